This design comes from an exercise in tuning for small area on the open sky130 flow, not from production work.
RTL that was checked went through simulation tests only; none was proved equivalent to the original.
The runs stand in the order in which they began. Some may have run side by side, so a run need not build on the results above it, and the first need not be the original design.
The series may have gaps, and a smaller design here may also do less where the tests do not look.
Function not checked in runs 2, 3, 8, 10, 13, 14, 19 and 20: the RTL went through the layout flow alone.
The flow treats the clock pin as an ideal source, which a real chip does not have.
No activity file was given, so power comes from the tool's default toggle rates.

## design.v

```verilog
`timescale 1ns / 1ps
module clk_gen(
    input clk, rst,
    input [16:0] baud,
    output tx_tick, rx_tick
);
int rx_max, tx_max;
int rx_count, tx_count;
reg tx_clk, rx_clk;
always@(posedge clk) begin
    if(rst)begin
        rx_max <= 0;
        tx_max <= 0;  
      end
    else begin    
        case(baud)
            4800 :  begin
                rx_max <=11'd649;
                tx_max <=14'd10416; 
                end
            9600  : begin
                rx_max <=11'd324;
                tx_max <=14'd5208;
                end
            14400 : begin 
                rx_max <=11'd215;
                tx_max <=14'd3472;
                end
            19200 : begin 
                rx_max <=11'd161;
                tx_max <=14'd2604;
                end
            38400: begin
                rx_max <=11'd79;
                tx_max <=14'd1302;
                end
            57600 : begin 
                rx_max <=11'd52;
                tx_max <=14'd868; 
                end             
            115200: begin 
                rx_max <=11'd25;
                tx_max <=14'd434; 
                end
            128000: begin 
                rx_max <=11'd23;
                tx_max <=14'd392; 
                end
            default: begin 
                rx_max <=11'd324;
                tx_max <=14'd5208;  
                end
        endcase
    end
end
always@(posedge clk)
begin
    if(rst) begin
        rx_count <= 0;
        rx_clk <= 0;
    end
    else begin
        if(rx_count <= rx_max)
        begin
            rx_count <= rx_count + 1;
        end
        else begin
            rx_clk   <= ~rx_clk;
            rx_count <= 0;
        end
    end
end
always@(posedge clk)
begin
    if(rst) begin
        tx_count <= 0;
        tx_clk <= 0;
    end
    else begin
        if(tx_count <= tx_max) begin
            tx_count <= tx_count + 1;
        end
        else begin
            tx_clk   <= ~tx_clk;
            tx_count <= 0;
        end
    end
end
assign rx_tick = !rst && !rx_clk && !(rx_count <= rx_max);
assign tx_tick = !rst && !tx_clk && !(tx_count <= tx_max);
endmodule
`timescale 1ns / 1ps
module uart_tx(
    input clk, tx_tick, tx_start,
    input rst, 
    input [7:0] tx_data,
    input [3:0] length,
    input parity_type,parity_en,
    input stop2,
    output reg tx, tx_done, tx_err
);
    logic [7:0] tx_reg;
    logic start_b;
    logic stop_b;
    logic parity_bit;
    integer count;
    localparam [2:0] idle = 0, 
                     start_bit = 1, 
                     send_data = 2, 
                     send_parity = 3, 
                     send_first_stop = 4, 
                     send_sec_stop = 5, 
                     done = 6;
    logic [2:0] state, next_state;
    assign start_b = 1'b0;
    assign stop_b  = 1'b1;
    always@(posedge clk)
    begin
        if(rst)
            parity_bit <= 1'b0;
        else if(tx_tick) begin
        if(parity_type == 1'b1) begin 
            case(length)
                4'd5 : parity_bit <= ^(tx_data[4:0]);  
                4'd6 : parity_bit <= ^(tx_data[5:0]); 
                4'd7 : parity_bit <= ^(tx_data[6:0]);
                4'd8 : parity_bit <= ^(tx_data[7:0]);
                default : parity_bit <= 1'b0; 
            endcase
        end
        else begin  
            case(length)
                4'd5 : parity_bit <= ~^(tx_data[4:0]); 
                4'd6 : parity_bit <= ~^(tx_data[5:0]); 
                4'd7 : parity_bit <= ~^(tx_data[6:0]);
                4'd8 : parity_bit <= ~^(tx_data[7:0]);
                default : parity_bit <= 1'b0; 
            endcase
         end 
        end
    end
    always@(posedge clk)
    begin
        if(rst)
            state <= idle;
        else if(tx_tick)
            state <= next_state;
    end
    always@(posedge clk)
    begin
        if(tx_tick && state == start_bit)
            tx_reg <= tx_data;
    end
    always@(*)
    begin
    next_state  = state;
    tx          = 1'b1;
    tx_done     = 1'b0; 
    tx_err      = 1'b0;
    case(state)
        idle : begin
            if(tx_start) 
                next_state = start_bit;
            else
                next_state = idle;
        end
        start_bit : begin
            tx          = start_b;
            next_state  = send_data;
        end  
        send_data: begin
            if(count < (length - 1)) begin
                next_state = send_data;
                tx         = tx_reg[count];
            end
            else if (parity_en)begin
                tx         = tx_reg[count];
                next_state  = send_parity;
            end
            else begin
                tx         = tx_reg[count];
                next_state  = send_first_stop;
            end
        end  
        send_parity: begin
            tx          = parity_bit;
            next_state  = send_first_stop;
        end
        send_first_stop : begin
            tx  = stop_b;
            if(stop2)           
                next_state  = send_sec_stop;       
            else
                next_state  = done;
        end
        send_sec_stop : begin
            tx          = stop_b;
            next_state  = done;
        end
        done : begin
            tx_done        = 1'b1;
            next_state  = idle;
        end
        default : next_state  = idle;
    endcase
    end
always@(posedge clk)
 begin
    if(rst)
        count <= 0;
    else if(tx_tick) begin
    case(state)
        send_data: begin
            count <= count + 1;
        end
        default : count <= 0;
    endcase
    end
 end
endmodule
`timescale 1ns / 1ps
module uart_rx(
    input clk, rx_tick, rx_start,
    input rst, rx,
    input [3:0] length,
    input parity_type,parity_en,
    input stop2,
    output reg [7:0] rx_out,
    output logic rx_done, rx_error
    );
 logic parity;   
 logic rx_par;
 logic [7:0] datard;
 int count;
 int bit_count;
 localparam [2:0] idle = 0, start_bit = 1, recv_data = 2, check_parity = 3, check_first_stop = 4, check_sec_stop= 5, done = 6;
 logic [2:0] state, next_state;
    always@(posedge clk)
    begin
        if(rst)
            state <= idle;
        else if(rx_tick)
            state <= next_state;
    end
    always@(*)
    begin
        next_state = state;
        rx_done    = (state == done);
        case(state)
            idle: begin
                if(rx_start && !rx)
                   next_state = start_bit;
                else
                   next_state = idle; 
            end
            start_bit: begin
                if(count == 7 && rx)  begin
                        next_state = idle;
                    end
                else if(count == 15) begin
                        next_state = recv_data;
                    end
                else  begin
                        next_state = start_bit;
                    end
            end
            recv_data: begin              
                if(count == 15 && bit_count == (length - 1)) begin
                    if(parity_en)
                        next_state = check_parity;
                    else
                        next_state = check_first_stop;
                end
                else
                    next_state = recv_data;
            end  
            check_parity: begin
                if (count == 15)
                    next_state = check_first_stop;
            end 
            check_first_stop : begin
                if (count == 15) begin
                    if(stop2)
                        next_state = check_sec_stop;
                    else
                        next_state = done; 
                   end
            end
            check_sec_stop: begin
                if (count == 15)
                    next_state = done; 
             end
            done :  begin
               next_state = idle;
            end    
            default : next_state = idle;
        endcase
    end
    always@(*)
    begin
        case(length)
            5: rx_par = ^datard[7:3];
            6: rx_par = ^datard[7:2];
            7: rx_par = ^datard[7:1];
            8: rx_par = ^datard[7:0];
            default : rx_par = 1'b0;
        endcase
    end
    always@(posedge clk)
    begin
        if(rst) begin
            count     <= 0;
            bit_count <= 0;
            datard    <= 0;
            parity    <= 0;
            rx_out    <= 0;
            rx_error  <= 0;
        end
        else if(rx_tick) begin
        case(state)
            idle: begin
                count     <= 0;
                bit_count <= 0;
                if(rx_start && !rx)
                    rx_error <= 1'b0;
             end
            start_bit: begin
                if(count < 15)
                    count <= count + 1;
                else
                    count <= 0;
            end
            recv_data: begin
                if(count < 15)
                    count <= count + 1;
                else begin
                    count <= 0;
                    bit_count <= bit_count + 1;
                end
                if(count == 7) begin
                    datard[7:0]   <=  {rx,datard[7:1]};   
                end
                else if(count == 15 && bit_count == (length - 1)) begin
                    case(length)
                        5: rx_out <= datard[7:3];
                        6: rx_out <= datard[7:2];
                        7: rx_out <= datard[7:1];
                        8: rx_out <= datard[7:0];
                        default : rx_out <= 8'h00;
                    endcase
                    if(parity_type)
                        parity <= rx_par;
                    else
                        parity <= ~rx_par;
                end
            end  
            check_parity: begin
                if(count < 15)
                    count <= count + 1;
                else
                    count <= 0; 
                if(count == 7 && rx != parity)
                    rx_error <= 1'b1;
            end   
            check_first_stop: begin
                if(count < 15)
                    count <= count + 1;
                else
                    count <= 0;
                if(count == 7 && rx != 1'b1)
                    rx_error <= 1'b1;
            end
            check_sec_stop: begin
                if(count < 15)
                    count <= count + 1;
                else
                    count <= 0;
                if(count == 7 && rx != 1'b1)
                    rx_error <= 1'b1;
            end
            done:  begin
                count <= 0;
                bit_count <= 0;
            end    
            default: begin
                count <= 0;
                bit_count <= 0;
            end
        endcase
        end
    end
 endmodule
`timescale 1ns / 1ps    
module uart_top (
    input clk, rst,
    input tx_start, rx_start,
    input [7:0] tx_data,
    input [16:0] baud,
    input [3:0] length,
    input parity_type, parity_en,
    input stop2,
    output tx_done,rx_done, tx_err, rx_err,
    output [7:0] rx_out
 );
wire tx_tick, rx_tick;
wire tx_rx;
clk_gen clk_dut (clk, rst, baud,tx_tick, rx_tick); 
uart_tx tx_dut  (clk, tx_tick,tx_start, rst, tx_data, length, parity_type, parity_en, stop2, tx_rx, tx_done, tx_err);
uart_rx rx_dut  (clk, rx_tick, rx_start, rst, tx_rx, length,parity_type, parity_en, stop2,rx_out,rx_done, rx_err);
endmodule
```

## run.sh

```bash
#!/bin/bash
# synth_recipe.tcl (not shown) runs the flow's synth.tcl, then flattens the netlist and writes it again
# the make line also repeats each setting of config.mk as NAME=value (left out here)
make -C /OpenROAD-flow-scripts/flow DESIGN_CONFIG=/design/flow/config.mk WORK_HOME=/design/flow/orfs CLKGATE_MAP_FILE= SYNTH_SCRIPT=/design/flow/synth_recipe.tcl finish
```

## config.mk

```make
export PLATFORM = sky130hd
export DESIGN_NAME = uart_top
export DESIGN_NICKNAME = uart_top
export VERILOG_FILES = /design/flow/design.v
export SDC_FILE = /design/flow/constraint.sdc
export NUM_CORES = 4
export LEC_CHECK = 0
export CAP_MARGIN = 20
export CORE_MARGIN = 2
export CORE_UTILIZATION = 40
export PLACE_DENSITY = 0.6
export SLEW_MARGIN = 20
```

## constraint.sdc

```tcl
create_clock -name core_clock -period 10.0 [get_ports {clk}]
set_input_delay 2.0000 -clock core_clock [delete_from_list [all_inputs] [get_ports {clk}]]
set_output_delay 2.0000 -clock core_clock [all_outputs]
set_load 0.01 [all_outputs]
```

==> summary.txt, run 1 <==
status no timing/DRC/antenna violations; total power 1.88 mW; DR vias/cell about 5.6; Crit Path Max Fanout 30; ys async rst share 0%; DRT iter0 DRCs roughly 750; H-tree Lvls 1; clock sink total about 210; DRT Pass-1 Iters 6; WP data arrival ~5.5 ns; hold_buf cts 0; EDFF count, synth 8; largest net degree at the start of global routing roughly 70; Port Buffers 46; register area share after synthesis about 36%; crit start category input port; Final ANT Viol Nets 0; DR vias 10.3k; ys flop type dfxtp_1; Clock Power Share between 40% and 50%; fin cells about 1.8k; Gate power share 5.9%; Die Y 178 um; most area-consuming cells after synthesis dfxtp_1, ha_1, nor2_1, xnor2_1, a21oi_1; first-pass GRT wire length 48.2 mm; DP Worst Slack approximately 4.3 ns; leakage around 4.6 nW; RSZ-0062 raised after global routing no; antenna violations before repair 0; Final Hold Fails 0; Post-Route Setup TNS 0 ns; vias in the first global route 9734; clk buf depth 3; clock latency (worst-skew pair) 0.52 ns; Chip Width 178 um; CTS resizes 0; dpl cell area about 13000 um^2; Final period util roughly half; Clk pin slew, worst setup/hold paths about 0.060 ns; Slew @ Worst Pin approximately 1.1 ns; WS Path Type in2reg; Power Density ~140 nW/um^2; Worst Setup End Kind register; min cycle time layout approximately 5.2 ns; final core occ between 40% and 50%; core area slightly below 30000 um^2; Clock Skew approximately 0.012 ns; Net Sw Frac 23.0%; Hold Slack roughly 0.46 ns; All-Layer GR Usage a little under a fifth; most common cell after layout, fill and taps aside dfxtp_1; Area Overhead vs Synth 13.2%; CP required between 10 and 15 ns; unique cell type count in the Yosys netlist 85; top-area cell type share of the netlist area between 30% and 40%; setup bufs post-CTS 0; mapped cell area between 10000 and 15000 um^2; Setup WS post-layout 4.84 ns; Slew Limit Fails 0; setup violators final 0; internal power 1.45 mW; nets@finish about 1.5k; worst vdd ir around 130 uV; GP Congestion 0.812; HPWL Detailed between 15 and 20 mm; Root Driver clkbuf_16; f_max 194 MHz; syn avg cell area 8.47 um^2; CTS buffer count 25; synthesized flop and latch total about 210; DRC 0; leading area contributor after synthesis dfxtp_1; WL/cell between 15 and 20 um; Synth Instances 1423; P_sw 0.433 mW; grt total ovfl 0; DP Cell Count between 1.5k and 2k; n_diodes 0; Rows between 60 and 70; Synthesized Nets 1522; most frequent cells in the layout dfxtp_1, nor2_1, nand2_1; CTS tree built; die area 31500 um^2; I/O pins 48; class of the worst hold path reg2reg; design area between 10000 and 15000 um^2; sequential share of power 46.0%; Max Cap Viol 0; Total Routed Length between 20 and 30 mm; Synth warnings 3; layout cell share with drive strength beyond 1 roughly 5.8%; Initial Util between 40% and 50%; Slew headroom 27.0%
## kinds of logic after synthesis
family | count (synthesis) | share of synthesized area [%]
DFF | 213 | 36.0
AOI/OAI and AO/OA | 274 | 15.8
other | 1 | 0.0311
muxes | 35 | 3.11
and+or+nand+nor | 589 | 25.3
xor gates and xnor gates | 117 | 8.73
adders and majority gates | 63 | 6.54
buffers and inverters | 131 | 4.49
## Yosys cell counts (all sizes together), types with 21 or more instances
cell type  instances
nand2             93
a21oi             87
xnor2             77
nand3             57
mux2i             33
clkbuf            43
nor4              45
ha                63
o31ai             21
dfxtp            205
a2111oi           27
inv               64
and3              24
buf               24
nand4             46
xor2              38
o21ai             42
nor2             186
or4               25
## worst paths after layout
| kind | end | slack (ns) | from | depth (start not counted) |
|---|---|---|---|---|
| worst min-delay path | clk_dut.tx_count[0] | 0.46 | clk_dut.tx_count[0] | 1 |
| worst max-delay path | tx_dut.state[2] | 4.84 | length[0] | 11 |
| worst min register to register | clk_dut.tx_count[0] | 0.46 | clk_dut.tx_count[0] | 1 |
| worst max register to register | tx_dut.count[13] | 6.51 | clk_dut.tx_count[5] | 9 |
## worst max-delay path: stages
cell and delay, ns:
clkdlybuf4s50_1 0.52, inv_1 0.13, ha_1 0.22, or3b_2 0.78, ha_1 0.42, and2_1 0.19, a221o_1 0.31, a221oi_1 0.50
nand2_1 0.14, o31ai_1 0.22, o41ai_1 0.10
## power by group through the flow
stage | clock [mW] | combinational (mW) | sequential, mW
after CTS | 0.936 | 0.112 | 0.863
final | 0.905 | 0.111 | 0.864
after global placement | 0 | 0.111 | 0.882
after floorplan | 0 | 0.0726 | 0.880
after detailed placement | 0 | 0.111 | 0.882
after global routing | 0.966 | 0.123 | 0.864
## routing by layer
metal / vias up / wire length [um] / GRT usage [%] / part of all wire, %
met3: 44 / 1160 / 2.57 / 4.1
met5: - / 0 / 0 / 0
met1: 4818 / 13800 / 25.4 / 49
met4: 0 / 643 / 4.88 / 2.3
li1: 5243 / - / - / -
met2: 201 / 12800 / 29.0 / 45
## cell type report
cell class	count	area, um^2
fill	2967	16000
inverter	64	240
clock inverter	6	62.6
multi-input combinational	1079	7210
timing repair buffer	58	548
sequential	213	4340
clock buffer	39	758
tap	390	488
==> inputs of run 2 (changes only) <==
==> design.v (replaced) <==
`timescale 1ns / 1ps
module clk_gen(
    input clk, rst,
    input [16:0] baud,
    output tx_tick, rx_tick
);
reg [13:0] tx_lim;
reg [9:0]  rx_lim;
always @(*) begin
    case (baud)
        17'd4800:   begin tx_lim = 14'd10417; rx_lim = 10'd650; end
        17'd9600:   begin tx_lim = 14'd5209;  rx_lim = 10'd325; end
        17'd14400:  begin tx_lim = 14'd3473;  rx_lim = 10'd216; end
        17'd19200:  begin tx_lim = 14'd2605;  rx_lim = 10'd162; end
        17'd38400:  begin tx_lim = 14'd1303;  rx_lim = 10'd80;  end
        17'd57600:  begin tx_lim = 14'd869;   rx_lim = 10'd53;  end
        17'd115200: begin tx_lim = 14'd435;   rx_lim = 10'd26;  end
        17'd128000: begin tx_lim = 14'd393;   rx_lim = 10'd24;  end
        default:    begin tx_lim = 14'd5209;  rx_lim = 10'd325; end
    endcase
end
reg [13:0] tx_count;
reg [9:0]  rx_count;
reg tx_ph, rx_ph;
wire tx_wrap = &(tx_count | ~tx_lim);
wire rx_wrap = &(rx_count | ~rx_lim);
always @(posedge clk) begin
    if (rst || tx_wrap) tx_count <= 0;
    else                tx_count <= tx_count + 1'b1;
    if (rst)            tx_ph <= 0;
    else if (tx_wrap)   tx_ph <= ~tx_ph;
end
always @(posedge clk) begin
    if (rst || rx_wrap) rx_count <= 0;
    else                rx_count <= rx_count + 1'b1;
    if (rst)            rx_ph <= 0;
    else if (rx_wrap)   rx_ph <= ~rx_ph;
end
assign tx_tick = tx_wrap && !tx_ph;
assign rx_tick = rx_wrap && !rx_ph;
endmodule
`timescale 1ns / 1ps
module uart_tx(
    input clk, tx_tick, tx_start,
    input rst,
    input [7:0] tx_data,
    input [3:0] length,
    input parity_type, parity_en,
    input stop2,
    output tx, tx_done
);
localparam [3:0] IDLE = 4'd0, START = 4'd1, PAR = 4'd2, STOP1 = 4'd3,
                 STOP2 = 4'd4, DONE = 4'd5;
reg [3:0] pos;
reg [7:0] tx_reg;
reg parity_bit;
wire [2:0] last = {1'b1, length[3] | (length[1] & length[0]), ~length[0]};
wire is_data = pos[3];
wire is_last = is_data && pos[2:0] == last;
wire par = ^(tx_data[4:0]) ^ (tx_data[5] & (length[3] | length[1]))
         ^ (tx_data[6] & (length[3] | (length[1] & length[0])))
         ^ (tx_data[7] & length[3]) ^ ~parity_type;
always @(posedge clk) begin
    if (pos == START) tx_reg <= tx_data;
    if (is_last) parity_bit <= par;
end
always @(posedge clk) begin
    if (rst)
        pos <= IDLE;
    else if (tx_tick) begin
        if (is_data)
            pos <= is_last ? (parity_en ? PAR : STOP1) : pos + 1'b1;
        else case (pos)
            IDLE:    pos <= tx_start ? START : IDLE;
            START:   pos <= 4'd8;
            PAR:     pos <= STOP1;
            STOP1:   pos <= stop2 ? STOP2 : DONE;
            STOP2:   pos <= DONE;
            default: pos <= IDLE;
        endcase
    end
end
assign tx = is_data ? tx_reg[pos[2:0]] :
            (pos == START) ? 1'b0 :
            (pos == PAR) ? parity_bit : 1'b1;
assign tx_done = (pos == DONE);
endmodule
`timescale 1ns / 1ps
module uart_rx(
    input clk, rx_tick, rx_start,
    input rst, rx,
    input [3:0] length,
    input parity_type, parity_en,
    input stop2,
    output reg [7:0] rx_out,
    output rx_done,
    output reg rx_error
);
localparam [3:0] IDLE = 4'd0, START = 4'd1, PAR = 4'd2, STOP1 = 4'd3,
                 STOP2 = 4'd4, DONE = 4'd5;
reg [3:0] pos;
reg [3:0] count;
reg [7:0] datard;
wire is_data = pos[3];
wire c7  = (count == 4'd7);
wire c15 = (count == 4'd15);
wire [3:0] first = {2'b10, length[1] ^ length[0], length[0]};   
always @(posedge clk) begin
    if (rx_tick) begin
        count <= (pos == IDLE) ? 4'd0 : count + 1'b1;
        if (is_data && c7)
            datard <= {rx & length[3],
                       (length[1] & length[0]) ? rx : datard[7],
                       (length[1] & ~length[0]) ? rx : datard[6],
                       (~length[1] & length[0]) ? rx : datard[5],
                       datard[4:1]};
    end
end
always @(posedge clk) begin
    if (rst) begin
        pos      <= IDLE;
        rx_out   <= 8'd0;
        rx_error <= 1'b0;
    end
    else if (rx_tick) begin
        if (is_data) begin
            if (c15) begin
                if (pos == 4'd15) begin
                    rx_out <= datard;
                    pos <= parity_en ? PAR : STOP1;
                end
                else
                    pos <= pos + 1'b1;
            end
        end
        else case (pos)
            IDLE: if (rx_start && !rx) begin
                pos <= START;
                rx_error <= 1'b0;
            end
            START: begin
                if (c7 && rx) pos <= IDLE;
                else if (c15) pos <= first;
            end
            PAR: begin
                if (c7 && (rx ^ ^rx_out ^ ~parity_type)) rx_error <= 1'b1;
                if (c15) pos <= STOP1;
            end
            STOP1: begin
                if (c7 && !rx) rx_error <= 1'b1;
                if (c15) pos <= stop2 ? STOP2 : DONE;
            end
            STOP2: begin
                if (c7 && !rx) rx_error <= 1'b1;
                if (c15) pos <= DONE;
            end
            default: pos <= IDLE;
        endcase
    end
end
assign rx_done = (pos == DONE);
endmodule
`timescale 1ns / 1ps
module uart_top (
    input clk, rst,
    input tx_start, rx_start,
    input [7:0] tx_data,
    input [16:0] baud,
    input [3:0] length,
    input parity_type, parity_en,
    input stop2,
    output tx_done,rx_done, tx_err, rx_err,
    output [7:0] rx_out
 );
wire tx_tick, rx_tick;
wire tx_rx;
clk_gen clk_dut (clk, rst, baud, tx_tick, rx_tick);
uart_tx tx_dut  (clk, tx_tick, tx_start, rst, tx_data, length, parity_type, parity_en, stop2, tx_rx, tx_done);
uart_rx rx_dut  (clk, rx_tick, rx_start, rst, tx_rx, length, parity_type, parity_en, stop2, rx_out, rx_done, rx_err);
assign tx_err = 1'b0;
endmodule
==> summary.txt, run 2 <==
adder-cell share of the synthesized area 4.52% (-2.0 points); XOR/XNOR share of the synthesized area 9.04% (+0.31 points); core area 9330 um^2 (-69%); Final ANT Viol Nets 0 (unchanged); crit start category input port; Synth Instances 415 (-71%); clk buf depth 2 (-1); worst vdd ir 58.8 uV (-55%); main combinational cell family by area after synthesis simple AND/OR/NAND/NOR gates; top cells by count, synth nor2_1, dfxtp_1, xnor2_1; DR vias 3094 (-70%); die area 10500 um^2 (-67%); first-pass GRT wire length 13.9 mm (-71%); Rows 35 (-44%); antenna violations before repair 0 (unchanged); synthesized flop and latch total 64 (-70%); ys async rst share 0% (unchanged); unique cell type count in the Yosys netlist 76 (-11%); max FFs per register 14; sequential cell area 1490 um^2 (-66%); critical path's top delay family simple AND/OR/NAND/NOR gates; fillcell total 922 (-69%); top-area cell type share of the netlist area 22.2% (-12 points); CP max-delay cell or4_4; I/O pins 48 (unchanged); Crit Path Max Fanout 10 (-67%); Initial Util 41.6% (+0.89 points); Worst Setup End Kind register; Total Routed Length 8.34 mm (-71%); Port Buffers 45 (-2.2%); class of the worst hold path reg2reg; Final Hold Fails 0 (unchanged); status no timing/DRC/antenna violations; Area Overhead vs Synth 17.5%; mux cell area share after synthesis 5.68% (+2.6 points); Clock Skew 0.00656 ns (-0.00562 ns); most common cell after layout, fill and taps aside nor2_1; GP Congestion 0.826 (+1.8%); Synthesized Nets 465 (-69%); DR vias/cell 5.20 (-6.7%); Die Y 102 um (-42%); total power 0.499 mW (-73%); CTS resizes 0 (unchanged); layout cell share with drive strength beyond 1 8.15% (+2.3 points); clock sink total 64 (-70%); most frequent cell after synthesis nor2_1; DRT Pass-1 Iters 4 (-2); Synth warnings 3 (unchanged); min cycle time layout 5.14 ns (-0.0298 ns); WS Path Type in2reg; DRT iter0 DRCs 123 (-84%); multi-input logic area 2200 um^2 (-69%); HP Start rx_dut.datard[4]; Largest Register clk_dut.tx_count; register area share after synthesis 38.5% (+2.4 points); setup violators final 0 (unchanged); hold_buf cts 0 (unchanged); syn avg cell area 9.34 um^2 (+10%); H-tree Lvls 3 (+2); leading area contributor after synthesis dfxtp_1; Chip Width 102 um (-42%); ys flop type dfxtp_1; clock latency (worst-skew pair) 0.34 ns (-0.18 ns); post-synthesis compound-gate area fraction 13.6% (-2.2 points); DRC 0 (unchanged); top flop regs clk_dut.tx_count x14, clk_dut.rx_count x10; largest net degree at the start of global routing 18 (-75%); Slew Limit Fails 0 (unchanged); Final period util 51.4% (-0.30 points); WL/cell 14.0 um (-8.8%); number of stages on the worst setup path 9 (-2); nets@finish 511 (-67%); most frequent cells in the layout nor2_1, clkdlybuf4s50_1, dfxtp_1; most area-consuming cells after synthesis dfxtp_1, edfxtp_1, xnor2_1, nor2_1, ha_1; RSZ-0062 raised after global routing no; CTS tree built; Root Driver clkbuf_8; Post-Route Setup TNS 0 ns (unchanged); WHS Endpoint rx_dut.datard[3]; setup bufs post-CTS 0 (unchanged); hold depth 0 (-1); Clk pin slew, worst setup/hold paths 0.07 ns (about the same); Worst R2R Path Depth 8 (-1); grt total ovfl 0 (unchanged); n_diodes 0 (unchanged); All-Layer GR Usage 16.8% (-1.2 points); WP data arrival 5.13 ns (-0.41 ns); EDFF count, synth 21 (+13); CTS buffer count 9 (-64%); CP required 10.00 ns (-0.38 ns); Power Density 110 nW/um^2 (-20%); Slew headroom 45.2% (+18 points); WP buf/inv 2 (unchanged); Slew @ Worst Pin 0.812 ns (-0.281 ns); Synth Area in Simple Gates 23.8% (-1.4 points); HPWL Detailed 6.35 mm (-68%); Reg2Reg Launch Point clk_dut.rx_count[2]; mapped cell area 3880 um^2 (-68%); worst reg2reg setup slack 7.36 ns (+0.85 ns); f_max 195 MHz (+0.58%); vias in the first global route 2932 (-70%); Max Cap Viol 0 (unchanged); critical path, cell by cell clkdlybuf4s50_1 > nor4bb_1 > nand4_1 > a21oi_2 > a41oi_1 > a2bb2oi_2 > or4_4 > clkinv_4 > and3_1; RR Endpoint rx_dut.datard[6]; CP max stage delay 0.58 ns (-0.20 ns); leakage 1.55 nW (-66%)
==> run 2: final cells by class <==
class / instances / share of cell area, %
Multi-Input combinational cell: 318 / 48.3
Sequential cell: 64 / 32.7
Timing Repair Buffer: 47 / 10.2
Tap cell: 129 / 3.54
Clock buffer: 11 / 2.88
Inverter: 21 / 1.84
Clock inverter: 5 / 0.522
==> run 2: worst register-to-register path, stage by stage (launching register included) <==
cell	delay, ns
dfxtp_1	0.46
nand2_1	0.09
o2bb2ai_1	0.12
a21o_1	0.17
a221oi_1	0.35
nor2_1	0.10
or4_4	0.49
clkinv_4	0.12
and3_1	0.40
==> run 2: kinds of logic after synthesis <==
logic type	Yosys count
flops	64
other cells	1
mux	19
simple gates	173
fa+ha+maj	14
xor+xnor	40
buf+inv	33
compound gates	71
==> run 2: how the worst max path moves through the flow <==
stage / start / to / slack, ns
2_1_floorplan: baud[1] / rx_dut.datard[0] / 5.28
3_3_place_gp: baud[1] / rx_dut.datard[7] / 4.54
3_5_place_dp: baud[1] / rx_dut.datard[7] / 4.52
4_1_cts: baud[1] / rx_dut.datard[7] / 4.88
5_1_grt: baud[12] / rx_dut.datard[6] / 4.68
6_report: baud[12] / rx_dut.datard[6] / 4.86
==> run 2: per-layer routing <==
layer / share of wire, % / track usage (%)
met5: 0 / 0
met1: 50 / 23.1
met3: 3.2 / 3.69
met2: 45 / 26.6
met4: 1.2 / 4.92
==> run 2: power breakdown <==
group	internal [mW]	leakage, nW	switching (mW)	total [mW]
clock network	0.0875	0.0843	0.0973	0.185
logic	0.0230	0.922	0.0187	0.0417
registers	0.270	0.544	0.00291	0.273
==> run 2: stage by stage <==
step                cells  worst slack [ns]  hold WS [ns]  cell area [um^2]  util [%]
floorplan             415              5.28         0.426              3880         -
global placement      579              4.54         0.439              4400      47.2
detailed placement    579              4.52         0.435              4400      47.2
CTS                   595              4.88         0.450              4560      48.9
global route          595              4.68         0.464              4560      48.9
finish                595              4.86         0.450              4560      48.9
==> inputs of run 3 (changes only) <==
--- a/config.mk
+++ b/config.mk
@@ -10,2 +10,5 @@
 export CORE_UTILIZATION = 40
+export CTS_BUF_LIST = sky130_fd_sc_hd__clkbuf_4
+export CTS_CLUSTER_DIAMETER = 100
+export CTS_CLUSTER_SIZE = 30
 export PLACE_DENSITY = 0.6
==> summary.txt, run 3 <==
layout cell share with drive strength beyond 1 8.58% (+0.43 points); DP Cell Count 579 (unchanged); WL/cell 14.0 um (about the same); register area share after synthesis 38.5% (unchanged); Die Y 102 um (unchanged); mapped cell area 3880 um^2 (unchanged); most frequent cell after synthesis nor2_1; grt total ovfl 0 (unchanged); fillcell total 931 (+0.98%); die area 10500 um^2 (unchanged); Clk pin slew, worst setup/hold paths 0.11 ns (+0.04 ns); CTS tree built; EDFF count, synth 21 (unchanged); top cells by count, synth nor2_1, dfxtp_1, xnor2_1; WS Path Type in2reg; leakage 1.53 nW (-1.1%); Final Hold Fails 0 (unchanged); most frequent cells in the layout nor2_1, clkdlybuf4s50_1, dfxtp_1; worst vdd ir 61.7 uV (+4.9%); most common cell after layout, fill and taps aside nor2_1; DR vias/cell 5.21 (+0.23%); sequential cell area 1490 um^2 (unchanged); status no timing/DRC/antenna violations; hold_buf cts 0 (unchanged); f_max 198 MHz (+1.7%); P_sw 0.115 mW (-3.4%); Rows 35 (unchanged); vias in the first global route 2926 (-0.20%); Post-Route Setup TNS 0 ns (unchanged); DP Worst Slack 4.52 ns (unchanged); top flop regs clk_dut.tx_count x14, clk_dut.rx_count x10; DRC 0 (unchanged); CTS resizes 0 (unchanged); Initial Util 41.6% (unchanged); All-Layer GR Usage 17.0% (+0.14 points); clock sink total 64 (unchanged); Synth warnings 3 (unchanged); Worst Setup End Kind register; setup violators final 0 (unchanged); syn avg cell area 9.34 um^2 (unchanged); setup bufs post-CTS 0 (unchanged); multi-input logic area 2200 um^2 (unchanged); first-pass GRT wire length 13.9 mm (+0.15%); crit start category input port; WP data arrival 5.13 ns (about the same); synthesized flop and latch total 64 (unchanged); DRT Pass-1 Iters 4 (unchanged); H-tree Lvls 3 (unchanged); largest net degree at the start of global routing 18 (unchanged); n_diodes 0 (unchanged); Slew headroom 47.0% (+1.8 points); Synthesized Nets 465 (unchanged); Area Overhead vs Synth 16.3%; clk buf depth 2 (unchanged); sequential share of power 59.0% (+4.4 points); nets@finish 511 (unchanged); Chip Width 102 um (unchanged); HPWL Detailed 6.35 mm (unchanged); internal power 0.347 mW (-8.8%); Gate power share 9.0% (+0.7 points); top-area cell type share of the netlist area 22.2% (unchanged); DR vias 3101 (+0.23%); ys flop type dfxtp_1; Net Sw Frac 24.9% (+1.1 points); min cycle time layout 5.05 ns (-0.0877 ns); class of the worst hold path reg2reg; Clock Power Share 31.9% (-5.1 points); Max Cap Viol 0 (unchanged); DRT iter0 DRCs 86 (-30%); core area 9330 um^2 (unchanged); Clock Skew 0.00977 ns (+0.00321 ns); RSZ-0062 raised after global routing no; Final period util 50.5% (-0.88 points); GP Congestion 0.826 (unchanged); ys async rst share 0% (unchanged); max FFs per register 14 (unchanged); Crit Path Max Fanout 10 (unchanged); Final ANT Viol Nets 0 (unchanged); CP required 10.08 ns (+0.08 ns); Total Routed Length 8.33 mm (about the same); Largest Register clk_dut.tx_count; Port Buffers 45 (unchanged); Slew Limit Fails 0 (unchanged); CTS buffer count 9 (unchanged); Power Density 102 nW/um^2 (-6.5%); leading area contributor after synthesis dfxtp_1; clock latency (worst-skew pair) 0.41 ns (+0.07 ns); I/O pins 48 (unchanged); Setup WS post-layout 4.95 ns (+0.0877 ns); unique cell type count in the Yosys netlist 76 (unchanged); total power 0.462 mW (-7.5%); Synth Instances 415 (unchanged); Root Driver clkbuf_4; fin cells 595 (unchanged); antenna violations before repair 0 (unchanged); Slew @ Worst Pin 0.784 ns (-0.0273 ns); most area-consuming cells after synthesis dfxtp_1, edfxtp_1, xnor2_1, nor2_1, ha_1
[run 3: cell counts after synthesis]
No cell type changed its count.
[run 3: cell families (layout without fill, tap and decap cells)]
family	count (synthesis)	count (layout)	share of synthesized area [%]
simple gates	173	173	23.8
other cells	1	1	0.0967
compound gates	71	71	13.6
flops	64	64	38.5
fa+ha+maj	14	14	4.52
xor+xnor	40	40	9.04
buf+inv	33	84	4.81
mux	19	19	5.68
[run 3: worst paths after layout]
path / from / end / slack (ns) / cells after the start
min: rx_dut.datard[4] / rx_dut.datard[3] / 0.46 / 0
max: baud[12] / rx_dut.datard[4] / 4.95 / 9
max reg2reg: clk_dut.rx_count[2] / rx_dut.datard[4] / 7.36 / 8
min reg2reg: rx_dut.datard[4] / rx_dut.datard[3] / 0.46 / 0
[run 3: worst max-delay path: stages]
cell,delay [ns]
clkdlybuf4s50_1,0.53
nor4bb_1,0.56
nand4_1,0.30
a211oi_4,0.38
a21o_1,0.17
a2bb2oi_2,0.08
or4_4,0.58
clkinv_4,0.12
and3_1,0.39
[run 3: per-stage QoR]
stage / hold slack, ns / instance area (um^2) / util (%)
floorplan: 0.426 / 3880 / -
global placement: 0.439 / 4400 / 47.2
detailed placement: 0.435 / 4400 / 47.2
CTS: 0.456 / 4510 / 48.3
global route: 0.473 / 4510 / 48.3
finish: 0.457 / 4510 / 48.3
[run 3: area by class of cell]
cell class | instances | area share (%)
clock buffers | 11 | 1.83
flip-flops and latches | 64 | 33.1
well taps | 129 | 3.58
multi-input cells | 318 | 48.8
clock inverters | 5 | 0.527
inverters | 21 | 1.86
repair buffers | 47 | 10.3
[run 3: power by group through the flow]
stage / clock network, mW / logic (mW) / registers (mW)
CTS: 0.155 / 0.0421 / 0.273
detailed placement: 0 / 0.0420 / 0.279
finish: 0.148 / 0.0417 / 0.273
global route: 0.166 / 0.0456 / 0.273
global placement: 0 / 0.0414 / 0.279
floorplan: 0 / 0.0223 / 0.278
[run 3: per-layer routing]
layer,wire length (um),GRT usage [%],vias to the layer above,share of wire (%)
met3,280,3.69,8,3.4
li1,-,-,1590,-
met1,4160,23.2,1457,50
met2,3780,26.9,46,45
met5,0,0,-,0
met4,114,5.23,0,1.4
==> inputs of run 4 (changes only) <==
--- a/design.v
+++ b/design.v
@@ -6,24 +6,31 @@
 );
-reg [13:0] tx_lim;
-reg [9:0]  rx_lim;
-always @(*) begin
-    case (baud)
-        17'd4800:   begin tx_lim = 14'd10417; rx_lim = 10'd650; end
-        17'd9600:   begin tx_lim = 14'd5209;  rx_lim = 10'd325; end
-        17'd14400:  begin tx_lim = 14'd3473;  rx_lim = 10'd216; end
-        17'd19200:  begin tx_lim = 14'd2605;  rx_lim = 10'd162; end
-        17'd38400:  begin tx_lim = 14'd1303;  rx_lim = 10'd80;  end
-        17'd57600:  begin tx_lim = 14'd869;   rx_lim = 10'd53;  end
-        17'd115200: begin tx_lim = 14'd435;   rx_lim = 10'd26;  end
-        17'd128000: begin tx_lim = 14'd393;   rx_lim = 10'd24;  end
-        default:    begin tx_lim = 14'd5209;  rx_lim = 10'd325; end
-    endcase
-end
 reg [13:0] tx_count;
-reg [9:0]  rx_count;
+reg [9:0] rx_count;
 reg tx_ph, rx_ph;
-wire tx_wrap = &(tx_count | ~tx_lim);
-wire rx_wrap = &(rx_count | ~rx_lim);
+wire c4800 = (baud == 17'd4800);
+wire c14400 = (baud == 17'd14400);
+wire c19200 = (baud == 17'd19200);
+wire c38400 = (baud == 17'd38400);
+wire c57600 = (baud == 17'd57600);
+wire c115200 = (baud == 17'd115200);
+wire c128000 = (baud == 17'd128000);
+wire c9600 = ~(c4800 | c14400 | c19200 | c38400 | c57600 | c115200 | c128000);
+wire tx_wrap = (c4800 & tx_count[3] & tx_count[5] & tx_count[8] & tx_count[11] & tx_count[13]) |
+    (c9600 & tx_count[4] & tx_count[6] & tx_count[7] & tx_count[10] & tx_count[12]) |
+    (c14400 & tx_count[3] & tx_count[9] & tx_count[10] & tx_count[11]) |
+    (c19200 & tx_count[2] & tx_count[5] & tx_count[7] & tx_count[9] & tx_count[11]) |
+    (c38400 & tx_count[1] & tx_count[2] & tx_count[3] & tx_count[7] & tx_count[8] & tx_count[10]) |
+    (c57600 & tx_count[2] & tx_count[3] & tx_count[4] & tx_count[6] & tx_count[7] & tx_count[8] & tx_count[9]) |
+    (c115200 & tx_count[1] & tx_count[3] & tx_count[5] & tx_count[9]) |
+    (c128000 & tx_count[9]);
+wire rx_wrap = (c4800 & rx_count[1] & rx_count[3] & rx_count[7] & rx_count[9]) |
+    (c9600 & rx_count[0] & rx_count[2] & rx_count[6] & rx_count[8]) |
+    (c14400 & rx_count[3] & rx_count[4] & rx_count[6] & rx_count[7]) |
+    (c19200 & rx_count[1] & rx_count[5] & rx_count[7]) |
+    (c38400 & rx_count[4] & rx_count[6]) |
+    (c57600 & rx_count[0] & rx_count[2] & rx_count[4] & rx_count[5]) |
+    (c115200 & rx_count[1] & rx_count[3] & rx_count[4]) |
+    (c128000 & rx_count[3] & rx_count[4]);
 always @(posedge clk) begin
-    if (rst || tx_wrap) tx_count <= 0;
+    if (rst || tx_wrap) tx_count <= 14'd119;
     else                tx_count <= tx_count + 1'b1;
@@ -33,3 +40,3 @@
 always @(posedge clk) begin
-    if (rst || rx_wrap) rx_count <= 0;
+    if (rst || rx_wrap) rx_count <= 10'd0;
     else                rx_count <= rx_count + 1'b1;
@@ -55,3 +62,2 @@
 reg [7:0] tx_reg;
-reg parity_bit;
 wire [2:0] last = {1'b1, length[3] | (length[1] & length[0]), ~length[0]};
@@ -64,3 +70,3 @@
     if (pos == START) tx_reg <= tx_data;
-    if (is_last) parity_bit <= par;
+    else if (is_last) tx_reg[0] <= par;
 end
@@ -84,3 +90,3 @@
             (pos == START) ? 1'b0 :
-            (pos == PAR) ? parity_bit : 1'b1;
+            (pos == PAR) ? tx_reg[0] : 1'b1;
 assign tx_done = (pos == DONE);
@@ -103,2 +109,3 @@
 reg [7:0] datard;
+reg par;
 wire is_data = pos[3];
@@ -110,2 +117,4 @@
         count <= (pos == IDLE) ? 4'd0 : count + 1'b1;
+        if (pos == IDLE) par <= ~parity_type;
+        else if (is_data && c7) par <= par ^ rx;
         if (is_data && c7)
@@ -145,3 +154,3 @@
             PAR: begin
-                if (c7 && (rx ^ ^rx_out ^ ~parity_type)) rx_error <= 1'b1;
+                if (c7 && (rx ^ par)) rx_error <= 1'b1;
                 if (c15) pos <= STOP1;
==> flow/run.sh (new file) <==
#!/bin/bash
# Standard layout (standard synthesis unchanged), with two changes:
#  - every input and output port still gets its own buffer, but a buf_1
#    instead of the flow's default port buffer cell;
#  - clock tree built from clkbuf_2 cells, without dummy loads.
set -euo pipefail
export BUFFER_PORTS_ARGS="-buffer_cell sky130_fd_sc_hd__buf_1"
export CTS_ARGS="-sink_clustering_enable -repair_clock_nets -buf_list sky130_fd_sc_hd__clkbuf_8 -root_buf sky130_fd_sc_hd__clkbuf_8 -sink_clustering_size 64 -sink_clustering_max_diameter 500 -dont_use_dummy_load"
bash standard.sh > standard_flow.log 2>&1
==> standard.sh (new file) <==
#!/bin/bash
# synth_recipe.tcl (not shown) runs the flow's synth.tcl, then flattens the netlist and writes it again
# the make line also repeats each setting of config.mk as NAME=value (left out here)
make -C /OpenROAD-flow-scripts/flow DESIGN_CONFIG=/design/flow/config.mk WORK_HOME=/design/flow/orfs CLKGATE_MAP_FILE= SYNTH_SCRIPT=/design/flow/synth_recipe.tcl "${@:-finish}"
--- a/config.mk
+++ b/config.mk
@@ -10,5 +10,2 @@
 export CORE_UTILIZATION = 40
-export CTS_BUF_LIST = sky130_fd_sc_hd__clkbuf_4
-export CTS_CLUSTER_DIAMETER = 100
-export CTS_CLUSTER_SIZE = 30
 export PLACE_DENSITY = 0.6
removed: run.sh
==> summary.txt, run 4 <==
layout cell share with drive strength beyond 1 7.24% (-1.3 points); CTS tree built; Rows 34 (-2.9%); EDFF count, synth 21 (unchanged); Crit Path Max Fanout 9 (-1); WP data arrival 3.94 ns (-1.19 ns); Synth Instances 396 (-4.6%); DR vias 2994 (-3.5%); WS Path Type in2reg; I/O pins 48 (unchanged); Port Buffers 45 (unchanged); RR Endpoint rx_dut.rx_error; sequential cell area 1490 um^2 (unchanged); worst reg2reg setup slack 7.54 ns (+0.18 ns); ys flop type dfxtp_1; clock latency (worst-skew pair) 0.34 ns (-0.07 ns); Max Cap Viol 0 (unchanged); first-pass GRT wire length 13.4 mm (-4.1%); Slew headroom 50.3% (+3.3 points); status no timing/DRC/antenna violations; top-area cell type share of the netlist area 23.4% (+1.2 points); dpl cell area 3950 um^2 (-10%); CP required 9.96 ns (-0.12 ns); hold depth 1 (+1); Area Overhead vs Synth 10.7%; most area-consuming cells after synthesis dfxtp_1, edfxtp_1, nor2_1, ha_1, xnor2_1; CTS buffer count 9 (unchanged); clock sink total 64 (unchanged); n_diodes 0 (unchanged); Slew @ Worst Pin 0.745 ns (-0.0390 ns); Final Hold Fails 0 (unchanged); Root Driver clkbuf_8; mapped cell area 3680 um^2 (-5.1%); syn avg cell area 9.29 um^2 (-0.55%); core area 8810 um^2 (-5.6%); All-Layer GR Usage 16.5% (-0.50 points); leading area contributor after synthesis dfxtp_1; Total Routed Length 7.74 mm (-7.2%); total power 0.488 mW (+5.7%); Worst R2R Path Depth 8 (unchanged); DR vias/cell 5.44 (+4.4%); die area 9980 um^2 (-4.9%); most common cell after layout, fill and taps aside nor2_1; Initial Util 41.8% (+0.22 points); Reg2Reg Launch Point tx_dut.pos[0]; WHS Endpoint clk_dut.tx_count[0]; Post-Route Setup TNS 0 ns (unchanged); H-tree Lvls 3 (unchanged); clk buf depth 2 (unchanged); most frequent cell after synthesis nor2_1; Clock Skew 0.0246 ns (+0.0148 ns); Chip Width 99.9 um (-2.5%); leakage 1.44 nW (-6.3%); setup bufs post-CTS 0 (unchanged); multi-input logic area 2080 um^2 (-5.2%); GP Congestion 0.880 (+6.5%); setup violators final 0 (unchanged); Power Density 120 nW/um^2 (+17%); DRC 0 (unchanged); Final period util 39.8% (-11 points); worst vdd ir 81.2 uV (+32%); grt total ovfl 0 (unchanged); CTS resizes 0 (unchanged); top cells by count, synth nor2_1, dfxtp_1, nand2_1; RSZ-0062 raised after global routing no; Largest Register clk_dut.tx_count; register area share after synthesis 40.5% (+2.1 points); HPWL Detailed 5.85 mm (-8.0%); synthesized flop and latch total 64 (unchanged); final core occ 46.3% (-2.1 points); hold_buf cts 0 (unchanged); largest net degree at the start of global routing 18 (unchanged); min cycle time layout 3.98 ns (-1.06 ns); class of the worst hold path reg2reg; f_max 251 MHz (+27%); vias in the first global route 2952 (+0.89%); DRT Pass-1 Iters 4 (unchanged); HP Start clk_dut.tx_count[0]; Clk pin slew, worst setup/hold paths 0.07 ns (-0.04 ns); unique cell type count in the Yosys netlist 62 (-18%); Die Y 99.9 um (-2.5%); fillcell total 859 (-7.7%); crit start category input port; max FFs per register 14 (unchanged); design area 4080 um^2 (-9.6%); top flop regs clk_dut.tx_count x14, clk_dut.rx_count x10; Worst Setup End Kind register; WL/cell 14.1 um (+0.45%); Synth warnings 3 (unchanged); Slew Limit Fails 0 (unchanged); most frequent cells in the layout nor2_1, buf_1, dfxtp_1; antenna violations before repair 0 (unchanged); Final ANT Viol Nets 0 (unchanged); nets@finish 494 (-3.3%); ys async rst share 0% (unchanged); Synthesized Nets 446 (-4.1%); DRT iter0 DRCs 108 (+26%)
==> run 4: metrics by stage <==
step                setup slack, ns  hold slack [ns]  instances
global route                   5.79            0.459        550
CTS                            5.96            0.420        550
global placement               5.65            0.403        541
detailed placement             5.63            0.404        541
floorplan                      6.26            0.384        396
finish                         6.02            0.418        550
==> run 4: cells by family after synthesis <==
logic type,synth area share [%]
AND/OR/NAND/NOR,25.5
AO/OA/AOI/OAI,13.6
flip-flops,40.5
XOR/XNOR,7.85
buffers and inverters,2.82
multiplexers,4.86
adder cells (fa/ha/maj),4.76
other,0.102
==> run 4: power breakdown <==
group	total (mW)	internal (mW)	switching (mW)	leakage, nW
clock network	0.162	0.0798	0.0825	0.0647
logic	0.0435	0.0195	0.0239	0.828
registers	0.283	0.274	0.00861	0.545
==> run 4: layout make-up <==
type / count / share of cell area (%)
Multi-Input combinational cell: 306 / 51.2
Sequential cell: 64 / 36.6
Timing Repair Buffer: 46 / 4.33
Tap cell: 108 / 3.32
Clock buffer: 9 / 3.04
Inverter: 17 / 1.57
==> run 4: how the worst max path moves through the flow <==
stage	start	endpoint	slack, ns	cells past startpoint
5_1_grt	baud[10]	rx_dut.datard[0]	5.79	7
6_report	baud[7]	rx_dut.datard[0]	6.02	7
4_1_cts	baud[7]	rx_dut.datard[0]	5.96	7
3_5_place_dp	baud[7]	rx_dut.datard[0]	5.63	7
3_3_place_gp	baud[7]	rx_dut.datard[0]	5.65	7
2_1_floorplan	baud[1]	rx_dut.datard[0]	6.26	6
==> run 4: critical path, cell delays in order <==
cell and delay, ns:
buf_1 0.15, nor4bb_1 0.59, nand4_1 0.16, nor3_1 0.16
a2111o_2 0.21, o21ai_4 0.11, nor2_1 0.56
==> run 4: metal layers <==
metal  track usage (%)  vias to the layer above  share of wire, %
met4              4.43                        0               1.2
met5                 0                        -                 0
met1              21.1                     1384                46
met2              27.9                       82                47
met3              4.18                        8               5.6
li1                  -                     1520                 -
==> inputs of run 5 (changes only) <==
--- a/flow/run.sh
+++ b/flow/run.sh
@@ -7,3 +7,3 @@
 export BUFFER_PORTS_ARGS="-buffer_cell sky130_fd_sc_hd__buf_1"
-export CTS_ARGS="-sink_clustering_enable -repair_clock_nets -buf_list sky130_fd_sc_hd__clkbuf_8 -root_buf sky130_fd_sc_hd__clkbuf_8 -sink_clustering_size 64 -sink_clustering_max_diameter 500 -dont_use_dummy_load"
+export CTS_ARGS="-sink_clustering_enable -repair_clock_nets -buf_list sky130_fd_sc_hd__clkbuf_4 -sink_clustering_size 32 -sink_clustering_max_diameter 300 -dont_use_dummy_load"
 bash standard.sh > standard_flow.log 2>&1
==> summary.txt, run 5 <==
status no timing/DRC/antenna violations; clock latency (worst-skew pair) 0.40 ns (+0.06 ns); class of the worst hold path reg2reg; WS Path Type in2reg; Root Driver clkbuf_4; Clock Skew 0.0391 ns (+0.0145 ns); leakage 1.41 nW (-1.6%); syn avg cell area 9.29 um^2 (unchanged); Synth warnings 3 (unchanged); worst reg2reg setup slack 7.54 ns (about the same); register area share after synthesis 40.5% (unchanged); DR vias 2970 (-0.80%); Final Hold Fails 0 (unchanged); setup violators final 0 (unchanged); top-area cell type share of the netlist area 23.4% (unchanged); EDFF count, synth 21 (unchanged); top flop regs clk_dut.tx_count x14, clk_dut.rx_count x10; clock sink total 64 (unchanged); mux cell area share after synthesis 4.86% (unchanged); Synthesized Nets 446 (unchanged); ys flop type dfxtp_1; RSZ-0062 raised after global routing no; Rows 34 (unchanged); Slew Limit Fails 0 (unchanged); Port Buffers 45 (unchanged); Crit Path Max Fanout 9 (unchanged); HPWL Detailed 5.85 mm (unchanged); most common cell after layout, fill and taps aside nor2_1; hold_buf cts 0 (unchanged); Slew headroom 50.0% (-0.35 points); Clk pin slew, worst setup/hold paths 0.10 ns (+0.03 ns); n_diodes 0 (unchanged); CTS buffer count 9 (unchanged); worst vdd ir 65.4 uV (-20%); Synth Area in Simple Gates 25.5% (unchanged); clk buf depth 2 (unchanged); Worst Setup End Kind register; setup bufs post-CTS 0 (unchanged); Post-Route Setup TNS 0 ns (unchanged); Max Cap Viol 0 (unchanged); most frequent cells in the layout nor2_1, buf_1, dfxtp_1; XOR/XNOR share of the synthesized area 7.85% (unchanged); H-tree Lvls 3 (unchanged); DRT Pass-1 Iters 5 (+1); vias in the first global route 2941 (-0.37%); CP required 10.01 ns (+0.05 ns); Die Y 99.9 um (unchanged); All-Layer GR Usage 16.6% (+0.088 points); antenna violations before repair 0 (unchanged); Synth Instances 396 (unchanged); Final ANT Viol Nets 0 (unchanged); grt total ovfl 0 (unchanged); Slew @ Worst Pin 0.751 ns (+0.00524 ns); adder-cell share of the synthesized area 4.76% (unchanged); first-pass GRT wire length 13.4 mm (unchanged); WP data arrival 3.95 ns (about the same); Power Density 111 nW/um^2 (-7.6%); DRT iter0 DRCs 144 (+33%); nets@finish 494 (unchanged); leading area contributor after synthesis dfxtp_1; top cells by count, synth nor2_1, dfxtp_1, nand2_1; Total Routed Length 7.67 mm (-0.87%); max FFs per register 14 (unchanged); CTS resizes 0 (unchanged); Largest Register clk_dut.tx_count; die area 9980 um^2 (unchanged); mapped cell area 3680 um^2 (unchanged); most frequent cell after synthesis nor2_1; Net Sw Frac 24.7% (+1.2 points); Clock Power Share 26.8% (-6.4 points); Final period util 39.4% (-0.48 points); Initial Util 41.8% (unchanged); Gate power share 9.8% (+0.9 points); DR vias/cell 5.40 (-0.80%); CTS tree built; unique cell type count in the Yosys netlist 62 (unchanged); WL/cell 13.9 um (-0.87%); core area 8810 um^2 (unchanged); total power 0.445 mW (-8.9%); post-synthesis compound-gate area fraction 13.6% (unchanged); min cycle time layout 3.94 ns (-0.0479 ns); layout cell share with drive strength beyond 1 7.24% (unchanged); sequential share of power 63.4% (+5.5 points); crit start category input port; DRC 0 (unchanged); P_sw 0.110 mW (-4.4%); GP Congestion 0.880 (unchanged); most area-consuming cells after synthesis dfxtp_1, edfxtp_1, nor2_1, ha_1, xnor2_1; Area Overhead vs Synth 9.21%; I/O pins 48 (unchanged); Chip Width 99.9 um (unchanged); f_max 254 MHz (+1.2%); main combinational cell family by area after synthesis simple AND/OR/NAND/NOR gates; synthesized flop and latch total 64 (unchanged); internal power 0.335 mW (-10%); ys async rst share 0% (unchanged); largest net degree at the start of global routing 18 (unchanged)
-- run 5: final timing paths --
kind | start | endpoint | depth (start not counted)
max | baud[7] | rx_dut.datard[1] | 7
max reg2reg | tx_dut.pos[0] | rx_dut.rx_error | 8
min reg2reg | clk_dut.tx_count[0] | clk_dut.tx_count[0] | 1
min | clk_dut.tx_count[0] | clk_dut.tx_count[0] | 1
-- run 5: per-layer routing --
metal  GRT usage [%]  wire length, um  up-vias
li1                -                -     1520
met5               0                0        -
met4            3.48               42        0
met1            21.0             3650     1386
met3            5.15              310        4
met2            28.0             3670       60
-- run 5: through the flow --
| stage | setup slack, ns | cells | hold WS [ns] | area, um^2 | utilization, % |
|---|---|---|---|---|---|
| 2_1_floorplan | 6.26 | 396 | 0.384 | 3680 | - |
| 3_3_place_gp | 5.65 | 541 | 0.403 | 3950 | 44.9 |
| 3_5_place_dp | 5.63 | 541 | 0.404 | 3950 | 44.9 |
| 4_1_cts | 6.04 | 550 | 0.429 | 4020 | 45.6 |
| 5_1_grt | 5.89 | 550 | 0.466 | 4020 | 45.6 |
| 6_report | 6.06 | 550 | 0.425 | 4020 | 45.6 |
-- run 5: power groups by stage --
stage          sequential [mW]  clock (mW)  combinational, mW
2_1_floorplan            0.286           0             0.0296
3_3_place_gp             0.288           0             0.0430
3_5_place_dp             0.288           0             0.0437
4_1_cts                  0.282       0.127             0.0442
5_1_grt                  0.284       0.137             0.0496
6_report                 0.282       0.119             0.0435
-- run 5: cell type report --
| cell class | instances | area [um^2] |
|---|---|---|
| fill | 864 | 4790 |
| multi-input combinational | 306 | 2080 |
| sequential | 64 | 1490 |
| timing repair buffer | 46 | 176 |
| tap | 108 | 135 |
| clock buffer | 9 | 67.6 |
| inverter | 17 | 63.8 |
-- run 5: cell families (layout without fill, tap and decap cells) --
| group | count (synthesis) | after routing |
|---|---|---|
| compound gates | 70 | 70 |
| xor+xnor | 33 | 33 |
| fa+ha+maj | 14 | 14 |
| buf+inv | 26 | 72 |
| flops | 64 | 64 |
| mux | 15 | 15 |
| other cells | 1 | 1 |
| simple gates | 173 | 173 |
-- run 5: worst max-delay path, stage by stage --
cell      delay, ns
buf_1          0.16
nor4bb_1       0.59
nand4_1        0.16
nor3_1         0.16
a2111o_2       0.21
o21ai_4        0.11
nor2_1         0.56
==> inputs of run 6 (changes only) <==
--- a/flow/run.sh
+++ b/flow/run.sh
@@ -8,2 +8,3 @@
 export CTS_ARGS="-sink_clustering_enable -repair_clock_nets -buf_list sky130_fd_sc_hd__clkbuf_4 -sink_clustering_size 32 -sink_clustering_max_diameter 300 -dont_use_dummy_load"
+export RECOVER_POWER=100
 bash standard.sh > standard_flow.log 2>&1
==> summary.txt, run 6 <==
hold_buf cts 0 (unchanged); most frequent cells in the layout nor2_1, dfxtp_1, buf_1; layout cell share with drive strength beyond 1 6.11% (-1.1 points); main combinational cell family by area after synthesis simple AND/OR/NAND/NOR gates; class of the worst hold path reg2reg; adder-cell share of the synthesized area 4.76% (unchanged); ys flop type dfxtp_1; CP max-delay cell o21ai_0; crit start category input port; Root Driver clkbuf_4; hold depth 1 (unchanged); Rows 34 (unchanged); post-synthesis compound-gate area fraction 13.6% (unchanged); critical path's top delay family compound AO/OA/AOI/OAI gates; most common cell after layout, fill and taps aside nor2_1; leading area contributor after synthesis dfxtp_1; busiest metal layer after global routing met2; EDFF count, synth 21 (unchanged); met3 Resource Use GR 5.15% (unchanged); most area-consuming cells after synthesis dfxtp_1, edfxtp_1, nor2_1, ha_1, xnor2_1; mapped cell area 3680 um^2 (unchanged); setup bufs post-CTS 0 (unchanged); register area share after synthesis 40.5% (unchanged); Worst R2R Path Depth 7 (-1); Post-Route Setup TNS 0 ns (unchanged); CTS tree built; Final period util 45.3% (+5.9 points); WL/cell 14.0 um (about the same); Clk pin slew, worst setup/hold paths 0.10 ns (about the same); top cells by count, synth nor2_1, dfxtp_1, nand2_1; Net Sw Frac 24.9% (+0.19 points); max FFs per register 14 (unchanged); clock sink total 64 (unchanged); Slew Limit Fails 0 (unchanged); die area 9980 um^2 (unchanged); worst reg2reg setup slack 7.32 ns (-0.22 ns); setup violators final 0 (unchanged); critical path, cell by cell buf_1 > nor4bb_1 > o21ai_0 > a21oi_1 > nor3_1 > o21ai_0 > inv_1 > a32o_1; Worst Setup End Kind register; mux cell area share after synthesis 4.86% (unchanged); multi-input logic area 2040 um^2 (-2.2%); DR vias 2977 (+0.24%); global routing usage on met1 21.0% (unchanged); Die Y 99.9 um (unchanged); nets@finish 494 (unchanged); HPWL Detailed 5.85 mm (unchanged); DR vias/cell 5.41 (+0.24%); All-Layer GR Usage 16.6% (unchanged); internal power 0.335 mW (about the same); top flop regs clk_dut.tx_count x14, clk_dut.rx_count x10; Initial Util 41.8% (unchanged); antenna violations before repair 0 (unchanged); I/O pins 48 (unchanged); CP most frequent cell o21ai_0; WS Path Type in2reg; Final Hold Fails 0 (unchanged); Chip Width 99.9 um (unchanged); n_diodes 0 (unchanged); total power 0.446 mW (+0.24%); DRC 0 (unchanged); grt total ovfl 0 (unchanged); Synth Area in Simple Gates 25.5% (unchanged); vias in the first global route 2941 (unchanged); Area Overhead vs Synth 7.89%; RSZ-0062 raised after global routing no; Reg2Reg Launch Point clk_dut.rx_count[4]; Total Routed Length 7.68 mm (about the same); synthesized flop and latch total 64 (unchanged); Gate power share 9.8% (about the same); Clock Power Share 27.0% (+0.2 points); WP data arrival 4.81 ns (+0.86 ns); status no timing/DRC/antenna violations; syn avg cell area 9.29 um^2 (unchanged); GP Congestion 0.880 (unchanged); H-tree Lvls 3 (unchanged); RR Endpoint rx_dut.pos[3]; Crit Path Max Fanout 9 (unchanged); Power Density 112 nW/um^2 (+1.5%); unique cell type count in the Yosys netlist 62 (unchanged); largest net degree at the start of global routing 18 (unchanged); CTS resizes 0 (unchanged); sequential cell area 1490 um^2 (unchanged); CP required 10.28 ns (+0.27 ns); Synth warnings 3 (unchanged); DRT iter0 DRCs 132 (-8.3%); Max Cap Viol 0 (unchanged); Slew @ Worst Pin 1.10 ns (+0.347 ns); first-pass GRT wire length 13.4 mm (unchanged); DRT Pass-1 Iters 4 (-1); Synth Instances 396 (unchanged); leakage 1.40 nW (-0.94%); clock latency (worst-skew pair) 0.41 ns (about the same); clk buf depth 2 (unchanged); CTS buffer count 9 (unchanged); f_max 221 MHz (-13%); Port Buffers 45 (unchanged); Clock Skew 0.0389 ns (-0.000249 ns); Synthesized Nets 446 (unchanged); sequential share of power 63.3% (about the same); ys async rst share 0% (unchanged); most frequent cell after synthesis nor2_1; WHS Endpoint clk_dut.tx_count[0]; worst vdd ir 65.4 uV (about the same); fillcell total 872 (+0.93%); XOR/XNOR share of the synthesized area 7.85% (unchanged); top-area cell type share of the netlist area 23.4% (unchanged); min cycle time layout 4.53 ns (+0.591 ns); core area 8810 um^2 (unchanged); WP buf/inv 2 (+1); CP max stage delay 0.80 ns (+0.21 ns); HP Start clk_dut.tx_count[0]; Largest Register clk_dut.tx_count; Slew headroom 26.8% (-23 points); P_sw 0.111 mW (+1.0%); met2 Usage GRT 28.0% (unchanged); Final ANT Viol Nets 0 (unchanged); final core occ 45.1% (-0.55 points)
-- run 6: cell counts after synthesis --
Identical to the previous run, type by type.
-- run 6: how the worst max path moves through the flow --
stage	slack [ns]	depth (start not counted)	start	to
floorplan	6.26	6	baud[1]	rx_dut.datard[0]
global placement	5.65	7	baud[7]	rx_dut.datard[0]
detailed placement	5.63	7	baud[7]	rx_dut.datard[0]
CTS	6.04	7	baud[7]	rx_dut.datard[0]
global route	5.25	8	baud[7]	rx_dut.pos[3]
finish	5.47	8	baud[7]	rx_dut.pos[3]
-- run 6: metal layers --
| layer | up-vias | share of wire [%] |
|---|---|---|
| met1 | 1383 | 47 |
| met2 | 64 | 48 |
| met5 | - | 0 |
| met4 | 0 | 0.98 |
| met3 | 8 | 4.1 |
| li1 | 1522 | - |
-- run 6: per-stage QoR --
stage	hold slack (ns)	area (um^2)	setup slack, ns	cells
5_1_grt	0.466	3970	5.25	550
6_report	0.425	3970	5.47	550
3_5_place_dp	0.404	3950	5.63	541
3_3_place_gp	0.403	3950	5.65	541
4_1_cts	0.429	4020	6.04	550
2_1_floorplan	0.384	3680	6.26	396
-- run 6: power groups by stage --
| stage | registers, mW | clock network, mW | logic [mW] |
|---|---|---|---|
| 6_report | 0.282 | 0.120 | 0.0435 |
| 5_1_grt | 0.284 | 0.137 | 0.0495 |
| 4_1_cts | 0.282 | 0.127 | 0.0442 |
| 3_5_place_dp | 0.288 | 0 | 0.0437 |
| 3_3_place_gp | 0.288 | 0 | 0.0430 |
| 2_1_floorplan | 0.286 | 0 | 0.0296 |
-- run 6: logic make-up (layout without fill, tap and decap cells) --
logic type                 Yosys count  count (layout)
buffers and inverters               26              72
xor gates and xnor gates            33              33
AOI/OAI and AO/OA                   70              70
other                                1               1
muxes                               15              15
DFF                                 64              64
and+or+nand+nor                    173             173
adders and majority gates           14              14
-- run 6: final cells by class --
cell class | instances | area share [%]
Multi-Input combinational cell | 306 | 51.4
Timing Repair Buffer | 46 | 4.35
Clock buffer | 9 | 1.70
Sequential cell | 64 | 37.6
Inverter | 17 | 1.61
Tap cell | 108 | 3.40
==> inputs of run 7 (changes only) <==
--- a/flow/run.sh
+++ b/flow/run.sh
@@ -4,3 +4,4 @@
 #    instead of the flow's default port buffer cell;
-#  - clock tree built from clkbuf_2 cells, without dummy loads.
+#  - clock tree built from clkbuf_4 cells, without dummy loads;
+#  - power recovery (downsizing of gates with slack) after global routing.
 set -euo pipefail
==> summary.txt, run 7 <==
Final ANT Viol Nets 0 (unchanged); ys async rst share 0% (unchanged); All-Layer GR Usage 16.6% (unchanged); Gate power share 9.8% (about the same); sequential cell area 1490 um^2 (unchanged); internal power 0.335 mW (unchanged); DRC 0 (unchanged); vias in the first global route 2941 (unchanged); Rows 34 (unchanged); ys flop type dfxtp_1; hold_buf cts 0 (unchanged); Worst Setup End Kind register; CTS tree built; fillcell total 872 (unchanged); HP Start clk_dut.tx_count[0]; multi-input logic area 2040 um^2 (unchanged); worst vdd ir 65.4 uV (unchanged); I/O pins 48 (unchanged); n_diodes 0 (unchanged); top flop regs clk_dut.tx_count x14, clk_dut.rx_count x10; grt total ovfl 0 (unchanged); first-pass GRT wire length 13.4 mm (unchanged); Clock Power Share 27.0% (about the same); Clock Skew 0.0389 ns (unchanged); Synth Instances 396 (unchanged); Synth warnings 3 (unchanged); sequential share of power 63.3% (about the same); max FFs per register 14 (unchanged); clock sink total 64 (unchanged); class of the worst hold path reg2reg; Final Hold Fails 0 (unchanged); Port Buffers 45 (unchanged); setup violators final 0 (unchanged); DR vias/cell 5.41 (unchanged); setup bufs post-CTS 0 (unchanged); Final period util 45.3% (unchanged); Net Sw Frac 24.9% (unchanged); nets@finish 494 (unchanged); Initial Util 41.8% (unchanged); die area 9980 um^2 (unchanged); Setup WS post-layout 5.47 ns (unchanged); most area-consuming cells after synthesis dfxtp_1, edfxtp_1, nor2_1, ha_1, xnor2_1; largest net degree at the start of global routing 18 (unchanged); Clk pin slew, worst setup/hold paths 0.10 ns (about the same); GP Congestion 0.880 (unchanged); min cycle time layout 4.53 ns (unchanged); Chip Width 99.9 um (unchanged); RSZ-0062 raised after global routing no; Power Density 112 nW/um^2 (unchanged); layout cell share with drive strength beyond 1 6.11% (unchanged); CTS buffer count 9 (unchanged); DP Worst Slack 5.63 ns (unchanged); clock latency (worst-skew pair) 0.41 ns (about the same); mapped cell area 3680 um^2 (unchanged); WHS Endpoint clk_dut.tx_count[0]; Worst R2R Path Depth 7 (unchanged); f_max 221 MHz (unchanged); worst reg2reg setup slack 7.32 ns (about the same); Post-Route Setup TNS 0 ns (unchanged); hold depth 1 (unchanged); WS Path Type in2reg; WP data arrival 4.81 ns (about the same); RR Endpoint rx_dut.pos[3]; HPWL Detailed 5.85 mm (unchanged); Slew Limit Fails 0 (unchanged); core area 8810 um^2 (unchanged); DRT iter0 DRCs 132 (unchanged); Total Routed Length 7.68 mm (unchanged); most common cell after layout, fill and taps aside nor2_1; Crit Path Max Fanout 9 (unchanged); top-area cell type share of the netlist area 23.4% (unchanged); Area Overhead vs Synth 7.89% (unchanged); Slew headroom 26.8% (unchanged); clk buf depth 2 (unchanged); EDFF count, synth 21 (unchanged); P_sw 0.111 mW (unchanged); CP required 10.28 ns (about the same); Root Driver clkbuf_4; H-tree Lvls 3 (unchanged); Synthesized Nets 446 (unchanged); Slew @ Worst Pin 1.10 ns (unchanged); DR vias 2977 (unchanged); CTS resizes 0 (unchanged); Hold Slack 0.425 ns (unchanged); synthesized flop and latch total 64 (unchanged); DRT Pass-1 Iters 4 (unchanged); top cells by count, synth nor2_1, dfxtp_1, nand2_1; most frequent cell after synthesis nor2_1; register area share after synthesis 40.5% (unchanged); Max Cap Viol 0 (unchanged); leakage 1.40 nW (unchanged); leading area contributor after synthesis dfxtp_1; antenna violations before repair 0 (unchanged); syn avg cell area 9.29 um^2 (unchanged); status no timing/DRC/antenna violations; most frequent cells in the layout nor2_1, dfxtp_1, buf_1; Die Y 99.9 um (unchanged); WL/cell 14.0 um (unchanged); Largest Register clk_dut.tx_count; total power 0.446 mW (unchanged); crit start category input port; unique cell type count in the Yosys netlist 62 (unchanged); Reg2Reg Launch Point clk_dut.rx_count[4]
==> run 7: cell counts after synthesis <==
No cell type changed its count.
==> run 7: routing by layer <==
| layer | routed length, um | up-vias | part of all wire (%) | GRT usage [%] |
|---|---|---|---|---|
| met3 | 315 | 8 | 4.1 | 5.15 |
| met1 | 3640 | 1383 | 47 | 21.0 |
| met2 | 3650 | 64 | 48 | 28.0 |
| met4 | 75 | 0 | 0.98 | 3.48 |
| li1 | - | 1522 | - | - |
| met5 | 0 | - | 0 | 0 |
==> run 7: layout make-up <==
type                       count  share of cell area, %
clock buffer                   9                   1.70
inverter                      17                   1.61
multi-input combinational    306                   51.4
sequential                    64                   37.6
tap                          108                   3.40
timing repair buffer          46                   4.35
==> run 7: power groups by stage <==
stage | registers, mW | clock network [mW] | logic, mW
global placement | 0.288 | 0 | 0.0430
global route | 0.284 | 0.137 | 0.0495
finish | 0.282 | 0.120 | 0.0435
detailed placement | 0.288 | 0 | 0.0437
CTS | 0.282 | 0.127 | 0.0442
floorplan | 0.286 | 0 | 0.0296
==> run 7: through the flow <==
step	utilization (%)	instances	instance area, um^2
floorplan	-	396	3680
global placement	44.9	541	3950
detailed placement	44.9	541	3950
CTS	45.6	550	4020
global route	45.1	550	3970
finish	45.1	550	3970
==> run 7: kinds of logic after synthesis <==
family	after synthesis	share of synthesized area [%]
adder cells (fa/ha/maj)	14	4.76
XOR/XNOR	33	7.85
AO/OA/AOI/OAI	70	13.6
AND/OR/NAND/NOR	173	25.5
multiplexers	15	4.86
buffers and inverters	26	2.82
flip-flops	64	40.5
other	1	0.102
==> run 7: worst max-delay path by stage <==
stage	start	endpoint	slack, ns	cells after the start
5_1_grt	baud[7]	rx_dut.pos[3]	5.25	8
3_5_place_dp	baud[7]	rx_dut.datard[0]	5.63	7
4_1_cts	baud[7]	rx_dut.datard[0]	6.04	7
3_3_place_gp	baud[7]	rx_dut.datard[0]	5.65	7
2_1_floorplan	baud[1]	rx_dut.datard[0]	6.26	6
6_report	baud[7]	rx_dut.pos[3]	5.47	8
==> run 7: worst max-delay path, stage by stage <==
cell and delay (ns):
buf_1 0.16, nor4bb_1 0.59, o21ai_0 0.18, a21oi_1 0.27, nor3_1 0.13, o21ai_0 0.80
inv_1 0.37, a32o_1 0.31
==> inputs of run 8 (changes only) <==
--- a/design.v
+++ b/design.v
@@ -17,10 +17,10 @@
 wire c9600 = ~(c4800 | c14400 | c19200 | c38400 | c57600 | c115200 | c128000);
-wire tx_wrap = (c4800 & tx_count[3] & tx_count[5] & tx_count[8] & tx_count[11] & tx_count[13]) |
-    (c9600 & tx_count[4] & tx_count[6] & tx_count[7] & tx_count[10] & tx_count[12]) |
-    (c14400 & tx_count[3] & tx_count[9] & tx_count[10] & tx_count[11]) |
-    (c19200 & tx_count[2] & tx_count[5] & tx_count[7] & tx_count[9] & tx_count[11]) |
-    (c38400 & tx_count[1] & tx_count[2] & tx_count[3] & tx_count[7] & tx_count[8] & tx_count[10]) |
-    (c57600 & tx_count[2] & tx_count[3] & tx_count[4] & tx_count[6] & tx_count[7] & tx_count[8] & tx_count[9]) |
-    (c115200 & tx_count[1] & tx_count[3] & tx_count[5] & tx_count[9]) |
-    (c128000 & tx_count[9]);
+wire tx_wrap = (c4800 & tx_count[5] & tx_count[8] & tx_count[11] & tx_count[13]) |
+    (c9600 & tx_count[3] & tx_count[6] & tx_count[7] & tx_count[10] & tx_count[12]) |
+    (c14400 & tx_count[9] & tx_count[10] & tx_count[11]) |
+    (c19200 & tx_count[2] & tx_count[3] & tx_count[4] & tx_count[7] & tx_count[9] & tx_count[11]) |
+    (c38400 & tx_count[1] & tx_count[2] & tx_count[7] & tx_count[8] & tx_count[10]) |
+    (c57600 & tx_count[2] & tx_count[4] & tx_count[6] & tx_count[7] & tx_count[8] & tx_count[9]) |
+    (c115200 & tx_count[1] & tx_count[5] & tx_count[9]) |
+    (c128000 & tx_count[3] & tx_count[4] & tx_count[5] & tx_count[6] & tx_count[7] & tx_count[8]);
 wire rx_wrap = (c4800 & rx_count[1] & rx_count[3] & rx_count[7] & rx_count[9]) |
@@ -33,5 +33,16 @@
     (c128000 & rx_count[3] & rx_count[4]);
-always @(posedge clk) begin
-    if (rst || tx_wrap) tx_count <= 14'd119;
-    else                tx_count <= tx_count + 1'b1;
+reg [14:0] tx_c;
+reg [10:0] rx_c;
+integer i;
+always @(*) begin
+    tx_c[0] = 1'b1;
+    for (i = 0; i < 14; i = i + 1) tx_c[i+1] = tx_c[i] & tx_count[i];
+    rx_c[0] = 1'b1;
+    for (i = 0; i < 10; i = i + 1) rx_c[i+1] = rx_c[i] & rx_count[i];
+end
+wire [13:0] tx_inc = tx_count ^ tx_c[13:0];
+wire [9:0] rx_inc = rx_count ^ rx_c[9:0];
+always @(posedge clk) begin
+    if (rst || tx_wrap) tx_count <= 14'd111;
+    else                tx_count <= tx_inc;
     if (rst)            tx_ph <= 0;
@@ -41,3 +52,3 @@
     if (rst || rx_wrap) rx_count <= 10'd0;
-    else                rx_count <= rx_count + 1'b1;
+    else                rx_count <= rx_inc;
     if (rst)            rx_ph <= 0;
--- a/flow/run.sh
+++ b/flow/run.sh
@@ -1,3 +1,3 @@
 #!/bin/bash
-# Standard layout (standard synthesis unchanged), with two changes:
+# Standard layout (standard synthesis unchanged), with three changes:
 #  - every input and output port still gets its own buffer, but a buf_1
@@ -6,2 +6,4 @@
 #  - power recovery (downsizing of gates with slack) after global routing.
+# The make output goes to standard_flow.log; ORFS keeps each step's log
+# under orfs/logs.
 set -euo pipefail
==> summary.txt, run 8 <==
DRT iter0 DRCs 119 (-9.8%); sequential share of power 63.5% (+0.2 points); Rows 34 (unchanged); worst vdd ir 49.6 uV (-24%); ys async rst share 0% (unchanged); Slew Limit Fails 9 (+9); P_sw 0.107 mW (-3.6%); syn avg cell area 9.85 um^2 (+6.1%); CP max stage delay 2.74 ns (+1.94 ns); I/O pins 48 (unchanged); setup bufs post-CTS 0 (unchanged); layout cell share with drive strength beyond 1 5.88% (-0.23 points); mapped cell area 3590 um^2 (-2.5%); Total Routed Length 7.22 mm (-5.9%); RSZ-0062 raised after global routing no; All-Layer GR Usage 15.9% (-0.65 points); top flop regs clk_dut.tx_count x14, clk_dut.rx_count x10; leakage 1.41 nW (+0.38%); WS Path Type in2reg; Crit Path Max Fanout 8 (-1); top cells by count, synth dfxtp_1, nor2_1, ha_1; Final period util 61.8% (+17 points); vias in the first global route 2673 (-9.1%); total power 0.440 mW (-1.2%); Clock Skew 0.0406 ns (+0.00178 ns); fin cells 516 (-6.2%); Clock Power Share 27.8% (+0.8 points); design area 3890 um^2 (-1.9%); Worst Setup End Kind register; leading area contributor after synthesis dfxtp_1; unique cell type count in the Yosys netlist 55 (-11%); internal power 0.333 mW (-0.43%); min cycle time layout 6.18 ns (+1.65 ns); EDFF count, synth 21 (unchanged); Net Sw Frac 24.3% (-0.61 points); Final Hold Fails 0 (unchanged); DRC 0 (unchanged); met1 WL 3.56 mm (-2.1%); CTS tree built; Synth warnings 3 (unchanged); final core occ 44.7% (-0.42 points); Hold Slack 0.391 ns (-0.0348 ns); critical path, cell by cell buf_1 > nor2b_1 > nand4_1 > a2111oi_2 > a2111oi_0 > a2111oi_0 > mux2i_1 > nor2_1; top-area cell type share of the netlist area 24.0% (+0.60 points); register area share after synthesis 41.6% (+1.0 points); Largest Register clk_dut.tx_count; most frequent cell after synthesis dfxtp_1; WL/cell 14.0 um (+0.29%); CP most frequent cell a2111oi_0; Failed Checks capacitance limit, slew limit; most common cell after layout, fill and taps aside buf_1; die area 9740 um^2 (-2.4%); Post-Route Setup TNS 0 ns (unchanged); core area 8720 um^2 (-0.97%); clk buf depth 2 (unchanged); CP max-delay cell a2111oi_0; synthesized flop and latch total 64 (unchanged); Slew headroom -135% (-160 points); Power Density 113 nW/um^2 (+0.67%); H-tree Lvls 3 (unchanged); GP Congestion 0.855 (-2.8%); nets@finish 478 (-3.2%); dpl cell area 3860 um^2 (-2.4%); most area-consuming cells after synthesis dfxtp_1, edfxtp_1, ha_1, nor2_1, mux2i_1; largest net degree at the start of global routing 32 (+14); DP Cell Count 507 (-6.3%); met2 wire len 3.21 mm (-12%); grt total ovfl 0 (unchanged); Final ANT Viol Nets 0 (unchanged); Gate power share 8.7% (-1.1 points); setup violators final 0 (unchanged); WP data arrival 6.46 ns (+1.65 ns); CTS resizes 0 (unchanged); Die Y 98.7 um (-1.2%); Slew @ Worst Pin 3.44 ns (+2.34 ns); Synth Instances 364 (-8.1%); f_max 162 MHz (-27%); n_diodes 0 (unchanged); Root Driver clkbuf_4; Initial Util 41.1% (-0.65 points); clock sink total 64 (unchanged); ys flop type dfxtp_1; CP required 10.28 ns (about the same); CTS buffer count 9 (unchanged); DP Worst Slack 5.41 ns (-0.221 ns); DR vias/cell 5.34 (-1.4%); most frequent cells in the layout buf_1, dfxtp_1, nor2_1; class of the worst hold path reg2reg; Setup WS post-layout 3.82 ns (-1.65 ns); first-pass GRT wire length 12.6 mm (-5.5%); antenna violations before repair 0 (unchanged); clock latency (worst-skew pair) 0.42 ns (about the same); Clk pin slew, worst setup/hold paths 0.08 ns (-0.02 ns); HPWL Detailed 5.46 mm (-6.5%); status finished with violations; Max Cap Viol 1 (+1); Synthesized Nets 432 (-3.1%); Top Metal Used met4; DR WL met3 334 um (+6.0%); max FFs per register 14 (unchanged); Port Buffers 45 (unchanged); Area Overhead vs Synth 8.58%; DRT Pass-1 Iters 5 (+1); DR vias 2755 (-7.5%); hold_buf cts 0 (unchanged); crit start category input port; Chip Width 98.7 um (-1.2%)
run 8: kinds of logic after synthesis:
group           synth area share, %
buf+inv                        3.70
compound gates                 12.4
simple gates                   21.8
mux                            5.58
xor+xnor                       3.66
flops                          41.6
fa+ha+maj                      11.2
other cells                   0.105
run 8: per-layer routing:
metal | track usage, % | up-vias
met2 | 24.8 | 72
met5 | 0 | -
li1 | - | 1404
met3 | 3.12 | 10
met1 | 21.9 | 1269
met4 | 6.43 | 0
run 8: final timing paths:
check                        endpoint  depth (start not counted)  slack, ns                start
setup / recovery     rx_dut.rx_out[1]                          8       3.82             baud[12]
hold / removal    clk_dut.tx_count[0]                          1       0.39  clk_dut.tx_count[0]
setup reg to reg     rx_dut.rx_out[1]                          7       5.53  clk_dut.rx_count[7]
hold reg to reg   clk_dut.tx_count[0]                          1       0.39  clk_dut.tx_count[0]
run 8: area by class of cell:
type | instances | area, um^2
clock buffers | 9 | 67.6
fillers | 857 | 4830
inverters | 22 | 82.6
multi-input cells | 266 | 1940
flip-flops and latches | 64 | 1490
well taps | 108 | 135
repair buffers | 47 | 180
run 8: power groups by stage:
stage	clock, mW	combinational [mW]	sequential (mW)
after global routing	0.139	0.0441	0.281
after detailed placement	0	0.0389	0.286
final	0.122	0.0383	0.280
after CTS	0.128	0.0392	0.280
after global placement	0	0.0379	0.285
after floorplan	0	0.0253	0.284
run 8: worst max-delay path, delay by kind of cell:
family	cells	cell delay, ns
buf+inv	1	0.13
compound gates	3	3.29
mux	1	0.36
simple gates	3	0.68
==> inputs of run 9 (changes only) <==
--- a/design.v
+++ b/design.v
@@ -17,18 +17,18 @@
 wire c9600 = ~(c4800 | c14400 | c19200 | c38400 | c57600 | c115200 | c128000);
-wire tx_wrap = (c4800 & tx_count[5] & tx_count[8] & tx_count[11] & tx_count[13]) |
-    (c9600 & tx_count[3] & tx_count[6] & tx_count[7] & tx_count[10] & tx_count[12]) |
-    (c14400 & tx_count[9] & tx_count[10] & tx_count[11]) |
-    (c19200 & tx_count[2] & tx_count[3] & tx_count[4] & tx_count[7] & tx_count[9] & tx_count[11]) |
-    (c38400 & tx_count[1] & tx_count[2] & tx_count[7] & tx_count[8] & tx_count[10]) |
-    (c57600 & tx_count[2] & tx_count[4] & tx_count[6] & tx_count[7] & tx_count[8] & tx_count[9]) |
-    (c115200 & tx_count[1] & tx_count[5] & tx_count[9]) |
-    (c128000 & tx_count[3] & tx_count[4] & tx_count[5] & tx_count[6] & tx_count[7] & tx_count[8]);
-wire rx_wrap = (c4800 & rx_count[1] & rx_count[3] & rx_count[7] & rx_count[9]) |
-    (c9600 & rx_count[0] & rx_count[2] & rx_count[6] & rx_count[8]) |
-    (c14400 & rx_count[3] & rx_count[4] & rx_count[6] & rx_count[7]) |
-    (c19200 & rx_count[1] & rx_count[5] & rx_count[7]) |
-    (c38400 & rx_count[4] & rx_count[6]) |
-    (c57600 & rx_count[0] & rx_count[2] & rx_count[4] & rx_count[5]) |
-    (c115200 & rx_count[1] & rx_count[3] & rx_count[4]) |
-    (c128000 & rx_count[3] & rx_count[4]);
+wire tx_wrap = (c4800 & tx_count[6] & tx_count[7] & tx_count[11] & tx_count[13]) |
+    (c9600 & tx_count[3] & tx_count[5] & tx_count[6] & tx_count[10] & tx_count[12]) |
+    (c14400 & tx_count[5] & tx_count[7] & tx_count[8] & tx_count[10] & tx_count[11]) |
+    (c19200 & tx_count[2] & tx_count[3] & tx_count[4] & tx_count[5] & tx_count[9] & tx_count[11]) |
+    (c38400 & tx_count[1] & tx_count[2] & tx_count[5] & tx_count[8] & tx_count[10]) |
+    (c57600 & tx_count[2] & tx_count[4] & tx_count[5] & tx_count[6] & tx_count[8] & tx_count[9]) |
+    (c115200 & tx_count[1] & tx_count[6] & tx_count[7] & tx_count[8]) |
+    (c128000 & tx_count[3] & tx_count[4] & tx_count[7] & tx_count[8]);
+wire rx_wrap = (c4800 & rx_count[1] & rx_count[3] & rx_count[4] & rx_count[7] & rx_count[9]) |
+    (c9600 & rx_count[0] & rx_count[2] & rx_count[4] & rx_count[6] & rx_count[8]) |
+    (c14400 & rx_count[3] & rx_count[5] & rx_count[6] & rx_count[7]) |
+    (c19200 & rx_count[1] & rx_count[4] & rx_count[5] & rx_count[7]) |
+    (c38400 & rx_count[5] & rx_count[6]) |
+    (c57600 & rx_count[0] & rx_count[2] & rx_count[6]) |
+    (c115200 & rx_count[1] & rx_count[3] & rx_count[5]) |
+    (c128000 & rx_count[3] & rx_count[5]);
 reg [14:0] tx_c;
@@ -45,3 +45,3 @@
 always @(posedge clk) begin
-    if (rst || tx_wrap) tx_count <= 14'd111;
+    if (rst || tx_wrap) tx_count <= 14'd15;
     else                tx_count <= tx_inc;
@@ -51,3 +51,3 @@
 always @(posedge clk) begin
-    if (rst || rx_wrap) rx_count <= 10'd0;
+    if (rst || rx_wrap) rx_count <= 10'd16;
     else                rx_count <= rx_inc;
==> summary.txt, run 9 <==
ys flop type dfxtp_1; Worst Setup End Kind register; max FFs per register 14 (unchanged); Reg2Reg Launch Point clk_dut.tx_count[0]; synthesized flop and latch total 64 (unchanged); hold depth 1 (unchanged); syn avg cell area 9.90 um^2 (+0.48%); H-tree Lvls 3 (unchanged); Post-Route Setup TNS 0 ns (unchanged); setup violators final 0 (unchanged); clk buf depth 2 (unchanged); Crit Path Max Fanout 8 (unchanged); DP Worst Slack 5.16 ns (-0.244 ns); DRT Pass-1 Iters 4 (-1); crit start category input port; mapped cell area 3570 um^2 (-0.35%); worst vdd ir 51.0 uV (+2.8%); leakage 1.51 nW (+7.3%); CP required 10.01 ns (-0.27 ns); nets@finish 477 (-0.21%); hold_buf cts 0 (unchanged); ys async rst share 0% (unchanged); top-area cell type share of the netlist area 24.1% (+0.084 points); Rows 34 (unchanged); RR Endpoint clk_dut.tx_count[13]; Final period util 46.8% (-15 points); Max Cap Viol 0 (-1); Clk pin slew, worst setup/hold paths 0.11 ns (+0.03 ns); Synthesized Nets 429 (-0.69%); Synth Instances 361 (-0.82%); WP data arrival 4.68 ns (-1.78 ns); Largest Register clk_dut.tx_count; design area 3890 um^2 (-0.22%); CTS tree built; Area Overhead vs Synth 8.72%; clock sink total 64 (unchanged); core area 8680 um^2 (-0.49%); min cycle time layout 4.68 ns (-1.50 ns); unique cell type count in the Yosys netlist 63 (+15%); HPWL Detailed 5.40 mm (-1.1%); CTS buffer count 9 (unchanged); WHS Endpoint clk_dut.tx_count[0]; Port Buffers 45 (unchanged); antenna violations before repair 0 (unchanged); setup bufs post-CTS 0 (unchanged); leading area contributor after synthesis dfxtp_1; top cells by count, synth dfxtp_1, nor2_1, ha_1; All-Layer GR Usage 15.3% (-0.58 points); vias in the first global route 2706 (+1.2%); most frequent cells in the layout buf_1, dfxtp_1, nor2_1; WS Path Type in2reg; worst reg2reg setup slack 6.95 ns (+1.42 ns); largest net degree at the start of global routing 32 (unchanged); RSZ-0062 raised after global routing no; Power Density 112 nW/um^2 (-1.0%); I/O pins 48 (unchanged); WL/cell 13.9 um (-0.82%); final core occ 44.8% (+0.12 points); top flop regs clk_dut.tx_count x14, clk_dut.rx_count x10; HP Start clk_dut.tx_count[0]; Slew @ Worst Pin 1.20 ns (-2.24 ns); clock latency (worst-skew pair) 0.41 ns (about the same); fillcell total 879 (+2.6%); die area 9710 um^2 (-0.33%); status no timing/DRC/antenna violations; Chip Width 98.5 um (-0.17%); Clock Skew 0.0417 ns (+0.00104 ns); most frequent cell after synthesis dfxtp_1; Worst R2R Path Depth 14 (+7); class of the worst hold path reg2reg; Die Y 98.5 um (-0.17%); Initial Util 41.2% (+0.057 points); Slew headroom 19.1% (+150 points); n_diodes 0 (unchanged); Slew Limit Fails 0 (-9); Synth warnings 3 (unchanged); most common cell after layout, fill and taps aside buf_1; Final ANT Viol Nets 0 (unchanged); dpl cell area 3850 um^2 (-0.23%); DRT iter0 DRCs 104 (-13%); most area-consuming cells after synthesis dfxtp_1, edfxtp_1, ha_1, mux2i_1, and2_1; layout cell share with drive strength beyond 1 5.90% (+0.014 points); Root Driver clkbuf_4; CTS resizes 0 (unchanged); first-pass GRT wire length 12.2 mm (-3.1%); sequential cell area 1490 um^2 (unchanged); multi-input logic area 1970 um^2 (+1.7%); DR vias 2778 (+0.83%); register area share after synthesis 41.7% (+0.15 points); total power 0.435 mW (-1.2%); GP Congestion 0.821 (-4.0%); Total Routed Length 7.15 mm (-1.0%); EDFF count, synth 21 (unchanged); Setup WS post-layout 5.32 ns (+1.50 ns); DR vias/cell 5.39 (+1.0%); DRC 0 (unchanged); Final Hold Fails 0 (unchanged); f_max 214 MHz (+32%); grt total ovfl 0 (unchanged)
[run 9: changes by cell type after synthesis, sizes merged, moves of 5 or more]
cell | before | now
nor2b | 8 | 2
and2 | 11 | 20
nand4 | 14 | 6
inv | 22 | 12
a21oi | 12 | 17
[run 9: worst max-delay path by stage]
| stage | start | end | slack (ns) | depth (start not counted) |
|---|---|---|---|---|
| after floorplan | baud[8] | rx_dut.datard[0] | 5.79 | 7 |
| final | baud[10] | rx_dut.datard[7] | 5.32 | 8 |
| after global placement | baud[10] | rx_dut.datard[7] | 5.27 | 8 |
| after global routing | baud[10] | rx_dut.datard[7] | 5.00 | 8 |
| after detailed placement | baud[10] | rx_dut.datard[0] | 5.16 | 8 |
| after CTS | baud[10] | rx_dut.datard[7] | 5.59 | 8 |
[run 9: stage by stage]
step	hold slack, ns	cells
after floorplan	0.362	361
after global placement	0.378	506
after detailed placement	0.374	506
after CTS	0.402	515
after global routing	0.408	515
final	0.400	515
[run 9: power breakdown]
part	total [mW]	leakage [nW]	switching [mW]	internal, mW
Sequential	0.278	0.536	0.00507	0.273
Clock	0.123	0.0414	0.0809	0.0419
Combinational	0.0343	0.931	0.0183	0.0161
Total	0.435	1.51	0.104	0.331
[run 9: layout make-up]
cell class              instances  area share (%)
clock buffers                   9            1.74
multi-input cells             276            50.7
inverters                      12            1.16
repair buffers                 46            4.54
well taps                     108            3.48
flip-flops and latches         64            38.4
[run 9: worst max-delay path: stages]
cell and delay (ns):
buf_1 0.12, nor4b_1 0.74, nand3_1 0.31, nor3_1 0.23, a2111oi_0 0.09, o21ai_0 0.46
nand2b_4 0.15, nor2_1 0.58
[run 9: routing by layer]
layer,GRT usage [%],up-vias,part of all wire [%]
met5,0,-,0
met2,24.8,69,47
met3,3.05,14,4.1
li1,-,1407,-
met1,19.9,1288,47
met4,7.17,0,1.8
[run 9: cell families after synthesis]
group / count (synthesis) / synth area share, %
compound gates: 54 / 9.73
other cells: 1 / 0.105
mux: 20 / 6.47
flops: 64 / 41.7
xor+xnor: 17 / 4.17
buf+inv: 21 / 2.35
simple gates: 152 / 24.3
fa+ha+maj: 32 / 11.2
==> inputs of run 10 (changes only) <==
==> design.v: back to that of run 8 <==
==> flow/run.sh (replaced) <==
#!/bin/bash
# Standard layout (standard synthesis unchanged), with these changes:
#  - every input and output port still gets its own buffer, but a buf_1
#    instead of the flow's default port buffer cell;
#  - clock tree built from clkbuf_4 cells, without dummy loads; leaf
#    buffers with many flip-flops are upsized (flow/post_cts.tcl);
#  - power recovery (downsizing of gates with slack) before global routing
#    (flow/pre_grt.tcl), whose repair_design then runs as usual.
# The make output goes to standard_flow.log; ORFS keeps each step's log
# under orfs/logs.
set -euo pipefail
HERE=$(pwd)
export BUFFER_PORTS_ARGS="-buffer_cell sky130_fd_sc_hd__buf_1"
export CTS_ARGS="-sink_clustering_enable -repair_clock_nets -buf_list sky130_fd_sc_hd__clkbuf_4 -sink_clustering_size 32 -sink_clustering_max_diameter 300 -dont_use_dummy_load"
export POST_CTS_TCL=$HERE/flow/post_cts.tcl
export PRE_GLOBAL_ROUTE_TCL=$HERE/flow/pre_grt.tcl
bash standard.sh > standard_flow.log 2>&1
==> flow/post_cts.tcl (new file) <==
set block [ord::get_db_block]
set big [[ord::get_db] findMaster sky130_fd_sc_hd__clkbuf_8]
foreach inst [$block getInsts] {
  if {[[$inst getMaster] getName] ne "sky130_fd_sc_hd__clkbuf_4"} { continue }
  set out [[$inst findITerm X] getNet]
  if {$out eq "NULL" || [$out getSigType] ne "CLOCK"} { continue }
  set n [llength [$out getITerms]]
  if {$n > 10} {
    puts "post_cts: [$inst getName] drives [expr {$n - 1}] pins, upsized to clkbuf_8"
    $inst swapMaster $big
  }
}
detailed_placement
==> flow/pre_grt.tcl (new file) <==
# Power recovery (downsizing gates that have slack) before global routing,
# so that global route's own repair_design still fixes any slew or
# capacitance violation it leaves.
estimate_parasitics -placement
repair_timing -recover_power 100 -verbose
detailed_placement
==> summary.txt, run 10 <==
Synth Area in Simple Gates 21.8% (-2.4 points); Rows 34 (unchanged); core area 8720 um^2 (+0.49%); mapped cell area 3590 um^2 (+0.35%); most area-consuming cells after synthesis dfxtp_1, edfxtp_1, ha_1, nor2_1, mux2i_1; sequential share of power 62.1% (-1.8 points); Synthesized Nets 432 (+0.70%); min cycle time layout 4.25 ns (-0.429 ns); Final ANT Viol Nets 0 (unchanged); EDFF count, synth 21 (unchanged); clock latency (worst-skew pair) 0.41 ns (about the same); Slew @ Worst Pin 1.03 ns (-0.175 ns); XOR/XNOR share of the synthesized area 3.66% (-0.50 points); ys async rst share 0% (unchanged); Net Sw Frac 24.1% (+0.18 points); leakage 1.43 nW (-5.4%); max FFs per register 14 (unchanged); Final Hold Fails 0 (unchanged); post-synthesis compound-gate area fraction 12.4% (+2.7 points); Clock Skew 0.0261 ns (-0.0156 ns); grt total ovfl 0 (unchanged); Slew Limit Fails 0 (unchanged); Max Cap Viol 0 (unchanged); most frequent cell after synthesis dfxtp_1; class of the worst hold path reg2reg; All-Layer GR Usage 16.0% (+0.66 points); Initial Util 41.1% (-0.057 points); setup violators final 0 (unchanged); DRT Pass-1 Iters 6 (+2); n_diodes 0 (unchanged); most frequent cells in the layout buf_1, dfxtp_1, nor2_1; Power Density 115 nW/um^2 (+2.7%); ys flop type dfxtp_1; main combinational cell family by area after synthesis simple AND/OR/NAND/NOR gates; CP required 10.32 ns (+0.31 ns); Clock Power Share 29.4% (+1.2 points); DR vias/cell 5.35 (-0.87%); Largest Register clk_dut.tx_count; Port Buffers 45 (unchanged); first-pass GRT wire length 12.7 mm (+3.8%); syn avg cell area 9.85 um^2 (-0.48%); f_max 235 MHz (+10%); clock sink total 64 (unchanged); synthesized flop and latch total 64 (unchanged); top cells by count, synth dfxtp_1, nor2_1, ha_1; largest net degree at the start of global routing 32 (unchanged); Crit Path Max Fanout 10 (+2); top-area cell type share of the netlist area 24.0% (-0.084 points); leading area contributor after synthesis dfxtp_1; RSZ-0062 raised after global routing no; mux cell area share after synthesis 5.58% (-0.89 points); CTS tree built; DRT iter0 DRCs 101 (-2.9%); hold depth 1 (unchanged); GP Congestion 0.855 (+4.2%); WS Path Type in2reg; Clk pin slew, worst setup/hold paths 0.08 ns (-0.03 ns); HPWL Detailed 5.46 mm (+1.2%); most common cell after layout, fill and taps aside buf_1; DRC 0 (unchanged); nets@finish 480 (+0.63%); P_sw 0.109 mW (+4.4%); antenna violations before repair 0 (unchanged); Post-Route Setup TNS 0 ns (unchanged); vias in the first global route 2694 (-0.44%); layout cell share with drive strength beyond 1 6.34% (+0.44 points); Worst Setup End Kind register; total power 0.451 mW (+3.6%); Total Routed Length 7.29 mm (+1.9%); unique cell type count in the Yosys netlist 55 (-13%); Gate power share 8.5% (+0.6 points); crit start category input port; Synth warnings 3 (unchanged); Final period util 42.5% (-4.3 points); Area Overhead vs Synth 9.21%; DR vias 2770 (-0.29%); fillcell total 861 (-2.0%); WP data arrival 4.57 ns (-0.11 ns); WL/cell 14.1 um (+1.3%); Chip Width 98.7 um (+0.17%); Slew headroom 29.9% (+11 points); Die Y 98.7 um (+0.17%); adder-cell share of the synthesized area 11.2% (-0.039 points); register area share after synthesis 41.6% (-0.15 points); worst vdd ir 49.6 uV (-2.8%); top flop regs clk_dut.tx_count x14, clk_dut.rx_count x10; I/O pins 48 (unchanged); Synth Instances 364 (+0.83%); internal power 0.342 mW (+3.3%); Worst R2R Path Depth 9 (-5); die area 9740 um^2 (+0.34%); status no timing/DRC/antenna violations
==> run 10: cell count changes after synthesis, moves of 4 or more <==
cell / previous run / this run
nor2b_1: 2 / 8
nor3_1: 12 / 8
a31oi_1: 2 / 6
nand2_1: 18 / 23
nand4_1: 6 / 13
inv_1: 12 / 22
and2_1: 20 / 11
==> run 10: worst paths after layout <==
| check | startpoint | end | slack, ns |
|---|---|---|---|
| setup reg to reg | tx_dut.pos[0] | rx_dut.pos[2] | 6.97 |
| hold / removal | clk_dut.tx_count[0] | clk_dut.tx_count[0] | 0.39 |
| setup / recovery | baud[12] | rx_dut.pos[2] | 5.75 |
| hold reg to reg | clk_dut.tx_count[0] | clk_dut.tx_count[0] | 0.39 |
==> run 10: stage by stage <==
step                hold WS, ns  area, um^2  std cells  worst slack, ns  utilization, %
floorplan                 0.362        3590        364             5.95               -
global placement          0.373        3860        507             5.37            44.2
detailed placement        0.374        3860        507             5.41            44.2
global route              0.412        3920        518             5.52            44.9
finish                    0.391        3920        518             5.75            44.9
==> run 10: power by group through the flow <==
stage	sequential, mW	combinational [mW]	clock (mW)
5_1_grt	0.280	0.0442	0.149
6_report	0.280	0.0383	0.133
3_3_place_gp	0.285	0.0379	0
3_5_place_dp	0.286	0.0389	0
2_1_floorplan	0.284	0.0253	0
==> run 10: area by class of cell <==
type	instances	area, um^2	area share, %
sequential	64	1490	38.1
timing repair buffer	49	190	4.85
clock buffer	9	80.1	2.04
tap	108	135	3.45
inverter	22	82.6	2.11
multi-input combinational	266	1940	49.5
==> run 10: logic make-up (layout without fill, tap and decap cells) <==
kind of cell	count (synthesis)	count (layout)
AO/OA/AOI/OAI	59	59
buffers and inverters	34	80
flip-flops	64	64
adder cells (fa/ha/maj)	32	32
XOR/XNOR	15	15
AND/OR/NAND/NOR	142	142
multiplexers	17	17
other	1	1
==> run 10: worst max-delay path, stage by stage <==
cell and delay (ns):
buf_1 0.10, nor2b_1 0.22, nand4_1 0.20, o32ai_2 0.09, a2111oi_0 0.92, nand2_1 0.16, nand2b_1 0.23, inv_1 0.22
nand3_1 0.23, mux2i_1 0.20
==> run 10: metal layers <==
layer,vias to the layer above,GRT usage (%),wire length [um]
li1,1408,-,-
met1,1272,21.9,3530
met2,79,25.1,3280
met3,11,3.12,368
met4,0,6.43,109
met5,-,0,0
==> inputs of run 11 (changes only) <==
==> design.v: back to that of run 9 <==
==> summary.txt, run 11 <==
Synth Area in Simple Gates 24.3% (+2.4 points); syn avg cell area 9.90 um^2 (+0.48%); Chip Width 98.5 um (-0.17%); mux cell area share after synthesis 6.48% (+0.89 points); top cells by count, synth dfxtp_1, nor2_1, ha_1; DP Cell Count 506 (-0.20%); RSZ-0062 raised after global routing no; top flop regs clk_dut.tx_count x14, clk_dut.rx_count x10; sequential share of power 62.4% (+0.3 points); adder-cell share of the synthesized area 11.2% (+0.039 points); antenna violations before repair 0 (unchanged); Final ANT Viol Nets 0 (unchanged); Port Buffers 45 (unchanged); leading area contributor after synthesis dfxtp_1; WS Path Type in2reg; crit path to rx_dut.datard[7]; DRT iter0 DRCs 108 (+6.9%); clock sink total 64 (unchanged); unique cell type count in the Yosys netlist 63 (+15%); Slew headroom 45.1% (+15 points); CP max stage delay 0.74 ns (-0.18 ns); fillcell total 875 (+1.6%); max FFs per register 14 (unchanged); DR vias 2796 (+0.94%); DRT Pass-1 Iters 4 (-2); I/O pins 48 (unchanged); Clock Power Share 29.8% (+0.4 points); Final Hold Fails 0 (unchanged); Clk pin slew, worst setup/hold paths 0.07 ns (about the same); leakage 1.52 nW (+6.8%); RR Endpoint clk_dut.tx_count[13]; n_diodes 0 (unchanged); ys flop type dfxtp_1; largest net degree at the start of global routing 32 (unchanged); Initial Util 41.2% (+0.057 points); critical path's top delay family simple AND/OR/NAND/NOR gates; layout cell share with drive strength beyond 1 5.90% (-0.44 points); grt total ovfl 0 (unchanged); Area Overhead vs Synth 9.10% (about the same); most common cell after layout, fill and taps aside buf_1; f_max 217 MHz (-8.0%); vias in the first global route 2683 (-0.41%); WP data arrival 4.63 ns (+0.06 ns); worst vdd ir 51.0 uV (+2.9%); Slew @ Worst Pin 0.811 ns (-0.214 ns); die area 9710 um^2 (-0.33%); Slew Limit Fails 0 (unchanged); EDFF count, synth 21 (unchanged); top-area cell type share of the netlist area 24.1% (+0.084 points); WL/cell 13.9 um (-1.3%); critical path, cell by cell buf_1 > nor4b_1 > nand3_1 > nor3_1 > a2111oi_1 > o21ai_1 > nand2b_4 > nor2_1; Setup crit start baud[10]; crit start category input port; Net Sw Frac 23.8% (-0.39 points); post-synthesis compound-gate area fraction 9.73% (-2.7 points); Post-Route Setup TNS 0 ns (unchanged); GP Congestion 0.821 (-4.0%); setup violators final 0 (unchanged); internal power 0.339 mW (-0.74%); CP required 10.02 ns (-0.30 ns); Worst Setup End Kind register; Gate power share 7.7% (-0.8 points); Total Routed Length 7.15 mm (-1.9%); Die Y 98.5 um (-0.17%); Worst R2R Path Depth 14 (+5); Reg2Reg Launch Point clk_dut.tx_count[1]; Rows 34 (unchanged); nets@finish 477 (-0.63%); ys async rst share 0% (unchanged); most frequent cell after synthesis dfxtp_1; clock latency (worst-skew pair) 0.40 ns (about the same); register area share after synthesis 41.7% (+0.15 points); Hold Slack 0.392 ns (+0.000894 ns); Crit Path Max Fanout 8 (-2); mapped cell area 3570 um^2 (-0.35%); status no timing/DRC/antenna violations; DR vias/cell 5.43 (+1.5%); Synthesized Nets 429 (-0.69%); most frequent cells in the layout buf_1, dfxtp_1, nor2_1; Synth warnings 3 (unchanged); class of the worst hold path reg2reg; synthesized flop and latch total 64 (unchanged); Max Cap Viol 0 (unchanged); main combinational cell family by area after synthesis simple AND/OR/NAND/NOR gates; Power Density 114 nW/um^2 (-0.80%); All-Layer GR Usage 15.4% (-0.63 points); DRC 0 (unchanged); CTS tree built; CP max-delay cell nor4b_1; number of stages on the worst setup path 8 (-2); Synth Instances 361 (-0.82%); Final period util 46.2% (+3.7 points); core area 8680 um^2 (-0.49%); WP buf/inv 1 (-1); HPWL Detailed 5.40 mm (-1.1%); min cycle time layout 4.62 ns (+0.367 ns); P_sw 0.106 mW (-2.8%); Largest Register clk_dut.tx_count; Clock Skew 0.0275 ns (+0.00143 ns); fin cells 515 (-0.58%); first-pass GRT wire length 12.2 mm (-3.6%); worst reg2reg setup slack 6.97 ns (about the same); most area-consuming cells after synthesis dfxtp_1, edfxtp_1, ha_1, mux2i_1, and2_1; XOR/XNOR share of the synthesized area 4.17% (+0.50 points)
[run 11: logic make-up (layout without fill, tap and decap cells)]
family,after synthesis,in the layout
AO/OA/AOI/OAI,54,54
adder cells (fa/ha/maj),32,32
multiplexers,20,20
other,1,1
buffers and inverters,21,67
flip-flops,64,64
XOR/XNOR,17,17
AND/OR/NAND/NOR,152,152
[run 11: worst min-delay path by stage]
stage                                   start                   to  slack [ns]  cells past startpoint
after floorplan           clk_dut.tx_count[0]  clk_dut.tx_count[0]        0.36                      1
after global placement    clk_dut.tx_count[0]  clk_dut.tx_count[0]        0.38                      1
after detailed placement  clk_dut.tx_count[0]  clk_dut.tx_count[0]        0.37                      1
after global routing      clk_dut.tx_count[0]  clk_dut.tx_count[0]        0.40                      1
final                     clk_dut.tx_count[0]  clk_dut.tx_count[0]        0.39                      1
[run 11: final cells by class]
cell class | count | area, um^2 | area share, %
repair buffers | 46 | 176 | 4.52
flip-flops and latches | 64 | 1490 | 38.2
well taps | 108 | 135 | 3.46
inverters | 12 | 45.0 | 1.15
clock buffers | 9 | 80.1 | 2.05
multi-input cells | 276 | 1970 | 50.6
[run 11: worst register-to-register path: cells and delay by family (launching register included)]
kind / cells / cell delay (ns)
simple gates: 1 / 0.06
xor+xnor: 1 / 0.15
fa+ha+maj: 12 / 2.40
flops: 1 / 0.33
[run 11: power by group through the flow]
| stage | clock network, mW | registers (mW) | logic, mW |
|---|---|---|---|
| floorplan | 0 | 0.282 | 0.0221 |
| global placement | 0 | 0.284 | 0.0335 |
| detailed placement | 0 | 0.284 | 0.0350 |
| global route | 0.147 | 0.279 | 0.0404 |
| finish | 0.133 | 0.278 | 0.0344 |
[run 11: per-layer routing]
metal  GRT usage (%)  routed length [um]  vias to the layer above
met5               0                   0                        -
met3            3.05                 335                       14
met1            20.0                3330                     1294
li1                -                   -                     1407
met4            7.17                 130                        0
met2            24.7                3350                       81
[run 11: per-stage QoR]
| step | area [um^2] | util, % | setup slack (ns) | power, mW |
|---|---|---|---|---|
| finish | 3900 | 44.9 | 5.38 | 0.445 |
| floorplan | 3570 | - | 5.79 | 0.304 |
| global route | 3900 | 44.9 | 5.07 | 0.466 |
| global placement | 3850 | 44.3 | 5.27 | 0.317 |
| detailed placement | 3850 | 44.3 | 5.16 | 0.319 |
==> inputs of run 12 (changes only) <==
--- a/flow/run.sh
+++ b/flow/run.sh
@@ -6,4 +6,5 @@
 #    buffers with many flip-flops are upsized (flow/post_cts.tcl);
-#  - power recovery (downsizing of gates with slack) before global routing
-#    (flow/pre_grt.tcl), whose repair_design then runs as usual.
+#  - power recovery (downsizing of gates with slack) after global routing
+#    (RECOVER_POWER), followed by a repair_design pass for any slew or
+#    capacitance violation it leaves (flow/post_grt.tcl).
 # The make output goes to standard_flow.log; ORFS keeps each step's log
@@ -15,3 +16,4 @@
 export POST_CTS_TCL=$HERE/flow/post_cts.tcl
-export PRE_GLOBAL_ROUTE_TCL=$HERE/flow/pre_grt.tcl
+export RECOVER_POWER=100
+export POST_GLOBAL_ROUTE_TCL=$HERE/flow/post_grt.tcl
 bash standard.sh > standard_flow.log 2>&1
==> flow/post_grt.tcl (new file) <==
# Global route's power recovery (RECOVER_POWER) runs after its repair_design;
# repair any slew or capacitance violation it left, then legalize and
# update the routing of the changed nets.
global_route -start_incremental
estimate_parasitics -global_routing
repair_design -verbose
detailed_placement
global_route -end_incremental
estimate_parasitics -global_routing
report_check_types -max_slew -max_capacitance -violators
removed: flow/pre_grt.tcl
==> summary.txt, run 12 <==
DRC 0 (unchanged); dpl cell area 3850 um^2 (unchanged); Port Buffers 45 (unchanged); Synth Instances 361 (unchanged); grt total ovfl 0 (unchanged); busiest metal layer after global routing met2; Rows 34 (unchanged); most frequent cells in the layout buf_1, dfxtp_1, nor2_1; syn avg cell area 9.90 um^2 (unchanged); Final Hold Fails 0 (unchanged); WS Path Type in2reg; met2 Usage GRT 24.6% (-0.10 points); Final ANT Viol Nets 0 (unchanged); met3 Resource Use GR 3.05% (unchanged); clock sink total 64 (unchanged); ys async rst share 0% (unchanged); Synth warnings 3 (unchanged); WL/cell 13.8 um (-0.24%); vias in the first global route 2694 (+0.41%); DP Cell Count 506 (unchanged); crit start category input port; CP max stage delay 0.75 ns (about the same); leading area contributor after synthesis dfxtp_1; mapped cell area 3570 um^2 (unchanged); Clock Power Share 29.9% (about the same); DR vias/cell 5.38 (-0.89%); global routing usage on met1 20.1% (+0.045 points); Synthesized Nets 429 (unchanged); Area Overhead vs Synth 9.07% (about the same); ys flop type dfxtp_1; top flop regs clk_dut.tx_count x14, clk_dut.rx_count x10; All-Layer GR Usage 15.4% (about the same); Final period util 46.8% (+0.65 points); Clk pin slew, worst setup/hold paths 0.07 ns (about the same); sequential share of power 62.4% (about the same); WP data arrival 4.70 ns (+0.07 ns); max FFs per register 14 (unchanged); Post-Route Setup TNS 0 ns (unchanged); unique cell type count in the Yosys netlist 63 (unchanged); Max Cap Viol 0 (unchanged); CP required 10.02 ns (about the same); setup violators final 0 (unchanged); Gate power share 7.7% (about the same); internal power 0.339 mW (about the same); largest net degree at the start of global routing 32 (unchanged); antenna violations before repair 0 (unchanged); class of the worst hold path reg2reg; Net Sw Frac 23.8% (about the same); register area share after synthesis 41.7% (unchanged); DRT Pass-1 Iters 4 (unchanged); sequential cell area 1490 um^2 (unchanged); Clock Skew 0.0280 ns (+0.000547 ns); clock latency (worst-skew pair) 0.40 ns (about the same); fin cells 515 (unchanged); die area 9710 um^2 (unchanged); DR vias 2771 (-0.89%); nets@finish 477 (unchanged); GP Congestion 0.821 (unchanged); n_diodes 0 (unchanged); Power Density 114 nW/um^2 (about the same); multi-input logic area 1970 um^2 (about the same); min cycle time layout 4.68 ns (+0.0649 ns); total power 0.445 mW (about the same); Chip Width 98.5 um (unchanged); worst reg2reg setup slack 6.96 ns (about the same); top-area cell type share of the netlist area 24.1% (unchanged); EDFF count, synth 21 (unchanged); I/O pins 48 (unchanged); critical path's top delay family simple AND/OR/NAND/NOR gates; Hold Slack 0.392 ns (+0.0000440 ns); Total Routed Length 7.13 mm (-0.24%); WHS Endpoint clk_dut.tx_count[0]; layout cell share with drive strength beyond 1 5.90% (unchanged); Worst Setup End Kind register; HPWL Detailed 5.40 mm (unchanged); Die Y 98.5 um (unchanged); most frequent cell after synthesis dfxtp_1; DRT iter0 DRCs 108 (unchanged); most common cell after layout, fill and taps aside buf_1; critical path, cell by cell buf_1 > nor4b_1 > nand3_1 > nor3_1 > a2111oi_0 > o21ai_0 > nand2b_4 > nor2_1; WP buf/inv 1 (unchanged); worst vdd ir 51.0 uV (about the same); synthesized flop and latch total 64 (unchanged); core area 8680 um^2 (unchanged); Slew Limit Fails 0 (unchanged); Largest Register clk_dut.tx_count; status no timing/DRC/antenna violations; Slew headroom 18.5% (-27 points); Slew @ Worst Pin 1.21 ns (+0.399 ns); HP Start clk_dut.tx_count[0]; RR Endpoint clk_dut.tx_count[13]; top cells by count, synth dfxtp_1, nor2_1, ha_1; P_sw 0.106 mW (about the same); hold depth 1 (unchanged); most area-consuming cells after synthesis dfxtp_1, edfxtp_1, ha_1, mux2i_1, and2_1; design area 3900 um^2 (about the same); fillcell total 876 (+0.11%); Crit Path Max Fanout 8 (unchanged); leakage 1.51 nW (-0.64%); Initial Util 41.2% (unchanged); first-pass GRT wire length 12.2 mm (unchanged); Worst R2R Path Depth 14 (unchanged); CTS tree built; CP max-delay cell nor4b_1; Reg2Reg Launch Point clk_dut.tx_count[1]; f_max 214 MHz (-1.4%)
==> run 12: worst register-to-register path, cell delays in order, from the launching register on <==
cell     delay [ns]
dfxtp_1        0.33
ha_1           0.19
ha_1           0.20
ha_1           0.20
ha_1           0.20
ha_1           0.20
ha_1           0.20
ha_1           0.20
ha_1           0.20
ha_1           0.20
ha_1           0.19
ha_1           0.20
ha_1           0.22
xnor2_1        0.15
nor3_1         0.06
==> run 12: power by group through the flow <==
stage          clock network (mW)  logic (mW)  registers, mW
2_1_floorplan                   0      0.0221          0.282
3_3_place_gp                    0      0.0335          0.284
3_5_place_dp                    0      0.0350          0.284
6_report                    0.133      0.0343          0.278
==> run 12: how the worst max path moves through the flow <==
stage | end | start | cells after the start | slack [ns]
final | rx_dut.datard[7] | baud[10] | 8 | 5.32
after global placement | rx_dut.datard[7] | baud[10] | 8 | 5.27
after floorplan | rx_dut.datard[0] | baud[8] | 7 | 5.79
after detailed placement | rx_dut.datard[0] | baud[10] | 8 | 5.16
==> run 12: kinds of logic (layout without fill, tap and decap cells) <==
family	Yosys count	after routing	share of synthesized area (%)
xor gates and xnor gates	17	17	4.17
and+or+nand+nor	152	152	24.3
buffers and inverters	21	67	2.35
other	1	1	0.105
DFF	64	64	41.7
AOI/OAI and AO/OA	54	54	9.73
adders and majority gates	32	32	11.2
muxes	20	20	6.47
==> run 12: metal layers <==
metal | part of all wire [%] | vias up
met5 | 0 | -
met4 | 1.8 | 0
met3 | 4.2 | 14
met2 | 47 | 68
met1 | 47 | 1285
li1 | - | 1404
==> run 12: layout make-up <==
type                    count  share of cell area, %
flip-flops and latches     64                   38.3
repair buffers             46                   4.53
multi-input cells         276                   50.5
clock buffers               9                   2.05
inverters                  12                   1.16
well taps                 108                   3.47
==> run 12: stage by stage <==
step / setup slack [ns] / utilization, %
finish: 5.32 / 44.9
detailed placement: 5.16 / 44.3
global placement: 5.27 / 44.3
floorplan: 5.79 / -
==> inputs of run 13 (changes only) <==
--- a/design.v
+++ b/design.v
@@ -17,10 +17,10 @@
 wire c9600 = ~(c4800 | c14400 | c19200 | c38400 | c57600 | c115200 | c128000);
-wire tx_wrap = (c4800 & tx_count[6] & tx_count[7] & tx_count[11] & tx_count[13]) |
-    (c9600 & tx_count[3] & tx_count[5] & tx_count[6] & tx_count[10] & tx_count[12]) |
-    (c14400 & tx_count[5] & tx_count[7] & tx_count[8] & tx_count[10] & tx_count[11]) |
-    (c19200 & tx_count[2] & tx_count[3] & tx_count[4] & tx_count[5] & tx_count[9] & tx_count[11]) |
-    (c38400 & tx_count[1] & tx_count[2] & tx_count[5] & tx_count[8] & tx_count[10]) |
-    (c57600 & tx_count[2] & tx_count[4] & tx_count[5] & tx_count[6] & tx_count[8] & tx_count[9]) |
-    (c115200 & tx_count[1] & tx_count[6] & tx_count[7] & tx_count[8]) |
-    (c128000 & tx_count[3] & tx_count[4] & tx_count[7] & tx_count[8]);
+wire tx_wrap = (c4800 & tx_count[3] & tx_count[5] & tx_count[7] & tx_count[8] & tx_count[9] & tx_count[11] & tx_count[13]) |
+    (c9600 & tx_count[4] & tx_count[6] & tx_count[8] & tx_count[9] & tx_count[10] & tx_count[12]) |
+    (c14400 & tx_count[3] & tx_count[7] & tx_count[12]) |
+    (c19200 & tx_count[2] & tx_count[5] & tx_count[8] & tx_count[10] & tx_count[11]) |
+    (c38400 & tx_count[1] & tx_count[2] & tx_count[3] & tx_count[11]) |
+    (c57600 & tx_count[2] & tx_count[3] & tx_count[4] & tx_count[6] & tx_count[9] & tx_count[10]) |
+    (c115200 & tx_count[1] & tx_count[3] & tx_count[5] & tx_count[7] & tx_count[10]) |
+    (c128000 & tx_count[7] & tx_count[10]);
 wire rx_wrap = (c4800 & rx_count[1] & rx_count[3] & rx_count[4] & rx_count[7] & rx_count[9]) |
@@ -45,3 +45,3 @@
 always @(posedge clk) begin
-    if (rst || tx_wrap) tx_count <= 14'd15;
+    if (rst || tx_wrap) tx_count <= 14'd759;
     else                tx_count <= tx_inc;
@@ -69,4 +69,4 @@
 );
-localparam [3:0] IDLE = 4'd0, START = 4'd1, PAR = 4'd2, STOP1 = 4'd3,
-                 STOP2 = 4'd4, DONE = 4'd5;
+localparam [3:0] PAR = 4'd0, START = 4'd1, STOP1 = 4'd2, STOP2 = 4'd3,
+                 DONE = 4'd4, IDLE = 4'd6;
 reg [3:0] pos;
@@ -99,5 +99,3 @@
 end
-assign tx = is_data ? tx_reg[pos[2:0]] :
-            (pos == START) ? 1'b0 :
-            (pos == PAR) ? tx_reg[0] : 1'b1;
+assign tx = (is_data || pos == PAR) ? tx_reg[pos[2:0]] : (pos != START);
 assign tx_done = (pos == DONE);
==> summary.txt, run 13 <==
clock latency (worst-skew pair) 0.40 ns (about the same); Synth Instances 364 (+0.83%); Rows 34 (unchanged); Final ANT Viol Nets 0 (unchanged); top-area cell type share of the netlist area 24.3% (+0.21 points); Final Hold Fails 0 (unchanged); sequential share of power 63.3% (+0.9 points); WP data arrival 4.81 ns (+0.11 ns); internal power 0.339 mW (about the same); mapped cell area 3540 um^2 (-0.88%); Slew headroom 24.8% (+6.3 points); Hold Slack 0.398 ns (+0.00648 ns); EDFF count, synth 21 (unchanged); top cells by count, synth dfxtp_1, nor2_1, ha_1; Setup crit start baud[5]; DRC 0 (unchanged); worst vdd ir 63.6 uV (+25%); DR vias 2898 (+4.6%); die area 9630 um^2 (-0.84%); DR WL met3 390 um (+29%); Max Cap Viol 0 (unchanged); unique cell type count in the Yosys netlist 57 (-9.5%); number of stages on the worst setup path 7 (-1); most frequent cell after synthesis dfxtp_1; Slew Limit Fails 0 (unchanged); Largest Register clk_dut.tx_count; core area 8640 um^2 (-0.49%); Net Sw Frac 23.4% (-0.32 points); Synthesized Nets 432 (+0.70%); DRT iter0 DRCs 166 (+54%); ys async rst share 0% (unchanged); CP max-delay cell a21oi_1; All-Layer GR Usage 16.2% (+0.79 points); Top Metal Used met4; I/O pins 48 (unchanged); largest net degree at the start of global routing 32 (unchanged); WL/cell 14.5 um (+4.5%); met1 WL 3.49 mm (+4.8%); most common cell after layout, fill and taps aside buf_1; Clock Power Share 27.8% (-2.1 points); Post-Route Setup TNS 0 ns (unchanged); Chip Width 98.1 um (-0.42%); clock sink total 64 (unchanged); GP Congestion 0.865 (+5.3%); status no timing/DRC/antenna violations; min cycle time layout 4.55 ns (-0.131 ns); CP required 10.26 ns (+0.24 ns); class of the worst hold path reg2reg; ys flop type dfxtp_1; synthesized flop and latch total 64 (unchanged); final core occ 45.0% (+0.091 points); most frequent cells in the layout buf_1, dfxtp_1, nor2_1; Slew @ Worst Pin 1.13 ns (-0.0821 ns); f_max 220 MHz (+2.9%); layout cell share with drive strength beyond 1 5.12% (-0.77 points); DR vias/cell 5.59 (+4.0%); DP Worst Slack 5.10 ns (-0.0607 ns); RR Endpoint clk_dut.tx_count[13]; first-pass GRT wire length 12.6 mm (+3.3%); Worst Setup End Kind register; Setup WS post-layout 5.45 ns (+0.131 ns); Clock Skew 0.0393 ns (+0.0113 ns); most area-consuming cells after synthesis dfxtp_1, edfxtp_1, ha_1, nor2_1, and2_1; critical path, cell by cell buf_1 > or4_1 > nor4b_1 > a221oi_1 > a21oi_1 > mux2i_1 > nor2_1; leakage 1.48 nW (-2.5%); Die Y 98.1 um (-0.42%); Total Routed Length 7.50 mm (+5.1%); Gate power share 8.9% (+1.2 points); Crit Path Max Fanout 8 (unchanged); Port Buffers 45 (unchanged); max FFs per register 14 (unchanged); met2 wire len 3.54 mm (+5.1%); Worst R2R Path Depth 14 (unchanged); leading area contributor after synthesis dfxtp_1; P_sw 0.104 mW (-1.9%); worst reg2reg setup slack 6.99 ns (+0.03 ns); CP max stage delay 0.94 ns (+0.19 ns); vias in the first global route 2728 (+1.3%); syn avg cell area 9.73 um^2 (-1.7%); DRT Pass-1 Iters 5 (+1); Area Overhead vs Synth 9.71%; crit start category input port; n_diodes 0 (unchanged); Initial Util 41.0% (-0.16 points); nets@finish 480 (+0.63%); Reg2Reg Launch Point clk_dut.tx_count[0]; register area share after synthesis 42.1% (+0.37 points); Power Density 114 nW/um^2 (-0.21%); Synth warnings 3 (unchanged); CTS tree built; Final period util 45.5% (-1.3 points); Clk pin slew, worst setup/hold paths 0.11 ns (+0.04 ns); antenna violations before repair 0 (unchanged); setup violators final 0 (unchanged); HPWL Detailed 5.64 mm (+4.5%); critical path's top delay family simple AND/OR/NAND/NOR gates; top flop regs clk_dut.tx_count x14, clk_dut.rx_count x10; WP buf/inv 1 (unchanged); WS Path Type in2reg; grt total ovfl 0 (unchanged); crit path to rx_dut.rx_out[2]
==> run 13: metrics by stage <==
step	std cells	cell area, um^2	power, mW
2_1_floorplan	364	3540	0.310
3_5_place_dp	509	3820	0.326
6_report	518	3890	0.443
3_3_place_gp	509	3820	0.325
==> run 13: kinds of logic after synthesis <==
group / after synthesis / share of synthesized area [%]
XOR/XNOR: 15 / 3.71
adder cells (fa/ha/maj): 32 / 11.3
multiplexers: 14 / 4.77
flip-flops: 64 / 42.1
AND/OR/NAND/NOR: 146 / 22.7
buffers and inverters: 27 / 2.97
other: 1 / 0.106
AO/OA/AOI/OAI: 65 / 12.4
==> run 13: area by class of cell <==
class                   count  area (um^2)
fillers                   858         4750
multi-input cells         273         1940
flip-flops and latches     64         1490
repair buffers             46          176
well taps                 108          135
clock buffers               9         73.8
inverters                  18         67.6
==> run 13: routing by layer <==
layer,global-route usage [%],vias up
met5,0,-
met4,3.74,0
met3,4.80,6
met2,25.9,72
met1,21.6,1384
li1,-,1436
==> run 13: worst min-delay path by stage <==
stage	startpoint	end	cells after the start
floorplan	clk_dut.tx_count[0]	clk_dut.tx_count[0]	1
finish	clk_dut.tx_count[0]	clk_dut.tx_count[0]	1
global placement	clk_dut.tx_count[0]	clk_dut.tx_count[0]	1
detailed placement	clk_dut.tx_count[0]	clk_dut.tx_count[0]	1
==> run 13: power by group through the flow <==
stage	Clock (mW)	Sequential [mW]	Combinational (mW)
2_1_floorplan	0	0.284	0.0264
3_3_place_gp	0	0.286	0.0390
3_5_place_dp	0	0.286	0.0395
6_report	0.123	0.280	0.0395
==> inputs of run 14 (changes only) <==
--- a/design.v
+++ b/design.v
@@ -16,19 +16,18 @@
 wire c128000 = (baud == 17'd128000);
-wire c9600 = ~(c4800 | c14400 | c19200 | c38400 | c57600 | c115200 | c128000);
-wire tx_wrap = (c4800 & tx_count[3] & tx_count[5] & tx_count[7] & tx_count[8] & tx_count[9] & tx_count[11] & tx_count[13]) |
-    (c9600 & tx_count[4] & tx_count[6] & tx_count[8] & tx_count[9] & tx_count[10] & tx_count[12]) |
-    (c14400 & tx_count[3] & tx_count[7] & tx_count[12]) |
-    (c19200 & tx_count[2] & tx_count[5] & tx_count[8] & tx_count[10] & tx_count[11]) |
-    (c38400 & tx_count[1] & tx_count[2] & tx_count[3] & tx_count[11]) |
-    (c57600 & tx_count[2] & tx_count[3] & tx_count[4] & tx_count[6] & tx_count[9] & tx_count[10]) |
-    (c115200 & tx_count[1] & tx_count[3] & tx_count[5] & tx_count[7] & tx_count[10]) |
-    (c128000 & tx_count[7] & tx_count[10]);
-wire rx_wrap = (c4800 & rx_count[1] & rx_count[3] & rx_count[4] & rx_count[7] & rx_count[9]) |
-    (c9600 & rx_count[0] & rx_count[2] & rx_count[4] & rx_count[6] & rx_count[8]) |
-    (c14400 & rx_count[3] & rx_count[5] & rx_count[6] & rx_count[7]) |
-    (c19200 & rx_count[1] & rx_count[4] & rx_count[5] & rx_count[7]) |
-    (c38400 & rx_count[5] & rx_count[6]) |
-    (c57600 & rx_count[0] & rx_count[2] & rx_count[6]) |
-    (c115200 & rx_count[1] & rx_count[3] & rx_count[5]) |
-    (c128000 & rx_count[3] & rx_count[5]);
+wire tx_wrap = (1'b1 & tx_count[5] & tx_count[6] & tx_count[7] & tx_count[11] & tx_count[13]) |
+    (~c4800 & tx_count[3] & tx_count[7] & tx_count[10] & tx_count[12]) |
+    (c14400 & tx_count[6] & tx_count[7] & tx_count[8] & tx_count[10] & tx_count[11]) |
+    (c19200 & tx_count[2] & tx_count[3] & tx_count[4] & tx_count[6] & tx_count[9] & tx_count[11]) |
+    (c38400 & tx_count[1] & tx_count[2] & tx_count[6] & tx_count[8] & tx_count[10]) |
+    (c57600 & tx_count[2] & tx_count[4] & tx_count[7] & tx_count[8] & tx_count[9]) |
+    (c115200 & tx_count[1] & tx_count[5] & tx_count[6] & tx_count[7] & tx_count[8]) |
+    (c128000 & tx_count[3] & tx_count[4] & tx_count[5] & tx_count[7] & tx_count[8]);
+wire rx_wrap = (1'b1 & rx_count[1] & rx_count[4] & rx_count[7] & rx_count[9]) |
+    (~c4800 & rx_count[0] & rx_count[2] & rx_count[3] & rx_count[6] & rx_count[8]) |
+    (c14400 & rx_count[5] & rx_count[6] & rx_count[7]) |
+    (c19200 & rx_count[1] & rx_count[3] & rx_count[5] & rx_count[7]) |
+    (c38400 & rx_count[3] & rx_count[4] & rx_count[6]) |
+    (c57600 & rx_count[0] & rx_count[2] & rx_count[3] & rx_count[4] & rx_count[5]) |
+    (c115200 & rx_count[1] & rx_count[5]) |
+    (c128000 & rx_count[5]);
 reg [14:0] tx_c;
@@ -45,3 +44,3 @@
 always @(posedge clk) begin
-    if (rst || tx_wrap) tx_count <= 14'd759;
+    if (rst || tx_wrap) tx_count <= 14'd47;
     else                tx_count <= tx_inc;
@@ -51,3 +50,3 @@
 always @(posedge clk) begin
-    if (rst || rx_wrap) rx_count <= 10'd16;
+    if (rst || rx_wrap) rx_count <= 10'd8;
     else                rx_count <= rx_inc;
@@ -118,3 +117,2 @@
 reg [7:0] datard;
-reg par;
 wire is_data = pos[3];
@@ -126,4 +124,2 @@
         count <= (pos == IDLE) ? 4'd0 : count + 1'b1;
-        if (pos == IDLE) par <= ~parity_type;
-        else if (is_data && c7) par <= par ^ rx;
         if (is_data && c7)
@@ -163,3 +159,3 @@
             PAR: begin
-                if (c7 && (rx ^ par)) rx_error <= 1'b1;
+                if (c7 && (rx ^ ^rx_out ^ ~parity_type)) rx_error <= 1'b1;
                 if (c15) pos <= STOP1;
==> summary.txt, run 14 <==
Power Density 111 nW/um^2 (-2.2%); most area-consuming cells after synthesis dfxtp_1, edfxtp_1, ha_1, nor2_1, xnor2_1; sequential share of power 63.0% (-0.3 points); clock sink total 63 (-1.6%); Post-Route Setup TNS 0 ns (unchanged); core area 8680 um^2 (+0.49%); DRT iter0 DRCs 119 (-28%); I/O pins 48 (unchanged); Final ANT Viol Nets 0 (unchanged); grt total ovfl 0 (unchanged); clock latency (worst-skew pair) 0.39 ns (about the same); Final Hold Fails 0 (unchanged); Slew @ Worst Pin 0.862 ns (-0.266 ns); DRT Pass-1 Iters 4 (-1); DRC 0 (unchanged); Largest Register clk_dut.tx_count; synthesized flop and latch total 63 (-1.6%); CTS tree built; internal power 0.332 mW (-1.9%); DP Cell Count 506 (-0.59%); Clk pin slew, worst setup/hold paths 0.08 ns (-0.03 ns); syn avg cell area 9.88 um^2 (+1.5%); leakage 1.44 nW (-2.6%); final core occ 45.0% (about the same); Max Cap Viol 0 (unchanged); layout cell share with drive strength beyond 1 5.64% (+0.52 points); Worst Setup End Kind register; Die Y 98.5 um (+0.34%); DR vias/cell 5.40 (-3.5%); Port Buffers 45 (unchanged); most frequent cell after synthesis dfxtp_1; WP data arrival 5.01 ns (+0.20 ns); Slew headroom 42.5% (+18 points); Hold Slack 0.393 ns (-0.00550 ns); first-pass GRT wire length 12.0 mm (-5.0%); Final period util 49.6% (+4.1 points); nets@finish 478 (-0.42%); Clock Power Share 28.2% (+0.4 points); mapped cell area 3570 um^2 (+0.71%); leading area contributor after synthesis dfxtp_1; DR vias 2787 (-3.8%); top-area cell type share of the netlist area 24.1% (-0.17 points); fillcell total 874 (+1.9%); P_sw 0.102 mW (-1.2%); CP max-delay cell a21oi_1; die area 9690 um^2 (+0.67%); unique cell type count in the Yosys netlist 54 (-5.3%); fin cells 516 (-0.39%); top flop regs clk_dut.tx_count x14, clk_dut.rx_count x10; largest net degree at the start of global routing 32 (unchanged); GP Congestion 0.908 (+4.9%); Gate power share 8.8% (about the same); setup violators final 0 (unchanged); Rows 34 (unchanged); All-Layer GR Usage 15.0% (-1.2 points); critical path, cell by cell clkbuf_1 > or4b_1 > or4b_4 > o32ai_2 > o21ai_0 > a21oi_1 > and3_1; CP required 10.05 ns (-0.21 ns); register area share after synthesis 41.0% (-1.1 points); ys flop type dfxtp_1; EDFF count, synth 20 (-4.8%); min cycle time layout 4.96 ns (+0.412 ns); Synth warnings 3 (unchanged); Slew Limit Fails 0 (unchanged); n_diodes 0 (unchanged); most frequent cells in the layout dfxtp_1, buf_1, nor2_1; ys async rst share 0% (unchanged); status no timing/DRC/antenna violations; Area Overhead vs Synth 9.40%; class of the worst hold path reg2reg; vias in the first global route 2694 (-1.2%); Total Routed Length 7.10 mm (-5.2%); Net Sw Frac 23.6% (+0.13 points); crit start category input port; WS Path Type in2reg; Initial Util 41.1% (+0.087 points); Synth Instances 361 (-0.82%); antenna violations before repair 0 (unchanged); f_max 202 MHz (-8.3%); Chip Width 98.5 um (+0.34%); total power 0.435 mW (-1.8%); worst vdd ir 71.1 uV (+12%); HPWL Detailed 5.35 mm (-5.1%); top cells by count, synth dfxtp_1, nor2_1, ha_1; WL/cell 13.8 um (-4.9%); Clock Skew 0.0254 ns (-0.0139 ns); Crit Path Max Fanout 10 (+2); max FFs per register 14 (unchanged); CP max stage delay 0.77 ns (-0.17 ns); Synthesized Nets 429 (-0.69%)
## run 14: changes by cell type after synthesis, moves of 4 or more
cell and delta:
or3_1 -5, mux2i_1 +4, a211oi_1 -4, xnor2_1 +4, o21ai_0 -6, nor2_1 +6
## run 14: final timing paths
path | cells after the start | slack, ns | to | start
hold reg to reg | 1 | 0.39 | clk_dut.tx_count[0] | clk_dut.tx_count[0]
setup reg to reg | 6 | 6.96 | rx_dut.datard[5] | clk_dut.rx_count[7]
hold / removal | 1 | 0.39 | clk_dut.tx_count[0] | clk_dut.tx_count[0]
setup / recovery | 7 | 5.04 | rx_dut.datard[5] | baud[16]
## run 14: final cells by class
class | count | area [um^2] | share of cell area (%)
Clock buffer | 9 | 73.8 | 1.89
Sequential cell | 63 | 1460 | 37.4
Tap cell | 108 | 135 | 3.46
Multi-Input combinational cell | 275 | 2000 | 51.2
Timing Repair Buffer | 47 | 184 | 4.71
Inverter | 14 | 52.6 | 1.35
## run 14: stage by stage
stage	worst slack, ns	cell area, um^2
final	5.04	3900
after detailed placement	4.60	3840
after global placement	4.69	3840
after floorplan	5.32	3570
## run 14: power by group through the flow
stage                     combinational, mW  sequential, mW  clock (mW)
final                                0.0381           0.274       0.123
after detailed placement             0.0389           0.280           0
after floorplan                      0.0251           0.278           0
after global placement               0.0381           0.280           0
## run 14: worst max-delay path: cells and delay by family
| family | cells | cell delay, ns |
|---|---|---|
| AOI/OAI and AO/OA | 3 | 1.24 |
| buffers and inverters | 1 | 0.14 |
| and+or+nand+nor | 3 | 1.62 |
## run 14: kinds of logic after synthesis
logic type | synth area share (%)
adders and majority gates | 11.2
and+or+nand+nor | 22.3
DFF | 41.0
xor gates and xnor gates | 6.03
other | 0.105
AOI/OAI and AO/OA | 10.0
buffers and inverters | 2.52
muxes | 6.80
## run 14: routing by layer
layer	share of wire [%]	up-vias	routed length, um	global-route usage [%]
li1	-	1404	-	-
met1	46	1300	3270	18.8
met2	48	75	3410	25.7
met3	4.7	8	335	2.70
met4	1.2	0	88	5.58
met5	0	-	0	0
==> inputs of run 15 (changes only) <==
--- a/design.v
+++ b/design.v
@@ -16,18 +16,18 @@
 wire c128000 = (baud == 17'd128000);
-wire tx_wrap = (1'b1 & tx_count[5] & tx_count[6] & tx_count[7] & tx_count[11] & tx_count[13]) |
-    (~c4800 & tx_count[3] & tx_count[7] & tx_count[10] & tx_count[12]) |
-    (c14400 & tx_count[6] & tx_count[7] & tx_count[8] & tx_count[10] & tx_count[11]) |
-    (c19200 & tx_count[2] & tx_count[3] & tx_count[4] & tx_count[6] & tx_count[9] & tx_count[11]) |
-    (c38400 & tx_count[1] & tx_count[2] & tx_count[6] & tx_count[8] & tx_count[10]) |
-    (c57600 & tx_count[2] & tx_count[4] & tx_count[7] & tx_count[8] & tx_count[9]) |
-    (c115200 & tx_count[1] & tx_count[5] & tx_count[6] & tx_count[7] & tx_count[8]) |
-    (c128000 & tx_count[3] & tx_count[4] & tx_count[5] & tx_count[7] & tx_count[8]);
-wire rx_wrap = (1'b1 & rx_count[1] & rx_count[4] & rx_count[7] & rx_count[9]) |
-    (~c4800 & rx_count[0] & rx_count[2] & rx_count[3] & rx_count[6] & rx_count[8]) |
-    (c14400 & rx_count[5] & rx_count[6] & rx_count[7]) |
-    (c19200 & rx_count[1] & rx_count[3] & rx_count[5] & rx_count[7]) |
-    (c38400 & rx_count[3] & rx_count[4] & rx_count[6]) |
-    (c57600 & rx_count[0] & rx_count[2] & rx_count[3] & rx_count[4] & rx_count[5]) |
-    (c115200 & rx_count[1] & rx_count[5]) |
-    (c128000 & rx_count[5]);
+wire tx_wrap = (1'b1 & tx_count[3] & tx_count[5] & tx_count[6] & tx_count[8] & tx_count[11] & tx_count[13]) |
+    (~c4800 & tx_count[4] & tx_count[8] & tx_count[10] & tx_count[12]) |
+    (c14400 & tx_count[3] & tx_count[6] & tx_count[9] & tx_count[10] & tx_count[11]) |
+    (c19200 & tx_count[2] & tx_count[5] & tx_count[6] & tx_count[7] & tx_count[9] & tx_count[11]) |
+    (c38400 & tx_count[1] & tx_count[2] & tx_count[3] & tx_count[6] & tx_count[7] & tx_count[8] & tx_count[10]) |
+    (c57600 & tx_count[2] & tx_count[3] & tx_count[4] & tx_count[10]) |
+    (c115200 & tx_count[1] & tx_count[3] & tx_count[5] & tx_count[6] & tx_count[9]) |
+    (c128000 & tx_count[6] & tx_count[9]);
+wire rx_wrap = (1'b1 & rx_count[1] & rx_count[3] & rx_count[7] & rx_count[9]) |
+    (~c4800 & rx_count[0] & rx_count[2] & rx_count[6] & rx_count[8]) |
+    (c14400 & rx_count[3] & rx_count[4] & rx_count[6] & rx_count[7]) |
+    (c19200 & rx_count[1] & rx_count[5] & rx_count[7]) |
+    (c38400 & rx_count[4] & rx_count[6]) |
+    (c57600 & rx_count[0] & rx_count[2] & rx_count[4] & rx_count[5]) |
+    (c115200 & rx_count[1] & rx_count[3] & rx_count[4]) |
+    (c128000 & rx_count[3] & rx_count[4]);
 reg [14:0] tx_c;
@@ -44,3 +44,3 @@
 always @(posedge clk) begin
-    if (rst || tx_wrap) tx_count <= 14'd47;
+    if (rst || tx_wrap) tx_count <= 14'd183;
     else                tx_count <= tx_inc;
@@ -50,3 +50,3 @@
 always @(posedge clk) begin
-    if (rst || rx_wrap) rx_count <= 10'd8;
+    if (rst || rx_wrap) rx_count <= 10'd0;
     else                rx_count <= rx_inc;
==> summary.txt, run 15 <==
status no timing/DRC/antenna violations; vias in the first global route 2586 (-4.0%); register area share after synthesis 41.1% (+0.12 points); CP required 10.05 ns (about the same); top flop regs clk_dut.tx_count x14, clk_dut.rx_count x10; Rows 34 (unchanged); class of the worst hold path reg2reg; Clock Skew 0.0156 ns (-0.00984 ns); max FFs per register 14 (unchanged); Port Buffers 45 (unchanged); antenna violations before repair 0 (unchanged); most frequent cell after synthesis dfxtp_1; All-Layer GR Usage 15.2% (+0.25 points); WHS Endpoint clk_dut.tx_count[0]; DR vias/cell 5.26 (-2.6%); Power Density 111 nW/um^2 (-0.27%); Total Routed Length 7.07 mm (-0.41%); crit start category input port; CTS tree built; Final period util 46.6% (-3.0 points); DR vias 2667 (-4.3%); Chip Width 98.3 um (-0.13%); mapped cell area 3560 um^2 (-0.28%); WP data arrival 4.71 ns (-0.30 ns); Setup crit start baud[9]; largest net degree at the start of global routing 28 (-13%); Synth Instances 353 (-2.2%); syn avg cell area 10.1 um^2 (+2.0%); grt total ovfl 0 (unchanged); GP Congestion 0.822 (-9.4%); Slew Limit Fails 0 (unchanged); Area Overhead vs Synth 8.51%; unique cell type count in the Yosys netlist 54 (unchanged); DP Worst Slack 5.20 ns (+0.600 ns); core area 8680 um^2 (unchanged); setup violators final 0 (unchanged); Initial Util 41.0% (-0.12 points); design area 3860 um^2 (-1.1%); nets@finish 469 (-1.9%); most frequent cells in the layout dfxtp_1, buf_1, nor2_1; RR Endpoint clk_dut.tx_count[13]; leading area contributor after synthesis dfxtp_1; WL/cell 14.0 um (+1.4%); DRT iter0 DRCs 117 (-1.7%); top-area cell type share of the netlist area 24.2% (+0.068 points); ys flop type dfxtp_1; HPWL Detailed 5.30 mm (-0.99%); Synth warnings 3 (unchanged); f_max 214 MHz (+6.4%); Max Cap Viol 0 (unchanged); Worst Setup End Kind register; hold depth 1 (unchanged); layout cell share with drive strength beyond 1 5.26% (-0.37 points); worst reg2reg setup slack 7.02 ns (+0.06 ns); HP Start clk_dut.tx_count[0]; first-pass GRT wire length 12.1 mm (+0.74%); most area-consuming cells after synthesis dfxtp_1, edfxtp_1, ha_1, mux2i_1, xnor2_1; Largest Register clk_dut.tx_count; fillcell total 889 (+1.7%); Setup WS post-layout 5.34 ns (+0.297 ns); min cycle time layout 4.66 ns (-0.297 ns); Final Hold Fails 0 (unchanged); I/O pins 48 (unchanged); Crit Path Max Fanout 11 (+1); Reg2Reg Launch Point clk_dut.tx_count[1]; DRT Pass-1 Iters 4 (unchanged); die area 9670 um^2 (-0.26%); Worst R2R Path Depth 14 (+8); n_diodes 0 (unchanged); Post-Route Setup TNS 0 ns (unchanged); clock latency (worst-skew pair) 0.39 ns (about the same); Final ANT Viol Nets 0 (unchanged); leakage 1.52 nW (+5.5%); synthesized flop and latch total 63 (unchanged); Slew headroom 36.4% (-6.2 points); WS Path Type in2reg; clock sink total 63 (unchanged); Slew @ Worst Pin 0.954 ns (+0.0927 ns); dpl cell area 3830 um^2 (-0.33%); top cells by count, synth dfxtp_1, nor2_1, ha_1; ys async rst share 0% (unchanged); total power 0.429 mW (-1.4%); Synthesized Nets 421 (-1.9%); worst vdd ir 74.0 uV (+4.1%); DRC 0 (unchanged); Clk pin slew, worst setup/hold paths 0.08 ns (about the same); EDFF count, synth 20 (unchanged); Die Y 98.3 um (-0.13%)
[run 15: layer usage]
layer | share of wire (%) | GRT usage [%] | up-vias | routed length [um]
met5 | 0 | 0 | - | 0
met4 | 0.85 | 6.01 | 0 | 60
met3 | 4.8 | 3.08 | 6 | 341
met2 | 47 | 24.6 | 64 | 3310
met1 | 48 | 20.0 | 1225 | 3360
li1 | - | - | 1372 | -
[run 15: cell families (layout without fill, tap and decap cells)]
group | count (synthesis) | after routing | synth area share (%)
buf+inv | 24 | 70 | 2.71
xor+xnor | 23 | 23 | 6.05
mux | 22 | 22 | 7.03
other cells | 1 | 1 | 0.105
compound gates | 46 | 46 | 9.28
fa+ha+maj | 32 | 32 | 11.3
simple gates | 142 | 142 | 22.5
flops | 63 | 63 | 41.1
[run 15: worst max-delay path, stage by stage]
cell,delay [ns]
buf_1,0.19
nor4b_1,0.56
nand4_1,0.24
o31ai_1,0.29
nor2_1,0.14
a21oi_1,0.78
and3_1,0.52
[run 15: worst max-delay path by stage]
stage / to / slack [ns] / depth (start not counted)
after floorplan: rx_dut.datard[0] / 5.94 / 6
after global placement: rx_dut.datard[6] / 5.29 / 7
after detailed placement: rx_dut.datard[6] / 5.20 / 7
final: rx_dut.datard[4] / 5.34 / 7
[run 15: area by class of cell]
type,count,area (um^2),share of cell area (%)
Sequential cell,63,1460,37.8
Inverter,13,48.8,1.26
Clock buffer,9,67.6,1.75
Tap cell,108,135,3.50
Multi-Input combinational cell,266,1960,50.8
Timing Repair Buffer,48,188,4.86
[run 15: through the flow]
step	hold WS [ns]	instances	util (%)
3_5_place_dp	0.379	497	44.1
6_report	0.398	507	44.5
2_1_floorplan	0.362	353	-
3_3_place_gp	0.372	497	44.1
[run 15: report_power, final]
part	internal [mW]	switching [mW]
registers	0.268	0.00479
clock network	0.0418	0.0770
logic	0.0177	0.0193
total	0.328	0.101
==> inputs of run 16 (changes only) <==
--- a/config.mk
+++ b/config.mk
@@ -9,4 +9,4 @@
 export CORE_MARGIN = 2
-export CORE_UTILIZATION = 40
-export PLACE_DENSITY = 0.6
+export CORE_UTILIZATION = 60
+export PLACE_DENSITY = 0.75
 export SLEW_MARGIN = 20
==> summary.txt, run 16 <==
dpl cell area 3790 um^2 (-1.1%); Area Overhead vs Synth 7.38%; Total Routed Length 7.05 mm (-0.40%); syn avg cell area 10.1 um^2 (unchanged); most frequent cell after synthesis dfxtp_1; Largest Register clk_dut.tx_count; core area 5820 um^2 (-33%); min cycle time layout 4.52 ns (-0.146 ns); top cells by count, synth dfxtp_1, nor2_1, ha_1; CP required 10.05 ns (about the same); Clk pin slew, worst setup/hold paths 0.08 ns (about the same); HPWL Detailed 5.35 mm (+0.87%); layout cell share with drive strength beyond 1 4.76% (-0.50 points); Synth Instances 353 (unchanged); DRC 0 (unchanged); WP data arrival 4.56 ns (-0.15 ns); Max Cap Viol 0 (unchanged); class of the worst hold path reg2reg; most area-consuming cells after synthesis dfxtp_1, edfxtp_1, ha_1, mux2i_1, xnor2_1; DRT iter0 DRCs 108 (-7.7%); Worst Setup End Kind register; Clock Skew 0.0235 ns (+0.00798 ns); GP Congestion 0.822 (about the same); DR vias/cell 5.84 (+11%); design area 3820 um^2 (-1.0%); nets@finish 469 (unchanged); mapped cell area 3560 um^2 (unchanged); Die Y 81.0 um (-18%); clock latency (worst-skew pair) 0.39 ns (about the same); Port Buffers 45 (unchanged); grt total ovfl 0 (unchanged); fillcell total 527 (-41%); status no timing/DRC/antenna violations; vias in the first global route 2640 (+2.1%); clock sink total 63 (unchanged); DRT Pass-1 Iters 4 (unchanged); Slew headroom 34.7% (-1.7 points); Post-Route Setup TNS 0 ns (unchanged); Final ANT Viol Nets 0 (unchanged); ys flop type dfxtp_1; ys async rst share 0% (unchanged); register area share after synthesis 41.1% (unchanged); Slew Limit Fails 0 (unchanged); leading area contributor after synthesis dfxtp_1; max FFs per register 14 (unchanged); I/O pins 48 (unchanged); EDFF count, synth 20 (unchanged); All-Layer GR Usage 23.2% (+8.0 points); most frequent cells in the layout dfxtp_1, buf_1, nor2_1; top flop regs clk_dut.tx_count x14, clk_dut.rx_count x10; Synthesized Nets 421 (unchanged); unique cell type count in the Yosys netlist 54 (unchanged); Crit Path Max Fanout 11 (unchanged); die area 6560 um^2 (-32%); setup violators final 0 (unchanged); worst vdd ir 70.2 uV (-5.1%); largest net degree at the start of global routing 28 (unchanged); CTS tree built; Final Hold Fails 0 (unchanged); f_max 221 MHz (+3.2%); WS Path Type in2reg; leakage 1.52 nW (about the same); crit start category input port; first-pass GRT wire length 11.7 mm (-3.5%); n_diodes 0 (unchanged); top-area cell type share of the netlist area 24.2% (unchanged); Synth warnings 3 (unchanged); Chip Width 81.0 um (-18%); Power Density 113 nW/um^2 (+2.1%); Rows 28 (-18%); antenna violations before repair 0 (unchanged); Initial Util 61.2% (+20 points); synthesized flop and latch total 63 (unchanged); WL/cell 14.9 um (+6.5%); DR vias 2768 (+3.8%); Slew @ Worst Pin 0.974 ns (+0.0196 ns); Final period util 45.2% (-1.5 points)
run 16: cell counts after synthesis:
Identical to the previous run, type by type.
run 16: cells by family (layout without fill, tap and decap cells):
| logic type | count (synthesis) | count (layout) | synth area share, % |
|---|---|---|---|
| AOI/OAI and AO/OA | 46 | 46 | 9.28 |
| DFF | 63 | 63 | 41.1 |
| muxes | 22 | 22 | 7.03 |
| and+or+nand+nor | 142 | 142 | 22.5 |
| xor gates and xnor gates | 23 | 23 | 6.05 |
| buffers and inverters | 24 | 70 | 2.71 |
| adders and majority gates | 32 | 32 | 11.3 |
| other | 1 | 1 | 0.105 |
run 16: metal layers:
metal	up-vias	wire [um]	track usage [%]
li1	1374	-	-
met1	1303	3130	28.1
met2	76	3460	40.0
met3	15	294	4.11
met4	0	160	10.7
met5	-	0	0
run 16: cell type report:
type / instances / area (um^2) / share of cell area, %
well taps: 75 / 93.8 / 2.46
clock buffers: 9 / 73.8 / 1.93
repair buffers: 48 / 188 / 4.91
inverters: 13 / 48.8 / 1.28
multi-input cells: 266 / 1960 / 51.2
flip-flops and latches: 63 / 1460 / 38.2
run 16: worst paths after layout:
path	end	slack [ns]	cells past startpoint	startpoint
setup / recovery	rx_dut.datard[3]	5.48	7	baud[9]
hold / removal	clk_dut.tx_count[0]	0.39	1	clk_dut.tx_count[0]
setup reg to reg	rx_dut.pos[2]	6.56	10	tx_dut.pos[1]
hold reg to reg	clk_dut.tx_count[0]	0.39	1	clk_dut.tx_count[0]
run 16: critical path, cell delays in order:
cell and delay, ns:
buf_1 0.19, nor4b_1 0.49, nand4_1 0.22, o31ai_1 0.27, nor2_1 0.13, a21oi_1 0.73, and3_1 0.52
run 16: metrics by stage:
| stage | total power [mW] | hold slack [ns] | instances | utilization [%] | worst slack, ns |
|---|---|---|---|---|---|
| floorplan | 0.303 | 0.362 | 353 | - | 5.94 |
| global placement | 0.316 | 0.371 | 464 | 65.1 | 5.31 |
| detailed placement | 0.318 | 0.377 | 464 | 65.1 | 5.27 |
| finish | 0.433 | 0.394 | 474 | 65.7 | 5.48 |
run 16: where the power goes:
group          internal, mW  total (mW)  switching (mW)
registers             0.268       0.273         0.00470
logic                0.0178      0.0375          0.0197
clock network        0.0460       0.123          0.0768
total                 0.332       0.433           0.101
==> inputs of run 17 (changes only) <==
--- a/config.mk
+++ b/config.mk
@@ -9,4 +9,4 @@
 export CORE_MARGIN = 2
-export CORE_UTILIZATION = 60
-export PLACE_DENSITY = 0.75
+export CORE_UTILIZATION = 25
+export PLACE_DENSITY = 0.45
 export SLEW_MARGIN = 20
==> summary.txt, run 17 <==
most area-consuming cells after synthesis dfxtp_1, edfxtp_1, ha_1, mux2i_1, xnor2_1; All-Layer GR Usage 10.6% (-13 points); f_max 230 MHz (+3.7%); top-area cell type share of the netlist area 24.2% (unchanged); Slew headroom 37.0% (+2.4 points); DRT Pass-1 Iters 4 (unchanged); internal power 0.333 mW (+0.19%); crit start category input port; Initial Util 25.6% (-36 points); DR vias/cell 4.70 (-19%); Gate power share 8.8% (about the same); P_sw 0.106 mW (+4.8%); fillcell total 1503 (+190%); Net Sw Frac 24.2% (+0.82 points); most frequent cells in the layout dfxtp_1, buf_1, nor2_1; DR vias 2723 (-1.6%); core area 13900 um^2 (+140%); Synth Instances 353 (unchanged); unique cell type count in the Yosys netlist 54 (unchanged); largest net degree at the start of global routing 28 (unchanged); total power 0.439 mW (+1.3%); Area Overhead vs Synth 11.6%; Largest Register clk_dut.tx_count; Power Density 111 nW/um^2 (-2.6%); ys flop type dfxtp_1; hold depth 1 (unchanged); clock latency (worst-skew pair) 0.39 ns (about the same); Post-Route Setup TNS 0 ns (unchanged); top flop regs clk_dut.tx_count x14, clk_dut.rx_count x10; DRT iter0 DRCs 128 (+19%); sequential share of power 62.2% (-0.8 points); grt total ovfl 0 (unchanged); most frequent cell after synthesis dfxtp_1; ys async rst share 0% (unchanged); Chip Width 123 um (+52%); Worst R2R Path Depth 10 (unchanged); nets@finish 469 (unchanged); setup violators final 0 (unchanged); vias in the first global route 2667 (+1.0%); CP required 10.05 ns (about the same); WP data arrival 4.40 ns (-0.16 ns); antenna violations before repair 0 (unchanged); WS Path Type in2reg; leading area contributor after synthesis dfxtp_1; worst reg2reg setup slack 6.62 ns (+0.06 ns); DRC 0 (unchanged); worst vdd ir 49.2 uV (-30%); Final ANT Viol Nets 0 (unchanged); status no timing/DRC/antenna violations; I/O pins 48 (unchanged); WL/cell 13.2 um (-11%); class of the worst hold path reg2reg; min cycle time layout 4.36 ns (-0.162 ns); Max Cap Viol 0 (unchanged); n_diodes 0 (unchanged); register area share after synthesis 41.1% (unchanged); max FFs per register 14 (unchanged); layout cell share with drive strength beyond 1 5.26% (+0.50 points); clock sink total 63 (unchanged); Synthesized Nets 421 (unchanged); GP Congestion 0.796 (-3.1%); Slew Limit Fails 0 (unchanged); Port Buffers 45 (unchanged); leakage 1.53 nW (+0.79%); syn avg cell area 10.1 um^2 (unchanged); Crit Path Max Fanout 11 (unchanged); first-pass GRT wire length 12.8 mm (+9.8%); Synth warnings 3 (unchanged); sequential cell area 1460 um^2 (unchanged); Worst Setup End Kind register; EDFF count, synth 20 (unchanged); CTS tree built; Clock Skew 0.0359 ns (+0.0123 ns); Clock Power Share 29.0% (+0.7 points); die area 15200 um^2 (+130%); Final period util 43.6% (-1.6 points); Die Y 123 um (+52%); top cells by count, synth dfxtp_1, nor2_1, ha_1; mapped cell area 3560 um^2 (unchanged); multi-input logic area 1980 um^2 (+1.1%); Slew @ Worst Pin 0.939 ns (-0.0353 ns); synthesized flop and latch total 63 (unchanged); Clk pin slew, worst setup/hold paths 0.08 ns (about the same); HPWL Detailed 5.76 mm (+7.7%); Final Hold Fails 0 (unchanged); Total Routed Length 7.62 mm (+8.2%); Rows 43 (+54%)
## run 17: cell types whose count changed in the layout (fill, tap and decap cells not counted), sizes merged
cell    before  now
clkbuf      13   12
buf         44   45
## run 17: final cells by class
type	instances	area share (%)
multi-input cells	266	49.8
clock buffers	9	1.86
inverters	13	1.23
flip-flops and latches	63	36.8
repair buffers	48	4.66
well taps	180	5.67
## run 17: cell families after synthesis
kind of cell	count (synthesis)	synth area share, %
and+or+nand+nor	142	22.5
xor gates and xnor gates	23	6.05
buffers and inverters	24	2.71
AOI/OAI and AO/OA	46	9.28
DFF	63	41.1
muxes	22	7.03
adders and majority gates	32	11.3
other	1	0.105
## run 17: routing by layer
layer / global-route usage [%] / routed length (um)
met1: 14.2 / 3700
met2: 16.6 / 3380
met3: 3.51 / 458
met4: 2.63 / 76
met5: 0 / 0
## run 17: final timing paths
check	start	to
worst max-delay path	baud[10]	rx_dut.datard[2]
worst min-delay path	clk_dut.tx_count[0]	clk_dut.tx_count[0]
worst max register to register	tx_dut.pos[1]	rx_dut.pos[2]
worst min register to register	clk_dut.tx_count[0]	clk_dut.tx_count[0]
## run 17: power groups by stage
stage	clock network (mW)	registers [mW]	logic, mW
2_1_floorplan	0	0.277	0.0251
3_3_place_gp	0	0.279	0.0380
3_5_place_dp	0	0.279	0.0392
6_report	0.127	0.273	0.0386
## run 17: through the flow
| stage | util, % | hold WS, ns | cell area (um^2) | std cells | worst slack [ns] |
|---|---|---|---|---|---|
| finish | 28.6 | 0.389 | 3970 | 579 | 5.64 |
| detailed placement | 28.2 | 0.374 | 3920 | 569 | 5.20 |
| global placement | 28.2 | 0.371 | 3920 | 569 | 5.23 |
| floorplan | - | 0.362 | 3560 | 353 | 5.94 |
## run 17: critical path, cell delays in order
cell and delay [ns]:
buf_1 0.15, nor4b_4 0.36, nand4_1 0.19, o31ai_1 0.29, nor2_1 0.15, a21oi_1 0.75, and3_1 0.50
==> inputs of run 18 (changes only) <==
--- a/flow/run.sh
+++ b/flow/run.sh
@@ -9,2 +9,5 @@
 #    capacitance violation it leaves (flow/post_grt.tcl).
+#  - after floorplanning, combinational cells from synthesis are put at their
+#    smallest drive strength (flow/downsize.tcl); placement's repair_design
+#    and the timing repairs size them back up where needed.
 # The make output goes to standard_flow.log; ORFS keeps each step's log
@@ -15,2 +18,3 @@
 export CTS_ARGS="-sink_clustering_enable -repair_clock_nets -buf_list sky130_fd_sc_hd__clkbuf_4 -sink_clustering_size 32 -sink_clustering_max_diameter 300 -dont_use_dummy_load"
+export POST_FLOORPLAN_TCL=$HERE/flow/downsize.tcl
 export POST_CTS_TCL=$HERE/flow/post_cts.tcl
==> flow/downsize.tcl (new file) <==
# Put each combinational cell from synthesis at its smallest drive strength
# (smaller area); the flow's repair_design after placement and its timing
# repair size cells back up where slew, capacitance or timing need it.
# Flip-flops, adders, ties and clock cells are left as they are.
set db [ord::get_db]
set block [ord::get_db_block]
set dont_use {}
if {[info exists ::env(DONT_USE_CELLS)]} { set dont_use $::env(DONT_USE_CELLS) }
proc is_dont_use {name pats} {
  foreach p $pats { if {[string match $p $name]} { return 1 } }
  return 0
}
set n 0
set saved 0.0
foreach inst [$block getInsts] {
  set m [$inst getMaster]
  set name [$m getName]
  if {![regexp {^(sky130_fd_sc_hd__([a-z0-9]+))_([0-9]+)$} $name -> base kind drive]} { continue }
  if {[regexp {^(df|edf|sdf|dl|conb|tap|fill|decap|diode|ha|fa|maj|clk|lpflow|probe)} $kind]} { continue }
  set area [expr {[$m getWidth] * [$m getHeight]}]
  set best ""
  set best_area $area
  foreach d {0 1 2 4} {
    if {$d >= $drive} { break }
    set cand [$db findMaster ${base}_$d]
    if {$cand eq "NULL" || [is_dont_use [$cand getName] $dont_use]} { continue }
    set a [expr {[$cand getWidth] * [$cand getHeight]}]
    if {$a < $best_area} { set best $cand; set best_area $a }
  }
  if {$best ne ""} {
    if {[$inst swapMaster $best]} {
      incr n
      set saved [expr {$saved + ($area - $best_area) / 1e6}]
    }
  }
}
puts "downsize: $n cells swapped to a smaller drive, [format %.1f $saved] um^2 less"
--- a/config.mk
+++ b/config.mk
@@ -9,4 +9,4 @@
 export CORE_MARGIN = 2
-export CORE_UTILIZATION = 25
-export PLACE_DENSITY = 0.45
+export CORE_UTILIZATION = 40
+export PLACE_DENSITY = 0.6
 export SLEW_MARGIN = 20
==> summary.txt, run 18 <==
status no timing/DRC/antenna violations; Net Sw Frac 23.7% (-0.48 points); ys async rst share 0% (unchanged); top flop regs clk_dut.tx_count x14, clk_dut.rx_count x10; Clock Skew 0.0211 ns (-0.0147 ns); clock latency (worst-skew pair) 0.40 ns (about the same); WHS Endpoint clk_dut.tx_count[0]; antenna violations before repair 0 (unchanged); WL/cell 13.7 um (+3.8%); DP Cell Count 498 (-12%); All-Layer GR Usage 15.0% (+4.4 points); crit start category input port; dpl cell area 3790 um^2 (-3.3%); core area 8680 um^2 (-37%); Crit Path Max Fanout 11 (unchanged); DR vias 2706 (-0.62%); EDFF count, synth 20 (unchanged); largest net degree at the start of global routing 28 (unchanged); setup violators final 0 (unchanged); Final period util 45.8% (+2.3 points); CP required 10.05 ns (about the same); Synth warnings 3 (unchanged); Power Density 114 nW/um^2 (+3.4%); worst vdd ir 44.1 uV (-10%); Slew @ Worst Pin 0.958 ns (+0.0188 ns); Area Overhead vs Synth 8.44%; grt total ovfl 0 (unchanged); Clk pin slew, worst setup/hold paths 0.09 ns (about the same); Max Cap Viol 0 (unchanged); Rows 34 (-21%); Port Buffers 45 (unchanged); synthesized flop and latch total 63 (unchanged); layout cell share with drive strength beyond 1 4.51% (-0.75 points); n_diodes 0 (unchanged); multi-input logic area 1950 um^2 (-1.4%); syn avg cell area 10.1 um^2 (unchanged); WP data arrival 4.63 ns (+0.23 ns); HP Start clk_dut.tx_count[0]; Worst Setup End Kind register; min cycle time layout 4.58 ns (+0.226 ns); sequential share of power 61.9% (-0.3 points); Post-Route Setup TNS 0 ns (unchanged); Synth Instances 353 (unchanged); sequential cell area 1460 um^2 (unchanged); DR vias/cell 5.34 (+13%); ys flop type dfxtp_1; class of the worst hold path reg2reg; Initial Util 41.0% (+15 points); Final ANT Viol Nets 0 (unchanged); design area 3860 um^2 (-2.8%); fillcell total 852 (-43%); HPWL Detailed 5.27 mm (-8.5%); most frequent cells in the layout buf_1, dfxtp_1, nor2_1; mapped cell area 3560 um^2 (unchanged); f_max 218 MHz (-4.9%); DRT iter0 DRCs 193 (+51%); most frequent cell after synthesis dfxtp_1; Slew Limit Fails 0 (unchanged); P_sw 0.105 mW (-1.5%); vias in the first global route 2603 (-2.4%); top cells by count, synth dfxtp_1, nor2_1, ha_1; Reg2Reg Launch Point clk_dut.tx_count[1]; Worst R2R Path Depth 14 (+4); leading area contributor after synthesis dfxtp_1; Synthesized Nets 421 (unchanged); Largest Register clk_dut.tx_count; first-pass GRT wire length 11.9 mm (-7.0%); Slew headroom 35.8% (-1.3 points); Hold Slack 0.393 ns (+0.00442 ns); internal power 0.336 mW (+1.1%); Total Routed Length 6.93 mm (-9.1%); Chip Width 98.3 um (-20%); Final Hold Fails 0 (unchanged); GP Congestion 0.853 (+7.1%); leakage 1.52 nW (-0.83%); most common cell after layout, fill and taps aside buf_1; CTS tree built; Gate power share 8.6% (-0.2 points); clock sink total 63 (unchanged); unique cell type count in the Yosys netlist 54 (unchanged); nets@finish 469 (unchanged); worst reg2reg setup slack 6.98 ns (+0.36 ns); RR Endpoint clk_dut.tx_count[13]; DRC 0 (unchanged); register area share after synthesis 41.1% (unchanged); max FFs per register 14 (unchanged); Clock Power Share 29.5% (+0.5 points); CP max stage delay 0.77 ns (+0.02 ns); most area-consuming cells after synthesis dfxtp_1, edfxtp_1, ha_1, mux2i_1, xnor2_1; top-area cell type share of the netlist area 24.2% (unchanged); CP max-delay cell a21oi_1; die area 9670 um^2 (-36%); WS Path Type in2reg; Die Y 98.3 um (-20%); critical path, cell by cell buf_1 > nor4b_1 > nand4_1 > o31ai_1 > nor2_1 > a21oi_1 > and3_1; DRT Pass-1 Iters 4 (unchanged); I/O pins 48 (unchanged); hold depth 1 (unchanged); fin cells 507 (-12%); total power 0.441 mW (+0.48%)
## run 18: cell counts after synthesis
Identical to the previous run, type by type.
## run 18: how the worst max path moves through the flow
stage / start / to / depth (start not counted)
final: baud[10] / rx_dut.datard[7] / 7
after detailed placement: baud[10] / rx_dut.datard[2] / 7
after global placement: baud[10] / rx_dut.datard[4] / 7
after floorplan: baud[10] / rx_dut.datard[0] / 6
## run 18: worst max-delay path, delay by kind of cell
family          cells  cell delay (ns)
simple gates        4             1.45
buf+inv             1             0.12
compound gates      2             1.06
## run 18: metrics by stage
| stage | setup WS, ns | utilization [%] |
|---|---|---|
| 3_3_place_gp | 5.10 | 43.7 |
| 6_report | 5.42 | 44.5 |
| 3_5_place_dp | 5.01 | 43.7 |
| 2_1_floorplan | 5.94 | - |
## run 18: cell families (layout without fill, tap and decap cells)
| logic type | after synthesis | count (layout) | synth area share (%) |
|---|---|---|---|
| xor gates and xnor gates | 23 | 23 | 6.05 |
| buffers and inverters | 24 | 70 | 2.71 |
| AOI/OAI and AO/OA | 46 | 46 | 9.28 |
| other | 1 | 1 | 0.105 |
| and+or+nand+nor | 142 | 142 | 22.5 |
| DFF | 63 | 63 | 41.1 |
| muxes | 22 | 22 | 7.03 |
| adders and majority gates | 32 | 32 | 11.3 |
## run 18: power by group through the flow
stage | registers, mW | clock network [mW] | logic, mW
2_1_floorplan | 0.277 | 0 | 0.0251
3_5_place_dp | 0.279 | 0 | 0.0381
3_3_place_gp | 0.279 | 0 | 0.0365
6_report | 0.273 | 0.130 | 0.0378
## run 18: routing by layer
layer  global-route usage, %  wire length, um  part of all wire, %
met1                    20.4             3470                   50
met2                    23.4             3140                   45
met3                    2.65              200                  2.9
met4                    6.64              121                  1.7
met5                       0                0                    0
## run 18: area by class of cell
type	instances	area share, %
inverter	13	1.26
tap	108	3.50
clock buffer	9	2.08
sequential	63	37.9
timing repair buffer	48	4.77
multi-input combinational	266	50.5
==> inputs of run 19 (changes only) <==
--- a/design.v
+++ b/design.v
@@ -16,18 +16,18 @@
 wire c128000 = (baud == 17'd128000);
-wire tx_wrap = (1'b1 & tx_count[3] & tx_count[5] & tx_count[6] & tx_count[8] & tx_count[11] & tx_count[13]) |
-    (~c4800 & tx_count[4] & tx_count[8] & tx_count[10] & tx_count[12]) |
-    (c14400 & tx_count[3] & tx_count[6] & tx_count[9] & tx_count[10] & tx_count[11]) |
-    (c19200 & tx_count[2] & tx_count[5] & tx_count[6] & tx_count[7] & tx_count[9] & tx_count[11]) |
-    (c38400 & tx_count[1] & tx_count[2] & tx_count[3] & tx_count[6] & tx_count[7] & tx_count[8] & tx_count[10]) |
-    (c57600 & tx_count[2] & tx_count[3] & tx_count[4] & tx_count[10]) |
-    (c115200 & tx_count[1] & tx_count[3] & tx_count[5] & tx_count[6] & tx_count[9]) |
-    (c128000 & tx_count[6] & tx_count[9]);
-wire rx_wrap = (1'b1 & rx_count[1] & rx_count[3] & rx_count[7] & rx_count[9]) |
-    (~c4800 & rx_count[0] & rx_count[2] & rx_count[6] & rx_count[8]) |
-    (c14400 & rx_count[3] & rx_count[4] & rx_count[6] & rx_count[7]) |
-    (c19200 & rx_count[1] & rx_count[5] & rx_count[7]) |
-    (c38400 & rx_count[4] & rx_count[6]) |
-    (c57600 & rx_count[0] & rx_count[2] & rx_count[4] & rx_count[5]) |
-    (c115200 & rx_count[1] & rx_count[3] & rx_count[4]) |
-    (c128000 & rx_count[3] & rx_count[4]);
+wire tx_wrap = (1'b1 & tx_count[5] & tx_count[6] & tx_count[7] & tx_count[11] & tx_count[13]) |
+    (~c4800 & tx_count[3] & tx_count[7] & tx_count[10] & tx_count[12]) |
+    (c14400 & tx_count[6] & tx_count[7] & tx_count[8] & tx_count[10] & tx_count[11]) |
+    (c19200 & tx_count[2] & tx_count[3] & tx_count[4] & tx_count[6] & tx_count[9] & tx_count[11]) |
+    (c38400 & tx_count[1] & tx_count[2] & tx_count[6] & tx_count[8] & tx_count[10]) |
+    (c57600 & tx_count[2] & tx_count[4] & tx_count[7] & tx_count[8] & tx_count[9]) |
+    (c115200 & tx_count[1] & tx_count[5] & tx_count[6] & tx_count[7] & tx_count[8]) |
+    (c128000 & tx_count[3] & tx_count[4] & tx_count[5] & tx_count[7] & tx_count[8]);
+wire rx_wrap = (1'b1 & rx_count[1] & rx_count[4] & rx_count[7] & rx_count[9]) |
+    (~c4800 & rx_count[0] & rx_count[2] & rx_count[3] & rx_count[6] & rx_count[8]) |
+    (c14400 & rx_count[5] & rx_count[6] & rx_count[7]) |
+    (c19200 & rx_count[1] & rx_count[3] & rx_count[5] & rx_count[7]) |
+    (c38400 & rx_count[3] & rx_count[4] & rx_count[6]) |
+    (c57600 & rx_count[0] & rx_count[2] & rx_count[3] & rx_count[4] & rx_count[5]) |
+    (c115200 & rx_count[1] & rx_count[5]) |
+    (c128000 & rx_count[5]);
 reg [14:0] tx_c;
@@ -44,3 +44,3 @@
 always @(posedge clk) begin
-    if (rst || tx_wrap) tx_count <= 14'd183;
+    if (rst || tx_wrap) tx_count <= 14'd47;
     else                tx_count <= tx_inc;
@@ -50,3 +50,3 @@
 always @(posedge clk) begin
-    if (rst || rx_wrap) rx_count <= 10'd0;
+    if (rst || rx_wrap) rx_count <= 10'd8;
     else                rx_count <= rx_inc;
@@ -68,4 +68,4 @@
 );
-localparam [3:0] PAR = 4'd0, START = 4'd1, STOP1 = 4'd2, STOP2 = 4'd3,
-                 DONE = 4'd4, IDLE = 4'd6;
+localparam [3:0] IDLE = 4'd0, START = 4'd1, PAR = 4'd2, STOP1 = 4'd3,
+                 STOP2 = 4'd4, DONE = 4'd5;
 reg [3:0] pos;
@@ -98,3 +98,5 @@
 end
-assign tx = (is_data || pos == PAR) ? tx_reg[pos[2:0]] : (pos != START);
+assign tx = is_data ? tx_reg[pos[2:0]] :
+            (pos == START) ? 1'b0 :
+            (pos == PAR) ? tx_reg[0] : 1'b1;
 assign tx_done = (pos == DONE);
@@ -117,2 +119,3 @@
 reg [7:0] datard;
+reg par;
 wire is_data = pos[3];
@@ -124,2 +127,4 @@
         count <= (pos == IDLE) ? 4'd0 : count + 1'b1;
+        if (pos == IDLE) par <= ~parity_type;
+        else if (is_data && c7) par <= par ^ rx;
         if (is_data && c7)
@@ -159,3 +164,3 @@
             PAR: begin
-                if (c7 && (rx ^ ^rx_out ^ ~parity_type)) rx_error <= 1'b1;
+                if (c7 && (rx ^ par)) rx_error <= 1'b1;
                 if (c15) pos <= STOP1;
--- a/flow/run.sh
+++ b/flow/run.sh
@@ -9,5 +9,2 @@
 #    capacitance violation it leaves (flow/post_grt.tcl).
-#  - after floorplanning, combinational cells from synthesis are put at their
-#    smallest drive strength (flow/downsize.tcl); placement's repair_design
-#    and the timing repairs size them back up where needed.
 # The make output goes to standard_flow.log; ORFS keeps each step's log
@@ -18,3 +15,2 @@
 export CTS_ARGS="-sink_clustering_enable -repair_clock_nets -buf_list sky130_fd_sc_hd__clkbuf_4 -sink_clustering_size 32 -sink_clustering_max_diameter 300 -dont_use_dummy_load"
-export POST_FLOORPLAN_TCL=$HERE/flow/downsize.tcl
 export POST_CTS_TCL=$HERE/flow/post_cts.tcl
removed: flow/downsize.tcl
==> summary.txt, run 19 <==
nets@finish 473 (+0.85%); WS Path Type in2reg; Crit Path Max Fanout 5 (-6); GP Congestion 0.850 (-0.36%); antenna violations before repair 0 (unchanged); Total Routed Length 7.15 mm (+3.2%); Worst Setup End Kind register; I/O pins 48 (unchanged); EDFF count, synth 21 (+5.0%); Slew headroom 25.0% (-11 points); CP required 10.28 ns (+0.23 ns); Synth warnings 3 (unchanged); Power Density 116 nW/um^2 (+1.4%); clock sink total 64 (+1.6%); DRT iter0 DRCs 165 (-15%); register area share after synthesis 42.1% (+1.1 points); clock latency (worst-skew pair) 0.41 ns (about the same); WP data arrival 4.55 ns (-0.08 ns); grt total ovfl 0 (unchanged); WL/cell 14.0 um (+2.4%); Clock Skew 0.0249 ns (+0.00375 ns); class of the worst hold path reg2reg; most frequent cell after synthesis dfxtp_1; ys flop type dfxtp_1; CTS tree built; ys async rst share 0% (unchanged); Max Cap Viol 0 (unchanged); Setup crit start baud[7]; f_max 235 MHz (+7.5%); DRC 0 (unchanged); Slew @ Worst Pin 1.12 ns (+0.158 ns); Final Hold Fails 0 (unchanged); Chip Width 98.1 um (-0.24%); DR vias/cell 5.41 (+1.3%); status no timing/DRC/antenna violations; Reg2Reg Launch Point clk_dut.tx_count[0]; DRT Pass-1 Iters 5 (+1); largest net degree at the start of global routing 25 (-11%); leading area contributor after synthesis dfxtp_1; setup violators final 0 (unchanged); unique cell type count in the Yosys netlist 61 (+13%); DP Worst Slack 5.50 ns (+0.490 ns); Initial Util 41.0% (about the same); HP Start clk_dut.tx_count[0]; most area-consuming cells after synthesis dfxtp_1, edfxtp_1, ha_1, mux2i_1, and2_1; Final ANT Viol Nets 0 (unchanged); Area Overhead vs Synth 9.68%; Largest Register clk_dut.tx_count; top flop regs clk_dut.tx_count x14, clk_dut.rx_count x10; crit start category input port; top cells by count, synth dfxtp_1, ha_1, nor2_1; n_diodes 0 (unchanged); All-Layer GR Usage 15.8% (+0.80 points); Final period util 42.6% (-3.2 points); total power 0.450 mW (+2.1%); most frequent cells in the layout dfxtp_1, buf_1, ha_1; syn avg cell area 9.95 um^2 (-1.3%); Rows 34 (unchanged); Setup WS post-layout 5.74 ns (+0.318 ns); min cycle time layout 4.26 ns (-0.318 ns); die area 9620 um^2 (-0.48%); Synth Instances 356 (+0.85%); Clk pin slew, worst setup/hold paths 0.07 ns (-0.02 ns); Slew Limit Fails 0 (unchanged); Die Y 98.1 um (-0.24%); core area 8640 um^2 (-0.49%); worst vdd ir 63.1 uV (+43%); layout cell share with drive strength beyond 1 5.21% (+0.70 points); Port Buffers 45 (unchanged); final core occ 45.0% (+0.51 points); HPWL Detailed 5.44 mm (+3.2%); first-pass GRT wire length 12.3 mm (+3.3%); leakage 1.46 nW (-3.9%); Synthesized Nets 424 (+0.71%); max FFs per register 14 (unchanged); Post-Route Setup TNS 0 ns (unchanged); top-area cell type share of the netlist area 24.3% (+0.12 points); DR vias 2763 (+2.1%); synthesized flop and latch total 64 (+1.6%); mapped cell area 3540 um^2 (-0.49%); vias in the first global route 2618 (+0.58%)
run 19: cell types whose count changed in the layout (fill, tap and decap cells not counted), moves of 4 or more:
cell      change
nor4b_1       -4
and2_0        +4
nand2_1       +7
and3_1        -4
nor2_1        -4
and2_1        -4
o21ai_0      +11
nand4b_1      +4
xnor2_1       -6
a21oi_1       -6
run 19: power breakdown:
part           switching [mW]  total, mW  internal [mW]
registers             0.00570      0.279          0.273
clock network          0.0808      0.135         0.0543
logic                  0.0189     0.0358         0.0169
total                   0.105      0.450          0.345
run 19: layout make-up:
class,instances,area [um^2]
inverter,14,52.6
multi-input combinational,268,1930
fill,833,4750
clock buffer,9,86.3
sequential,64,1490
tap,108,135
timing repair buffer,48,185
run 19: metal layers:
metal  vias up  wire length [um]  global-route usage, %
met3         9               416                   4.15
met2        74              3140                   24.4
met4         0                64                   5.45
li1       1406                 -                      -
met5         -                 0                      0
met1      1274              3530                   21.4
run 19: kinds of logic after synthesis:
| kind of cell | synth area share [%] |
|---|---|
| AND/OR/NAND/NOR | 22.4 |
| other | 0.106 |
| AO/OA/AOI/OAI | 12.7 |
| flip-flops | 42.1 |
| adder cells (fa/ha/maj) | 11.3 |
| buffers and inverters | 2.65 |
| multiplexers | 4.95 |
| XOR/XNOR | 3.71 |
run 19: critical path, stage by stage:
cell	delay, ns
buf_1	0.11
nor4_1	0.33
nand4b_1	0.26
a21oi_1	0.20
o31ai_1	0.17
a2111oi_2	0.88
clkbuf_2	0.32
mux2i_1	0.21
nor2_1	0.05
run 19: worst paths after layout:
| check | to | slack (ns) | depth (start not counted) |
|---|---|---|---|
| max | rx_dut.rx_out[2] | 5.74 | 9 |
| min | clk_dut.tx_count[0] | 0.39 | 1 |
| max reg2reg | clk_dut.tx_count[13] | 6.93 | 14 |
| min reg2reg | clk_dut.tx_count[0] | 0.39 | 1 |
run 19: stage by stage:
stage | std cells | hold WS, ns | instance area [um^2]
finish | 511 | 0.389 | 3880
detailed placement | 501 | 0.376 | 3820
floorplan | 356 | 0.362 | 3540
global placement | 501 | 0.369 | 3820
==> inputs of run 20 (changes only) <==
--- a/design.v
+++ b/design.v
@@ -16,18 +16,18 @@
 wire c128000 = (baud == 17'd128000);
-wire tx_wrap = (1'b1 & tx_count[5] & tx_count[6] & tx_count[7] & tx_count[11] & tx_count[13]) |
-    (~c4800 & tx_count[3] & tx_count[7] & tx_count[10] & tx_count[12]) |
-    (c14400 & tx_count[6] & tx_count[7] & tx_count[8] & tx_count[10] & tx_count[11]) |
-    (c19200 & tx_count[2] & tx_count[3] & tx_count[4] & tx_count[6] & tx_count[9] & tx_count[11]) |
-    (c38400 & tx_count[1] & tx_count[2] & tx_count[6] & tx_count[8] & tx_count[10]) |
-    (c57600 & tx_count[2] & tx_count[4] & tx_count[7] & tx_count[8] & tx_count[9]) |
-    (c115200 & tx_count[1] & tx_count[5] & tx_count[6] & tx_count[7] & tx_count[8]) |
-    (c128000 & tx_count[3] & tx_count[4] & tx_count[5] & tx_count[7] & tx_count[8]);
-wire rx_wrap = (1'b1 & rx_count[1] & rx_count[4] & rx_count[7] & rx_count[9]) |
-    (~c4800 & rx_count[0] & rx_count[2] & rx_count[3] & rx_count[6] & rx_count[8]) |
-    (c14400 & rx_count[5] & rx_count[6] & rx_count[7]) |
-    (c19200 & rx_count[1] & rx_count[3] & rx_count[5] & rx_count[7]) |
-    (c38400 & rx_count[3] & rx_count[4] & rx_count[6]) |
-    (c57600 & rx_count[0] & rx_count[2] & rx_count[3] & rx_count[4] & rx_count[5]) |
-    (c115200 & rx_count[1] & rx_count[5]) |
-    (c128000 & rx_count[5]);
+wire tx_wrap = (1'b1 & tx_count[3] & tx_count[5] & tx_count[6] & tx_count[8] & tx_count[11] & tx_count[13]) |
+    (~c4800 & tx_count[4] & tx_count[8] & tx_count[10] & tx_count[12]) |
+    (c14400 & tx_count[3] & tx_count[6] & tx_count[9] & tx_count[10] & tx_count[11]) |
+    (c19200 & tx_count[2] & tx_count[5] & tx_count[6] & tx_count[7] & tx_count[9] & tx_count[11]) |
+    (c38400 & tx_count[1] & tx_count[2] & tx_count[3] & tx_count[6] & tx_count[7] & tx_count[8] & tx_count[10]) |
+    (c57600 & tx_count[2] & tx_count[3] & tx_count[4] & tx_count[10]) |
+    (c115200 & tx_count[1] & tx_count[3] & tx_count[5] & tx_count[6] & tx_count[9]) |
+    (c128000 & tx_count[6] & tx_count[9]);
+wire rx_wrap = (1'b1 & rx_count[1] & rx_count[3] & rx_count[7] & rx_count[9]) |
+    (~c4800 & rx_count[0] & rx_count[2] & rx_count[6] & rx_count[8]) |
+    (c14400 & rx_count[3] & rx_count[4] & rx_count[6] & rx_count[7]) |
+    (c19200 & rx_count[1] & rx_count[5] & rx_count[7]) |
+    (c38400 & rx_count[4] & rx_count[6]) |
+    (c57600 & rx_count[0] & rx_count[2] & rx_count[4] & rx_count[5]) |
+    (c115200 & rx_count[1] & rx_count[3] & rx_count[4]) |
+    (c128000 & rx_count[3] & rx_count[4]);
 reg [14:0] tx_c;
@@ -44,3 +44,3 @@
 always @(posedge clk) begin
-    if (rst || tx_wrap) tx_count <= 14'd47;
+    if (rst || tx_wrap) tx_count <= 14'd183;
     else                tx_count <= tx_inc;
@@ -50,3 +50,3 @@
 always @(posedge clk) begin
-    if (rst || rx_wrap) rx_count <= 10'd8;
+    if (rst || rx_wrap) rx_count <= 10'd0;
     else                rx_count <= rx_inc;
@@ -68,4 +68,4 @@
 );
-localparam [3:0] IDLE = 4'd0, START = 4'd1, PAR = 4'd2, STOP1 = 4'd3,
-                 STOP2 = 4'd4, DONE = 4'd5;
+localparam [3:0] PAR = 4'd0, START = 4'd1, STOP1 = 4'd2, STOP2 = 4'd3,
+                 DONE = 4'd4, IDLE = 4'd6;
 reg [3:0] pos;
@@ -98,5 +98,3 @@
 end
-assign tx = is_data ? tx_reg[pos[2:0]] :
-            (pos == START) ? 1'b0 :
-            (pos == PAR) ? tx_reg[0] : 1'b1;
+assign tx = (is_data || pos == PAR) ? tx_reg[pos[2:0]] : (pos != START);
 assign tx_done = (pos == DONE);
==> summary.txt, run 20 <==
antenna violations before repair 0 (unchanged); WS Path Type in2reg; unique cell type count in the Yosys netlist 54 (-11%); Rows 34 (unchanged); most frequent cells in the layout buf_1, dfxtp_1, nor2_1; grt total ovfl 0 (unchanged); most area-consuming cells after synthesis dfxtp_1, edfxtp_1, ha_1, and2_1, nor2_1; Final Hold Fails 0 (unchanged); top flop regs clk_dut.tx_count x14, clk_dut.rx_count x10; Max Cap Viol 0 (unchanged); class of the worst hold path reg2reg; crit start category input port; clock latency (worst-skew pair) 0.40 ns (about the same); n_diodes 0 (unchanged); vias in the first global route 2664 (+1.8%); internal power 0.336 mW (-2.6%); worst vdd ir 45.1 uV (-28%); syn avg cell area 9.98 um^2 (+0.35%); leading area contributor after synthesis dfxtp_1; Power Density 114 nW/um^2 (-1.4%); I/O pins 48 (unchanged); Area Overhead vs Synth 8.83%; Net Sw Frac 23.9% (+0.43 points); Slew Limit Fails 0 (unchanged); setup violators final 0 (unchanged); Initial Util 41.0% (about the same); Setup crit start baud[1]; Chip Width 98.1 um (about the same); Synthesized Nets 423 (-0.24%); Reg2Reg Launch Point clk_dut.tx_count[1]; DR vias/cell 5.40 (-0.13%); Post-Route Setup TNS 0 ns (unchanged); Largest Register clk_dut.tx_count; Port Buffers 45 (unchanged); layout cell share with drive strength beyond 1 5.47% (+0.26 points); mapped cell area 3540 um^2 (about the same); DRT Pass-1 Iters 4 (-1); GP Congestion 0.847 (-0.28%); Slew @ Worst Pin 1.03 ns (-0.0870 ns); total power 0.441 mW (-2.1%); Gate power share 8.4% (+0.5 points); sequential share of power 63.1% (+1.1 points); CTS tree built; most common cell after layout, fill and taps aside buf_1; most frequent cell after synthesis dfxtp_1; Crit Path Max Fanout 13 (+8); Clock Skew 0.0374 ns (+0.0125 ns); DR vias 2754 (-0.33%); largest net degree at the start of global routing 33 (+32%); Clk pin slew, worst setup/hold paths 0.08 ns (about the same); leakage 1.39 nW (-4.2%); Final period util 48.0% (+5.4 points); max FFs per register 14 (unchanged); synthesized flop and latch total 64 (unchanged); CP required 10.03 ns (-0.25 ns); top cells by count, synth dfxtp_1, nor2_1, ha_1; die area 9630 um^2 (about the same); Die Y 98.1 um (about the same); Total Routed Length 7.41 mm (+3.6%); EDFF count, synth 21 (unchanged); min cycle time layout 4.80 ns (+0.540 ns); core area 8640 um^2 (unchanged); All-Layer GR Usage 16.3% (+0.53 points); HP Start clk_dut.tx_count[0]; Synth warnings 3 (unchanged); ys flop type dfxtp_1; DRT iter0 DRCs 81 (-51%); Setup WS post-layout 5.20 ns (-0.540 ns); Worst Setup End Kind register; Final ANT Viol Nets 0 (unchanged); top-area cell type share of the netlist area 24.3% (about the same); WL/cell 14.5 um (+3.8%); DP Worst Slack 5.40 ns (-0.0962 ns); Slew headroom 31.4% (+6.4 points); ys async rst share 0% (unchanged); WP data arrival 4.84 ns (+0.29 ns); Clock Power Share 28.5% (-1.5 points); P_sw 0.105 mW (-0.25%); Synth Instances 355 (-0.28%); nets@finish 472 (-0.21%); f_max 208 MHz (-11%); DRC 0 (unchanged); HPWL Detailed 5.58 mm (+2.6%); status no timing/DRC/antenna violations; register area share after synthesis 42.1% (about the same); clock sink total 64 (unchanged); first-pass GRT wire length 12.8 mm (+4.2%)
==> run 20: power by group through the flow <==
stage / combinational [mW] / clock (mW) / sequential, mW
2_1_floorplan: 0.0236 / 0 / 0.283
3_5_place_dp: 0.0377 / 0 / 0.284
3_3_place_gp: 0.0366 / 0 / 0.284
6_report: 0.0371 / 0.125 / 0.278
==> run 20: worst paths after layout <==
path	to	slack, ns	depth (start not counted)
setup / recovery	rx_dut.datard[1]	5.20	7
hold / removal	clk_dut.tx_count[0]	0.41	1
setup reg to reg	clk_dut.tx_count[13]	6.95	14
hold reg to reg	clk_dut.tx_count[0]	0.41	1
==> run 20: routing by layer <==
layer | wire length (um) | global-route usage [%] | vias up
met2 | 3370 | 25.3 | 66
met3 | 335 | 3.51 | 13
met1 | 3580 | 22.5 | 1285
met5 | 0 | 0 | -
met4 | 127 | 5.98 | 0
li1 | - | - | 1390
==> run 20: cells by family after synthesis <==
logic type	share of synthesized area, %
adder cells (fa/ha/maj)	11.3
buffers and inverters	2.54
other	0.106
AND/OR/NAND/NOR	23.2
AO/OA/AOI/OAI	11.5
flip-flops	42.1
XOR/XNOR	4.20
multiplexers	5.05
==> run 20: final cells by class <==
class	count	area (um^2)
Clock buffer	9	73.8
Fill cell	858	4780
Inverter	13	48.8
Multi-Input combinational cell	268	1920
Sequential cell	64	1490
Tap cell	108	135
Timing Repair Buffer	48	188
==> run 20: worst max-delay path, stage by stage <==
cell	delay, ns
buf_1	0.07
nor4_1	0.60
nand4_1	0.31
a211oi_1	0.29
a311oi_1	0.13
a21oi_1	0.86
and3_1	0.56
==> run 20: per-stage QoR <==
step	hold slack, ns	utilization (%)	std cells	cell area, um^2
final	0.405	44.7	510	3860
after floorplan	0.362	-	355	3540
after global placement	0.375	44.2	500	3820
after detailed placement	0.382	44.2	500	3820

static timing again, ports no longer ideal:
The flow's constraints put no driver on any port. The routed layouts listed below were extracted and timed again, unchanged, in two steps. Step 1: set_driving_cell puts a clkbuf_16 on clk and a buf_2 on each other input, an assumption about the parent block. Step 2, shift: input delay + t, output delay - t, t = (earliest + latest rising clock arrival at the registers) / 2. This alone moves slack from input paths to output paths. Slacks: ideal / step 1 / step 2; pairs: ideal / step 1.
run	t (ns)	setup WS [ns]	cell pins on the clock port's net
run 1	0.565	4.835 / 4.861 / 4.296	1
run 2	0.361	4.865 / 4.864 / 4.503	1
run 3	0.431	4.953 / 4.950 / 4.519	1
run 4	0.355	6.015 / 6.022 / 5.668	1
run 5	0.408	6.063 / 6.066 / 5.658	1
run 6	0.415	5.472 / 5.475 / 5.059	1
run 7	0.415	5.472 / 5.475 / 5.059	1
run 8	0.425	3.820 / 3.817 / 3.392	1
run 9	0.416	5.323 / 5.329 / 4.913	1
run 10	0.430	5.752 / 5.753 / 5.323	1
run 11	0.416	5.385 / 5.390 / 4.973	1
run 12	0.417	5.320 / 5.325 / 4.908	1
run 13	0.413	5.451 / 5.456 / 5.042	1
run 14	0.405	5.039 / 5.045 / 4.640	1
run 15	0.411	5.336 / 5.343 / 4.932	1
run 16	0.409	5.481 / 5.483 / 5.074	1
run 17	0.404	5.644 / 5.652 / 5.248	1
run 18	0.424	5.418 / 5.425 / 5.001	1
run 19	0.428	5.736 / 5.746 / 5.317	1
run 20	0.407	5.196 / 5.201 / 4.794	1
For run 1, which loses most, drivers alone change the setup slack by +0.026 ns; drivers and shift together by -0.539 ns.
